Background: an optimization exercise with open tools, aiming at a short achievable clock period and few clock cycles. Do not read the settings as production practice. RTL that was checked went through simulation tests only; none was proved equivalent to the original. The runs stand in the order in which they began. Some may have run side by side, so a run need not build on the results above it, and the first need not be the original design. Some runs may be left out. An edit can pass the tests and still lose a function that they never use. The RTL of runs 5, 6, 8 and 9 was laid out without a check of its function.

===== flow/constraint.sdc =====
create_clock -name core_clock -period 6.0 [get_ports {clk}]
set_input_delay 1.2000 -clock core_clock [delete_from_list [all_inputs] [get_ports {clk}]]
set_output_delay 1.2000 -clock core_clock [all_outputs]
set_load 0.01 [all_outputs]

===== flow/design.v =====
module ALU(Ain, Bin, ALUop, out, Z, V, N);
	input [15:0] Ain, Bin;
	input [1:0] ALUop;
	output [15:0] out;
	output Z;
	output V;
	output N;
	reg [15:0] out;
	reg Z, V, N;
always @(*) begin
case(ALUop)
	2'b00: out = Ain + Bin;  
	2'b01: out = Ain - Bin;  
	2'b10: out = Ain & Bin;  
	2'b11: out = ~(Bin);  
	default: out = 16'bxxxxxxxxxxxxxxxx;   
endcase
if(out == 0) begin  
	Z = 1;
	V = 0;
	N = 0;
end else if ( {~(Ain[15] && Bin[15]),(Ain[15] && Bin[15])} == 2'b01) begin  
	Z = 0;
	V = 1;
	N = 0;
end else if (out[15] == 1) begin  
	Z = 0;
	V = 0;
	N = 1;
end else begin 
	Z = 0;
	V = 0;
	N = 0;
end
end
endmodule 
module shifter(in, shift, sout);
	input [15:0] in; 
	input [1:0] shift; 
	output reg [15:0] sout;
always @(*) begin
case(shift)
2'b00: begin
sout = in; 
end
2'b01: begin
sout[0] = 0;
sout[1] = in[0];
sout[2] = in[1];
sout[3] = in[2];
sout[4] = in[3];
sout[5] = in[4];
sout[6] = in[5];
sout[7] = in[6];
sout[8] = in[7];
sout[9] = in[8];
sout[10] = in[9];
sout[11] = in[10];
sout[12] = in[11];
sout[13] = in[12];
sout[14] = in[13];
sout[15] = in[14];
end
2'b10: begin
sout[0] = in[1];
sout[1] = in[2];
sout[2] = in[3];
sout[3] = in[4];
sout[4] = in[5];
sout[5] = in[6];
sout[6] = in[7];
sout[7] = in[8];
sout[8] = in[9];
sout[9] = in[10];
sout[10] = in[11];
sout[11] = in[12];
sout[12] = in[13];
sout[13] = in[14];
sout[14] = in[15];
sout[15] = 0;
end
2'b11: begin
sout[0] = in[1];
sout[1] = in[2];
sout[2] = in[3];
sout[3] = in[4];
sout[4] = in[5];
sout[5] = in[6];
sout[6] = in[7];
sout[7] = in[8];
sout[8] = in[9];
sout[9] = in[10];
sout[10] = in[11];
sout[11] = in[12];
sout[12] = in[13];
sout[13] = in[14];
sout[14] = in[15];
sout[15] = in[15];
end
default: sout = 16'bxxxxxxxxxxxxxxxx;  
endcase
end 
endmodule 
module regfile(data_in,writenum,write,readnum,clk,data_out);
	input [15:0] data_in;
	input [2:0] writenum, readnum;
	input write;
	input clk;
	output [15:0] data_out;
	wire [7:0] topdecoderoutput;
	wire [7:0] bottomdecoderoutput;
	wire [15:0] R0;
	wire [15:0] R1;
	wire [15:0] R2;
	wire [15:0] R3;
	wire [15:0] R4;
	wire [15:0] R5;
	wire [15:0] R6;
	wire [15:0] R7;
decoder #(3,8) topinstance(writenum, topdecoderoutput);
vDFFE #(16) regzero(clk, (topdecoderoutput[0] && write), data_in, R0);
vDFFE #(16) regone(clk, (topdecoderoutput[1] && write), data_in, R1);
vDFFE #(16) regtwo(clk, (topdecoderoutput[2] && write), data_in, R2);
vDFFE #(16) regthree(clk, (topdecoderoutput[3] && write), data_in, R3);
vDFFE #(16) regfour(clk, (topdecoderoutput[4] && write), data_in, R4);
vDFFE #(16) regfive(clk, (topdecoderoutput[5] && write), data_in, R5);
vDFFE #(16) regsix(clk, (topdecoderoutput[6] && write), data_in, R6);
vDFFE #(16) regseven(clk, (topdecoderoutput[7] && write), data_in, R7);
decoder #(3,8) bottominstance(readnum, bottomdecoderoutput);
Mux8a #(16) bottommux(R7,R6,R5,R4,R3,R2,R1,R0, bottomdecoderoutput, data_out);
endmodule 
module decoder(a,b);
 parameter n = 2;
 parameter m = 4;
 input [n-1:0] a;
 output [m-1:0] b;
 wire [m-1:0] b = 1 << a;
endmodule
module Mux8a(regseven,regsix,regfive,regfour,regthree,regtwo,regone,regzero, decoderoutput, data_out);
	parameter k = 1;
	input [k-1:0] regseven,regsix,regfive,regfour,regthree,regtwo,regone,regzero;
	input [7:0] decoderoutput;
	output [k-1:0] data_out;
	reg [k-1:0] data_out;
always @(*) begin
	case(decoderoutput)
		8'b00000001: data_out = regzero;
		8'b00000010: data_out = regone;
		8'b00000100: data_out = regtwo;
		8'b00001000: data_out = regthree;
		8'b00010000: data_out = regfour;
		8'b00100000: data_out = regfive;
		8'b01000000: data_out = regsix;
		8'b10000000: data_out = regseven;
		default: data_out = {k{1'bx}};
	endcase
end
endmodule 
module vDFFE(clk, load, in, storedval);
	parameter n = 1;
	input clk, load;
	input [n-1:0] in;
	output [n-1:0] storedval;
	reg [n-1:0] storedval;
	wire [n-1:0] next_out;
	assign next_out = load ? in : storedval;
	always @(posedge clk)
	storedval <= next_out;
endmodule 
module datapath (clk,  
                readnum,
                vsel,
                loada,
                loadb,
                shift,
                asel,
                bsel,
                ALUop,
                loadc,
                loads,
                writenum,
                write,  
                Zout, Vout, Nout,
                C,
		mdata,
		sximm8,
		sximm5,
		PC
             );				 
	input [3:0] vsel;  
	input [15:0] mdata;				 
	input [15:0] sximm8;  
	input [8:0] PC;					 
	wire [15:0] data_in;
	input [15:0] sximm5;  
	input [2:0]  writenum;	 
	input write;
	input clk;
	input [2:0] readnum;
	wire [15:0] data_out;
	input loada;  
	wire [15:0] outa;
	input loadb;  
	wire [15:0] outb; 
	input [1:0] shift;  
	wire [15:0] sout; 		
	input bsel;  
	wire [15:0] Bin; 
	input asel;  
	wire [15:0] Ain;		 
	input [1:0] ALUop;  
	wire [15:0] out;
	wire Z, V, N;
	input loadc;  
	output [15:0] C; 
	input loads;  
	output Zout, Vout, Nout;
modifiedmux #(16) muxnine(mdata, sximm8, {7'b0, PC}, C, vsel, data_in);  
regfile REGFILE(data_in, writenum, write, readnum, clk, data_out);  
vDFFEx #(16) rlea(clk, loada, data_out, outa);  
Mux3a #(16) muxsix(16'b0, outa, asel, Ain);  
vDFFEx #(16) rleb(clk, loadb, data_out, outb);  
shifter shifterinstance(outb, shift, sout);  
Mux3a #(16) muxseven(sximm5, sout, bsel, Bin);  
ALU aluinstance(Ain, Bin, ALUop, out, Z, V, N);  
vDFFEx #(16) rlec(clk, loadc, out, C);  
modifiedvDFFEx status(clk, loads, Z, V, N, Zout, Vout, Nout);	   
endmodule 
module vDFFEx(clk, load, in, out);		 
	parameter n = 1;
	input clk, load;
	input [n-1:0] in;
	output [n-1:0] out;
	reg [n-1:0] out;
	wire [n-1:0] next_out;
	assign next_out = load ? in : out;
	always @(posedge clk)
	out <= next_out;
endmodule 
module Mux3a(a, b, selector, out);		 
	parameter k = 1;
	input [k-1:0] a, b;
	input selector;
	output [k-1:0] out;
	reg [k-1:0] out;
always @(*) begin				 
	case(selector)
		1'b1: out = a;
		1'b0: out = b;
		default: out = {k{1'bx}};
	endcase
end
endmodule 
module modifiedmux(a, b, c, d, selector, out);		 
	parameter k = 1;
	input [k-1:0] a, b, c, d;
	input [3:0] selector;
	output [k-1:0] out;
	reg [k-1:0] out;
always @(*) begin				 
	case(selector)
		4'b1000: out = a;
		4'b0100: out = b;
		4'b0010: out = c;
		4'b0001: out = d;
		default: out = {k{1'b0}};
	endcase
end
endmodule 
module modifiedvDFFEx(clk, load, Z, V, N, Zout, Vout, Nout);		 
	input clk, load, Z, V, N;
	output Zout;
	output Vout;
	output Nout;
	reg Zout, Vout, Nout;
	wire next_outz, next_outv, next_outn;
	assign next_outz = load ? Z: Zout;  
	assign next_outv = load ? V: Vout;  
	assign next_outn = load ? N: Nout;  
	always @(posedge clk) begin
		Zout <= next_outz;  
		Vout <= next_outv;
		Nout <= next_outn;
	end
endmodule 
module instructiondecoder (outtid, nsel, opcode, op, writenum, readnum, sximm5, sximm8,  ALUop, shift, cond, sxim8);
input [15:0] outtid;	 
input [2:0] nsel;
output [2:0] opcode;	 
output [1:0] op;
output reg [2:0] cond;
wire [2:0] Rm;			
wire [2:0] Rd;
wire [2:0] Rn;
wire [2:0] out;
output [2:0] writenum;
output [2:0] readnum;
output [8:0] sxim8;
reg [7:0] im8;
wire [7:0] imm8;
wire [4:0] imm5;
output [15:0] sximm8; 	 
output [15:0] sximm5; 	 
output [1:0] ALUop;		  
output reg [1:0] shift;		 
assign opcode = outtid[15:13];			  
assign op = outtid[12:11];
assign Rm = outtid[2:0];
assign Rd = outtid[7:5];
assign Rn = outtid[10:8];
always @(*) begin					 
if(opcode == 3'b100 && op == 2'b00) begin
	shift = 2'b00;		  
	cond = 3'b111;
	im8=8'b0;
end 
else if(opcode==3'b001 && op == 2'b00) begin	 
shift=2'b00;
cond = outtid[10:8];
im8 = outtid[7:0];
end
else if(opcode==3'b010 && op==2'b11) begin  
shift = 2'b00;
cond = 3'b101;  
im8 = outtid[7:0];
end
else if(opcode==3'b010 && op==2'b00) begin  
shift = 2'b00;
cond = 3'b110;
im8 = 8'b0;
end
else if(opcode == 3'b010 && op==2'b10) begin  
shift = 2'b00;
cond = 3'b111;
im8 = 8'b0;
end 
else begin 
	shift = outtid[4:3];   
	cond = 3'b111;
	im8 = 8'b0;
end
end
assign imm8 = outtid[7:0];
assign imm5 = outtid[4:0];
modifiedmuxid #(3) modifiedmuxinstance(Rn, Rd, Rm, nsel, out);		 
assign readnum = out;
assign writenum = out;
assign sximm5 = {{(16-5+1){imm5[5-1]}},imm5[3:0]};  
assign sximm8 = {{(16-8+1){imm8[8-1]}},imm8[6:0]};  
assign sxim8 = {{(9-8+1){im8[7]}},im8[6:0]};	 
assign ALUop = outtid[12:11];
endmodule
module modifiedmuxid(a, b, c, selector, out);		 
	parameter k = 1;
	input [k-1:0] a, b, c;
	input [2:0] selector;
	output [k-1:0] out;
	reg [k-1:0] out;
always @(*) begin				 
	case(selector)
		3'b100: out = a;
		3'b010: out = b;
		3'b001: out = c;
		default: out = {k{1'b0}};
	endcase
end
endmodule 
module statemachine(opcode, op, reset, clk,
nsel,
vsel,
write, 
loada,
loadb,
bsel,
asel,
loadc,
loads,
load_ir,
load_pc,
reset_pc,
addr_sel,
m_cmd,
load_addr,
halt_state_output,stage2
);
	output reg load_pc;		 
	output reg reset_pc;
	output reg [1:0] m_cmd;		 
	output reg addr_sel;		 
	output reg load_ir;		 
	output reg load_addr;		 
	output reg stage2;
	input [2:0] opcode;  
	input [1:0] op; 
	input reset;
	input clk;
	reg [5:0] present_state;
	reg [5:0] next_state;
	output reg halt_state_output;		 
	output reg [2:0] nsel;	
	output reg [3:0] vsel;  
	output reg write;
	output reg loada;  
	output reg loadb;  
	output reg bsel;  
	output reg asel;  
	output reg loadc;  
	output reg loads;  
always @(*) begin
if(reset == 1) begin			 
	next_state = 6'b100000;
end else begin
	case(present_state)		 
	6'b100000: next_state = 6'b100001;	 
	6'b100001: next_state = 6'b100010;	 
	6'b100010: next_state = 6'b100011;
	6'b100011: next_state = 6'b100100;
	6'b100100: 					 
		if(opcode == 3'b101 && op == 2'b00) begin
			next_state = 6'b110101				 ;
		end else if(opcode == 3'b101 && op == 2'b01) begin
			next_state = 6'b100101			 ;
		end else if(opcode == 3'b101 && op == 2'b10) begin
			next_state = 6'b101101			 ; 
		end else if(opcode == 3'b101 && op == 2'b11) begin
			next_state = 6'b110010				 ;
		end
			else if(opcode == 3'b110 && op == 2'b10) begin
			next_state = 6'b101000		 ;
		end else if (opcode == 3'b110 && op == 2'b00) begin
			next_state = 6'b101010			 ;
		end 
		else if (opcode == 3'b011 && op == 2'b00) begin		 
			next_state = 6'b111001				 ;
		end else if (opcode == 3'b100 && op == 2'b00) begin
			next_state = 6'b111111;
		end 
		else if(opcode == 3'b001 && op ==2'b00)begin 
			next_state = 6'b100001;
		end
		else if(opcode==3'b010 && op==2'b11) begin  
			next_state = 6'b000010;
		end
		else if(opcode==3'b010 && op==2'b00) begin
			next_state = 6'b000001;	 
		end 
		else begin 
			next_state = 6'b010101;
		end
	6'b110101				 : next_state = 6'b110110;		 
	6'b110110: next_state = 6'b110111;
	6'b110111: next_state = 6'b111000;
	6'b111000: next_state = 6'b100001;
	6'b100101			 : next_state = 6'b100110;		 
	6'b100110: next_state = 6'b100111;
	6'b100111: next_state = 6'b100001;
	6'b101000		 : next_state = 6'b100001;
	6'b101010			 : next_state = 6'b101011;
	6'b101011: next_state = 6'b101100;
	6'b101100: next_state = 6'b100001;
  	6'b101101			 : next_state = 6'b101110;
 	6'b101110: next_state =6'b110000;
  	6'b110000: next_state = 6'b110001;
  	6'b110001: next_state = 6'b100001; 
  	6'b110010				 : next_state = 6'b110011;
  	6'b110011: next_state = 6'b110100; 
  	6'b110100: next_state = 6'b100001;
	6'b111001				 : next_state = 6'b111010;	 
	6'b111010: next_state = 6'b111011;
	6'b111011: next_state = 6'b111100;
	6'b111100: next_state = 6'b111101;
	6'b111101: next_state = 6'b111110;
	6'b111110: next_state = 6'b001100;
	6'b001100: next_state = 6'b100001;
	6'b111111: next_state = 6'b010000; 	 
	6'b010000: next_state = 6'b010001;
	6'b010001: next_state = 6'b010010;
	6'b010010: next_state = 6'b010011;
	6'b010011: next_state = 6'b010100;
	6'b010100: next_state = 6'b100001;
	6'b000010:next_state=6'b100001;
	6'b000001:next_state=6'b000000;
	6'b000000:next_state = 6'b000011;
	6'b000011:next_state = 6'b100001;
 	6'b010101: next_state = 6'b010101; 	  
	default: next_state = 6'b100000; 
	endcase
end
end
always @(posedge clk)
	present_state <= next_state;
always @(*) begin
	case(present_state)				  
		6'b100000: begin				 				
	nsel = 0;
	vsel = 0;
	loada = 0;
        loadb = 0;	
        asel = 0;
        bsel = 0;
        loadc = 0;
        loads = 0;
        write = 0; 
	halt_state_output = 0;
	stage2 = 1'b0;
	reset_pc = 1;	  
	load_pc = 1;
	load_ir = 0;
	m_cmd = 2'b00;
	addr_sel = 1;
	load_addr = 0;
end
		6'b100001: begin		
	load_ir = 0;
	load_pc = 0;
	reset_pc = 0;
	addr_sel  = 1;  
	m_cmd = 2'b01;		 
	addr_sel = 1;
	load_addr = 0;
	nsel = 0;
	vsel = 0;
	loada = 0;
        loadb = 0;	
        asel = 0;
        bsel = 0;
        loadc = 0;
        loads = 0;
        write = 0; 
	halt_state_output = 0;
	stage2 = 1'b0;
end
		6'b100010: begin
	load_ir = 1;		 
	load_pc = 0;
	reset_pc = 0;
	m_cmd = 2'b01;		 
	addr_sel = 1;
	load_addr = 0;
	nsel = 0;
	vsel = 0;
	loada = 0;
        loadb = 0;	
        asel = 0;
        bsel = 0;
        loadc = 0;
        loads = 0;
        write = 0; 
	halt_state_output = 0;
	stage2 = 1'b0;
end
		6'b100011: begin
	load_ir = 0;		 
	load_pc = 1;
	reset_pc = 0;
	m_cmd = 2'b00;		 
	addr_sel = 0;
	load_addr = 0;
	nsel = 0;
	vsel = 0;
	loada = 0;
        loadb = 0;	
        asel = 0;
        bsel = 0;
        loadc = 0;
        loads = 0;
        write = 0; 
	halt_state_output = 0;
stage2 = 1'b0;
end
		6'b100100: begin			 
				nsel = 0;
				vsel = 0;
				loada = 0;
        			loadb = 0;	
        			asel = 1;
        			bsel = 1;
        			loadc = 0;
        			loads = 0;
        			write = 0; 
				stage2 = 1'b0;
				reset_pc = 0;
				load_pc  = 0;
				m_cmd = 2'b00;
				addr_sel = 0;
				load_ir = 0;
				load_addr = 0;
				halt_state_output = 0;
end
		6'b100101			 : begin		 
			nsel = 3'b001;
			vsel = 0;
			loada = 0;
       			loadb = 1;	
        		asel = 1;
        		bsel = 1;
        		loadc = 0;
        		loads = 0;
        		write = 0; 
			halt_state_output = 0;
			reset_pc = 0;
			load_pc  = 0;
			m_cmd = 2'b00;
			addr_sel = 0;
			load_ir = 0;
			load_addr = 0;
			stage2 = 1'b0;
			end	
		6'b100110: begin      
		stage2 = 1'b0;		
		nsel = 3'b100;
		vsel = 0;
		loada = 1;
        	loadb = 0;	
        	asel = 1;
        	bsel = 1;
        	loadc = 0;
        	loads = 0;
        	write = 0; 
		halt_state_output = 0;
				reset_pc = 0;
				load_pc  = 0;
				m_cmd = 2'b00;
				addr_sel = 0;
				load_ir = 0;
				load_addr = 0;
		end
		6'b100111: begin		 
		stage2 = 1'b0;
		nsel = 3'b100;
		vsel = 0;
		loada = 0;
        	loadb = 0;	
        	asel = 0;
        	bsel = 0;
        	loadc = 0;				
        	loads = 1;
        	write = 0; 
		halt_state_output = 0;
				reset_pc = 0;
				load_pc  = 0;
				m_cmd = 2'b00;
				addr_sel = 0;
				load_ir = 0;
				load_addr = 0;
	end 
	6'b101101			 : begin			 
		stage2 = 1'b0;
		nsel = 3'b001;
		vsel = 0;
		loada = 0;
        	loadb = 1;	
        	asel = 1;
        	bsel = 1;
        	loadc = 0;
        	loads = 0;
        	write = 0; 
		halt_state_output = 0;
				reset_pc = 0;
				load_pc  = 0;
				m_cmd = 2'b00;
				addr_sel = 0;
				load_ir = 0;
				load_addr = 0;
   end
		6'b101110: begin	 
      stage2 = 1'b0;
      nsel = 3'b100;
			vsel = 0;
			loada = 1;
      loadb = 0;	
      asel = 1;
      bsel = 1;
      loadc = 0;
      loads = 0;
      write = 0; 
			halt_state_output = 0;
				reset_pc = 0;
				load_pc  = 0;
				m_cmd = 2'b00;
				addr_sel = 0;
				load_ir = 0;
				load_addr = 0;
    end
      6'b110000: begin		 
      stage2 = 1'b0;
      nsel = 0;
	vsel = 0;
	loada = 0;
      loadb = 0;	
      asel = 0;
      bsel = 0;
      loadc = 1;
      loads = 0;
      write = 0; 
			halt_state_output = 0;
				reset_pc = 0;
				load_pc  = 0;
				m_cmd = 2'b00;
				addr_sel = 0;
				load_ir = 0;
				load_addr = 0;
      end
    	6'b110001: begin	 
        stage2 = 1'b0;
      nsel = 3'b010;
			vsel = 4'b0001;
			loada = 0;
      loadb = 0;	
      asel = 1;
      bsel = 1;
      loadc = 0;
      loads = 0;
      write = 1; 
			halt_state_output = 0;
				reset_pc = 0;
				load_pc  = 0;
				m_cmd = 2'b00;
				addr_sel = 0;
				load_ir = 0;
				load_addr = 0;
      end
    6'b110010				 : begin  
      stage2 = 1'b0;
      nsel = 3'b001;
			vsel = 0;
			loada = 0;
      loadb = 1;	
      asel = 1;
      bsel = 1;
      loadc = 0;
      loads = 0;
      write = 0; 
			halt_state_output = 0;
				reset_pc = 0;
				load_pc  = 0;
				m_cmd = 2'b00;
				addr_sel = 0;
				load_ir = 0;
				load_addr = 0;
    end
    6'b110011: begin	 
      stage2 = 1'b0;
      nsel = 3'b001;
			vsel = 0;
			loada = 0;
      loadb = 0;	
      asel = 1;
      bsel = 0;
      loadc = 1;
      loads = 0;
      write = 0; 
			halt_state_output = 0;
				reset_pc = 0;
				load_pc  = 0;
				m_cmd = 2'b00;
				addr_sel = 0;
				load_ir = 0;
				load_addr = 0;
      end
        6'b110100: begin	 
      stage2 = 1'b0;
      nsel = 3'b010;
			vsel = 4'b0001;
			loada = 0;
      loadb = 0;	
      asel = 1;
      bsel = 1;
      loadc = 0;
      loads = 0;
      write = 1; 
			halt_state_output = 0;
				reset_pc = 0;
				load_pc  = 0;
				m_cmd = 2'b00;
				addr_sel = 0;
				load_ir = 0;
				load_addr = 0;
    end
	6'b101000		 : begin	 
      stage2 = 1'b0;
      nsel = 3'b100;
			vsel = 4'b0100;
			loada = 0;
      			loadb = 0;	
      			asel = 1;
      			bsel = 0;
      loadc = 1;
      loads = 0;
      write = 1; 
			halt_state_output = 0;
				reset_pc = 0;
				load_pc  = 0;
				m_cmd = 2'b00;
				addr_sel = 0;
				load_ir = 0;
				load_addr = 0;
	end
	6'b101010			 : begin		 
      stage2 = 1'b0;
      nsel = 3'b001;
			vsel = 0;
			loada = 0;
      			loadb = 1;	
      			asel = 1;
      			bsel = 1;
      loadc = 0;
      loads = 0;
      write = 0; 
			halt_state_output = 0;
				load_pc = 0;
				reset_pc = 0;
				m_cmd = 2'b00;
				addr_sel = 0;
				load_ir = 0;
				load_addr = 0;
	end
	6'b101011: begin	 
      stage2 = 1'b0;
           nsel = 3'b001;
		vsel = 0;
		loada = 0;
      		loadb = 0;	
      		asel = 1;
      		bsel = 0;
      loadc = 1;
      loads = 0;
      write = 0; 
			halt_state_output = 0;
				reset_pc = 0;
				load_pc  = 0;
				m_cmd = 2'b00;
				addr_sel = 0;
				load_ir = 0;
				load_addr = 0;	
				reset_pc = 0;
				m_cmd = 2'b00;
				load_addr = 0;
	end
	6'b101100: begin	 
      stage2 = 1'b0;
      nsel = 3'b010;
			vsel = 4'b0001;
			loada = 0;
      			loadb = 0;	
      			asel = 1;
      			bsel = 1;
      loadc = 0;
      loads = 0;
      write = 1; 
		halt_state_output = 0;
				reset_pc = 0;
				load_pc  = 0;
				addr_sel  = 0;
				m_cmd = 2'b00;
				addr_sel = 0;
				load_ir = 0;
				load_addr = 0;
	end
	6'b110101				 : begin		 
stage2 = 1'b0;
                nsel = 3'b100;
		vsel = 0;
                loada = 1;
                loadb = 0;	
                asel = 1;
                bsel = 1;
                loadc = 0;
                loads = 0;
halt_state_output = 0;
                write = 0; 
		reset_pc = 0;
		load_pc  = 0;
		addr_sel  = 0;
		m_cmd = 2'b00;
		addr_sel = 0;
		load_ir = 0;
		load_addr = 0;
	end
	6'b110110: begin		 
stage2 = 1'b0;
		halt_state_output = 0;
		nsel = 3'b001;
		vsel = 0;
                loada = 0;
                loadb = 1;	
                asel = 1;
                bsel = 1;
                loadc = 0;
                loads = 0;
                write = 0; 
				reset_pc = 0;
				load_pc  = 0;
				addr_sel  = 0;
				m_cmd = 2'b00;
				addr_sel = 0;
				load_ir = 0;
				load_addr = 0;
	end 
	6'b110111:	begin	 
	stage2 = 1'b0;
		halt_state_output = 0;
		nsel = 0;
		vsel = 0;
                loada = 0;
                loadb = 0;	
                asel = 0;
                bsel = 0;
                loadc = 1;
                loads = 0;
                write = 0; 
				reset_pc = 0;
				load_pc  = 0;
				addr_sel  = 0;
				m_cmd = 2'b00;
				addr_sel = 0;
				load_ir = 0;
				load_addr = 0;
	end
	6'b111000: 	begin		 
halt_state_output = 0;
		nsel = 3'b010;
		vsel = 4'b0001;
                loada = 0;
                loadb = 0;	
		stage2 = 1'b0;
                asel = 1;
                bsel = 1;
                loadc = 0;
                loads = 0;
                write = 1; 
				reset_pc = 0;
				load_pc  = 0;
				addr_sel  = 0;
				m_cmd = 2'b00;
				addr_sel = 0;
				load_ir = 0;
				load_addr = 0;
	end
6'b111001				 : begin		 
	reset_pc = 0;	
	load_pc  = 0;
	m_cmd = 2'b00;
	addr_sel = 1;
	load_ir = 0;
	load_addr = 0;
	nsel = 3'b100;  
	vsel = 0;
	loada = 1;  
    	loadb = 0;	
    	asel = 1;
    	bsel = 1;
    	loadc = 0;
    	loads = 0;
    	write = 0; 	  
halt_state_output = 0;
stage2 = 1'b0;
end
6'b111010: begin
	reset_pc = 0;
	load_pc  = 0;
	m_cmd = 2'b00;
	addr_sel = 1;
	load_ir = 0;
	load_addr = 0;
	nsel = 3'b100;  
	vsel = 0;
	loada = 0;
    	loadb = 0;	
    	asel = 0;
    	bsel = 1;
    	loadc = 1;  
    	loads = 0;
    	write = 0; 
	halt_state_output = 0;
stage2 = 1'b0;
end	
6'b111011:  begin
	reset_pc = 0;
	load_pc  = 0;
	m_cmd = 2'b00;
	addr_sel = 1;
	load_ir = 0;
	load_addr = 1;  
	nsel = 3'b100;  
	vsel = 0;
	loada = 0;
    	loadb = 0;	
    	asel = 1;
    	bsel = 1;
    	loadc = 0;
    	loads = 0;
    	write = 0; 
halt_state_output = 0;
stage2 = 1'b0;
end	
6'b111100: begin
	reset_pc = 0;
	load_pc  = 0;
	m_cmd = 2'b01;	 
	addr_sel = 0;  
	load_ir = 0;
	load_addr = 0;  
	nsel = 3'b100;  
	vsel = 0;
stage2 = 1'b0;
	loada = 0;
    	loadb = 0;	
    	asel = 1;
    	bsel = 1;
    	loadc = 0;
    	loads = 0;
    	write = 0; 
	halt_state_output = 0;
end	
6'b111101: begin			 
	reset_pc = 0;		 
	load_pc  = 0;
	m_cmd = 2'b01;
	addr_sel = 0;  
	load_ir = 0;
stage2 = 1'b0;
	load_addr = 0;  
	nsel = 3'b100;  
	vsel = 0;
	loada = 0;
    	loadb = 0;	
    	asel = 1;
    	bsel = 1;
    	loadc = 0;
    	loads = 0;
    	write = 0; 
	halt_state_output = 0;
end	
6'b111110: begin
	reset_pc = 0;
	load_pc  = 0;
stage2 = 1'b0;
	m_cmd = 2'b01;
	addr_sel = 0;  
	load_ir = 0;
	load_addr = 0;  
	nsel = 3'b010;  
	vsel = 4'b1000;  
	loada = 0;
    	loadb = 0;	
    	asel = 1;
    	bsel = 1;
   	loadc = 0;
    	loads = 0;
    	write = 1; 
halt_state_output = 0;
end	
6'b001100: begin
	reset_pc = 0;
	load_pc  = 0;
	m_cmd = 2'b01;
stage2 = 1'b0;
	addr_sel = 0;  
	load_ir = 0;
	load_addr = 0;  
	nsel = 3'b010;  
	vsel = 4'b1000;  
	loada = 0;
    	loadb = 0;	
    	asel = 1;
    	bsel = 1;
   	loadc = 0;
    	loads = 0;
    	write = 1; 
	halt_state_output = 0;
end	
6'b111111: begin			  
	reset_pc = 0;
	load_pc  = 0;
stage2 = 1'b0;
	m_cmd = 2'b00;
	addr_sel = 0;
	load_ir = 0;
	load_addr = 0;
	nsel = 3'b100;  
	vsel = 0;
	loada = 1;  
    	loadb = 0;	
    	asel = 1;
    	bsel = 1;
    	loadc = 0;
    	loads = 0;
    	write = 0; 
halt_state_output = 0;
end	
6'b010000: begin
	reset_pc = 0;
	load_pc  = 0;
	m_cmd = 2'b00;
	addr_sel = 0;
stage2 = 1'b0;
	load_ir = 0;
	load_addr = 0;
	nsel = 3'b100;  
	vsel = 0;
	loada = 0;  
    	loadb = 0;	
    	asel = 0;
    	bsel = 1;
    	loadc = 1;
    	loads = 0;
    	write = 0; 
halt_state_output = 0;
end	
6'b010001: begin
	reset_pc = 0;
	load_pc  = 0;
	m_cmd = 2'b00;
	addr_sel = 0;
	load_ir = 0;
stage2 = 1'b0;
	load_addr = 1;
	nsel = 3'b100;  
	vsel = 0;
	loada = 0;  
    	loadb = 0;	
    	asel = 1;
    	bsel = 1;
    	loadc = 0;
    	loads = 0;
halt_state_output = 0;
    	write = 0; 
end	
6'b010010: begin  
	reset_pc = 0;
	load_pc  = 0; 
	m_cmd = 2'b00;
stage2 = 1'b0;
	addr_sel = 0;
	load_ir = 0;
	load_addr = 0;
	nsel = 3'b010;  
	vsel = 0;
	loada = 0;  
    	loadb = 1;	 
    	asel = 1;	 
    	bsel = 1;
    	loadc = 0;
    	loads = 0;
    	write = 0; 
halt_state_output = 0;
end	
6'b010011: begin
	reset_pc = 0;
	load_pc  = 0;
	m_cmd = 2'b00;
stage2 = 1'b0;
	addr_sel = 0;
	load_ir = 0;
	load_addr = 0;
	nsel = 3'b010;  
	vsel = 0;
	loada = 0;  
    	loadb = 0;	
    	asel = 1;
    	bsel = 0;
    	loadc = 1;	 
    	loads = 0;	
    	write = 0; 
halt_state_output = 0;
end	
6'b010100: begin
	reset_pc = 0;
	load_pc  = 0;
	m_cmd = 2'b10;	 
	addr_sel = 0;
	load_ir = 0;
stage2 = 1'b0;
	load_addr = 0;
	nsel = 3'b010;  
	vsel = 0;
	loada = 1;  
    	loadb = 0;	
    	asel = 1;
    	bsel = 1;
    	loadc = 0;
    	loads = 0;
    	write = 0; 
	halt_state_output = 0;
end	
	6'b010101: begin		 
	halt_state_output = 1;
	reset_pc = 1;		 
	load_pc  = 0;
	m_cmd = 2'b00;  
	addr_sel = 0;  
	load_ir = 0;
stage2 = 1'b0;
	load_addr = 0;  
	nsel = 3'b010;  
	vsel = 0;  
	loada = 0;
    	loadb = 0;	
    	asel = 1;
    	bsel = 1;
    	loadc = 0;
    	loads = 0;
    	write = 0; 
	end	
6'b000010: begin
	nsel = 3'b100;  
	vsel = 4'b0010;
stage2 = 1'b0;
	loada = 0;
        loadb = 0;	
        asel = 0;
        bsel = 0;
        loadc = 0;
        loads = 0;
        write = 1; 
	halt_state_output = 0;
	reset_pc = 0;	 
	load_pc = 0;
	load_ir = 1;
	m_cmd = 2'b00;
	addr_sel = 1;
	load_addr = 0;
	end
6'b000001: begin		 
	nsel = 3'b010;
	vsel = 4'b0000;
	loada = 0;
	loadb = 1;
	asel = 1;
	bsel = 1;
	loadc = 0;
	loads = 0;
	write = 0;
	halt_state_output = 0;
	stage2 = 1'b0;
	reset_pc = 0;
	load_pc = 0;
	load_ir = 0;
	m_cmd = 2'b00;
	addr_sel = 0;
	load_addr = 0;
	end
6'b000000: begin		 
	nsel = 3'b000;
	vsel = 4'b0000;
	loada = 0;
	loadb = 0;
	asel = 1;
	bsel = 0;
	loadc = 1;
	loads = 0;
	write = 0;
	halt_state_output = 0;
	stage2 = 1'b0;
	reset_pc = 0;
	load_pc = 0;
	load_ir = 0;
	m_cmd = 2'b00;
	addr_sel = 0;
	load_addr = 0;
	end
6'b000011: begin		 
	nsel = 3'b000;
	vsel = 4'b0000;
	loada = 0;
	loadb = 0;
	asel = 1;
	bsel = 1;
	loadc = 0;
	loads = 0;
	write = 0;
	halt_state_output = 0;
	stage2 = 1'b0;
	reset_pc = 0;
	load_pc = 1;
	load_ir = 0;
	m_cmd = 2'b00;
	addr_sel = 0;
	load_addr = 0;
	end
default: begin
	nsel = 3'b000;
	vsel = 4'b0000;
	loada = 0;
	loadb = 0;
	asel = 0;
	bsel = 0;
	loadc = 0;
	loads = 0;
	write = 0;
	halt_state_output = 0;
	stage2 = 1'b0;
	reset_pc = 0;
	load_pc = 0;
	load_ir = 0;
	m_cmd = 2'b00;
	addr_sel = 0;
	load_addr = 0;
	end
endcase
end
endmodule
module cpu(clk, reset, read_data, datapath_out, N, V, Z, mem_addr, m_cmd, write_data,halt_state_output);
input clk, reset;
input [15:0] read_data;
output [15:0] datapath_out;
output N,V,Z; 
output [8:0] mem_addr;
output halt_state_output;
wire [15:0] outtid;  
wire [2:0] nsel;
wire [2:0] opcode;
wire [1:0] op;
wire [2:0] cond;
wire [2:0] writenum;
wire [2:0] readnum;
wire [15:0] sximm8;  
wire [15:0] sximm5;  
wire [8:0] sxim8; 
wire [1:0] ALUop; 
	wire [3:0] vsel;  
	wire [15:0] mdata;
	wire [8:0] PCin;
	wire write;
	wire loada;  
	wire loadb;  
	wire [1:0] shift;  
	wire bsel;  
	wire asel;  
	wire loadc;  
	wire loads;  
wire load_ir, load_pc, reset_pc, addr_sel, load_addr;
output [1:0] m_cmd;
wire [8:0] in1;
assign in1 = 9'b0;	  
wire [8:0] PC;
wire [8:0] next_pc;
output [15:0] write_data;
wire [8:0] dataaddout;
wire [8:0] counterout;
wire [8:0] dataout_PC;
wire stage2;
vDFFE #(16) instructionregisterinstantiation(clk, load_ir, read_data, outtid);  
instructiondecoder instructiondecoderinstantiation(outtid, nsel, opcode, op, writenum, readnum, sximm5, sximm8,  ALUop, shift,cond,sxim8); 
statemachine FSM(opcode, op, reset, clk,
nsel,
vsel,
write, 
loada,
loadb,
bsel,
asel,
loadc,
loads,
load_ir,
load_pc,
reset_pc,
addr_sel,
m_cmd,
load_addr,
halt_state_output,
stage2
);
datapath DP(clk,  
                readnum,
                vsel,
                loada,
                loadb,
                shift,
                asel,
                bsel,
                ALUop,
                loadc,
                loads,
                writenum,
                write,  
                Z, V, N,
                datapath_out,
		mdata,
		sximm8,
		sximm5,
		PCin-9'd2
             );
Counter PC_counter(PC, counterout, Z, N, V, sxim8, cond,stage2,datapath_out);   
Mux3a #(9) PCmux(in1, counterout, reset_pc, next_pc); 	
vDFFE #(9) PCinstance(clk, load_pc, next_pc, PC);  
vDFFE #(9) DataAddressinstance(clk, load_addr, write_data[8:0], dataaddout);	 
Mux3a #(9) PCDataAddressmuxinstance(PC, dataaddout, addr_sel, mem_addr);	   
assign PCin = PC;	 
assign write_data = datapath_out;   
assign mdata = read_data;
endmodule 
module Counter(in, out, Z, N, V, sxim8, cond,stage2,datapath_out);	 
input [8:0] in;
input Z,V,N;
input [8:0]sxim8;
input [2:0]cond;
input stage2;
input [15:0] datapath_out;
output reg [8:0] out;		 
always @(*) begin		  
case(cond) 
	3'b000:begin
		out=in+9'd1+sxim8;	 
	end
	3'b001:begin			 
		if(Z==1)
			out=in+9'd1+sxim8;	
		else 
			out=in+9'd1;
	end
	3'b010:begin			 
		if(Z==0)
			out=in+9'd1+sxim8;
		else 
			out=in+9'd1;
	end
	3'b011:begin 			 
		if(N!=V)
			out=in+9'd1+sxim8;
		else 
			out=in+9'd1;
	end
	3'b100:begin			 
		if(N!=V || Z==1)
			out=in+9'd1+sxim8;
		else 
			out=in+9'd1;
	end
	3'b101:begin
		out=in+9'd1+sxim8;
		end
	3'b110: begin
		out = datapath_out[8:0];
		end
	default:out=in+9'd1;
endcase
end
endmodule

===== flow/config.mk =====
export PLATFORM = sky130hd
export DESIGN_NAME = cpu
export DESIGN_NICKNAME = cpu
export VERILOG_FILES = /design/flow/design.v
export SDC_FILE = /design/flow/constraint.sdc
export NUM_CORES = 4
export LEC_CHECK = 0
export CAP_MARGIN = 20
export CORE_MARGIN = 2
export CORE_UTILIZATION = 40
export SLEW_MARGIN = 20

===== flow/run.sh =====
#!/bin/bash
# synth_recipe.tcl (not shown) runs the flow's synth.tcl, then flattens the netlist and writes it again
# the make line also repeats each setting of config.mk as NAME=value (left out here)
make -C /OpenROAD-flow-scripts/flow DESIGN_CONFIG=/design/flow/config.mk WORK_HOME=/design/flow/orfs CLKGATE_MAP_FILE= SYNTH_SCRIPT=/design/flow/synth_recipe.tcl finish

==> summary.txt, run 1 <==
Tmin final 5.59 ns; die span in x roughly 190 um; deepest clock path buffer count 3; Syn Std Cell Area ~14000 sq um; Worst Setup End Kind register; synth warn 14; root buf cell clkbuf_16; largest net degree at the start of global routing 40; CTS tree done; starting DRC count in detailed routing 908; syn avg cell area ~10 sq um; Critical Path Max Stage Delay just under 0.6 ns; setup bufs post-CTS 0; Worst-Margin Slew 1.00 ns; gr ovfl total 0; crit path cell chain nand2b_1 > or3_1 > a21oi_1 > nor3_1 > inv_1 > ha_2 > buf_4 > a211oi_1 > a221oi_1 > a211oi_4 > nand2_1 > o21ai_0 > xor2_1 > ha_1 > a21oi_1 > o22ai_1 > a211o_1 > a21oi_1 > xnor2_1 > nor2_1 > a31oi_1 > or4_1 > o41a_1; port buffer count 64; Layout area overhead 14.1%; Mapped Cells between 1000 and 1500; Vias/cell 5.75; initial cell density of the core 40.7%; Fin Hold WS between 0.5 and 0.6 ns; cell taking the most area after synthesis edfxtp_1; core box area 33600 sq um; CTS buffer count 27; DRT Pass-1 Iters 5; sum of negative setup slack 0 ns; Commonest cells post-synth edfxtp_1, nand2_1, a21oi_1; dpl hpwl between 20000 and 30000 um; WL final between 30000 and 40000 um; RePlAce Congestion between 0.9 and 1; GR Util All Layers a little over a fifth; Final period util ~93%; Hold Fails Final Rpt 0; antenna violations before repair 1; Synth Flop Type edfxtp_1; die height 189 um; number of synthesized flops with an enable pin 213; worst-path fanout max 20; Worst-Skew Late Latency about 0.56 ns; die area about 36000 sq um; total number of vias between 10000 and 15000; cell family with most CP delay compound AO/OA/AOI/OAI gates; most common cell in the netlist edfxtp_1; ANT nets after route 0; share of layout cells above drive strength 1 under 10%; RSZ-0062 raised after global routing no; htree depth 1; sequential element share of the synthesized area 50.8%; Top cell by count, worst path a21oi_1; max capacitance violation total 0; outcome no timing/DRC/antenna violations; Area contributors post-synth edfxtp_1, nand2_1, dfxtp_1; Fmax ~180 MHz; post-CTS sizing 0; Slew Limit Fails 0; I/O Pins 65; hold_buf cts 0; Synth top area share a little under half; CP bufs+invs 2; antenna diode count 0; Worst Hold Class reg -> reg; skew final about 0.019 ns; Critical-path top delay cell or4_1; # setup viols final 0; Sink Count about 240; vias in the first global route 9911; register bit total from synthesis 241; startpoint class of the critical path register; Nets around 1400; wire per inst roughly 21 um; synth unique cells slightly below 90; Arrival @ worst endpoint around 6 ns; row count 67; CTS clk-pin slew, worst paths about 0.060 ns; first-pass GRT wire length between 50000 and 60000 um; CP required between 6 and 7 ns; drt drc 0; asr flop ratio synth 0%; net count after synthesis about 1400; WS Path Type reg -> reg; slew margin rel. around a third
[metrics by stage]
| stage | util (%) | setup slack [ns] | instances | cell area, sq um |
|---|---|---|---|---|
| global route | 46.5 | 0.00590 | 1855 | 15600 |
| finish | 46.5 | 0.410 | 1855 | 15600 |
| detailed placement | 43.9 | 0.300 | 1805 | 14800 |
| CTS | 46.4 | 0.284 | 1855 | 15600 |
| global placement | 43.9 | 0.464 | 1804 | 14800 |
| floorplan | - | 0.337 | 1340 | 13700 |
[final cells by class]
class,count,area [sq um]
fillers,3130,18000
flip-flops and latches,241,6960
multi-input cells,962,6150
repair buffers,107,963
clock buffers,41,749
well taps,448,561
inverters,47,176
clock inverters,9,60.1
[worst reg2reg max path, stage by stage, from the launching register on]
cell	delay (ns)
edfxtp_1	0.38
nand2b_1	0.19
or3_1	0.36
a21oi_1	0.19
nor3_1	0.12
inv_1	0.12
ha_2	0.27
buf_4	0.25
a211oi_1	0.06
a221oi_1	0.58
a211oi_4	0.08
nand2_1	0.09
o21ai_0	0.12
xor2_1	0.18
ha_1	0.37
a21oi_1	0.21
o22ai_1	0.11
a211o_1	0.31
a21oi_1	0.18
xnor2_1	0.08
nor2_1	0.10
a31oi_1	0.07
or4_1	0.59
o41a_1	0.33
[cells in the final DEF (no fill, tap or decap), drive strengths merged, types with 20 or more instances in the layout]
cell	count
nor2	84
ha	42
dfxtp	28
nor3	26
inv	49
and2	20
o21ai	83
edfxtp	213
nand3	37
xnor2	34
a31oi	20
nand2	182
clkbuf	41
nor2b	29
clkdlybuf4s50	64
nand2b	20
buf	43
a21oi	102
[registers in the layout, summed over array words and instances (netlist names), 9 cells and up]
register / cells
DataAddressinstance.storedval: 9
instructionregisterinstantiation.storedval: 16
DP.rleb.out: 16
DP.REGFILE.regthree.storedval: 16
DP.REGFILE.regsix.storedval: 16
DP.REGFILE.regone.storedval: 16
DP.REGFILE.regfive.storedval: 16
DP.REGFILE.regtwo.storedval: 16
DP.rlec.out: 16
DP.REGFILE.regzero.storedval: 16
DP.REGFILE.regseven.storedval: 16
DP.rlea.out: 16
DP.REGFILE.regfour.storedval: 16
PCinstance.storedval: 9
[cells by family after synthesis]
family                   synth area share (%)
AND/OR/NAND/NOR                          16.1
AO/OA/AOI/OAI                            18.7
flip-flops                               50.8
buffers and inverters                    4.95
XOR/XNOR                                 3.39
adder cells (fa/ha/maj)                  4.13
multiplexers                             1.87
[layer usage]
layer  up-vias  wire, um  share of wire (%)  GRT usage, %
met5         -         0                  0             0
met4         0       753                1.9          4.90
met3        50      2690                6.9          2.26
met2       402     18300                 47          35.3
met1      5148     17100                 44          29.9
li1       5062         -                  -             -
[final timing paths]
check	from	endpoint	slack, ns	depth (start not counted)
setup / recovery	instructionregisterinstantiation.storedval[14]	DP.status.Vout	0.41	23
hold / removal	DP.status.load	DP.status.Vout	0.57	0
setup reg to reg	instructionregisterinstantiation.storedval[14]	DP.status.Vout	0.41	23
hold reg to reg	DP.status.load	DP.status.Vout	0.57	0
Testbench counts, summed over its fixed seeds: cycles 242,615.
Power of run 1 is not shown: the default activity estimate is doubtful for this run.
==> run 2: changes to the inputs <==
==> flow/design.v (replaced) <==
module cpu(clk, reset, read_data, datapath_out, N, V, Z, mem_addr, m_cmd, write_data, halt_state_output);
  input clk, reset;
  input [15:0] read_data;
  output [15:0] datapath_out;
  output N, V, Z;
  output [8:0] mem_addr;
  output [1:0] m_cmd;
  output [15:0] write_data;
  output halt_state_output;
  reg [127:0] rf;             
  reg [15:0]  C;
  reg         fN, fV, fZ;
  reg         halted;
  reg [8:0]   pcF;            
  reg         fv;             
  reg [8:0]   fa, fa1;        
  reg [15:0]  IR;
  reg         iv;             
  reg [8:0]   ipc1, ipc2;     
  reg [8:0]   itgt;           
  reg [1:0]   scnt;           
  reg         d_add, d_cmp, d_and, d_mvn, d_mov, d_movi, d_ldr, d_str, d_bx, d_bl, d_halt;
  reg         d_we;           
  reg [7:0]   d_wsel;         
  reg [7:0]   d_asel;         
  reg [7:0]   d_bsel;         
  reg [1:0]   d_sh;           
  reg         c_alw, c_z, c_nz, c_lt, c_le, c_c;    
  reg         dop, dst;       
  reg [8:0]   daddr;
  reg         ld1, ld2;       
  reg [2:0]   ld1rd, ld2rd;
  reg         kill;           
  reg [8:0]   kpc;
  wire exec = iv & (scnt == 2'd0) & ~kill & ~halted;
  reg [15:0] A, Braw;
  integer k;
  always @(*) begin
    A = 16'd0; Braw = 16'd0;
    for (k = 0; k < 8; k = k + 1) begin
      A    = A    | ({16{d_asel[k]}} & rf[16*k +: 16]);
      Braw = Braw | ({16{d_bsel[k]}} & rf[16*k +: 16]);
    end
  end
  reg [15:0] shB;
  always @(*) begin
    case (d_sh)
      2'b00: shB = Braw;
      2'b01: shB = {Braw[14:0], 1'b0};
      2'b10: shB = {1'b0, Braw[15:1]};
      default: shB = {Braw[15], Braw[15:1]};
    endcase
  end
  wire [15:0] sx5  = {{11{IR[4]}}, IR[4:0]};
  wire [15:0] sx8  = {{8{IR[7]}}, IR[7:0]};
  wire        mem  = d_ldr | d_str;
  wire [15:0] addB = mem ? sx5 : shB;
  wire [15:0] sum  = A + addB;
  wire [15:0] diff = A - shB;
  wire        eqz  = (A == shB);
  wire        nV   = ~eqz & A[15] & shB[15];
  wire        nN   = ~eqz & ~nV & diff[15];
  wire [8:0]  blv  = itgt - 9'd2;
  reg [15:0] res;
  always @(*) begin
    res = 16'd0;
    if (d_add)  res = res | sum;
    if (d_and)  res = res | (A & shB);
    if (d_mvn)  res = res | ~shB;
    if (d_mov)  res = res | shB;
    if (d_movi) res = res | sx8;
    if (d_bl)   res = res | {7'd0, blv};
  end
  reg [15:0] cnext;
  always @(*) begin
    if (d_ldr)              cnext = sum;
    else if (d_str | d_bx)  cnext = Braw;
    else if (d_movi)        cnext = 16'd0;
    else                    cnext = res;
  end
  wire cwr = d_add | d_and | d_mvn | d_mov | d_movi | d_ldr | d_str | d_bx;
  wire flt   = fN | fV;
  wire takec = c_alw | (c_z & fZ) | (c_nz & ~fZ) | (c_lt & flt) | (c_le & (flt | fZ)) | c_c;
  wire taken = exec & takec;
  wire [8:0] tgt = c_c ? C[8:0] : itgt;
  wire redir = taken & ~dop;
  assign mem_addr = dop ? daddr : (redir ? tgt : pcF);
  assign m_cmd    = dop ? (dst ? 2'b10 : 2'b01) : (halted ? 2'b00 : 2'b01);
  assign write_data = C;
  assign datapath_out = C;
  assign N = fN;
  assign V = fV;
  assign Z = fZ;
  assign halt_state_output = halted;
  wire flush      = (exec & (takec | d_bx)) | kill;   
  wire ir_free    = ~iv | exec | kill;
  wire cap        = fv & ~flush & ir_free;
  wire drop_stall = fv & ~flush & ~ir_free;
  wire fetch_seq  = ~dop & ~halted & ~redir & ~(iv & d_bx) & ~drop_stall & ~kill;
  wire [8:0] fa_n = redir ? tgt : pcF;
  wire [8:0] fa1_n = fa_n + 9'd1;
  wire [15:0] rd = read_data;
  wire [4:0] op5 = rd[15:11];
  wire p_add  = op5 == 5'b10100;
  wire p_cmp  = op5 == 5'b10101;
  wire p_and  = op5 == 5'b10110;
  wire p_mvn  = op5 == 5'b10111;
  wire p_movi = op5 == 5'b11010;
  wire p_mov  = op5 == 5'b11000;
  wire p_ldr  = op5 == 5'b01100;
  wire p_str  = op5 == 5'b10000;
  wire p_b    = op5 == 5'b00100;
  wire p_bl   = op5 == 5'b01011;
  wire p_bx   = op5 == 5'b01000;
  wire p_halt = ~(p_add | p_cmp | p_and | p_mvn | p_movi | p_mov | p_ldr | p_str | p_b | p_bl | p_bx);
  wire [2:0] rRn = rd[10:8], rRd = rd[7:5], rRm = rd[2:0];
  wire use_rn = p_add | p_cmp | p_and | p_ldr | p_str | p_movi | p_bl;
  wire use_rd = p_add | p_and | p_mvn | p_mov | p_ldr | p_str | p_bx;
  wire use_rm = p_add | p_cmp | p_and | p_mvn | p_mov;
  wire dep0 = iv & d_ldr & ((use_rn & (rRn == IR[7:5])) | (use_rd & (rRd == IR[7:5])) | (use_rm & (rRm == IR[7:5])));
  wire dep1 = ld1 & ((use_rn & (rRn == ld1rd)) | (use_rd & (rRd == ld1rd)) | (use_rm & (rRm == ld1rd)));
  wire [2:0] bnum = (p_str | p_bx) ? rRd : rRm;
  wire [2:0] wnum = (p_movi | p_bl) ? rRn : rRd;
  wire [2:0] cnd = rd[10:8];
  integer r;
  always @(posedge clk) begin
    for (r = 0; r < 8; r = r + 1) begin
      if (exec & d_we & d_wsel[r])
        rf[16*r +: 16] <= res;
      else if (ld2 & (ld2rd == r))
        rf[16*r +: 16] <= read_data;
    end
    if (exec & cwr) C <= cnext;
    if (exec & d_cmp) begin
      fZ <= eqz; fV <= nV; fN <= nN;
    end
    if (cap) begin
      IR <= rd;
      ipc1 <= fa1;
      ipc2 <= fa1 + 9'd1;
      itgt <= fa1 + {rd[7], rd[7:0]};
      scnt <= dep0 ? 2'd2 : (dep1 ? 2'd1 : 2'd0);
      d_add <= p_add; d_cmp <= p_cmp; d_and <= p_and; d_mvn <= p_mvn;
      d_mov <= p_mov; d_movi <= p_movi; d_ldr <= p_ldr; d_str <= p_str;
      d_bx <= p_bx; d_bl <= p_bl; d_halt <= p_halt;
      d_we <= p_add | p_and | p_mvn | p_mov | p_movi | p_bl;
      d_wsel <= 8'd1 << wnum;
      d_asel <= 8'd1 << rRn;
      d_bsel <= 8'd1 << bnum;
      d_sh <= (p_add | p_cmp | p_and | p_mvn | p_mov) ? rd[4:3] : 2'b00;
      c_alw <= (p_b & (cnd == 3'b000 | cnd == 3'b101)) | p_bl;
      c_z   <= p_b & (cnd == 3'b001);
      c_nz  <= p_b & (cnd == 3'b010);
      c_lt  <= p_b & (cnd == 3'b011);
      c_le  <= p_b & (cnd == 3'b100);
      c_c   <= p_b & (cnd == 3'b110);
    end else if (scnt != 2'd0)
      scnt <= scnt - 2'd1;
    daddr <= sum[8:0];
    dst <= d_str;
    ld1rd <= IR[7:5];
    ld2rd <= ld1rd;
    kpc <= ipc1;
    fa <= fa_n;
    fa1 <= fa1_n;
    if (kill)
      pcF <= kpc;
    else if (drop_stall)
      pcF <= fa;
    else if (exec & d_bx)
      pcF <= Braw[8:0];
    else if (taken)
      pcF <= redir ? fa1_n : tgt;
    else if (fetch_seq)
      pcF <= fa1_n;
    if (reset) begin
      pcF <= 9'd0;
      fv <= 1'b0;
      iv <= 1'b0;
      scnt <= 2'd0;
      dop <= 1'b0;
      ld1 <= 1'b0;
      ld2 <= 1'b0;
      kill <= 1'b0;
      halted <= 1'b0;
    end else begin
      fv <= redir | fetch_seq;
      iv <= cap | (iv & ~ir_free);
      dop <= exec & mem;
      ld1 <= exec & d_ldr;
      ld2 <= ld1;
      kill <= exec & d_str & ((sum[8:0] == ipc1) | (sum[8:0] == ipc2));
      if (exec & d_halt) halted <= 1'b1;
    end
  end
endmodule
==> run 2 against run 1 <==
Worst hold slack got worse by 0.18 ns. Still clean on timing, DRC and antenna. Largest cell class unchanged. Clock skew is 0.0054 ns lower. Core utilization is 1.2 points lower. Synthesized cell count rose by 27%. Sequential share of layout area shrank 1.4 points. Non-clock buffer count decreased by 13. Via count rose by 32%. Design area grew 19%. Synthesized area up 22%. Critical path depth decreased by 10.
==> summary.txt, run 2 <==
Hold Fails Final Rpt 0 (unchanged); Synth Flop Type edfxtp_1 (unchanged); DRT Pass-1 Iters 7 (was 5); number of synthesized flops with an enable pin 226 (was 213); most frequent cells in the layout edfxtp_1, nand2_1, o21ai_0 (was edfxtp_1, nand2_1, a21oi_1); WHS Path Cells 0 (unchanged); Commonest cells post-synth edfxtp_1, nand2_1, o21ai_0 (was edfxtp_1, nand2_1, a21oi_1); startpoint class of the critical path register (unchanged); vias in the first global route 13500 (was 9911); port buffer count 64 (unchanged); synth warn 1 (was 14); largest net degree at the start of global routing 47 (was 40); setup bufs post-CTS 0 (unchanged); Most flops, register rf; die span in x 209 um (was 189 um); max capacitance violation total 0 (unchanged); hold endpoint kpc[1] (was DP.status.Vout); CTS tree done (unchanged); Worst-Skew Late Latency 0.58 ns (was 0.56 ns); initial cell density of the core 40.8% (was 40.7%); worst-path fanout max 16 (was 20); net count after synthesis 1783 (was 1402); Mapped Cells 1705 (was 1340); reg2reg start d_bsel[0] (was instructionregisterinstantiation.storedval[14]); Top Registers rf x128, C x16; r2r setup slk 0.76 ns (was 0.41 ns); htree depth 1 (unchanged); register bit total from synthesis 287 (was 241); CTS clk-pin slew, worst paths 0.06 ns (about the same); Fin Hold WS 0.387 ns (was 0.571 ns); asr flop ratio synth 0% (unchanged); CTS buffer count 31 (was 27); ANT nets after route 0 (unchanged); crit path cell chain a22oi_1 > nand4_1 > mux2i_1 > o21ai_0 > inv_1 > a21oi_1 > ha_1 > o21ai_0 > o21ai_0 > a21oi_1 > xnor2_1 > a221oi_2 > o21ai_0 (was nand2b_1 > or3_1 > a21oi_1 > nor3_1 > inv_1 > ha_2 > buf_4 > a211oi_1 > a221oi_1 > a211oi_4 > nand2_1 > o21ai_0 > xor2_1 > ha_1 > a21oi_1 > o22ai_1 > a211o_1 > a21oi_1 > xnor2_1 > nor2_1 > a31oi_1 > or4_1 > o41a_1); fillers 3870 (was 3130); drt drc 0 (unchanged); Critical Path Max Stage Delay 0.97 ns (was 0.59 ns); row count 74 (was 67); die area 43500 sq um (was 35700 sq um); Worst Setup End Kind register (unchanged); Top cell by count, worst path o21ai_0 (was a21oi_1); reg2reg path depth 13 (was 23); slew margin rel. 24.9% (was 32.8%); Synth top area share 40.6% (was 46.7%); outcome no timing/DRC/antenna violations (unchanged); Syn Std Cell Area 16700 sq um (was 13700 sq um); antenna violations before repair 1 (unchanged); first-pass GRT wire length 85700 um (was 59200 um); syn avg cell area 9.81 sq um (was 10.2 sq um); WS Path Type reg -> reg (unchanged); sequential element share of the synthesized area 47.9% (was 50.8%); Reg2Reg Capture Point C[5] (was DP.status.Vout); Sink Count 287 (was 241); crit path from d_bsel[0] (was instructionregisterinstantiation.storedval[14]); Worst Hold Class reg -> reg (unchanged); Nets 1761 (was 1448); I/O Pins 65 (unchanged); skew final 0.0132 ns (was 0.0186 ns); Vias/cell 6.28 (was 5.75); GR Util All Layers 26.0% (was 21.3%); max reg flops between 100 and 150; post-CTS sizing 0 (unchanged); Tmin final 5.24 ns (was 5.59 ns); dpl hpwl 40500 um (was 28000 um); commonest non-fill, non-tap cell in the layout edfxtp_1 (unchanged); Worst Hold Launch ipc1[1] (was DP.status.load); root buf cell clkbuf_16 (unchanged); most common cell in the netlist edfxtp_1 (unchanged); core box area 41000 sq um (was 33600 sq um); Critical-path top delay cell a221oi_2 (was or4_1); Worst-Margin Slew 1.12 ns (was 1.00 ns); Final period util 87.3% (was 93.2%); gr ovfl total 0 (unchanged); register area 8010 sq um (was 6960 sq um); Arrival @ worst endpoint 5.50 ns (was 5.89 ns); sum of negative setup slack 0 ns (unchanged); share of layout cells above drive strength 1 7.33% (was 9.03%); Slew Limit Fails 0 (unchanged); die height 209 um (was 189 um); starting DRC count in detailed routing 2041 (was 908); Layout area overhead 10.9% (was 14.1%); total number of vias 14100 (was 10700); WL final 57700 um (was 38800 um); cell taking the most area after synthesis edfxtp_1 (unchanged); deepest clock path buffer count 3 (unchanged); hold_buf cts 0 (unchanged); CP required 6.26 ns (was 6.30 ns); RSZ-0062 raised after global routing no (unchanged); multi-input logic area 7880 sq um (was 6150 sq um); RePlAce Congestion 0.947 (was 0.969); synth unique cells 85 (was 89); wire per inst 25.8 um (was 20.9 um); # setup viols final 0 (unchanged); Fmax 191 MHz (was 179 MHz); Area contributors post-synth edfxtp_1, dfxtp_1, a22oi_1 (was edfxtp_1, nand2_1, dfxtp_1)
[run 2: cell types whose count changed after synthesis, sizes merged, moves of 14 or more]
cell	previous run	this run
nand3	37	13
mux2i	14	36
clkbuf	59	101
xor2	19	39
o21ai	83	194
nand4	4	38
ha	42	58
nand2	182	223
dfxtp	28	61
a22oi	16	141
nor2b	29	15
buf	31	48
a21oi	102	75
[run 2: layout make-up]
type / count / area share [%]
Multi-Input combinational cell: 1208 / 42.4
Sequential cell: 287 / 43.1
Clock buffer: 40 / 4.36
Timing Repair Buffer: 94 / 4.66
Clock inverter: 15 / 0.546
Inverter: 61 / 1.23
Antenna cell: 2 / 0.0270
Tap cell: 532 / 3.59
[run 2: cell families after synthesis]
group / Yosys count / share of synthesized area (%)
multiplexers: 58 / 3.68
XOR/XNOR: 78 / 4.25
adder cells (fa/ha/maj): 61 / 4.64
AND/OR/NAND/NOR: 489 / 13.8
flip-flops: 287 / 47.9
buffers and inverters: 210 / 5.30
AO/OA/AOI/OAI: 522 / 20.4
[run 2: per-layer routing]
metal	vias to the layer above	global-route usage (%)	share of wire [%]
met3	154	3.88	8.7
met5	-	0	0
met2	799	42.8	47
li1	6272	-	-
met1	6843	34.5	41
met4	0	10.2	3.8
[run 2: through the flow]
stage	setup WS [ns]	util [%]	instances	area [sq um]
floorplan	1.77	-	1705	16700
global placement	1.19	43.0	2182	17600
detailed placement	1.09	43.0	2182	17600
CTS	1.06	45.2	2237	18600
global route	0.669	45.2	2237	18600
finish	0.761	45.3	2239	18600
[run 2: worst max path at each step]
stage / depth (start not counted) / to / slack (ns)
after floorplan: 10 / scnt[0] / 1.77
after global placement: 13 / C[5] / 1.19
after detailed placement: 13 / C[5] / 1.09
after CTS: 13 / C[5] / 1.06
after global routing: 13 / rf[117] / 0.67
final: 13 / C[5] / 0.76
[run 2: critical path: cells and delay by family (launching register included)]
kind | cells | cell delay, ns
AO/OA/AOI/OAI | 8 | 2.85
adder cells (fa/ha/maj) | 1 | 0.30
flip-flops | 1 | 0.87
multiplexers | 1 | 0.14
XOR/XNOR | 1 | 0.23
AND/OR/NAND/NOR | 1 | 0.40
buffers and inverters | 1 | 0.13
Testbench counts for the RTL of run 2, summed over its fixed seeds: cycles 45,678.
Power of run 2 is not shown: the default activity estimate is doubtful for this run.
==> run 3: changes to the inputs <==
--- a/flow/config.mk
+++ b/flow/config.mk
@@ -5,7 +5,10 @@
 export SDC_FILE = /design/flow/constraint.sdc
 export NUM_CORES = 4
 export LEC_CHECK = 0
+export ABC_CLOCK_PERIOD_IN_PS = 2000
 export CAP_MARGIN = 20
 export CORE_MARGIN = 2
 export CORE_UTILIZATION = 40
+export SETUP_SLACK_MARGIN = 3.5
 export SLEW_MARGIN = 20
+export TNS_END_PERCENT = 100
==> run 3 against run 2 <==
Still clean. Non-clock buffer count rose by 283. Worst setup slack gained 1.3 ns. First-iteration DRC count grew 0.20%. Core utilization up 12 points. Global-route usage increased by 3.6 points. Flip-flop and latch count unchanged. Die area unchanged.
==> summary.txt, run 3 <==
htree depth 2 (was 1); Reg2Reg Capture Point fN (was C[5]); WS Path Type reg -> reg (unchanged); synth unique cells 85 (unchanged); Top cell by count, worst path buf_4 (was o21ai_0); I/O Pins 65 (unchanged); Layout area overhead 40.7% (was 10.9%); most frequent cells in the layout edfxtp_1, buf_4, nand2_1 (was edfxtp_1, nand2_1, o21ai_0); drt drc 0 (unchanged); most common cell in the netlist edfxtp_1 (unchanged); Slew Limit Fails 0 (unchanged); Synth top area share 40.6% (unchanged); max capacitance violation total 0 (unchanged); commonest non-fill, non-tap cell in the layout edfxtp_1 (unchanged); Nets 2055 (was 1761); sequential element share of the synthesized area 47.9% (unchanged); Mapped Cells 1705 (unchanged); WHS Path Cells 0 (unchanged); root buf cell clkbuf_16 (unchanged); RSZ-0062 raised after global routing yes (was no); worst-path fanout max 5 (was 16); CTS clk-pin slew, worst paths 0.06 ns (about the same); Synth Flop Type edfxtp_1 (unchanged); r2r setup slk 2.03 ns (was 0.76 ns); vias in the first global route 14900 (was 13500); number of synthesized flops with an enable pin 226 (unchanged); DRT Pass-1 Iters 6 (was 7); syn avg cell area 9.81 sq um (unchanged); ANT nets after route 0 (unchanged); CTS tree done (unchanged); sum of negative setup slack 0 ns (unchanged); WL final 68000 um (was 57700 um); share of layout cells above drive strength 1 37.5% (was 7.33%); dpl hpwl 41500 um (was 40500 um); GR Util All Layers 29.6% (was 26.0%); final core occ 57.4% (was 45.3%); largest net degree at the start of global routing 34 (was 47); CP bufs+invs 4 (was 1); Vias/cell 6.30 (was 6.28); die height 209 um (unchanged); antenna violations before repair 3 (was 1); Fmax 252 MHz (was 191 MHz); RePlAce Congestion 0.918 (was 0.947); Tmin final 3.97 ns (was 5.24 ns); CTS buffer count 35 (was 31); Hold Fails Final Rpt 0 (unchanged); row count 74 (unchanged); Most flops, register rf (unchanged); synth warn 1 (unchanged); port buffer count 64 (unchanged); cell family with most CP delay compound AO/OA/AOI/OAI gates (unchanged); max reg flops 128 (unchanged); total number of vias 16000 (was 14100); Fin Hold WS 0.398 ns (was 0.387 ns); Syn Std Cell Area 16700 sq um (unchanged); skew final 0.0293 ns (was 0.0132 ns); Worst Hold Class reg -> reg (unchanged); Area contributors post-synth edfxtp_1, dfxtp_1, a22oi_1 (unchanged); gr ovfl total 0 (unchanged); # setup viols final 0 (unchanged); Arrival @ worst endpoint 4.27 ns (was 5.50 ns); Commonest cells post-synth edfxtp_1, nand2_1, o21ai_0 (unchanged); outcome no timing/DRC/antenna violations (unchanged); asr flop ratio synth 0% (unchanged); reg2reg path depth 15 (was 13); Sink Count 287 (unchanged); net count after synthesis 1783 (unchanged); Top Registers rf x128, C x16 (unchanged); deepest clock path buffer count 3 (unchanged); core box area 41000 sq um (unchanged); Worst-Margin Slew 1.08 ns (was 1.12 ns); hold_buf cts 0 (unchanged); Worst Setup End Kind register (unchanged); register bit total from synthesis 287 (unchanged); startpoint class of the critical path register (unchanged); Worst-Skew Late Latency 0.55 ns (was 0.58 ns); wire per inst 26.8 um (was 25.8 um); crit path cell chain buf_12 > buf_4 > a22oi_2 > nand4_1 > buf_4 > nand2_2 > o21ai_2 > buf_4 > ha_1 > o21bai_1 > a2111oi_0 > o31ai_1 > a31oi_1 > xnor2_1 > a211oi_4 (was a22oi_1 > nand4_1 > mux2i_1 > o21ai_0 > inv_1 > a21oi_1 > ha_1 > o21ai_0 > o21ai_0 > a21oi_1 > xnor2_1 > a221oi_2 > o21ai_0); die area 43500 sq um (unchanged); hold endpoint kpc[3] (was kpc[1]); cell taking the most area after synthesis edfxtp_1 (unchanged); reg2reg start d_bsel[2] (was d_bsel[0]); slew margin rel. 27.8% (was 24.9%); Worst Hold Launch ipc1[3] (was ipc1[1]); first-pass GRT wire length 96300 um (was 85700 um); starting DRC count in detailed routing 2045 (was 2041); CP required 6.30 ns (was 6.26 ns); Critical Path Max Stage Delay 0.56 ns (was 0.97 ns); Critical-path top delay cell a2111oi_0 (was a221oi_2); die span in x 209 um (unchanged); initial cell density of the core 40.8% (unchanged); Final period util 66.1% (was 87.3%)
[run 3: worst register-to-register path: stages (launching register included)]
cell and delay [ns]:
edfxtp_1 0.44, buf_12 0.17, buf_4 0.14, a22oi_2 0.17, nand4_1 0.26, buf_4 0.25, nand2_2 0.06, o21ai_2 0.07
buf_4 0.16, ha_1 0.35, o21bai_1 0.13, a2111oi_0 0.56, o31ai_1 0.15, a31oi_1 0.26, xnor2_1 0.14, a211oi_4 0.41
[run 3: logic make-up (layout without fill, tap and decap cells)]
group / Yosys count / in the layout / share of synthesized area [%]
XOR/XNOR: 78 / 78 / 4.25
AO/OA/AOI/OAI: 522 / 522 / 20.4
flip-flops: 287 / 287 / 47.9
other: 0 / 2 / 0
adder cells (fa/ha/maj): 61 / 61 / 4.64
buffers and inverters: 210 / 498 / 5.30
multiplexers: 58 / 58 / 3.68
AND/OR/NAND/NOR: 489 / 496 / 13.8
[run 3: layer usage]
layer / up-vias / global-route usage, % / part of all wire (%)
met5: - / 0 / 0.019
met4: 2 / 14.6 / 5.5
met3: 241 / 6.51 / 11
met2: 1077 / 45.8 / 45
met1: 7748 / 39.3 / 39
li1: 6892 / - / -
[run 3: what timing repair did]
action / CTS / global route
resized for setup: 459 / 198
pin swaps: 105 / 93
buffers inserted: 215 / 60
gates cloned: 6 / 8
endpoints found under the setup margin: 439 / 414
[run 3: metrics by stage]
step / std cells / area [sq um] / setup slack (ns)
2_1_floorplan: 1705 / 17400 / 2.42
3_3_place_gp: 2183 / 18200 / 1.46
3_5_place_dp: 2183 / 18200 / 1.32
4_1_cts: 2464 / 22200 / 2.11
5_1_grt: 2532 / 23500 / 1.98
6_report: 2534 / 23500 / 2.03
[run 3: how the worst max path moves through the flow]
stage / from / end / cells past startpoint
detailed placement: d_bsel[4] / C[9] / 14
floorplan: d_bsel[1] / C[10] / 15
global placement: d_bsel[3] / C[9] / 14
finish: d_bsel[2] / fN / 15
global route: d_bsel[7] / kill / 17
CTS: d_bsel[2] / rf[47] / 15
[run 3: final cells by class]
cell class,instances,area (sq um)
Timing Repair Buffer,377,3670
Clock inverter,21,216
Fill cell,3306,17500
Antenna cell,2,5.00
Inverter,61,241
Tap cell,532,666
Multi-Input combinational cell,1215,9820
Sequential cell,287,8020
Clock buffer,39,912
Power of run 3 is not shown: the default activity estimate is doubtful for this run.
==> run 4: changes to the inputs <==
==> flow/config.mk (replaced) <==
export PLATFORM = sky130hd
export DESIGN_NAME = cpu
export DESIGN_NICKNAME = cpu
export VERILOG_FILES = /design/flow/design.v
export SDC_FILE = /design/flow/constraint.sdc
export NUM_CORES = 4
export LEC_CHECK = 0
export ABC_CLOCK_PERIOD_IN_PS = 2500
export CAP_MARGIN = 20
export CORE_MARGIN = 2
export CORE_UTILIZATION = 40
export SETUP_SLACK_MARGIN = 2.5
export SLEW_MARGIN = 20
==> run 4 against run 3 <==
Still clean on timing, DRC and antenna. Cell count shrank 0.99%. Wire length grew 2.5%. Via count grew 0.55%. Largest cell class unchanged.
==> summary.txt, run 4 <==
outcome no timing/DRC/antenna violations (unchanged); most frequent cells in the layout edfxtp_1, buf_4, nand2_1 (unchanged); skew final 0.0184 ns (was 0.0293 ns); synth unique cells 85 (unchanged); critical path depth in cells 18 (was 15); Mapped Cells 1705 (unchanged); core box area 41000 sq um (unchanged); WHS Path Cells 0 (unchanged); number of synthesized flops with an enable pin 226 (unchanged); antenna diode count 0 (was 2); Worst-Skew Late Latency 0.53 ns (was 0.55 ns); antenna violations before repair 1 (was 3); row count 74 (unchanged); dpl hpwl 42300 um (was 41500 um); Worst Hold Class reg -> reg (unchanged); fillers 3416 (was 3306); gr ovfl total 0 (unchanged); max reg flops 128 (unchanged); Slew Limit Fails 0 (unchanged); DRT Pass-1 Iters 7 (was 6); reg2reg path depth 18 (was 15); max capacitance violation total 0 (unchanged); WS Path Type reg -> reg (unchanged); htree depth 2 (unchanged); Worst Setup End Kind register (unchanged); CTS tree done (unchanged); Arrival @ worst endpoint 4.37 ns (was 4.27 ns); cell family with most CP delay compound AO/OA/AOI/OAI gates (unchanged); die area 43500 sq um (unchanged); WL final 69700 um (was 68000 um); worst-path fanout max 5 (unchanged); sum of negative setup slack 0 ns (unchanged); slew margin rel. 25.7% (was 27.8%); Hold Fails Final Rpt 0 (unchanged); register bit total from synthesis 287 (unchanged); Worst-Margin Slew 1.11 ns (was 1.08 ns); cell taking the most area after synthesis edfxtp_1 (unchanged); die span in x 209 um (unchanged); synth warn 1 (unchanged); crit path cell chain buf_6 > buf_8 > buf_6 > a22oi_2 > nand4_1 > buf_4 > mux2_4 > o21ai_4 > a21oi_2 > ha_4 > buf_6 > a21o_1 > a41oi_4 > o21bai_4 > xor2_4 > a211oi_4 > buf_6 > o41ai_4 (was buf_12 > buf_4 > a22oi_2 > nand4_1 > buf_4 > nand2_2 > o21ai_2 > buf_4 > ha_1 > o21bai_1 > a2111oi_0 > o31ai_1 > a31oi_1 > xnor2_1 > a211oi_4); Area contributors post-synth edfxtp_1, dfxtp_1, a22oi_1 (unchanged); startpoint class of the critical path register (unchanged); most common cell in the netlist edfxtp_1 (unchanged); Layout area overhead 36.5% (was 40.7%); drt drc 0 (unchanged); initial cell density of the core 40.8% (unchanged); I/O Pins 65 (unchanged); vias in the first global route 15000 (was 14900); root buf cell clkbuf_16 (unchanged); commonest non-fill, non-tap cell in the layout edfxtp_1 (unchanged); die height 209 um (unchanged); Critical Path Max Stage Delay 0.43 ns (was 0.56 ns); wire per inst 27.8 um (was 26.8 um); total number of vias 16000 (about the same); largest net degree at the start of global routing 49 (was 34); Final period util 67.6% (was 66.1%); ANT nets after route 0 (unchanged); Sink Count 287 (unchanged); Cells after DPL 2183 (unchanged); CTS buffer count 35 (unchanged); net count after synthesis 1783 (unchanged); sequential element share of the synthesized area 47.9% (unchanged); GR Util All Layers 30.7% (was 29.6%); asr flop ratio synth 0% (unchanged); Nets 2029 (was 2055); Commonest cells post-synth edfxtp_1, nand2_1, o21ai_0 (unchanged); Synth top area share 40.6% (unchanged); Vias/cell 6.40 (was 6.30); Top Registers rf x128, C x16 (unchanged); fin cells 2509 (was 2534); CP bufs+invs 6 (was 4); Fmax 246 MHz (was 252 MHz); first-pass GRT wire length 99800 um (was 96300 um); starting DRC count in detailed routing 2348 (was 2045); share of layout cells above drive strength 1 32.1% (was 37.5%); Top cell by count, worst path buf_6 (was buf_4); Critical-path top delay cell edfxtp_1 (was a2111oi_0); Syn Std Cell Area 16700 sq um (unchanged); RSZ-0062 raised after global routing yes (unchanged); # setup viols final 0 (unchanged); syn avg cell area 9.81 sq um (unchanged); RePlAce Congestion 0.970 (was 0.918); CTS clk-pin slew, worst paths 0.06 ns (about the same); Most flops, register rf (unchanged); Synth Flop Type edfxtp_1 (unchanged); port buffer count 64 (unchanged); CP required 6.31 ns (was 6.30 ns); Tmin final 4.06 ns (was 3.97 ns); deepest clock path buffer count 3 (unchanged)
==> run 4: cell types whose count changed in the layout (fill, tap and decap cells not counted), sizes merged, moves of 2 or more <==
cell and delta:
clkbuf -2, and4b -3, o2111a +2, clkdlybuf4s50 +49, clkinv -3, dlygate4sd2 -16
buf -48, clkdlybuf4s15 -4, diode -2, dlymetal6s2s +3
==> run 4: cells by family (layout without fill, tap and decap cells) <==
logic type               count (synthesis)  after routing  share of synthesized area (%)
AO/OA/AOI/OAI                          522            524                           20.4
AND/OR/NAND/NOR                        489            492                           13.8
flip-flops                             287            287                           47.9
buffers and inverters                  210            477                           5.30
XOR/XNOR                                78             78                           4.25
adder cells (fa/ha/maj)                 61             61                           4.64
multiplexers                            58             58                           3.68
==> run 4: metal layers <==
metal	up-vias	global-route usage, %	share of wire, %
met5	-	0	0.016
met4	2	13.9	5.6
met3	248	6.58	12
met2	1158	46.2	43
met1	7810	42.5	39
li1	6829	-	-
==> run 4: layout make-up <==
cell class | instances | area [sq um] | share of cell area (%)
Multi-Input combinational cell | 1213 | 9530 | 41.7
Inverter | 61 | 230 | 1.01
Clock buffer | 44 | 972 | 4.26
Timing Repair Buffer | 353 | 3210 | 14.1
Clock inverter | 19 | 223 | 0.975
Tap cell | 532 | 666 | 2.91
Sequential cell | 287 | 8020 | 35.1
==> run 4: per-stage QoR <==
| step | util [%] | worst slack, ns | hold WS, ns | cell area [sq um] |
|---|---|---|---|---|
| floorplan | - | 2.36 | 0.367 | 16800 |
| global placement | 43.2 | 1.18 | 0.373 | 17700 |
| detailed placement | 43.2 | 1.19 | 0.375 | 17700 |
| CTS | 53.3 | 2.11 | 0.395 | 21900 |
| global route | 55.7 | 1.92 | 0.409 | 22800 |
| finish | 55.7 | 1.94 | 0.395 | 22800 |
==> run 4: what timing repair did <==
| item | CTS | global route |
|---|---|---|
| buffers inserted | 204 | 52 |
| pin swaps | 98 | 99 |
| gates resized for setup | 330 | 156 |
| hold buffers | 0 | 0 |
| gates cloned | 5 | 2 |
| endpoints found under the setup margin | 166 | 145 |
==> run 4: worst register-to-register path, stage by stage, from the launching register on <==
cell and delay [ns]:
edfxtp_1 0.43, buf_6 0.15, buf_8 0.13, buf_6 0.11, a22oi_2 0.16, nand4_1 0.12, buf_4 0.17, mux2_4 0.28
o21ai_4 0.20, a21oi_2 0.11, ha_4 0.31, buf_6 0.12, a21o_1 0.21, a41oi_4 0.33, o21bai_4 0.15, xor2_4 0.26
a211oi_4 0.11, buf_6 0.16, o41ai_4 0.36
==> run 4: final timing paths <==
| kind | start | end | slack (ns) |
|---|---|---|---|
| worst max-delay path | d_bsel[6] | C[10] | 1.94 |
| worst min-delay path | ipc1[1] | kpc[1] | 0.39 |
| worst max register to register | d_bsel[6] | C[10] | 1.94 |
| worst min register to register | ipc1[1] | kpc[1] | 0.39 |
Power of run 4 is not shown: the default activity estimate is doubtful for this run.
==> run 5: changes to the inputs <==
--- a/flow/design.v
+++ b/flow/design.v
@@ -10,6 +10,7 @@
   reg [127:0] rf;             
   reg [15:0]  C;
   reg         fN, fV, fZ;
+  reg         fNZ, fLT, fLE;   
   reg         halted;
   reg [8:0]   pcF;            
   reg         fv;             
@@ -23,8 +24,7 @@
   reg         d_we;           
   reg [7:0]   d_wsel;         
   reg [7:0]   d_asel;         
-  reg [7:0]   d_bsel;         
-  reg [1:0]   d_sh;           
+  reg [7:0]   d_bn, d_bl1, d_br1, d_ba1;  
   reg         c_alw, c_z, c_nz, c_lt, c_le, c_c;    
   reg         dop, dst;       
   reg [8:0]   daddr;
@@ -33,58 +33,40 @@
   reg         kill;           
   reg [8:0]   kpc;
   wire exec = iv & (scnt == 2'd0) & ~kill & ~halted;
-  reg [15:0] A, Braw;
+  reg [15:0] A, B;
   integer k;
   always @(*) begin
-    A = 16'd0; Braw = 16'd0;
+    A = 16'd0; B = 16'd0;
     for (k = 0; k < 8; k = k + 1) begin
-      A    = A    | ({16{d_asel[k]}} & rf[16*k +: 16]);
-      Braw = Braw | ({16{d_bsel[k]}} & rf[16*k +: 16]);
+      A = A | ({16{d_asel[k]}} & rf[16*k +: 16]);
+      B = B | ({16{d_bn[k]}} & rf[16*k +: 16])
+            | ({16{d_bl1[k]}} & {rf[16*k +: 15], 1'b0})
+            | ({16{d_br1[k]}} & {1'b0, rf[16*k+1 +: 15]})
+            | ({16{d_ba1[k]}} & {rf[16*k+15], rf[16*k+1 +: 15]});
     end
-  end
-  reg [15:0] shB;
-  always @(*) begin
-    case (d_sh)
-      2'b00: shB = Braw;
-      2'b01: shB = {Braw[14:0], 1'b0};
-      2'b10: shB = {1'b0, Braw[15:1]};
-      default: shB = {Braw[15], Braw[15:1]};
-    endcase
   end
   wire [15:0] sx5  = {{11{IR[4]}}, IR[4:0]};
   wire [15:0] sx8  = {{8{IR[7]}}, IR[7:0]};
   wire        mem  = d_ldr | d_str;
-  wire [15:0] addB = mem ? sx5 : shB;
-  wire [15:0] sum  = A + addB;
-  wire [15:0] diff = A - shB;
-  wire        eqz  = (A == shB);
-  wire        nV   = ~eqz & A[15] & shB[15];
+  wire [15:0] sumR = A + B;
+  wire [15:0] sumI = A + sx5;
+  wire [15:0] diff = A - B;
+  wire        eqz  = (A == B);
+  wire        nV   = ~eqz & A[15] & B[15];
   wire        nN   = ~eqz & ~nV & diff[15];
+  wire        nLT  = ~eqz & (nV | diff[15]);
   wire [8:0]  blv  = itgt - 9'd2;
-  reg [15:0] res;
-  always @(*) begin
-    res = 16'd0;
-    if (d_add)  res = res | sum;
-    if (d_and)  res = res | (A & shB);
-    if (d_mvn)  res = res | ~shB;
-    if (d_mov)  res = res | shB;
-    if (d_movi) res = res | sx8;
-    if (d_bl)   res = res | {7'd0, blv};
-  end
-  reg [15:0] cnext;
-  always @(*) begin
-    if (d_ldr)              cnext = sum;
-    else if (d_str | d_bx)  cnext = Braw;
-    else if (d_movi)        cnext = 16'd0;
-    else                    cnext = res;
-  end
+  wire [15:0] resc = ({16{d_add}} & sumR) | ({16{d_and}} & (A & B)) | ({16{d_mvn}} & ~B);
+  wire [15:0] res  = resc | ({16{d_mov}} & B) | ({16{d_movi}} & sx8) | ({16{d_bl}} & {7'd0, blv});
+  wire [15:0] cnext = resc | ({16{d_mov | d_str | d_bx}} & B) | ({16{d_ldr}} & sumI);
   wire cwr = d_add | d_and | d_mvn | d_mov | d_movi | d_ldr | d_str | d_bx;
-  wire flt   = fN | fV;
-  wire takec = c_alw | (c_z & fZ) | (c_nz & ~fZ) | (c_lt & flt) | (c_le & (flt | fZ)) | c_c;
+  wire [15:0] Braw = B;
+  wire takec = c_alw | (c_z & fZ) | (c_nz & fNZ) | (c_lt & fLT) | (c_le & fLE) | c_c;
   wire taken = exec & takec;
   wire [8:0] tgt = c_c ? C[8:0] : itgt;
   wire redir = taken & ~dop;
-  assign mem_addr = dop ? daddr : (redir ? tgt : pcF);
+  wire redir_a = iv & (scnt == 2'd0) & ~dop & takec;
+  assign mem_addr = redir_a ? tgt : (dop ? daddr : pcF);
   assign m_cmd    = dop ? (dst ? 2'b10 : 2'b01) : (halted ? 2'b00 : 2'b01);
   assign write_data = C;
   assign datapath_out = C;
@@ -120,6 +102,7 @@
   wire dep0 = iv & d_ldr & ((use_rn & (rRn == IR[7:5])) | (use_rd & (rRd == IR[7:5])) | (use_rm & (rRm == IR[7:5])));
   wire dep1 = ld1 & ((use_rn & (rRn == ld1rd)) | (use_rd & (rRd == ld1rd)) | (use_rm & (rRm == ld1rd)));
   wire [2:0] bnum = (p_str | p_bx) ? rRd : rRm;
+  wire [1:0] bsh = (p_add | p_cmp | p_and | p_mvn | p_mov) ? rd[4:3] : 2'b00;
   wire [2:0] wnum = (p_movi | p_bl) ? rRn : rRd;
   wire [2:0] cnd = rd[10:8];
   integer r;
@@ -133,6 +116,7 @@
     if (exec & cwr) C <= cnext;
     if (exec & d_cmp) begin
       fZ <= eqz; fV <= nV; fN <= nN;
+      fNZ <= ~eqz; fLT <= nLT; fLE <= nLT | eqz;
     end
     if (cap) begin
       IR <= rd;
@@ -146,8 +130,10 @@
       d_we <= p_add | p_and | p_mvn | p_mov | p_movi | p_bl;
       d_wsel <= 8'd1 << wnum;
       d_asel <= 8'd1 << rRn;
-      d_bsel <= 8'd1 << bnum;
-      d_sh <= (p_add | p_cmp | p_and | p_mvn | p_mov) ? rd[4:3] : 2'b00;
+      d_bn  <= (bsh == 2'b00) ? (8'd1 << bnum) : 8'd0;
+      d_bl1 <= (bsh == 2'b01) ? (8'd1 << bnum) : 8'd0;
+      d_br1 <= (bsh == 2'b10) ? (8'd1 << bnum) : 8'd0;
+      d_ba1 <= (bsh == 2'b11) ? (8'd1 << bnum) : 8'd0;
       c_alw <= (p_b & (cnd == 3'b000 | cnd == 3'b101)) | p_bl;
       c_z   <= p_b & (cnd == 3'b001);
       c_nz  <= p_b & (cnd == 3'b010);
@@ -156,7 +142,7 @@
       c_c   <= p_b & (cnd == 3'b110);
     end else if (scnt != 2'd0)
       scnt <= scnt - 2'd1;
-    daddr <= sum[8:0];
+    daddr <= sumI[8:0];
     dst <= d_str;
     ld1rd <= IR[7:5];
     ld2rd <= ld1rd;
@@ -189,7 +175,7 @@
       dop <= exec & mem;
       ld1 <= exec & d_ldr;
       ld2 <= ld1;
-      kill <= exec & d_str & ((sum[8:0] == ipc1) | (sum[8:0] == ipc2));
+      kill <= exec & d_str & ((sumI[8:0] == ipc1) | (sumI[8:0] == ipc2));
       if (exec & d_halt) halted <= 1'b1;
     end
   end
==> flow/config.mk (replaced) <==
export PLATFORM = sky130hd
export DESIGN_NAME = cpu
export DESIGN_NICKNAME = cpu
export VERILOG_FILES = /design/flow/design.v
export SDC_FILE = /design/flow/constraint.sdc
export NUM_CORES = 4
export LEC_CHECK = 0
export ABC_CLOCK_PERIOD_IN_PS = 2000
export CAP_MARGIN = 20
export CORE_MARGIN = 2
export CORE_UTILIZATION = 40
export SETUP_SLACK_MARGIN = 3.5
export SLEW_MARGIN = 20
export TNS_END_PERCENT = 100
==> run 5 against run 4 <==
Still clean on timing, DRC and antenna. Fmax is 0.23% higher. Critical path depth is 1 higher. Clock skew is 0.016 ns higher.
==> summary.txt, run 5 <==
syn avg cell area 9.82 sq um (was 9.81 sq um); Critical-path top delay cell edfxtp_1 (unchanged); CTS clk-pin slew, worst paths 0.06 ns (about the same); xor/xnor share of the synthesized area 4.09% (was 4.25%); CP required 6.26 ns (was 6.31 ns); share of layout cells above drive strength 1 36.3% (was 32.1%); Sink Count 312 (was 287); Most flops, register rf (unchanged); Worst-Skew Late Latency 0.58 ns (was 0.53 ns); sum of negative setup slack 0 ns (unchanged); hold_buf cts 0 (unchanged); WL final 86300 um (was 69700 um); Slew Limit Fails 0 (unchanged); Worst Hold Class reg -> reg (unchanged); Reg2Reg Capture Point rf[93] (was C[10]); crit path from d_ba1[2] (was d_bsel[6]); RSZ-0062 raised after global routing yes (unchanged); number of synthesized flops with an enable pin 251 (was 226); most common cell in the netlist edfxtp_1 (unchanged); largest net degree at the start of global routing 36 (was 49); gr ovfl total 0 (unchanged); synth warn 1 (unchanged); outcome no timing/DRC/antenna violations (unchanged); Fmax 247 MHz (was 246 MHz); register bit total from synthesis 312 (was 287); dpl hpwl 52200 um (was 42300 um); sequential element share of the synthesized area 46.3% (was 47.9%); reg2reg start d_ba1[2] (was d_bsel[6]); Vias/cell 6.67 (was 6.40); Syn Std Cell Area 18900 sq um (was 16700 sq um); GR Util All Layers 33.0% (was 30.7%); Nets 2307 (was 2029); CTS buffer count 38 (was 35); worst-path fanout max 8 (was 5); Worst Setup End Kind register (unchanged); root buf cell clkbuf_16 (unchanged); antenna violations before repair 1 (unchanged); net count after synthesis 2004 (was 1783); first-pass GRT wire length 121000 um (was 99800 um); total number of vias 19100 (was 16000); skew final 0.0341 ns (was 0.0184 ns); max reg flops 128 (unchanged); main combinational cell family by area after synthesis compound AO/OA/AOI/OAI gates (unchanged); deepest clock path buffer count 3 (unchanged); most frequent cells in the layout edfxtp_1, buf_4, a22oi_1 (was edfxtp_1, buf_4, nand2_1); core box area 46700 sq um (was 41000 sq um); initial cell density of the core 40.5% (was 40.8%); starting DRC count in detailed routing 2997 (was 2348); Final period util 67.5% (was 67.6%); RePlAce Congestion 1.01 (was 0.970); Synth Flop Type edfxtp_1 (unchanged); ANT nets after route 0 (unchanged); asr flop ratio synth 0% (unchanged); Worst-Margin Slew 1.31 ns (was 1.11 ns); mux cell area share after synthesis 4.28% (was 3.68%); Top Registers rf x128, C x16 (unchanged); # setup viols final 0 (unchanged); row count 79 (was 74); Area contributors post-synth edfxtp_1, a22oi_1, dfxtp_1 (was edfxtp_1, dfxtp_1, a22oi_1); Compound-Gate Fraction of Synth Area 22.0% (was 20.4%); synth unique cells 73 (was 85); r2r setup slk 1.95 ns (was 1.94 ns); startpoint class of the critical path register (unchanged); Layout area overhead 40.5% (was 36.5%); simple-gate area share of the yosys netlist 14.5% (was 13.8%); DRT Pass-1 Iters 18 (was 7); slew margin rel. 12.5% (was 25.7%); max capacitance violation total 0 (unchanged); die area 49000 sq um (was 43500 sq um); WS Path Type reg -> reg (unchanged); commonest non-fill, non-tap cell in the layout edfxtp_1 (unchanged); Post-Synth Adder-Cell Area 4.21% (was 4.64%); I/O Pins 65 (unchanged); drt drc 0 (unchanged); Hold Fails Final Rpt 0 (unchanged); CP endpoint rf[93] (was C[10]); WHS Path Cells 0 (unchanged); Arrival @ worst endpoint 4.31 ns (was 4.37 ns); Critical Path Max Stage Delay 0.40 ns (was 0.43 ns); Mapped Cells 1925 (was 1705); cell taking the most area after synthesis edfxtp_1 (unchanged); CTS tree done (unchanged); reg2reg path depth 19 (was 18); die height 221 um (was 209 um); crit path cell chain or2_4 > buf_8 > buf_4 > buf_12 > a22o_1 > a221oi_2 > nand4_1 > buf_6 > ha_4 > nor3_4 > nand2_1 > nor3_2 > or2_1 > o211ai_1 > buf_4 > xnor2_4 > a2111oi_4 > buf_6 > a21oi_1 (was buf_6 > buf_8 > buf_6 > a22oi_2 > nand4_1 > buf_4 > mux2_4 > o21ai_4 > a21oi_2 > ha_4 > buf_6 > a21o_1 > a41oi_4 > o21bai_4 > xor2_4 > a211oi_4 > buf_6 > o41ai_4); port buffer count 64 (unchanged); vias in the first global route 18000 (was 15000); Synth top area share 39.9% (was 40.6%); wire per inst 30.1 um (was 27.8 um); die span in x 221 um (was 209 um); htree depth 2 (unchanged); Tmin final 4.05 ns (was 4.06 ns); Commonest cells post-synth edfxtp_1, a22oi_1, nor2_1 (was edfxtp_1, nand2_1, o21ai_0)
==> run 5: cell types whose count changed after synthesis, sizes merged, moves of 17 or more <==
cell	previous run	this run
o21ai	194	107
a22o	5	31
a21oi	75	121
nand3	13	54
and3	11	28
clkbuf	101	123
edfxtp	226	251
a221oi	6	31
nand2	223	132
nor2	84	172
a22oi	141	199
==> run 5: cells by family after synthesis <==
logic type | count (synthesis)
adder cells (fa/ha/maj) | 62
flip-flops | 312
multiplexers | 77
AND/OR/NAND/NOR | 569
buffers and inverters | 218
AO/OA/AOI/OAI | 605
XOR/XNOR | 82
==> run 5: what timing repair did <==
| action | CTS | global route |
|---|---|---|
| setup endpoints to repair | 502 | 475 |
| pin swaps | 146 | 92 |
| cloned | 10 | 12 |
| gates resized for setup | 533 | 246 |
| buffers inserted | 246 | 53 |
==> run 5: worst min-delay path by stage <==
stage / to / from / slack (ns)
final: kpc[1] / ipc1[1] / 0.40
after detailed placement: kpc[1] / ipc1[1] / 0.38
after CTS: kpc[1] / ipc1[1] / 0.40
after global routing: kpc[7] / ipc1[7] / 0.43
after global placement: kpc[0] / ipc1[0] / 0.38
after floorplan: kpc[7] / ipc1[7] / 0.36
==> run 5: layout make-up <==
type / count / area (sq um)
Fill cell: 3864 / 20100
Multi-Input combinational cell: 1397 / 11400
Sequential cell: 312 / 8770
Timing Repair Buffer: 416 / 4170
Clock buffer: 50 / 1030
Tap cell: 607 / 759
Inverter: 63 / 239
Clock inverter: 19 / 181
Antenna cell: 2 / 5.00
==> run 5: stage by stage <==
stage          utilization (%)  area (sq um)  std cells  setup slack (ns)  hold slack [ns]
3_5_place_dp              43.0         20100       2474              1.28            0.384
3_3_place_gp              43.0         20100       2474              1.29            0.382
2_1_floorplan                -         19100       1925              2.12            0.362
6_report                  57.0         26600       2866              1.95            0.402
4_1_cts                   53.6         25000       2799              2.08            0.404
5_1_grt                   56.9         26600       2864              1.79            0.429
==> run 5: worst max-delay path: cells and delay by family, from the launching register on <==
| family | cells | cell delay (ns) |
|---|---|---|
| XOR/XNOR | 1 | 0.14 |
| buffers and inverters | 6 | 0.95 |
| AO/OA/AOI/OAI | 5 | 0.90 |
| flip-flops | 1 | 0.40 |
| AND/OR/NAND/NOR | 6 | 1.16 |
| adder cells (fa/ha/maj) | 1 | 0.17 |
==> run 5: per-layer routing <==
layer  GRT usage (%)  vias up  part of all wire [%]
met1            43.1     9310                    38
met3            8.80      346                    12
li1                -     7945                     -
met5               0        -                     0
met4            17.3        0                   6.3
met2            50.2     1524                    44
Power of run 5 is not shown: the default activity estimate is doubtful for this run.
==> run 6: changes to the inputs <==
==> flow/config.mk (replaced) <==
export PLATFORM = sky130hd
export DESIGN_NAME = cpu
export DESIGN_NICKNAME = cpu
export VERILOG_FILES = /design/flow/design.v
export SDC_FILE = /design/flow/constraint.sdc
export NUM_CORES = 4
export LEC_CHECK = 0
export ABC_CLOCK_PERIOD_IN_PS = 1000
export CAP_MARGIN = 20
export CORE_MARGIN = 2
export CORE_UTILIZATION = 40
export SETUP_SLACK_MARGIN = 4.0
export SLEW_MARGIN = 20
export TNS_END_PERCENT = 100
==> run 6 against run 5 <==
Non-clock buffer count up 83. Critical endpoint is now rf[45]. Synthesized area unchanged. Fmax grew 0.48%. Flip-flop and latch count unchanged. Critical path depth stayed put. Die area did not move. Highest routed layer unchanged. Still clean. Cell count increased by 2.9%. Clock skew grew 0.0020 ns. Core utilization increased by 3.7 points. Global-route usage increased by 2.2 points. Via count grew 4.7%.
==> summary.txt, run 6 <==
Most flops, register rf (unchanged); Worst-Skew Late Latency 0.58 ns (about the same); row count 79 (unchanged); Tmin final 4.03 ns (was 4.05 ns); port buffer count 64 (unchanged); CTS clk-pin slew, worst paths 0.06 ns (about the same); htree depth 2 (unchanged); register bit total from synthesis 312 (unchanged); Fmax 248 MHz (was 247 MHz); skew final 0.0361 ns (was 0.0341 ns); setup ws final 1.97 ns (was 1.95 ns); deepest clock path buffer count 3 (unchanged); CTS tree done (unchanged); reg2reg start d_ba1[2] (unchanged); # setup viols final 0 (unchanged); max capacitance violation total 0 (unchanged); fillers 3584 (was 3864); Slew Limit Fails 0 (unchanged); Worst Hold Launch ipc1[1] (unchanged); share of layout cells above drive strength 1 42.9% (was 36.3%); max reg flops 128 (unchanged); commonest non-fill, non-tap cell in the layout edfxtp_1 (unchanged); die area 49000 sq um (unchanged); slew margin rel. 11.0% (was 12.5%); CP required 6.27 ns (was 6.26 ns); most frequent cells in the layout edfxtp_1, buf_4, a22oi_1 (unchanged); max layer used met4 (unchanged); largest net degree at the start of global routing 34 (was 36); reg2reg path depth 19 (unchanged); ANT nets after route 0 (unchanged); total number of vias 20000 (was 19100); Sink Count 312 (unchanged); CTS buffer count 38 (unchanged); Fin Hold WS 0.402 ns (about the same); Nets 2391 (was 2307); Synth Flop Type edfxtp_1 (unchanged); vias in the first global route 18800 (was 18000); initial cell density of the core 40.5% (unchanged); WL final 91800 um (was 86300 um); die span in x 221 um (unchanged); Top Registers rf x128, C x16 (unchanged); met3 WL post-DR 12600 um (was 10400 um); Area contributors post-synth edfxtp_1, a22oi_1, dfxtp_1 (unchanged); antenna violations before repair 0 (was 1); drt drc 0 (unchanged); Syn Std Cell Area 18900 sq um (unchanged); Mapped Cells 1925 (unchanged); RSZ-0062 raised after global routing yes (unchanged); pre-CTS setup slack 1.28 ns (unchanged); WHS Path Cells 0 (unchanged); die height 221 um (unchanged); DRT Pass-1 Iters 18 (unchanged); Commonest cells post-synth edfxtp_1, a22oi_1, nor2_1 (unchanged); sum of negative setup slack 0 ns (unchanged); net count after synthesis 2004 (unchanged); Final period util 67.1% (was 67.5%); r2r setup slk 1.97 ns (was 1.95 ns); gr ovfl total 0 (unchanged); Synth top area share 39.9% (unchanged); post-route cell area 28300 sq um (was 26600 sq um); startpoint class of the critical path register (unchanged); dpl hpwl 52200 um (unchanged); Worst Setup End Kind register (unchanged); WS Path Type reg -> reg (unchanged); Hold Fails Final Rpt 0 (unchanged); most common cell in the netlist edfxtp_1 (unchanged); hold endpoint kpc[1] (unchanged); number of synthesized flops with an enable pin 251 (unchanged); Area after DPL 20100 sq um (unchanged); wire per inst 31.1 um (was 30.1 um); synth warn 1 (unchanged); GR Util All Layers 35.2% (was 33.0%); root buf cell clkbuf_16 (unchanged); Vias/cell 6.79 (was 6.67); core box area 46700 sq um (unchanged); Reg2Reg Capture Point rf[45] (was rf[93]); RePlAce Congestion 1.01 (unchanged); DRT met1 WL 32500 um (about the same); met2 wire length 39700 um (was 38000 um); starting DRC count in detailed routing 3276 (was 2997); asr flop ratio synth 0% (unchanged); Worst Hold Class reg -> reg (unchanged); syn avg cell area 9.82 sq um (unchanged); cell taking the most area after synthesis edfxtp_1 (unchanged); first-pass GRT wire length 128000 um (was 121000 um); worst-path fanout max 8 (unchanged); I/O Pins 65 (unchanged); synth unique cells 73 (unchanged); outcome no timing/DRC/antenna violations (unchanged); sequential element share of the synthesized area 46.3% (unchanged); Arrival @ worst endpoint 4.30 ns (was 4.31 ns); Layout area overhead 49.6% (was 40.5%); Worst-Margin Slew 1.33 ns (was 1.31 ns)
run 6: cell counts after synthesis:
No cell type changed its count.
run 6: cells by family after synthesis:
logic type	after synthesis	share of synthesized area, %
AO/OA/AOI/OAI	605	22.0
XOR/XNOR	82	4.09
adder cells (fa/ha/maj)	62	4.21
buffers and inverters	218	4.66
flip-flops	312	46.3
multiplexers	77	4.28
AND/OR/NAND/NOR	569	14.5
run 6: critical path, cell delays in order (launching register included):
cell and delay [ns]:
edfxtp_1 0.40, or2_4 0.26, buf_8 0.15, buf_4 0.14, buf_12 0.12, a22o_1 0.23, a221oi_2 0.19, nand4_1 0.15
buf_6 0.16, ha_4 0.17, nor3_4 0.21, nand2_1 0.11, nor3_2 0.23, or2_1 0.19, o211ai_1 0.10, buf_4 0.18
xnor2_4 0.14, a2111oi_4 0.31, buf_6 0.20, a21oi_1 0.07
run 6: area by class of cell:
| cell class | count | area [sq um] | area share (%) |
|---|---|---|---|
| clock buffers | 50 | 1030 | 3.63 |
| repair buffers | 499 | 5240 | 18.5 |
| diodes | 1 | 2.50 | 0.00885 |
| inverters | 63 | 244 | 0.863 |
| multi-input cells | 1398 | 12100 | 42.6 |
| flip-flops and latches | 312 | 8770 | 31.0 |
| clock inverters | 19 | 181 | 0.642 |
| well taps | 607 | 759 | 2.69 |
run 6: how the worst max path moves through the flow:
stage          startpoint  endpoint  slack, ns  cells past startpoint
2_1_floorplan    d_ba1[7]   rf[108]       2.12                     16
3_3_place_gp     d_ba1[6]    rf[44]       1.29                     13
3_5_place_dp     d_br1[0]       fLT       1.28                     12
4_1_cts          d_ba1[2]    rf[44]       2.08                     16
5_1_grt          d_ba1[2]    rf[44]       1.82                     18
6_report         d_ba1[2]    rf[45]       1.97                     19
run 6: through the flow:
| stage | instances | utilization [%] |
|---|---|---|
| after CTS | 2879 | 56.9 |
| after global routing | 2948 | 60.6 |
| final | 2949 | 60.6 |
| after global placement | 2474 | 43.0 |
| after floorplan | 1925 | - |
| after detailed placement | 2474 | 43.0 |
run 6: what timing repair did:
item | in CTS | in global routing
endpoints found under the setup margin | 565 | 533
pin swaps | 189 | 130
cloned | 24 | 7
gates resized for setup | 813 | 283
setup buffers | 312 | 62
hold buffers | 0 | 0
run 6: layer usage:
layer	track usage [%]	vias up
li1	-	8105
met2	53.0	1728
met5	0	-
met4	21.7	0
met1	44.1	9741
met3	11.0	457
Power of run 6 is not shown: the default activity estimate is doubtful for this run.
==> run 7: changes to the inputs <==
--- a/flow/design.v
+++ b/flow/design.v
@@ -10,14 +10,20 @@
   reg [127:0] rf;             
   reg [15:0]  C;
   reg         fN, fV, fZ;
-  reg         fNZ, fLT, fLE;   
+  reg         fNZ, fLT, fLE, fGE, fGT;   
   reg         halted;
   reg [8:0]   pcF;            
   reg         fv;             
   reg [8:0]   fa, fa1;        
+  reg         fpred;          
+  reg [3:0]   bv;
+  reg [35:0]  bpc, btg;       
+  reg [1:0]   bptr;
   reg [15:0]  IR;
   reg         iv;             
-  reg [8:0]   ipc1, ipc2;     
+  reg [8:0]   ipc0, ipc1, ipc2;   
+  reg         ipred;          
+  reg         d_bwd;          
   reg [8:0]   itgt;           
   reg [1:0]   scnt;           
   reg         d_add, d_cmp, d_and, d_mvn, d_mov, d_movi, d_ldr, d_str, d_bx, d_bl, d_halt;
@@ -25,7 +31,7 @@
   reg [7:0]   d_wsel;         
   reg [7:0]   d_asel;         
   reg [7:0]   d_bn, d_bl1, d_br1, d_ba1;  
-  reg         c_alw, c_z, c_nz, c_lt, c_le, c_c;    
+  reg         c_alw, c_z, c_nz, c_lt, c_le, c_ge, c_gt, c_c;    
   reg         dop, dst;       
   reg [8:0]   daddr;
   reg         ld1, ld2;       
@@ -61,7 +67,8 @@
   wire [15:0] cnext = resc | ({16{d_mov | d_str | d_bx}} & B) | ({16{d_ldr}} & sumI);
   wire cwr = d_add | d_and | d_mvn | d_mov | d_movi | d_ldr | d_str | d_bx;
   wire [15:0] Braw = B;
-  wire takec = c_alw | (c_z & fZ) | (c_nz & fNZ) | (c_lt & fLT) | (c_le & fLE) | c_c;
+  wire takec = c_alw | (c_z & fZ) | (c_nz & fNZ) | (c_lt & fLT) | (c_le & fLE)
+             | (c_ge & fGE) | (c_gt & fGT) | c_c;
   wire taken = exec & takec;
   wire [8:0] tgt = c_c ? C[8:0] : itgt;
   wire redir = taken & ~dop;
@@ -81,6 +88,17 @@
   wire fetch_seq  = ~dop & ~halted & ~redir & ~(iv & d_bx) & ~drop_stall & ~kill;
   wire [8:0] fa_n = redir ? tgt : pcF;
   wire [8:0] fa1_n = fa_n + 9'd1;
+  reg        hit;
+  reg [8:0]  htg;
+  integer q;
+  always @(*) begin
+    hit = 1'b0; htg = 9'd0;
+    for (q = 0; q < 4; q = q + 1)
+      if (bv[q] & (bpc[9*q +: 9] == fa_n)) begin
+        hit = 1'b1; htg = htg | btg[9*q +: 9];
+      end
+  end
+  wire [8:0] nxt_n = hit ? htg : fa1_n;
   wire [15:0] rd = read_data;
   wire [4:0] op5 = rd[15:11];
   wire p_add  = op5 == 5'b10100;
@@ -105,6 +123,8 @@
   wire [1:0] bsh = (p_add | p_cmp | p_and | p_mvn | p_mov) ? rd[4:3] : 2'b00;
   wire [2:0] wnum = (p_movi | p_bl) ? rRn : rRd;
   wire [2:0] cnd = rd[10:8];
+  wire p_bc = p_b & (cnd == 3'b001 | cnd == 3'b010 | cnd == 3'b011 | cnd == 3'b100);
+  wire pr = fpred & p_bc;    
   integer r;
   always @(posedge clk) begin
     for (r = 0; r < 8; r = r + 1) begin
@@ -116,13 +136,16 @@
     if (exec & cwr) C <= cnext;
     if (exec & d_cmp) begin
       fZ <= eqz; fV <= nV; fN <= nN;
-      fNZ <= ~eqz; fLT <= nLT; fLE <= nLT | eqz;
+      fNZ <= ~eqz; fLT <= nLT; fLE <= nLT | eqz; fGE <= ~nLT; fGT <= ~(nLT | eqz);
     end
     if (cap) begin
       IR <= rd;
       ipc1 <= fa1;
       ipc2 <= fa1 + 9'd1;
-      itgt <= fa1 + {rd[7], rd[7:0]};
+      itgt <= pr ? fa1 : fa1 + {rd[7], rd[7:0]};
+      ipc0 <= fa;
+      ipred <= pr;
+      d_bwd <= p_bc & rd[7] & ~fpred;
       scnt <= dep0 ? 2'd2 : (dep1 ? 2'd1 : 2'd0);
       d_add <= p_add; d_cmp <= p_cmp; d_and <= p_and; d_mvn <= p_mvn;
       d_mov <= p_mov; d_movi <= p_movi; d_ldr <= p_ldr; d_str <= p_str;
@@ -135,10 +158,12 @@
       d_br1 <= (bsh == 2'b10) ? (8'd1 << bnum) : 8'd0;
       d_ba1 <= (bsh == 2'b11) ? (8'd1 << bnum) : 8'd0;
       c_alw <= (p_b & (cnd == 3'b000 | cnd == 3'b101)) | p_bl;
-      c_z   <= p_b & (cnd == 3'b001);
-      c_nz  <= p_b & (cnd == 3'b010);
-      c_lt  <= p_b & (cnd == 3'b011);
-      c_le  <= p_b & (cnd == 3'b100);
+      c_z   <= p_b & (pr ? (cnd == 3'b010) : (cnd == 3'b001));
+      c_nz  <= p_b & (pr ? (cnd == 3'b001) : (cnd == 3'b010));
+      c_lt  <= p_b & ~pr & (cnd == 3'b011);
+      c_le  <= p_b & ~pr & (cnd == 3'b100);
+      c_ge  <= pr & (cnd == 3'b011);
+      c_gt  <= pr & (cnd == 3'b100);
       c_c   <= p_b & (cnd == 3'b110);
     end else if (scnt != 2'd0)
       scnt <= scnt - 2'd1;
@@ -149,6 +174,15 @@
     kpc <= ipc1;
     fa <= fa_n;
     fa1 <= fa1_n;
+    fpred <= hit;
+    for (q = 0; q < 4; q = q + 1)
+      if (exec & d_str & (sumI[8:0] == bpc[9*q +: 9])) bv[q] <= 1'b0;
+    if (exec & takec & d_bwd) begin
+      bv[bptr] <= 1'b1;
+      bpc[9*bptr +: 9] <= ipc0;
+      btg[9*bptr +: 9] <= itgt;
+      bptr <= bptr + 2'd1;
+    end
     if (kill)
       pcF <= kpc;
     else if (drop_stall)
@@ -156,9 +190,9 @@
     else if (exec & d_bx)
       pcF <= Braw[8:0];
     else if (taken)
-      pcF <= redir ? fa1_n : tgt;
+      pcF <= redir ? nxt_n : tgt;
     else if (fetch_seq)
-      pcF <= fa1_n;
+      pcF <= nxt_n;
     if (reset) begin
       pcF <= 9'd0;
       fv <= 1'b0;
@@ -169,6 +203,8 @@
       ld2 <= 1'b0;
       kill <= 1'b0;
       halted <= 1'b0;
+      bv <= 4'd0;
+      bptr <= 2'd0;
     end else begin
       fv <= redir | fetch_seq;
       iv <= cap | (iv & ~ir_free);
==> flow/config.mk (replaced) <==
export PLATFORM = sky130hd
export DESIGN_NAME = cpu
export DESIGN_NICKNAME = cpu
export VERILOG_FILES = /design/flow/design.v
export SDC_FILE = /design/flow/constraint.sdc
export NUM_CORES = 4
export LEC_CHECK = 0
export ABC_CLOCK_PERIOD_IN_PS = 2000
export CAP_MARGIN = 20
export CORE_MARGIN = 2
export CORE_UTILIZATION = 40
export SETUP_SLACK_MARGIN = 3.5
export SLEW_MARGIN = 20
export TNS_END_PERCENT = 100
==> run 7 against run 6 <==
Worst setup slack worse by 0.27 ns. Design area is 20% higher. Die area rose by 24%. Wire length is 17% higher. Worst hold slack got worse by 0.021 ns. Synthesized area up 24%. Synthesized cell count increased by 22%. Critical path depth down 2. Largest cell class unchanged.
==> summary.txt, run 7 <==
Arrival @ worst endpoint 4.66 ns (was 4.30 ns); Final period util 71.6% (was 67.1%); initial cell density of the core 40.6% (was 40.5%); wire per inst 30.0 um (was 31.1 um); Area contributors post-synth edfxtp_1, a22oi_1, dfxtp_1 (unchanged); starting DRC count in detailed routing 3669 (was 3276); die height 246 um (was 221 um); most common cell in the netlist edfxtp_1 (unchanged); Synth top area share 43.1% (was 39.9%); GR Util met2 51.0% (was 53.0%); max reg flops 128 (unchanged); asr flop ratio synth 0% (unchanged); number of synthesized flops with an enable pin 337 (was 251); outcome no timing/DRC/antenna violations (unchanged); Sink Count 405 (was 312); CTS clk-pin slew, worst paths 0.06 ns (about the same); grt met3 use 10.7% (was 11.0%); Commonest cells post-synth edfxtp_1, nand2_1, a22oi_1 (was edfxtp_1, a22oi_1, nor2_1); fillers 4617 (was 3584); crit path cell chain buf_6 > a22o_1 > a221oi_2 > nand3_1 > nor2_2 > nand4_1 > buf_6 > ha_4 > or3_4 > buf_4 > a21oi_4 > or4_4 > a21oi_4 > a211oi_2 > xnor2_1 > a2111o_2 > mux2_4 (was or2_4 > buf_8 > buf_4 > buf_12 > a22o_1 > a221oi_2 > nand4_1 > buf_6 > ha_4 > nor3_4 > nand2_1 > nor3_2 > or2_1 > o211ai_1 > buf_4 > xnor2_4 > a2111oi_4 > buf_6 > a21oi_1); port buffer count 64 (unchanged); Worst-Skew Late Latency 0.62 ns (was 0.58 ns); CTS tree done (unchanged); skew final 0.0508 ns (was 0.0361 ns); I/O Pins 65 (unchanged); CTS buffer count 47 (was 38); register bit total from synthesis 405 (was 312); # setup viols final 0 (unchanged); dpl hpwl 61900 um (was 52200 um); first-pass GRT wire length 151000 um (was 128000 um); CP required 6.37 ns (was 6.27 ns); gr ovfl total 0 (unchanged); Worst-Margin Slew 1.07 ns (was 1.33 ns); Critical-path top delay cell a2111o_2 (was edfxtp_1); post-route cell area 33800 sq um (was 28300 sq um); Slew Limit Fails 0 (unchanged); Layout area overhead 44.0% (was 49.6%); share of layout cells above drive strength 1 35.7% (was 42.9%); Top Registers rf x128, bpc x36, btg x36 (was rf x128, C x16); Syn Std Cell Area 23500 sq um (was 18900 sq um); WL final 108000 um (was 91800 um); most frequent cells in the layout edfxtp_1, buf_4, nand2_1 (was edfxtp_1, buf_4, a22oi_1); cell taking the most area after synthesis edfxtp_1 (unchanged); sequential element share of the synthesized area 48.9% (was 46.3%); slew margin rel. 28.8% (was 11.0%); antenna violations before repair 3 (was 0); Nets 2865 (was 2391); Most flops, register rf (unchanged); core box area 57900 sq um (was 46700 sq um); synth unique cells 75 (was 73); total number of vias 23400 (was 20000); drt drc 0 (unchanged); GR Util All Layers 33.9% (was 35.2%); die area 60700 sq um (was 49000 sq um); Area after DPL 25100 sq um (was 20100 sq um); synth warn 1 (unchanged); Vias/cell 6.51 (was 6.79); Synth Flop Type edfxtp_1 (unchanged); Worst Hold Class reg -> reg (unchanged); vias in the first global route 22100 (was 18800); sum of negative setup slack 0 ns (unchanged); DRT Pass-1 Iters 10 (was 18); Mapped Cells 2347 (was 1925); net count after synthesis 2430 (was 2004); deepest clock path buffer count 3 (unchanged); Worst Setup End Kind register (unchanged); row count 88 (was 79); root buf cell clkbuf_16 (unchanged); largest net degree at the start of global routing 40 (was 34); RePlAce Congestion 0.976 (was 1.01); ANT nets after route 0 (unchanged); most used routing layer met2 (unchanged); syn avg cell area 10.0 sq um (was 9.82 sq um); GRT met1 Usage 44.2% (was 44.1%); htree depth 2 (unchanged); max capacitance violation total 0 (unchanged); WS Path Type reg -> reg (unchanged); startpoint class of the critical path register (unchanged); RSZ-0062 raised after global routing yes (unchanged); die span in x 246 um (was 221 um); Critical Path Max Stage Delay 0.58 ns (was 0.40 ns); Hold Fails Final Rpt 0 (unchanged); Fmax 233 MHz (was 248 MHz); commonest non-fill, non-tap cell in the layout edfxtp_1 (unchanged); Tmin final 4.29 ns (was 4.03 ns); worst-path fanout max 8 (unchanged)
-- run 7: changes by cell type after synthesis, sizes merged, moves of 17 or more --
cell / before / now
nand2: 132 / 274
o21ai: 107 / 208
edfxtp: 251 / 337
inv: 63 / 146
xnor2: 48 / 123
nor2: 172 / 125
a21oi: 121 / 83
and3: 28 / 8
clkbuf: 123 / 141
mux2i: 46 / 29
nor4: 5 / 22
-- run 7: metal layers --
| layer | up-vias | part of all wire (%) |
|---|---|---|
| met3 | 486 | 13 |
| li1 | 9621 | - |
| met5 | - | 0.010 |
| met1 | 11400 | 37 |
| met4 | 2 | 5.9 |
| met2 | 1870 | 43 |
-- run 7: cells by family after synthesis --
group | Yosys count | share of synthesized area, %
AO/OA/AOI/OAI | 682 | 19.4
XOR/XNOR | 162 | 6.04
adder cells (fa/ha/maj) | 66 | 3.60
buffers and inverters | 314 | 5.31
flip-flops | 405 | 48.9
multiplexers | 75 | 3.81
AND/OR/NAND/NOR | 643 | 12.9
-- run 7: final cells by class --
| cell class | instances | area (sq um) | share of cell area (%) |
|---|---|---|---|
| Sequential cell | 405 | 11500 | 34.0 |
| Timing Repair Buffer | 544 | 5890 | 17.4 |
| Multi-Input combinational cell | 1636 | 13300 | 39.4 |
| Antenna cell | 1 | 2.50 | 0.00740 |
| Tap cell | 765 | 957 | 2.83 |
| Clock buffer | 63 | 1320 | 3.90 |
| Inverter | 148 | 569 | 1.68 |
| Clock inverter | 24 | 267 | 0.788 |
-- run 7: timing repair --
item / in CTS / in global routing
endpoints found under the setup margin: 633 / 524
pin swaps: 186 / 124
gates resized for setup: 633 / 270
cloned: 27 / 1
hold buffers: 0 / 0
buffers inserted: 335 / 86
-- run 7: path summary, 6_finish.rpt --
kind	from	end	slack, ns	cells after the start
worst min register to register	ipc1[0]	kpc[0]	0.38	0
worst min-delay path	ipc1[0]	kpc[0]	0.38	0
worst max-delay path	d_bl1[2]	rf[79]	1.71	17
worst max register to register	d_bl1[2]	rf[79]	1.71	17
-- run 7: critical path, delay by kind of cell, from the launching register on --
| kind | cells | cell delay, ns |
|---|---|---|
| xor gates and xnor gates | 1 | 0.12 |
| muxes | 1 | 0.32 |
| buffers and inverters | 3 | 0.55 |
| AOI/OAI and AO/OA | 6 | 1.36 |
| and+or+nand+nor | 5 | 1.01 |
| DFF | 1 | 0.50 |
| adders and majority gates | 1 | 0.16 |
-- run 7: metrics by stage --
stage	hold WS, ns	setup WS [ns]	std cells	utilization (%)
floorplan	0.367	1.94	2347	-
global placement	0.380	1.17	3049	43.3
detailed placement	0.382	1.08	3049	43.3
CTS	0.387	1.88	3498	55.2
global route	0.387	1.63	3585	58.4
finish	0.381	1.71	3586	58.4
Testbench counts for the RTL of run 7, summed over its fixed seeds: cycles 44,776.
Power of run 7 is not shown: the default activity estimate is doubtful for this run.
==> run 8: changes to the inputs <==
==> flow/design.v (replaced) <==
module cpu(clk, reset, read_data, datapath_out, N, V, Z, mem_addr, m_cmd, write_data, halt_state_output);
  input clk, reset;
  input [15:0] read_data;
  output [15:0] datapath_out;
  output N, V, Z;
  output [8:0] mem_addr;
  output [1:0] m_cmd;
  output [15:0] write_data;
  output halt_state_output;
  reg [127:0] rf;             
  reg [15:0]  C;
  reg         fN, fV, fZ;
  reg         fNZ, fLT, fLE, fGE, fGT;   
  reg         halted;
  reg [8:0]   pcF;            
  reg         fv;             
  reg [8:0]   fa, fa1;        
  reg         fpred;          
  reg [3:0]   bv;
  reg [35:0]  bpc, btg;       
  reg [1:0]   bptr;
  reg [15:0]  IR;
  reg         iv;             
  reg [8:0]   ipc0, ipc1, ipc2;   
  reg         d_bwd;          
  reg [8:0]   itgt;           
  reg [1:0]   scnt;           
  reg [15:0]  Aop, Bop;       
  reg         d_add, d_cmp, d_and, d_mvn, d_mov, d_movi, d_ldr, d_str, d_bx, d_bl, d_halt, d_cc;
  reg         d_we;           
  reg [7:0]   d_wsel;         
  reg [2:0]   d_wnum;         
  reg [2:0]   d_srcA, d_srcB;
  reg [1:0]   d_bsh;
  reg         c_alw, c_z, c_nz, c_lt, c_le, c_ge, c_gt;    
  reg         tk;             
  reg         ra;             
  reg         dop, dst;       
  reg [8:0]   daddr;
  reg         mcw, mcr;       
  reg         ld1, ld2;       
  reg [2:0]   ld1rd, ld2rd;
  reg         kill;           
  reg [8:0]   kpc;
  function [15:0] shf;
    input [15:0] x;
    input [1:0] s;
    case (s)
      2'b00: shf = x;
      2'b01: shf = {x[14:0], 1'b0};
      2'b10: shf = {1'b0, x[15:1]};
      default: shf = {x[15], x[15:1]};
    endcase
  endfunction
  wire exec = iv & (scnt == 2'd0) & ~kill & ~halted;
  wire [15:0] A = Aop, B = Bop;
  wire [15:0] sx5  = {{11{IR[4]}}, IR[4:0]};
  wire [15:0] sx8  = {{8{IR[7]}}, IR[7:0]};
  wire        mem  = d_ldr | d_str;
  wire [15:0] sumR = A + B;
  wire [15:0] sumI = A + sx5;
  wire [15:0] diff = A - B;
  wire        eqz  = (A == B);
  wire        nV   = ~eqz & A[15] & B[15];
  wire        nN   = ~eqz & ~nV & diff[15];
  wire        nLT  = ~eqz & (nV | diff[15]);
  wire [8:0]  blv  = itgt - 9'd2;
  wire [15:0] resc = ({16{d_add}} & sumR) | ({16{d_and}} & (A & B)) | ({16{d_mvn}} & ~B);
  wire [15:0] res  = resc | ({16{d_mov}} & B) | ({16{d_movi}} & sx8) | ({16{d_bl}} & {7'd0, blv});
  wire [15:0] cnext = resc | ({16{d_mov | d_str | d_bx}} & B) | ({16{d_ldr}} & sumI);
  wire cwr = d_add | d_and | d_mvn | d_mov | d_movi | d_ldr | d_str | d_bx;
  wire wrE = exec & d_we;
  wire cmpE = exec & d_cmp;
  wire gZ   = cmpE ? eqz : fZ;
  wire gNZ  = cmpE ? ~eqz : fNZ;
  wire gLT  = cmpE ? nLT : fLT;
  wire gLE  = cmpE ? (nLT | eqz) : fLE;
  wire gGE  = cmpE ? ~nLT : fGE;
  wire gGT  = cmpE ? ~(nLT | eqz) : fGT;
  wire taken = exec & tk;
  wire redir = taken & ~dop;
  wire slow  = d_bx | d_cc;      
  assign mem_addr = ra ? itgt : (dop ? daddr : pcF);
  assign m_cmd    = {mcw, mcr};
  assign write_data = C;
  assign datapath_out = C;
  assign N = fN;
  assign V = fV;
  assign Z = fZ;
  assign halt_state_output = halted;
  wire flush      = (exec & (tk | slow)) | kill;   
  wire ir_free    = ~iv | exec | kill;
  wire cap        = fv & ~flush & ir_free;
  wire drop_stall = fv & ~flush & ~ir_free;
  wire fetch_seq  = ~dop & ~halted & ~redir & ~(iv & slow) & ~drop_stall & ~kill;
  wire [8:0] fa_n = ra ? itgt : pcF;
  wire [8:0] fa1_n = fa_n + 9'd1;
  reg        hit;
  reg [8:0]  htg;
  integer q;
  always @(*) begin
    hit = 1'b0; htg = 9'd0;
    for (q = 0; q < 4; q = q + 1)
      if (bv[q] & (bpc[9*q +: 9] == fa_n)) begin
        hit = 1'b1; htg = htg | btg[9*q +: 9];
      end
  end
  wire [8:0] nxt_n = hit ? htg : fa1_n;
  wire [15:0] rd = read_data;
  wire [4:0] op5 = rd[15:11];
  wire p_add  = op5 == 5'b10100;
  wire p_cmp  = op5 == 5'b10101;
  wire p_and  = op5 == 5'b10110;
  wire p_mvn  = op5 == 5'b10111;
  wire p_movi = op5 == 5'b11010;
  wire p_mov  = op5 == 5'b11000;
  wire p_ldr  = op5 == 5'b01100;
  wire p_str  = op5 == 5'b10000;
  wire p_b    = op5 == 5'b00100;
  wire p_bl   = op5 == 5'b01011;
  wire p_bx   = op5 == 5'b01000;
  wire p_halt = ~(p_add | p_cmp | p_and | p_mvn | p_movi | p_mov | p_ldr | p_str | p_b | p_bl | p_bx);
  wire [2:0] rRn = rd[10:8], rRd = rd[7:5], rRm = rd[2:0];
  wire use_rn = p_add | p_cmp | p_and | p_ldr | p_str | p_movi | p_bl;
  wire use_rd = p_add | p_and | p_mvn | p_mov | p_ldr | p_str | p_bx;
  wire use_rm = p_add | p_cmp | p_and | p_mvn | p_mov;
  wire dep0 = iv & d_ldr & ((use_rn & (rRn == IR[7:5])) | (use_rd & (rRd == IR[7:5])) | (use_rm & (rRm == IR[7:5])));
  wire dep1 = ld1 & ((use_rn & (rRn == ld1rd)) | (use_rd & (rRd == ld1rd)) | (use_rm & (rRm == ld1rd)));
  wire [2:0] bnum = (p_str | p_bx) ? rRd : rRm;
  wire [1:0] bsh = (p_add | p_cmp | p_and | p_mvn | p_mov) ? rd[4:3] : 2'b00;
  wire [2:0] wnum = (p_movi | p_bl) ? rRn : rRd;
  wire [2:0] cnd = rd[10:8];
  wire p_bc = p_b & (cnd == 3'b001 | cnd == 3'b010 | cnd == 3'b011 | cnd == 3'b100);
  wire pr = fpred & p_bc;    
  wire [1:0] scnt_c = dep0 ? 2'd2 : (dep1 ? 2'd1 : 2'd0);
  wire n_alw = (p_b & (cnd == 3'b000 | cnd == 3'b101)) | p_bl;
  wire n_z   = p_b & (pr ? (cnd == 3'b010) : (cnd == 3'b001));
  wire n_nz  = p_b & (pr ? (cnd == 3'b001) : (cnd == 3'b010));
  wire n_lt  = p_b & ~pr & (cnd == 3'b011);
  wire n_le  = p_b & ~pr & (cnd == 3'b100);
  wire n_ge  = pr & (cnd == 3'b011);
  wire n_gt  = pr & (cnd == 3'b100);
  reg [15:0] rfA, rfB;
  integer k;
  always @(*) begin
    rfA = 16'd0; rfB = 16'd0;
    for (k = 0; k < 8; k = k + 1) begin
      if (rRn == k)  rfA = rf[16*k +: 16];
      if (bnum == k) rfB = rf[16*k +: 16];
    end
  end
  wire [15:0] Anew = (wrE & (d_wnum == rRn)) ? res : ((ld2 & (ld2rd == rRn)) ? rd : rfA);
  wire [15:0] Bnew = (wrE & (d_wnum == bnum)) ? res : ((ld2 & (ld2rd == bnum)) ? rd : rfB);
  wire       iv_n   = cap | (iv & ~ir_free);
  wire [1:0] scnt_n = cap ? scnt_c : ((scnt != 2'd0) ? scnt - 2'd1 : 2'd0);
  wire       a_alw = cap ? n_alw : c_alw;
  wire       a_z   = cap ? n_z   : c_z;
  wire       a_nz  = cap ? n_nz  : c_nz;
  wire       a_lt  = cap ? n_lt  : c_lt;
  wire       a_le  = cap ? n_le  : c_le;
  wire       a_ge  = cap ? n_ge  : c_ge;
  wire       a_gt  = cap ? n_gt  : c_gt;
  wire tk_n = a_alw | (a_z & gZ) | (a_nz & gNZ) | (a_lt & gLT) | (a_le & gLE) | (a_ge & gGE) | (a_gt & gGT);
  wire dop_n = exec & mem;
  integer r;
  always @(posedge clk) begin
    for (r = 0; r < 8; r = r + 1) begin
      if (wrE & d_wsel[r])
        rf[16*r +: 16] <= res;
      else if (ld2 & (ld2rd == r))
        rf[16*r +: 16] <= read_data;
    end
    if (exec & cwr) C <= cnext;
    if (cmpE) begin
      fZ <= eqz; fV <= nV; fN <= nN;
    end
    fNZ <= gNZ; fLT <= gLT; fLE <= gLE; fGE <= gGE; fGT <= gGT;
    if (cap) begin
      IR <= rd;
      Aop <= Anew;
      Bop <= shf(Bnew, bsh);
      ipc1 <= fa1;
      ipc2 <= fa1 + 9'd1;
      itgt <= pr ? fa1 : fa1 + {rd[7], rd[7:0]};
      ipc0 <= fa;
      d_bwd <= p_bc & rd[7] & ~fpred;
      d_add <= p_add; d_cmp <= p_cmp; d_and <= p_and; d_mvn <= p_mvn;
      d_mov <= p_mov; d_movi <= p_movi; d_ldr <= p_ldr; d_str <= p_str;
      d_bx <= p_bx; d_bl <= p_bl; d_halt <= p_halt;
      d_cc <= p_b & (cnd == 3'b110);
      d_we <= p_add | p_and | p_mvn | p_mov | p_movi | p_bl;
      d_wsel <= 8'd1 << wnum;
      d_wnum <= wnum;
      d_srcA <= rRn;
      d_srcB <= bnum;
      d_bsh <= bsh;
    end else if (ld2) begin
      if (ld2rd == d_srcA) Aop <= rd;
      if (ld2rd == d_srcB) Bop <= shf(rd, d_bsh);
    end
    c_alw <= a_alw; c_z <= a_z; c_nz <= a_nz; c_lt <= a_lt; c_le <= a_le; c_ge <= a_ge; c_gt <= a_gt;
    tk <= tk_n;
    scnt <= scnt_n;
    daddr <= sumI[8:0];
    dst <= d_str;
    ld1rd <= IR[7:5];
    ld2rd <= ld1rd;
    kpc <= ipc1;
    fa <= fa_n;
    fa1 <= fa1_n;
    fpred <= hit;
    for (q = 0; q < 4; q = q + 1)
      if (exec & d_str & (sumI[8:0] == bpc[9*q +: 9])) bv[q] <= 1'b0;
    if (taken & d_bwd) begin
      bv[bptr] <= 1'b1;
      bpc[9*bptr +: 9] <= ipc0;
      btg[9*bptr +: 9] <= itgt;
      bptr <= bptr + 2'd1;
    end
    if (kill)
      pcF <= kpc;
    else if (drop_stall)
      pcF <= fa;
    else if (exec & d_bx)
      pcF <= Bop[8:0];
    else if (exec & d_cc)
      pcF <= C[8:0];
    else if (taken)
      pcF <= redir ? nxt_n : itgt;
    else if (fetch_seq)
      pcF <= nxt_n;
    if (reset) begin
      pcF <= 9'd0;
      fv <= 1'b0;
      iv <= 1'b0;
      scnt <= 2'd0;
      ra <= 1'b0;
      dop <= 1'b0;
      mcw <= 1'b0;
      mcr <= 1'b1;
      ld1 <= 1'b0;
      ld2 <= 1'b0;
      kill <= 1'b0;
      halted <= 1'b0;
      bv <= 4'd0;
      bptr <= 2'd0;
    end else begin
      fv <= redir | fetch_seq;
      iv <= iv_n;
      ra <= tk_n & iv_n & (scnt_n == 2'd0) & ~dop_n;
      dop <= dop_n;
      mcw <= exec & d_str;
      mcr <= dop_n ? ~d_str : ~(halted | (exec & d_halt));
      ld1 <= exec & d_ldr;
      ld2 <= ld1;
      kill <= exec & d_str & ((sumI[8:0] == ipc1) | (sumI[8:0] == ipc2));
      if (exec & d_halt) halted <= 1'b1;
    end
  end
endmodule
==> run 8 against run 7 <==
Still clean. Clock skew is 0.018 ns lower. Flip-flop and latch count is 6 higher. Global-route usage is 3.6 points lower. Via count is 2.2% higher.
==> summary.txt, run 8 <==
reg2reg path depth 12 (was 17); ANT nets after route 0 (unchanged); Synth Flop Type edfxtp_1 (unchanged); skew final 0.0332 ns (was 0.0508 ns); WS Path Type reg -> reg (unchanged); die span in x 257 um (was 246 um); Sink Count 411 (was 405); most frequent cells in the layout nand2_1, edfxtp_1, buf_4 (was edfxtp_1, buf_4, nand2_1); WL final 105000 um (was 108000 um); Commonest cells post-synth nand2_1, o21ai_0, edfxtp_1 (was edfxtp_1, nand2_1, a22oi_1); Worst Setup End Kind register (unchanged); final core occ 53.7% (was 58.4%); RSZ-0062 raised after global routing yes (unchanged); sequential element share of the synthesized area 44.9% (was 48.9%); antenna diode count 0 (was 1); I/O Pins 65 (unchanged); startpoint class of the critical path register (unchanged); share of layout cells above drive strength 1 30.8% (was 35.7%); sum of negative setup slack 0 ns (unchanged); WHS Path Cells 0 (unchanged); Layout area overhead 32.6% (was 44.0%); Syn Std Cell Area 25600 sq um (was 23500 sq um); starting DRC count in detailed routing 2754 (was 3669); Tmin final 3.37 ns (was 4.29 ns); gr ovfl total 0 (unchanged); CTS clk-pin slew, worst paths 0.06 ns (about the same); # setup viols final 0 (unchanged); syn avg cell area 9.41 sq um (was 10.0 sq um); RePlAce Congestion 0.965 (was 0.976); DRT Pass-1 Iters 9 (was 10); most common cell in the netlist nand2_1 (was edfxtp_1); largest net degree at the start of global routing 47 (was 40); antenna violations before repair 0 (was 3); Synth top area share 38.4% (was 43.1%); GR Util All Layers 30.4% (was 33.9%); register bit total from synthesis 411 (was 405); Arrival @ worst endpoint 3.71 ns (was 4.66 ns); Slew Limit Fails 0 (unchanged); slew margin rel. 29.2% (was 28.8%); net count after synthesis 2803 (was 2430); Top Registers rf x128, bpc x36, btg x36 (unchanged); CP required 6.34 ns (was 6.37 ns); port buffer count 64 (unchanged); CTS tree done (unchanged); total number of vias 23900 (was 23400); initial cell density of the core 40.5% (was 40.6%); Fmax 297 MHz (was 233 MHz); Worst-Skew Late Latency 0.62 ns (about the same); deepest clock path buffer count 3 (unchanged); Vias/cell 6.16 (was 6.51); drt drc 0 (unchanged); CTS buffer count 46 (was 47); Worst-Margin Slew 1.06 ns (was 1.07 ns); synth unique cells 101 (was 75); die area 66000 sq um (was 60700 sq um); die height 257 um (was 246 um); commonest non-fill, non-tap cell in the layout nand2_1 (was edfxtp_1); Hold Fails Final Rpt 0 (unchanged); cell taking the most area after synthesis edfxtp_1 (unchanged); max capacitance violation total 0 (unchanged); setup ws final 2.63 ns (was 1.71 ns); Worst Hold Class reg -> reg (unchanged); htree depth 2 (unchanged); first-pass GRT wire length 151000 um (about the same); Mapped Cells 2721 (was 2347); number of synthesized flops with an enable pin 327 (was 337); wire per inst 27.0 um (was 30.0 um); worst-path fanout max 5 (was 8); row count 92 (was 88); hold_buf cts 0 (unchanged); root buf cell clkbuf_16 (unchanged); Most flops, register rf (unchanged); core box area 63200 sq um (was 57900 sq um); dpl hpwl 68700 um (was 61900 um); max reg flops 128 (unchanged); fillers 5416 (was 4617); Nets 3076 (was 2865); outcome no timing/DRC/antenna violations (unchanged); Area contributors post-synth edfxtp_1, dfxtp_1, o21ai_0 (was edfxtp_1, a22oi_1, dfxtp_1); pre-CTS setup slack 0.815 ns (was 1.08 ns); synth warn 1 (unchanged); vias in the first global route 22800 (was 22100); Final period util 56.1% (was 71.6%); asr flop ratio synth 0% (unchanged)
[run 8: cell types whose count changed after synthesis, moves of 28 or more]
cell	previous run	this run
o21ai_0	207	331
o22ai_1	5	33
nand4_1	66	26
mux2i_1	21	66
nand2_1	274	373
a22oi_1	210	51
a21oi_1	83	120
[run 8: path summary, 6_finish.rpt]
path,startpoint,endpoint,slack [ns]
worst max-delay path,Bop[5],rf[15],2.63
worst min-delay path,ipc1[2],kpc[2],0.39
worst max register to register,Bop[5],rf[15],2.63
worst min register to register,ipc1[2],kpc[2],0.39
[run 8: logic make-up (layout without fill, tap and decap cells)]
group / count (synthesis) / after routing / share of synthesized area, %
flip-flops: 411 / 411 / 44.9
AND/OR/NAND/NOR: 787 / 789 / 14.4
multiplexers: 104 / 104 / 5.06
adder cells (fa/ha/maj): 64 / 64 / 3.22
buffers and inverters: 379 / 684 / 6.22
XOR/XNOR: 174 / 174 / 6.16
AO/OA/AOI/OAI: 802 / 805 / 20.0
[run 8: cell type report]
cell class | count | area [sq um] | area share, %
repair buffers | 424 | 4150 | 12.2
clock buffers | 60 | 1230 | 3.63
inverters | 171 | 727 | 2.14
repair inverters | 4 | 45.0 | 0.133
well taps | 846 | 1060 | 3.12
flip-flops and latches | 411 | 11500 | 33.9
clock inverters | 25 | 245 | 0.723
multi-input cells | 1936 | 15000 | 44.1
[run 8: timing repair]
action,in CTS,in global routing
pin swaps,153,80
gates cloned,13,2
buffers inserted,230,46
setup endpoints to repair,576,337
resized for setup,679,167
[run 8: layer usage]
metal	routed length (um)	vias up	GRT usage [%]	part of all wire [%]
li1	-	10500	-	-
met1	41400	11800	40.0	40
met2	49000	1300	49.6	47
met3	9240	298	5.05	8.8
met4	5100	0	12.6	4.9
met5	0	-	0	0
[run 8: critical path, cell delays in order (launching register included)]
cell and delay [ns]:
edfxtp_1 0.53, inv_2 0.10, ha_4 0.29, or3b_4 0.38
a31o_4 0.24, nor2b_4 0.14, a31o_4 0.24, a311oi_4 0.25
xnor2_2 0.12, a221oi_2 0.37, buf_6 0.21, buf_12 0.14
o21ai_1 0.07
[run 8: stage by stage]
step,instance area [sq um],hold WS (ns),instances
after CTS,32900,0.394,3829
after floorplan,26400,0.367,2721
final,33900,0.390,3877
after global routing,33900,0.415,3877
after global placement,27500,0.386,3500
after detailed placement,27500,0.381,3501
Power of run 8 is not shown: the default activity estimate is doubtful for this run.
==> run 9: changes to the inputs <==
--- a/flow/design.v
+++ b/flow/design.v
@@ -140,17 +140,25 @@
   wire n_le  = p_b & ~pr & (cnd == 3'b100);
   wire n_ge  = pr & (cnd == 3'b011);
   wire n_gt  = pr & (cnd == 3'b100);
-  reg [15:0] rfA, rfB;
+  reg [15:0] rfN, rfD, rfM, rfA_h, rfB_h;
   integer k;
   always @(*) begin
-    rfA = 16'd0; rfB = 16'd0;
+    rfN = 16'd0; rfD = 16'd0; rfM = 16'd0; rfA_h = 16'd0; rfB_h = 16'd0;
     for (k = 0; k < 8; k = k + 1) begin
-      if (rRn == k)  rfA = rf[16*k +: 16];
-      if (bnum == k) rfB = rf[16*k +: 16];
+      if (rRn == k)   rfN = rf[16*k +: 16];
+      if (rRd == k)   rfD = rf[16*k +: 16];
+      if (rRm == k)   rfM = rf[16*k +: 16];
+      if (d_srcA == k) rfA_h = rf[16*k +: 16];
+      if (d_srcB == k) rfB_h = rf[16*k +: 16];
     end
   end
-  wire [15:0] Anew = (wrE & (d_wnum == rRn)) ? res : ((ld2 & (ld2rd == rRn)) ? rd : rfA);
-  wire [15:0] Bnew = (wrE & (d_wnum == bnum)) ? res : ((ld2 & (ld2rd == bnum)) ? rd : rfB);
+  wire [15:0] vN = (wrE & (d_wnum == rRn)) ? res : ((ld2 & (ld2rd == rRn)) ? rd : rfN);
+  wire [15:0] vD = (wrE & (d_wnum == rRd)) ? res : ((ld2 & (ld2rd == rRd)) ? rd : rfD);
+  wire [15:0] vM = (wrE & (d_wnum == rRm)) ? res : ((ld2 & (ld2rd == rRm)) ? rd : rfM);
+  wire        bRd = p_str | p_bx;
+  wire [15:0] Bnew = bRd ? vD : shf(vM, bsh);
+  wire [15:0] Ahold = (ld2 & (ld2rd == d_srcA)) ? rd : rfA_h;
+  wire [15:0] Bhold = shf((ld2 & (ld2rd == d_srcB)) ? rd : rfB_h, d_bsh);
   wire       iv_n   = cap | (iv & ~ir_free);
   wire [1:0] scnt_n = cap ? scnt_c : ((scnt != 2'd0) ? scnt - 2'd1 : 2'd0);
   wire       a_alw = cap ? n_alw : c_alw;
@@ -177,8 +185,6 @@
     fNZ <= gNZ; fLT <= gLT; fLE <= gLE; fGE <= gGE; fGT <= gGT;
     if (cap) begin
       IR <= rd;
-      Aop <= Anew;
-      Bop <= shf(Bnew, bsh);
       ipc1 <= fa1;
       ipc2 <= fa1 + 9'd1;
       itgt <= pr ? fa1 : fa1 + {rd[7], rd[7:0]};
@@ -194,10 +200,9 @@
       d_srcA <= rRn;
       d_srcB <= bnum;
       d_bsh <= bsh;
-    end else if (ld2) begin
-      if (ld2rd == d_srcA) Aop <= rd;
-      if (ld2rd == d_srcB) Bop <= shf(rd, d_bsh);
-    end
+    end
+    Aop <= cap ? vN : Ahold;
+    Bop <= cap ? Bnew : Bhold;
     c_alw <= a_alw; c_z <= a_z; c_nz <= a_nz; c_lt <= a_lt; c_le <= a_le; c_ge <= a_ge; c_gt <= a_gt;
     tk <= tk_n;
     scnt <= scnt_n;
==> run 9 against run 8 <==
Still clean. Worst hold slack better by 0.0038 ns. Synthesized cell count is 18% higher. Non-clock buffer count is 68 higher. Count of clock-buffer cells in the layout is 11 higher. Cell count is 15% higher. Wire length is 20% higher. Via count is 21% higher. Die area is 15% higher. First-iteration DRC count is 62% higher. Core utilization is 0.052 points higher. Register-to-register slack better by 0.32 ns. Global-route usage is 1.5 points higher. Critical path type unchanged. Critical endpoint is now C[14].
==> summary.txt, run 9 <==
crit path from IR[0] (was Bop[5]); Fmax 328 MHz (was 297 MHz); post-route cell area 39200 sq um (was 33900 sq um); asr flop ratio synth 0% (unchanged); reg2reg path depth 10 (was 12); cell family with most CP delay compound AO/OA/AOI/OAI gates (unchanged); Synth top area share 30.1% (was 38.4%); most frequent cells in the layout nand2_1, edfxtp_1, buf_4 (unchanged); fillers 6327 (was 5416); RePlAce Congestion 0.978 (was 0.965); drt drc 0 (unchanged); share of layout cells above drive strength 1 32.2% (was 30.8%); row count 99 (was 92); outcome no timing/DRC/antenna violations (unchanged); Tmin final 3.05 ns (was 3.37 ns); worst-path fanout max 3 (was 5); die span in x 275 um (was 257 um); Worst Hold Class reg -> reg (unchanged); Most flops, register rf (unchanged); Worst-Margin Slew 0.962 ns (was 1.06 ns); Vias/cell 6.44 (was 6.16); vias in the first global route 26200 (was 22800); CTS buffer count 48 (was 46); register bit total from synthesis 411 (unchanged); I/O Pins 65 (unchanged); synth unique cells 106 (was 101); ANT nets after route 0 (unchanged); net count after synthesis 3281 (was 2803); die area 75700 sq um (was 66000 sq um); Commonest cells post-synth nand2_1, o21ai_0, edfxtp_1 (unchanged); commonest non-fill, non-tap cell in the layout nand2_1 (unchanged); deepest clock path buffer count 3 (unchanged); multi-input logic area 19100 sq um (was 15000 sq um); Hold Fails Final Rpt 0 (unchanged); hold endpoint kpc[7] (was kpc[2]); sum of negative setup slack 0 ns (unchanged); Nets 3552 (was 3076); skew final 0.0521 ns (was 0.0332 ns); htree depth 2 (unchanged); CP bufs+invs 0 (was 3); CP required 6.37 ns (was 6.34 ns); total number of vias 28800 (was 23900); WHS Path Cells 0 (unchanged); register area 11300 sq um (was 11500 sq um); Layout area overhead 33.1% (was 32.6%); first-pass GRT wire length 179000 um (was 151000 um); WS Path Type reg -> reg (unchanged); RSZ-0062 raised after global routing yes (unchanged); hold_buf cts 0 (unchanged); startpoint class of the critical path register (unchanged); gr ovfl total 0 (unchanged); initial cell density of the core 40.4% (was 40.5%); CTS tree done (unchanged); max capacitance violation total 0 (unchanged); max reg flops 128 (unchanged); WL final 126000 um (was 105000 um); Worst Hold Launch ipc1[7] (was ipc1[2]); root buf cell clkbuf_16 (unchanged); Critical Path Max Stage Delay 0.41 ns (was 0.53 ns); # setup viols final 0 (unchanged); sequential element share of the synthesized area 38.0% (was 44.9%); port buffer count 64 (unchanged); pre-CTS setup slack 1.84 ns (was 0.815 ns); final core occ 53.8% (was 53.7%); critical path depth in cells 10 (was 12); crit path cell chain ha_2 > fa_2 > a211o_1 > a21o_4 > a2111oi_4 > nor3_2 > o32a_1 > a21o_1 > nand4b_1 > o311ai_2 (was inv_2 > ha_4 > or3b_4 > a31o_4 > nor2b_4 > a31o_4 > a311oi_4 > xnor2_2 > a221oi_2 > buf_6 > buf_12 > o21ai_1); Reg2Reg Capture Point C[14] (was rf[15]); DRT Pass-1 Iters 8 (was 9); Area after DPL 31100 sq um (was 27500 sq um); Sink Count 411 (unchanged); slew margin rel. 35.9% (was 29.2%); Final period util 50.8% (was 56.1%); Area contributors post-synth edfxtp_1, dfxtp_1, nand2_1 (was edfxtp_1, dfxtp_1, o21ai_0); cell taking the most area after synthesis edfxtp_1 (unchanged); Worst-Skew Late Latency 0.65 ns (was 0.62 ns); synth warn 1 (unchanged); most common cell in the netlist nand2_1 (unchanged); Synth Flop Type edfxtp_1 (unchanged); Arrival @ worst endpoint 3.41 ns (was 3.71 ns); die height 275 um (was 257 um); dpl hpwl 77500 um (was 68700 um); GR Util All Layers 31.9% (was 30.4%); core box area 72800 sq um (was 63200 sq um); largest net degree at the start of global routing 50 (was 47); syn avg cell area 9.20 sq um (was 9.41 sq um); CTS clk-pin slew, worst paths 0.06 ns (about the same); Worst Setup End Kind register (unchanged); reg2reg start IR[0] (was Bop[5]); setup ws final 2.95 ns (was 2.63 ns); wire per inst 28.2 um (was 27.0 um); antenna violations before repair 4 (was 0); starting DRC count in detailed routing 4448 (was 2754); r2r setup slk 2.95 ns (was 2.63 ns); number of synthesized flops with an enable pin 295 (was 327); Top Registers rf x128, bpc x36, btg x36 (unchanged); Critical-path top delay cell edfxtp_1 (unchanged); Slew Limit Fails 0 (unchanged); Mapped Cells 3199 (was 2721); Syn Std Cell Area 29400 sq um (was 25600 sq um)
run 9: cell type report:
type | instances | area share [%]
diodes | 2 | 0.0128
well taps | 959 | 3.06
inverters | 157 | 1.69
clock buffers | 71 | 3.50
multi-input cells | 2358 | 48.7
flip-flops and latches | 411 | 28.8
repair inverters | 2 | 0.0447
repair buffers | 492 | 13.6
clock inverters | 19 | 0.572
run 9: cells by family (layout without fill, tap and decap cells):
kind of cell,after synthesis,count (layout),share of synthesized area (%)
buffers and inverters,435,741,6.13
other,0,2,0
DFF,411,411,38.0
muxes,255,255,12.0
xor gates and xnor gates,173,173,5.26
AOI/OAI and AO/OA,940,940,21.0
and+or+nand+nor,921,926,14.9
adders and majority gates,64,64,2.80
run 9: timing repair:
item	CTS	global route
resized for setup	639	318
endpoints found under the setup margin	523	271
pin swaps	123	159
gates cloned	19	7
buffers inserted	246	82
run 9: how the worst max path moves through the flow:
stage                  end
4_1_cts        mem_addr[8]
2_1_floorplan      itgt[8]
3_5_place_dp       Bop[14]
5_1_grt              bv[3]
3_3_place_gp       Bop[13]
6_report             C[14]
run 9: routing by layer:
layer | vias up | global-route usage, % | wire length (um)
li1 | 12400 | - | -
met1 | 14000 | 42.9 | 49100
met2 | 1982 | 48.6 | 55100
met3 | 423 | 7.41 | 14800
met4 | 0 | 14.8 | 7110
met5 | - | 0 | 0
run 9: per-stage QoR:
step	hold slack, ns	cells
after floorplan	0.368	3199
after global placement	0.374	4025
after detailed placement	0.380	4025
after CTS	0.393	4380
after global routing	0.405	4470
final	0.394	4471
Power of run 9 is not shown: the default activity estimate is doubtful for this run.
==> run 10: changes to the inputs <==
--- a/flow/design.v
+++ b/flow/design.v
@@ -35,10 +35,12 @@
   reg         c_alw, c_z, c_nz, c_lt, c_le, c_ge, c_gt;    
   reg         tk;             
   reg         ra;             
+  reg [8:0]   mar;            
   reg         dop, dst;       
   reg [8:0]   daddr;
   reg         mcw, mcr;       
   reg         ld1, ld2;       
+  reg         ld2c;           
   reg [2:0]   ld1rd, ld2rd;
   reg         kill;           
   reg [8:0]   kpc;
@@ -58,7 +60,11 @@
   wire [15:0] sx8  = {{8{IR[7]}}, IR[7:0]};
   wire        mem  = d_ldr | d_str;
   wire [15:0] sumR = A + B;
-  wire [15:0] sumI = A + sx5;
+  wire [5:0]  lo5  = {1'b0, A[4:0]} + {1'b0, IR[4:0]};
+  wire [10:0] hiP  = A[15:5] + 11'd1;
+  wire [10:0] hiM  = A[15:5] - 11'd1;
+  wire [10:0] hiI  = (lo5[5] & ~IR[4]) ? hiP : ((~lo5[5] & IR[4]) ? hiM : A[15:5]);
+  wire [15:0] sumI = {hiI, lo5[4:0]};
   wire [15:0] diff = A - B;
   wire        eqz  = (A == B);
   wire        nV   = ~eqz & A[15] & B[15];
@@ -80,7 +86,7 @@
   wire taken = exec & tk;
   wire redir = taken & ~dop;
   wire slow  = d_bx | d_cc;      
-  assign mem_addr = ra ? itgt : (dop ? daddr : pcF);
+  assign mem_addr = mar;
   assign m_cmd    = {mcw, mcr};
   assign write_data = C;
   assign datapath_out = C;
@@ -93,7 +99,7 @@
   wire cap        = fv & ~flush & ir_free;
   wire drop_stall = fv & ~flush & ~ir_free;
   wire fetch_seq  = ~dop & ~halted & ~redir & ~(iv & slow) & ~drop_stall & ~kill;
-  wire [8:0] fa_n = ra ? itgt : pcF;
+  wire [8:0] fa_n = mar;
   wire [8:0] fa1_n = fa_n + 9'd1;
   reg        hit;
   reg [8:0]  htg;
@@ -121,8 +127,8 @@
   wire p_bx   = op5 == 5'b01000;
   wire p_halt = ~(p_add | p_cmp | p_and | p_mvn | p_movi | p_mov | p_ldr | p_str | p_b | p_bl | p_bx);
   wire [2:0] rRn = rd[10:8], rRd = rd[7:5], rRm = rd[2:0];
-  wire use_rn = p_add | p_cmp | p_and | p_ldr | p_str | p_movi | p_bl;
-  wire use_rd = p_add | p_and | p_mvn | p_mov | p_ldr | p_str | p_bx;
+  wire use_rn = p_add | p_cmp | p_and | p_ldr | p_str;
+  wire use_rd = p_str | p_bx;
   wire use_rm = p_add | p_cmp | p_and | p_mvn | p_mov;
   wire dep0 = iv & d_ldr & ((use_rn & (rRn == IR[7:5])) | (use_rd & (rRd == IR[7:5])) | (use_rm & (rRm == IR[7:5])));
   wire dep1 = ld1 & ((use_rn & (rRn == ld1rd)) | (use_rd & (rRd == ld1rd)) | (use_rm & (rRm == ld1rd)));
@@ -152,13 +158,14 @@
       if (d_srcB == k) rfB_h = rf[16*k +: 16];
     end
   end
-  wire [15:0] vN = (wrE & (d_wnum == rRn)) ? res : ((ld2 & (ld2rd == rRn)) ? rd : rfN);
-  wire [15:0] vD = (wrE & (d_wnum == rRd)) ? res : ((ld2 & (ld2rd == rRd)) ? rd : rfD);
-  wire [15:0] vM = (wrE & (d_wnum == rRm)) ? res : ((ld2 & (ld2rd == rRm)) ? rd : rfM);
+  wire        ldw = ld2 & ~ld2c;    
+  wire [15:0] vN = (wrE & (d_wnum == rRn)) ? res : ((ldw & (ld2rd == rRn)) ? rd : rfN);
+  wire [15:0] vD = (wrE & (d_wnum == rRd)) ? res : ((ldw & (ld2rd == rRd)) ? rd : rfD);
+  wire [15:0] vM = (wrE & (d_wnum == rRm)) ? res : ((ldw & (ld2rd == rRm)) ? rd : rfM);
   wire        bRd = p_str | p_bx;
   wire [15:0] Bnew = bRd ? vD : shf(vM, bsh);
-  wire [15:0] Ahold = (ld2 & (ld2rd == d_srcA)) ? rd : rfA_h;
-  wire [15:0] Bhold = shf((ld2 & (ld2rd == d_srcB)) ? rd : rfB_h, d_bsh);
+  wire [15:0] Ahold = (ldw & (ld2rd == d_srcA)) ? rd : rfA_h;
+  wire [15:0] Bhold = shf((ldw & (ld2rd == d_srcB)) ? rd : rfB_h, d_bsh);
   wire       iv_n   = cap | (iv & ~ir_free);
   wire [1:0] scnt_n = cap ? scnt_c : ((scnt != 2'd0) ? scnt - 2'd1 : 2'd0);
   wire       a_alw = cap ? n_alw : c_alw;
@@ -168,14 +175,34 @@
   wire       a_le  = cap ? n_le  : c_le;
   wire       a_ge  = cap ? n_ge  : c_ge;
   wire       a_gt  = cap ? n_gt  : c_gt;
-  wire tk_n = a_alw | (a_z & gZ) | (a_nz & gNZ) | (a_lt & gLT) | (a_le & gLE) | (a_ge & gGE) | (a_gt & gGT);
+  wire tk_n = cap & (n_alw | (n_z & gZ) | (n_nz & gNZ) | (n_lt & gLT) | (n_le & gLE) | (n_ge & gGE) | (n_gt & gGT));
   wire dop_n = exec & mem;
+  wire ra_n  = tk_n & ~dop_n;
+  wire [8:0] itgt_n = cap ? (pr ? fa1 : fa1 + {rd[7], rd[7:0]}) : itgt;
+  reg [8:0] pcF_n;
+  always @(*) begin
+    if (kill)
+      pcF_n = kpc;
+    else if (drop_stall)
+      pcF_n = fa;
+    else if (exec & d_bx)
+      pcF_n = Bop[8:0];
+    else if (exec & d_cc)
+      pcF_n = C[8:0];
+    else if (taken)
+      pcF_n = redir ? nxt_n : itgt;
+    else if (fetch_seq)
+      pcF_n = nxt_n;
+    else
+      pcF_n = pcF;
+  end
+  wire [8:0] mar_n = ra_n ? itgt_n : (dop_n ? sumI[8:0] : pcF_n);
   integer r;
   always @(posedge clk) begin
     for (r = 0; r < 8; r = r + 1) begin
       if (wrE & d_wsel[r])
         rf[16*r +: 16] <= res;
-      else if (ld2 & (ld2rd == r))
+      else if (ldw & (ld2rd == r))
         rf[16*r +: 16] <= read_data;
     end
     if (exec & cwr) C <= cnext;
@@ -187,7 +214,6 @@
       IR <= rd;
       ipc1 <= fa1;
       ipc2 <= fa1 + 9'd1;
-      itgt <= pr ? fa1 : fa1 + {rd[7], rd[7:0]};
       ipc0 <= fa;
       d_bwd <= p_bc & rd[7] & ~fpred;
       d_add <= p_add; d_cmp <= p_cmp; d_and <= p_and; d_mvn <= p_mvn;
@@ -205,6 +231,7 @@
     Bop <= cap ? Bnew : Bhold;
     c_alw <= a_alw; c_z <= a_z; c_nz <= a_nz; c_lt <= a_lt; c_le <= a_le; c_ge <= a_ge; c_gt <= a_gt;
     tk <= tk_n;
+    itgt <= itgt_n;
     scnt <= scnt_n;
     daddr <= sumI[8:0];
     dst <= d_str;
@@ -222,20 +249,12 @@
       btg[9*bptr +: 9] <= itgt;
       bptr <= bptr + 2'd1;
     end
-    if (kill)
-      pcF <= kpc;
-    else if (drop_stall)
-      pcF <= fa;
-    else if (exec & d_bx)
-      pcF <= Bop[8:0];
-    else if (exec & d_cc)
-      pcF <= C[8:0];
-    else if (taken)
-      pcF <= redir ? nxt_n : itgt;
-    else if (fetch_seq)
-      pcF <= nxt_n;
+    pcF <= pcF_n;
+    mar <= mar_n;
+    ld2c <= ld1 & wrE & (d_wnum == ld1rd);
     if (reset) begin
       pcF <= 9'd0;
+      mar <= 9'd0;
       fv <= 1'b0;
       iv <= 1'b0;
       scnt <= 2'd0;
@@ -252,7 +271,7 @@
     end else begin
       fv <= redir | fetch_seq;
       iv <= iv_n;
-      ra <= tk_n & iv_n & (scnt_n == 2'd0) & ~dop_n;
+      ra <= ra_n;
       dop <= dop_n;
       mcw <= exec & d_str;
       mcr <= dop_n ? ~d_str : ~(halted | (exec & d_halt));
==> run 10 against run 9 <==
Core utilization up 0.074 points. Wire length fell by 1.0%. Sequential share of layout area increased by 1.1 points. Synthesized cell count down 2.9%. Register-to-register slack got worse by 0.04 ns. Cell count shrank 4.5%. Worst hold slack lost 0.023 ns. Synthesized area down 5.0%. Critical path type unchanged. Critical endpoint is now mar[1].
==> summary.txt, run 10 <==
outcome no timing/DRC/antenna violations (unchanged); max capacitance violation total 0 (unchanged); Top Registers rf x128, bpc x36, btg x36 (unchanged); Critical Path Max Stage Delay 0.53 ns (was 0.41 ns); dpl hpwl 74700 um (was 77500 um); syn avg cell area 9.00 sq um (was 9.20 sq um); total number of vias 28200 (was 28800); Final period util 51.3% (was 50.8%); core box area 68900 sq um (was 72800 sq um); worst-path fanout max 7 (was 3); commonest non-fill, non-tap cell in the layout nand2_1 (unchanged); sum of negative setup slack 0 ns (unchanged); I/O Pins 65 (unchanged); root buf cell clkbuf_16 (unchanged); Hold Fails Final Rpt 0 (unchanged); CTS clk-pin slew, worst paths 0.07 ns (was 0.06 ns); vias in the first global route 26000 (was 26200); DRT Pass-1 Iters 7 (was 8); register bit total from synthesis 404 (was 411); r2r setup slk 2.92 ns (was 2.95 ns); Most flops, register rf (unchanged); deepest clock path buffer count 3 (unchanged); asr flop ratio synth 0% (unchanged); starting DRC count in detailed routing 4566 (was 4448); WL final 125000 um (was 126000 um); post-route cell area 37100 sq um (was 39200 sq um); Synth top area share 30.7% (was 30.1%); Slew Limit Fails 0 (unchanged); CTS tree done (unchanged); cell family with most CP delay simple AND/OR/NAND/NOR gates (was compound AO/OA/AOI/OAI gates); initial cell density of the core 40.6% (was 40.4%); die area 72000 sq um (was 75700 sq um); Worst-Margin Slew 1.06 ns (was 0.962 ns); Arrival @ worst endpoint 3.59 ns (was 3.41 ns); synth warn 1 (unchanged); port buffer count 64 (unchanged); Nets 3371 (was 3552); Area after DPL 29700 sq um (was 31100 sq um); first-pass GRT wire length 174000 um (was 179000 um); startpoint class of the critical path register (unchanged); Area contributors post-synth edfxtp_1, dfxtp_1, o21ai_0 (was edfxtp_1, dfxtp_1, nand2_1); slew margin rel. 29.6% (was 35.9%); number of synthesized flops with an enable pin 286 (was 295); Mapped Cells 3105 (was 3199); Fin Hold WS 0.371 ns (was 0.394 ns); Fmax 325 MHz (was 328 MHz); share of layout cells above drive strength 1 31.1% (was 32.2%); Critical-path top delay cell or4_4 (was edfxtp_1); RSZ-0062 raised after global routing yes (unchanged); ANT nets after route 0 (unchanged); row count 96 (was 99); Worst Setup End Kind register (unchanged); skew final 0.0551 ns (was 0.0521 ns); largest net degree at the start of global routing 79 (was 50); Commonest cells post-synth nand2_1, o21ai_0, edfxtp_1 (unchanged); die span in x 268 um (was 275 um); wire per inst 29.2 um (was 28.2 um); Vias/cell 6.60 (was 6.44); RePlAce Congestion 0.971 (was 0.978); antenna violations before repair 7 (was 4); final core occ 53.8% (about the same); WS Path Type reg -> reg (unchanged); crit path cell chain inv_2 > ha_4 > inv_4 > nor4_2 > or4_4 > o21ai_2 > nand3_4 > mux2i_4 > a211oi_4 > buf_6 > buf_6 > nor2_1 > nor3_1 > nor3_1 (was ha_2 > fa_2 > a211o_1 > a21o_4 > a2111oi_4 > nor3_2 > o32a_1 > a21o_1 > nand4b_1 > o311ai_2); net count after synthesis 3179 (was 3281); CP bufs+invs 4 (was 0); most common cell in the netlist nand2_1 (unchanged); drt drc 0 (unchanged); most frequent cells in the layout nand2_1, edfxtp_1, o21ai_0 (was nand2_1, edfxtp_1, buf_4); Layout area overhead 32.7% (was 33.1%); htree depth 2 (unchanged); CP required 6.51 ns (was 6.37 ns); Tmin final 3.08 ns (was 3.05 ns); cell taking the most area after synthesis edfxtp_1 (unchanged); gr ovfl total 0 (unchanged); Syn Std Cell Area 28000 sq um (was 29400 sq um); GR Util All Layers 32.8% (was 31.9%); synth unique cells 85 (was 106); Sink Count 404 (was 411); Worst-Skew Late Latency 0.64 ns (was 0.65 ns); CTS buffer count 49 (was 48); die height 268 um (was 275 um); Synth Flop Type edfxtp_1 (unchanged); max reg flops 128 (unchanged); # setup viols final 0 (unchanged); Worst Hold Class reg -> reg (unchanged); hold_buf cts 0 (unchanged); sequential element share of the synthesized area 39.2% (was 38.0%)
## run 10: cell types whose count changed after synthesis, sizes merged, moves of 22 or more
cell,delta
buf,-37
clkbuf,+35
a21oi,+30
o21ai,+28
nand2,+24
mux2i,-23
a22oi,+22
## run 10: cells by family (layout without fill, tap and decap cells)
group | count (synthesis) | count (layout) | synth area share [%]
DFF | 404 | 404 | 39.2
muxes | 235 | 235 | 12.0
other | 0 | 1 | 0
adders and majority gates | 56 | 56 | 2.59
AOI/OAI and AO/OA | 923 | 923 | 20.3
xor gates and xnor gates | 184 | 184 | 5.76
and+or+nand+nor | 883 | 883 | 14.2
buffers and inverters | 420 | 653 | 6.06
## run 10: worst reg2reg max path, stage by stage, from the launching register on
cell,delay (ns)
dfxtp_4,0.40
inv_2,0.08
ha_4,0.26
inv_4,0.11
nor4_2,0.06
or4_4,0.53
o21ai_2,0.28
nand3_4,0.13
mux2i_4,0.22
a211oi_4,0.26
buf_6,0.16
buf_6,0.13
nor2_1,0.05
nor3_1,0.21
nor3_1,0.06
## run 10: final cells by class
type	count	area (sq um)
tap	931	1160
fill	6008	31800
clock inverter	19	215
sequential	404	11100
inverter	144	609
antenna	1	2.50
multi-input combinational	2281	17900
timing repair inverter	1	7.51
timing repair buffer	416	4710
clock buffer	73	1420
## run 10: path summary, 6_finish.rpt
| path | from | cells past startpoint | to |
|---|---|---|---|
| setup / recovery | Bop[10] | 14 | mar[1] |
| hold / removal | ipc1[1] | 0 | kpc[1] |
| hold reg to reg | ipc1[1] | 0 | kpc[1] |
| setup reg to reg | Bop[10] | 14 | mar[1] |
## run 10: metal layers
layer / share of wire [%] / vias to the layer above / global-route usage, %
met3: 14 / 545 / 9.53
met5: 0.090 / - / 0
met4: 6.3 / 16 / 17.0
li1: - / 11800 / -
met1: 37 / 13600 / 42.8
met2: 43 / 2266 / 49.2
## run 10: repair_timing
item / 4_1_cts / 5_1_grt
gates cloned: 18 / 8
hold endpoints to repair: 0 / 0
resized for setup: 654 / 279
setup endpoints to repair: 574 / 303
pin swaps: 140 / 101
setup buffers: 187 / 75
## run 10: stage by stage
step / worst slack [ns] / std cells
2_1_floorplan: 2.78 / 3105
3_3_place_gp: 1.62 / 3888
3_5_place_dp: 1.63 / 3888
4_1_cts: 2.90 / 4185
5_1_grt: 2.87 / 4269
6_report: 2.92 / 4270
Testbench counts for the RTL of run 10, summed over its fixed seeds: cycles 44,536.
Power of run 10 is not shown: the default activity estimate is doubtful for this run.
==> run 11: changes to the inputs <==
--- a/flow/design.v
+++ b/flow/design.v
@@ -65,11 +65,15 @@
   wire [10:0] hiM  = A[15:5] - 11'd1;
   wire [10:0] hiI  = (lo5[5] & ~IR[4]) ? hiP : ((~lo5[5] & IR[4]) ? hiM : A[15:5]);
   wire [15:0] sumI = {hiI, lo5[4:0]};
-  wire [15:0] diff = A - B;
+  wire        c15  = (A[14:0] >= B[14:0]);
   wire        eqz  = (A == B);
-  wire        nV   = ~eqz & A[15] & B[15];
-  wire        nN   = ~eqz & ~nV & diff[15];
-  wire        nLT  = ~eqz & (nV | diff[15]);
+  wire        ab15 = A[15] & B[15];
+  wire        nV   = ~eqz & ab15;
+  wire        r15  = A[15] ^ ~B[15] ^ c15;
+  wire        nN   = ~eqz & ~nV & r15;
+  wire        nLT1 = ~eqz & (ab15 | (A[15] ^ B[15]));
+  wire        nLT0 = ~eqz & (ab15 | ~(A[15] ^ B[15]));
+  wire        nLT  = c15 ? nLT1 : nLT0;
   wire [8:0]  blv  = itgt - 9'd2;
   wire [15:0] resc = ({16{d_add}} & sumR) | ({16{d_and}} & (A & B)) | ({16{d_mvn}} & ~B);
   wire [15:0] res  = resc | ({16{d_mov}} & B) | ({16{d_movi}} & sx8) | ({16{d_bl}} & {7'd0, blv});
@@ -159,11 +163,13 @@
     end
   end
   wire        ldw = ld2 & ~ld2c;    
-  wire [15:0] vN = (wrE & (d_wnum == rRn)) ? res : ((ldw & (ld2rd == rRn)) ? rd : rfN);
-  wire [15:0] vD = (wrE & (d_wnum == rRd)) ? res : ((ldw & (ld2rd == rRd)) ? rd : rfD);
-  wire [15:0] vM = (wrE & (d_wnum == rRm)) ? res : ((ldw & (ld2rd == rRm)) ? rd : rfM);
+  wire [15:0] oN = (ldw & (ld2rd == rRn)) ? rd : rfN;
+  wire [15:0] oD = (ldw & (ld2rd == rRd)) ? rd : rfD;
+  wire [15:0] oM = (ldw & (ld2rd == rRm)) ? rd : rfM;
+  wire        eN = wrE & (d_wnum == rRn);
+  wire        eD = wrE & (d_wnum == rRd);
+  wire        eM = wrE & (d_wnum == rRm);
   wire        bRd = p_str | p_bx;
-  wire [15:0] Bnew = bRd ? vD : shf(vM, bsh);
   wire [15:0] Ahold = (ldw & (ld2rd == d_srcA)) ? rd : rfA_h;
   wire [15:0] Bhold = shf((ldw & (ld2rd == d_srcB)) ? rd : rfB_h, d_bsh);
   wire       iv_n   = cap | (iv & ~ir_free);
@@ -175,28 +181,44 @@
   wire       a_le  = cap ? n_le  : c_le;
   wire       a_ge  = cap ? n_ge  : c_ge;
   wire       a_gt  = cap ? n_gt  : c_gt;
-  wire tk_n = cap & (n_alw | (n_z & gZ) | (n_nz & gNZ) | (n_lt & gLT) | (n_le & gLE) | (n_ge & gGE) | (n_gt & gGT));
+  wire gLT1 = cmpE ? nLT1 : fLT;
+  wire gLT0 = cmpE ? nLT0 : fLT;
+  wire gLE1 = cmpE ? (nLT1 | eqz) : fLE;
+  wire gLE0 = cmpE ? (nLT0 | eqz) : fLE;
+  wire [7:0] ttab1 = {1'b0, 1'b0, 1'b1, fpred ^ gLE1, fpred ^ gLT1, fpred ^ gNZ, fpred ^ gZ, 1'b1};
+  wire [7:0] ttab0 = {1'b0, 1'b0, 1'b1, fpred ^ gLE0, fpred ^ gLT0, fpred ^ gNZ, fpred ^ gZ, 1'b1};
+  wire tk1 = cap & ((p_b & ttab1[cnd]) | p_bl);
+  wire tk0 = cap & ((p_b & ttab0[cnd]) | p_bl);
+  wire tk_n = c15 ? tk1 : tk0;
   wire dop_n = exec & mem;
   wire ra_n  = tk_n & ~dop_n;
+  wire ra1   = tk1 & ~dop_n;
+  wire ra0   = tk0 & ~dop_n;
   wire [8:0] itgt_n = cap ? (pr ? fa1 : fa1 + {rd[7], rd[7:0]}) : itgt;
-  reg [8:0] pcF_n;
-  always @(*) begin
-    if (kill)
-      pcF_n = kpc;
-    else if (drop_stall)
-      pcF_n = fa;
-    else if (exec & d_bx)
-      pcF_n = Bop[8:0];
-    else if (exec & d_cc)
-      pcF_n = C[8:0];
-    else if (taken)
-      pcF_n = redir ? nxt_n : itgt;
-    else if (fetch_seq)
-      pcF_n = nxt_n;
-    else
-      pcF_n = pcF;
-  end
-  wire [8:0] mar_n = ra_n ? itgt_n : (dop_n ? sumI[8:0] : pcF_n);
+  wire selK = kill;
+  wire selD = fv & iv & ~exec & ~kill;       
+  wire selX = exec & d_bx;
+  wire selC = exec & d_cc;
+  wire selT = taken & dop;                   
+  wire selN = redir | fetch_seq;             
+  wire selH = ~(selK | selD | selX | selC | selT | selN);
+  wire [8:0] pcF_n = ({9{selK}} & kpc) | ({9{selD}} & fa) | ({9{selX}} & Bop[8:0])
+                   | ({9{selC}} & C[8:0]) | ({9{selT}} & itgt) | ({9{selN}} & nxt_n)
+                   | ({9{selH}} & pcF);
+  wire        sA  = cap & eN;
+  wire        sB0 = cap & (bRd ? eD : (eM & (bsh == 2'b00)));
+  wire        sBL = cap & ~bRd & eM & (bsh == 2'b01);
+  wire        sBR = cap & ~bRd & eM & bsh[1];
+  wire        sBA = cap & ~bRd & eM & (bsh == 2'b11);
+  wire [15:0] Aoth = cap ? (eN ? 16'd0 : oN) : Ahold;
+  wire [15:0] Both = cap ? (bRd ? (eD ? 16'd0 : oD) : (eM ? 16'd0 : shf(oM, bsh))) : Bhold;
+  wire [15:0] Anext = ({16{sA}} & res) | Aoth;
+  wire [15:0] Bnext = ({16{sB0}} & res) | ({16{sBL}} & {res[14:0], 1'b0})
+                    | ({16{sBR}} & {sBA & res[15], res[15:1]}) | Both;
+  wire [8:0] mar_o = dop_n ? sumI[8:0] : pcF_n;
+  wire [8:0] mar1  = ra1 ? itgt_n : mar_o;
+  wire [8:0] mar0  = ra0 ? itgt_n : mar_o;
+  wire [8:0] mar_n = c15 ? mar1 : mar0;
   integer r;
   always @(posedge clk) begin
     for (r = 0; r < 8; r = r + 1) begin
@@ -227,8 +249,8 @@
       d_srcB <= bnum;
       d_bsh <= bsh;
     end
-    Aop <= cap ? vN : Ahold;
-    Bop <= cap ? Bnew : Bhold;
+    Aop <= Anext;
+    Bop <= Bnext;
     c_alw <= a_alw; c_z <= a_z; c_nz <= a_nz; c_lt <= a_lt; c_le <= a_le; c_ge <= a_ge; c_gt <= a_gt;
     tk <= tk_n;
     itgt <= itgt_n;
==> flow/flow/run.sh (new file) <==
#!/bin/bash
set -euo pipefail
export BUFFER_PORTS_ARGS="-buffer_cell sky130_fd_sc_hd__buf_4"
bash standard.sh > standard_flow.log 2>&1
==> flow/standard.sh (new file) <==
#!/bin/bash
# synth_recipe.tcl (not shown) runs the flow's synth.tcl, then flattens the netlist and writes it again
# the make line also repeats each setting of config.mk as NAME=value (left out here)
make -C /OpenROAD-flow-scripts/flow DESIGN_CONFIG=/design/flow/config.mk WORK_HOME=/design/flow/orfs CLKGATE_MAP_FILE= SYNTH_SCRIPT=/design/flow/synth_recipe.tcl "${@:-finish}"
removed: flow/run.sh
==> run 11 against run 10 <==
First-iteration DRC count shrank 16%. Synthesized area shrank 1.1%. Wire length shrank 1.5%. Worst hold slack gained 0.023 ns. Design area shrank 2.1%. Highest routed layer unchanged.
==> summary.txt, run 11 <==
worst-path fanout max 5 (was 7); WL final 123000 um (was 125000 um); DRT Pass-1 Iters 9 (was 7); gr ovfl total 0 (unchanged); sum of negative setup slack 0 ns (unchanged); reg2reg start d_srcB[1] (was Bop[10]); Synth Flop Type edfxtp_1 (unchanged); fillers 5925 (was 6008); CTS buffer count 47 (was 49); Vias/cell 6.58 (was 6.60); wire per inst 29.7 um (was 29.2 um); Tmin final 3.26 ns (was 3.08 ns); syn avg cell area 9.14 sq um (was 9.00 sq um); htree depth 2 (unchanged); core box area 68500 sq um (was 68900 sq um); RSZ-0062 raised after global routing yes (unchanged); Reg2Reg Capture Point Bop[11] (was mar[1]); hold_buf cts 0 (unchanged); I/O Pins 65 (unchanged); drt drc 0 (unchanged); Worst-Margin Slew 0.938 ns (was 1.06 ns); dpl hpwl 77200 um (was 74700 um); root buf cell clkbuf_16 (unchanged); r2r setup slk 2.74 ns (was 2.92 ns); port buffer count 64 (unchanged); CTS tree done (unchanged); Slew Limit Fails 0 (unchanged); slew margin rel. 37.5% (was 29.6%); Worst Setup End Kind register (unchanged); total number of vias 27200 (was 28200); asr flop ratio synth 0% (unchanged); CP endpoint Bop[11] (was mar[1]); Worst-Skew Late Latency 0.65 ns (was 0.64 ns); register bit total from synthesis 402 (was 404); cell taking the most area after synthesis edfxtp_1 (unchanged); sequential element share of the synthesized area 39.5% (was 39.2%); Syn Std Cell Area 27600 sq um (was 28000 sq um); row count 96 (unchanged); max capacitance violation total 0 (unchanged); Commonest cells post-synth nand2_1, o21ai_0, edfxtp_1 (unchanged); net count after synthesis 3099 (was 3179); number of synthesized flops with an enable pin 288 (was 286); mux cell area share after synthesis 11.2% (was 12.0%); Critical-path top delay cell a222oi_1 (was or4_4); antenna violations before repair 3 (was 7); Critical Path Max Stage Delay 0.77 ns (was 0.53 ns); reg2reg path depth 11 (was 14); first-pass GRT wire length 176000 um (was 174000 um); WS Path Type reg -> reg (unchanged); Top Registers rf x128, bpc x36, btg x36 (unchanged); GR Util All Layers 33.4% (was 32.8%); crit path cell chain buf_6 > buf_12 > mux2_2 > a22oi_2 > o221ai_2 > a222oi_1 > a21oi_2 > buf_4 > a221o_1 > a221oi_2 > o221ai_1 (was inv_2 > ha_4 > inv_4 > nor4_2 > or4_4 > o21ai_2 > nand3_4 > mux2i_4 > a211oi_4 > buf_6 > buf_6 > nor2_1 > nor3_1 > nor3_1); Fmax 306 MHz (was 325 MHz); Nets 3291 (was 3371); crit path from d_srcB[1] (was Bop[10]); Synth top area share 31.3% (was 30.7%); most common cell in the netlist nand2_1 (unchanged); CTS clk-pin slew, worst paths 0.07 ns (about the same); largest net degree at the start of global routing 65 (was 79); Post-Synth Adder-Cell Area 2.66% (was 2.59%); Sink Count 402 (was 404); ANT nets after route 0 (unchanged); xor/xnor share of the synthesized area 6.08% (was 5.76%); Mapped Cells 3024 (was 3105); startpoint class of the critical path register (unchanged); most frequent cells in the layout nand2_1, edfxtp_1, buf_4 (was nand2_1, edfxtp_1, o21ai_0); Area contributors post-synth edfxtp_1, dfxtp_1, o21ai_0 (unchanged); Worst Hold Class reg -> reg (unchanged); # setup viols final 0 (unchanged); starting DRC count in detailed routing 3851 (was 4566); main combinational cell family by area after synthesis compound AO/OA/AOI/OAI gates (unchanged); outcome no timing/DRC/antenna violations (unchanged); deepest clock path buffer count 3 (unchanged); share of layout cells above drive strength 1 32.0% (was 31.1%); skew final 0.0468 ns (was 0.0551 ns); max reg flops 128 (unchanged); commonest non-fill, non-tap cell in the layout nand2_1 (unchanged); initial cell density of the core 40.4% (was 40.6%); die height 267 um (was 268 um); die area 71200 sq um (was 72000 sq um); Final period util 54.4% (was 51.3%); synth unique cells 86 (was 85); CP required 6.48 ns (was 6.51 ns); simple-gate area share of the yosys netlist 13.6% (was 14.2%); RePlAce Congestion 0.998 (was 0.971); Layout area overhead 31.4% (was 32.7%); vias in the first global route 25600 (was 26000); Hold Fails Final Rpt 0 (unchanged); Arrival @ worst endpoint 3.74 ns (was 3.59 ns); Most flops, register rf (unchanged); die span in x 267 um (was 268 um); synth warn 1 (unchanged); Compound-Gate Fraction of Synth Area 21.0% (was 20.3%)
-- run 11: kinds of logic (layout without fill, tap and decap cells) --
logic type               after synthesis  in the layout
XOR/XNOR                             191            191
multiplexers                         226            226
flip-flops                           402            402
adder cells (fa/ha/maj)               57             57
buffers and inverters                413            639
AO/OA/AOI/OAI                        913            914
other                                  0              1
AND/OR/NAND/NOR                      822            825
-- run 11: per-stage QoR --
stage / instance area, sq um / std cells / setup WS, ns / utilization (%) / hold slack, ns
floorplan: 28800 / 3024 / 2.82 / - / 0.329
global placement: 29300 / 3766 / 1.71 / 42.8 / 0.376
detailed placement: 29300 / 3767 / 1.68 / 42.9 / 0.378
CTS: 35000 / 4074 / 2.91 / 51.1 / 0.394
global route: 36300 / 4136 / 2.68 / 53.1 / 0.408
finish: 36300 / 4137 / 2.74 / 53.1 / 0.394
-- run 11: layout make-up --
cell class	count	area [sq um]	area share, %
antenna	1	2.50	0.00689
clock inverter	29	312	0.857
clock buffer	58	1290	3.55
inverter	145	591	1.63
timing repair buffer	407	4330	11.9
tap	882	1100	3.04
multi-input combinational	2213	17700	48.6
sequential	402	11100	30.4
-- run 11: timing repair --
action                     CTS  global route
setup endpoints to repair  487           279
setup buffers              205            58
gates cloned                15             4
gates resized for setup    497           203
pin swaps                  161           127
-- run 11: how the worst min path moves through the flow --
stage | start | end | depth (start not counted)
detailed placement | ipc1[3] | kpc[3] | 0
global route | ipc1[2] | kpc[2] | 0
global placement | ipc1[0] | kpc[0] | 0
CTS | ipc1[3] | kpc[3] | 0
finish | ipc1[3] | kpc[3] | 0
floorplan | ld1rd[0] | ld2rd[0] | 0
-- run 11: routing by layer --
metal | GRT usage (%) | routed length [um] | up-vias
li1 | - | - | 11600
met1 | 44.4 | 47600 | 13300
met2 | 50.9 | 53700 | 1898
met3 | 8.66 | 14700 | 466
met4 | 15.5 | 6990 | 4
met5 | 0 | 23 | -
-- run 11: worst max-delay path: cells and delay by family, from the launching register on --
family	cells	cell delay [ns]
compound gates	7	1.97
flops	1	0.34
buf+inv	3	0.44
mux	1	0.33
Testbench counts for the RTL of run 11, summed over its fixed seeds: cycles 44,536.
Power of run 11 is not shown: the default activity estimate is doubtful for this run.
==> run 12: changes to the inputs <==
--- a/flow/design.v
+++ b/flow/design.v
@@ -9,6 +9,9 @@
   output halt_state_output;
   reg [127:0] rf;             
   reg [15:0]  C;
+  reg [15:0]  Wr, Wc;
+  reg [7:0]   wv;
+  reg         wcv;
   reg         fN, fV, fZ;
   reg         fNZ, fLT, fLE, fGE, fGT;   
   reg         halted;
@@ -75,9 +78,10 @@
   wire        nLT0 = ~eqz & (ab15 | ~(A[15] ^ B[15]));
   wire        nLT  = c15 ? nLT1 : nLT0;
   wire [8:0]  blv  = itgt - 9'd2;
-  wire [15:0] resc = ({16{d_add}} & sumR) | ({16{d_and}} & (A & B)) | ({16{d_mvn}} & ~B);
-  wire [15:0] res  = resc | ({16{d_mov}} & B) | ({16{d_movi}} & sx8) | ({16{d_bl}} & {7'd0, blv});
-  wire [15:0] cnext = resc | ({16{d_mov | d_str | d_bx}} & B) | ({16{d_ldr}} & sumI);
+  wire [15:0] rlog = ({16{d_and}} & (A & B)) | ({16{d_mvn}} & ~B);
+  wire [15:0] ro   = rlog | ({16{d_mov}} & B) | ({16{d_movi}} & sx8) | ({16{d_bl}} & {7'd0, blv});
+  wire [15:0] res  = ({16{d_add}} & sumR) | ro;
+  wire [15:0] cnext = ({16{d_add}} & sumR) | rlog | ({16{d_mov | d_str | d_bx}} & B) | ({16{d_ldr}} & sumI);
   wire cwr = d_add | d_and | d_mvn | d_mov | d_movi | d_ldr | d_str | d_bx;
   wire wrE = exec & d_we;
   wire cmpE = exec & d_cmp;
@@ -92,7 +96,7 @@
   wire slow  = d_bx | d_cc;      
   assign mem_addr = mar;
   assign m_cmd    = {mcw, mcr};
-  assign write_data = C;
+  assign write_data = Wc;    
   assign datapath_out = C;
   assign N = fN;
   assign V = fV;
@@ -150,16 +154,21 @@
   wire n_le  = p_b & ~pr & (cnd == 3'b100);
   wire n_ge  = pr & (cnd == 3'b011);
   wire n_gt  = pr & (cnd == 3'b100);
+  reg [127:0] rfe;
+  integer e;
+  always @(*)
+    for (e = 0; e < 8; e = e + 1)
+      rfe[16*e +: 16] = wv[e] ? Wr : rf[16*e +: 16];
   reg [15:0] rfN, rfD, rfM, rfA_h, rfB_h;
   integer k;
   always @(*) begin
     rfN = 16'd0; rfD = 16'd0; rfM = 16'd0; rfA_h = 16'd0; rfB_h = 16'd0;
     for (k = 0; k < 8; k = k + 1) begin
-      if (rRn == k)   rfN = rf[16*k +: 16];
-      if (rRd == k)   rfD = rf[16*k +: 16];
-      if (rRm == k)   rfM = rf[16*k +: 16];
-      if (d_srcA == k) rfA_h = rf[16*k +: 16];
-      if (d_srcB == k) rfB_h = rf[16*k +: 16];
+      if (rRn == k)   rfN = rfe[16*k +: 16];
+      if (rRd == k)   rfD = rfe[16*k +: 16];
+      if (rRm == k)   rfM = rfe[16*k +: 16];
+      if (d_srcA == k) rfA_h = rfe[16*k +: 16];
+      if (d_srcB == k) rfB_h = rfe[16*k +: 16];
     end
   end
   wire        ldw = ld2 & ~ld2c;    
@@ -203,7 +212,7 @@
   wire selN = redir | fetch_seq;             
   wire selH = ~(selK | selD | selX | selC | selT | selN);
   wire [8:0] pcF_n = ({9{selK}} & kpc) | ({9{selD}} & fa) | ({9{selX}} & Bop[8:0])
-                   | ({9{selC}} & C[8:0]) | ({9{selT}} & itgt) | ({9{selN}} & nxt_n)
+                   | ({9{selC}} & (wcv ? Wc[8:0] : C[8:0])) | ({9{selT}} & itgt) | ({9{selN}} & nxt_n)
                    | ({9{selH}} & pcF);
   wire        sA  = cap & eN;
   wire        sB0 = cap & (bRd ? eD : (eM & (bsh == 2'b00)));
@@ -212,9 +221,12 @@
   wire        sBA = cap & ~bRd & eM & (bsh == 2'b11);
   wire [15:0] Aoth = cap ? (eN ? 16'd0 : oN) : Ahold;
   wire [15:0] Both = cap ? (bRd ? (eD ? 16'd0 : oD) : (eM ? 16'd0 : shf(oM, bsh))) : Bhold;
-  wire [15:0] Anext = ({16{sA}} & res) | Aoth;
-  wire [15:0] Bnext = ({16{sB0}} & res) | ({16{sBL}} & {res[14:0], 1'b0})
-                    | ({16{sBR}} & {sBA & res[15], res[15:1]}) | Both;
+  wire        ad  = d_add;
+  wire [15:0] Anext = ({16{sA & ad}} & sumR) | ({16{sA & ~ad}} & ro) | Aoth;
+  wire [15:0] Bnext = ({16{sB0 & ad}} & sumR) | ({16{sBL & ad}} & {sumR[14:0], 1'b0})
+                    | ({16{sBR & ad}} & {sBA & sumR[15], sumR[15:1]})
+                    | ({16{sB0 & ~ad}} & ro) | ({16{sBL & ~ad}} & {ro[14:0], 1'b0})
+                    | ({16{sBR & ~ad}} & {sBA & ro[15], ro[15:1]}) | Both;
   wire [8:0] mar_o = dop_n ? sumI[8:0] : pcF_n;
   wire [8:0] mar1  = ra1 ? itgt_n : mar_o;
   wire [8:0] mar0  = ra0 ? itgt_n : mar_o;
@@ -222,12 +234,14 @@
   integer r;
   always @(posedge clk) begin
     for (r = 0; r < 8; r = r + 1) begin
-      if (wrE & d_wsel[r])
-        rf[16*r +: 16] <= res;
+      if (wv[r])
+        rf[16*r +: 16] <= Wr;
       else if (ldw & (ld2rd == r))
         rf[16*r +: 16] <= read_data;
     end
-    if (exec & cwr) C <= cnext;
+    Wr <= res;
+    Wc <= cnext;
+    if (wcv) C <= Wc;
     if (cmpE) begin
       fZ <= eqz; fV <= nV; fN <= nN;
     end
@@ -288,6 +302,8 @@
       ld2 <= 1'b0;
       kill <= 1'b0;
       halted <= 1'b0;
+      wv <= 8'd0;
+      wcv <= 1'b0;
       bv <= 4'd0;
       bptr <= 2'd0;
     end else begin
@@ -301,6 +317,8 @@
       ld2 <= ld1;
       kill <= exec & d_str & ((sumI[8:0] == ipc1) | (sumI[8:0] == ipc2));
       if (exec & d_halt) halted <= 1'b1;
+      wv <= wrE ? d_wsel : 8'd0;
+      wcv <= exec & cwr;
     end
   end
 endmodule
==> run 12 against run 11 <==
Die area is 12% higher. First-iteration DRC count is 22% higher. Global-route usage is 0.86 points higher. Clock skew is 0.028 ns higher. Fmax is 10% higher. Cell count is 14% higher. Sequential share of layout area is 1.7 points lower. Worst setup slack better by 0.30 ns. Critical path depth is 1 higher. Worst hold slack worse by 0.0086 ns. Non-clock buffer count is 31 higher. Synthesized cell count is 14% higher. Largest cell class unchanged. Highest routed layer unchanged.
==> summary.txt, run 12 <==
outcome no timing/DRC/antenna violations (unchanged); register bit total from synthesis 443 (was 402); crit path cell chain ha_4 > and4_4 > and3_4 > a2111o_1 > a211o_4 > a211oi_2 > a31oi_2 > a21oi_4 > buf_12 > buf_4 > mux2i_1 > a22o_1 (was buf_6 > buf_12 > mux2_2 > a22oi_2 > o221ai_2 > a222oi_1 > a21oi_2 > buf_4 > a221o_1 > a221oi_2 > o221ai_1); first-pass GRT wire length 204000 um (was 176000 um); RePlAce Congestion 1.01 (was 0.998); startpoint class of the critical path register (unchanged); core box area 77200 sq um (was 68500 sq um); most common cell in the netlist nand2_1 (unchanged); commonest non-fill, non-tap cell in the layout nand2_1 (unchanged); I/O Pins 65 (unchanged); Commonest cells post-synth nand2_1, o21ai_0, edfxtp_1 (unchanged); setup ws final 3.03 ns (was 2.74 ns); Top Registers rf x128, bpc x36, btg x36 (unchanged); r2r setup slk 3.03 ns (was 2.74 ns); CP required 6.60 ns (was 6.48 ns); max reg flops 128 (unchanged); DRT Pass-1 Iters 7 (was 9); reg2reg start Aop[7] (was d_srcB[1]); Vias/cell 6.62 (was 6.58); Most flops, register rf (unchanged); RSZ-0062 raised after global routing yes (unchanged); skew final 0.0747 ns (was 0.0468 ns); final core occ 54.0% (was 53.1%); fillers 6586 (was 5925); Worst-Skew Late Latency 0.67 ns (was 0.65 ns); asr flop ratio synth 0% (unchanged); number of synthesized flops with an enable pin 288 (unchanged); starting DRC count in detailed routing 4686 (was 3851); worst-path fanout max 6 (was 5); Arrival @ worst endpoint 3.56 ns (was 3.74 ns); die span in x 283 um (was 267 um); syn avg cell area 9.06 sq um (was 9.14 sq um); largest net degree at the start of global routing 79 (was 65); Critical Path Max Stage Delay 0.43 ns (was 0.77 ns); pre-CTS setup slack 1.60 ns (was 1.68 ns); htree depth 2 (unchanged); crit path from Aop[7] (was d_srcB[1]); ANT nets after route 0 (unchanged); deepest clock path buffer count 3 (unchanged); synth unique cells 103 (was 86); CTS buffer count 52 (was 47); drt drc 0 (unchanged); Worst Hold Class reg -> reg (unchanged); slew margin rel. 25.5% (was 37.5%); Tmin final 2.97 ns (was 3.26 ns); sum of negative setup slack 0 ns (unchanged); most frequent cells in the layout nand2_1, buf_4, edfxtp_1 (was nand2_1, edfxtp_1, buf_4); max capacitance violation total 0 (unchanged); GR Util All Layers 34.3% (was 33.4%); cell taking the most area after synthesis edfxtp_1 (unchanged); reg2reg path depth 12 (was 11); Hold Fails Final Rpt 0 (unchanged); root buf cell clkbuf_16 (unchanged); # setup viols final 0 (unchanged); total number of vias 31200 (was 27200); gr ovfl total 0 (unchanged); dpl hpwl 87600 um (was 77200 um); vias in the first global route 28200 (was 25600); WL final 146000 um (was 123000 um); die area 80000 sq um (was 71200 sq um); CTS clk-pin slew, worst paths 0.08 ns (was 0.07 ns); Final period util 49.4% (was 54.4%); Sink Count 443 (was 402); Critical-path top delay cell dfxtp_4 (was a222oi_1); CP endpoint mar[7] (was Bop[11]); Worst-Margin Slew 1.12 ns (was 0.938 ns); synth warn 1 (unchanged); Reg2Reg Capture Point mar[7] (was Bop[11]); port buffer count 64 (unchanged); die height 283 um (was 267 um); Synth Flop Type edfxtp_1 (unchanged); initial cell density of the core 40.3% (was 40.4%); Fmax 337 MHz (was 306 MHz); Slew Limit Fails 0 (unchanged); hold_buf cts 0 (unchanged); sequential element share of the synthesized area 37.8% (was 39.5%); CTS tree done (unchanged); wire per inst 30.9 um (was 29.7 um); WS Path Type reg -> reg (unchanged); Area contributors post-synth edfxtp_1, dfxtp_1, mux4_2 (was edfxtp_1, dfxtp_1, o21ai_0); Nets 3703 (was 3291); share of layout cells above drive strength 1 33.9% (was 32.0%); antenna violations before repair 6 (was 3); Syn Std Cell Area 31100 sq um (was 27600 sq um); net count after synthesis 3511 (was 3099); Layout area overhead 33.9% (was 31.4%); Synth top area share 27.8% (was 31.3%); Mapped Cells 3436 (was 3024); Worst Setup End Kind register (unchanged); row count 102 (was 96)
run 12: changes by cell type after synthesis, moves of 22 or more:
cell      previous run  this run
mux2_2              53        89
o211ai_1            33        57
a211oi_1            30        57
nand3_1             31        58
mux2i_1            111       134
inv_1              141       182
dfxtp_1            114       155
o32ai_1              0        22
nand2_1            377       403
nor2_1             183       227
buf_2               25        80
o21ai_0            357       328
run 12: metrics by stage:
stage	hold WS [ns]	instances	area, sq um
global route	0.395	4712	41700
floorplan	0.329	3436	32200
finish	0.386	4717	41700
detailed placement	0.377	4294	32700
global placement	0.372	4293	32700
CTS	0.384	4615	39600
run 12: repair_timing:
item | CTS | global route
gates cloned | 29 | 5
pin swaps | 113 | 126
endpoints found under the setup margin | 161 | 180
buffers inserted | 194 | 92
resized for setup | 563 | 270
run 12: area by class of cell:
type / instances / area, sq um / area share [%]
inverter: 191 / 830 / 1.99
clock buffer: 74 / 1580 / 3.80
timing repair buffer: 438 / 4990 / 12.0
clock inverter: 24 / 323 / 0.775
multi-input combinational: 2498 / 20600 / 49.5
timing repair inverter: 4 / 38.8 / 0.0931
sequential: 443 / 11900 / 28.7
antenna: 5 / 12.5 / 0.0300
tap: 1040 / 1300 / 3.12
run 12: kinds of logic after synthesis:
kind of cell / share of synthesized area [%]
multiplexers: 13.0
adder cells (fa/ha/maj): 2.36
AO/OA/AOI/OAI: 20.4
buffers and inverters: 6.44
AND/OR/NAND/NOR: 14.5
flip-flops: 37.8
XOR/XNOR: 5.57
run 12: worst min path at each step:
stage               cells after the start     start        to
finish                                  0   ipc1[5]    kpc[5]
floorplan                               0  ld1rd[0]  ld2rd[0]
CTS                                     0   ipc1[3]    kpc[3]
global placement                        0   ipc1[7]    kpc[7]
detailed placement                      0   ipc1[7]    kpc[7]
global route                            0   ipc1[5]    kpc[5]
run 12: worst max-delay path: cells and delay by family (launching register included):
family	cells	cell delay (ns)
DFF	1	0.43
muxes	1	0.20
AOI/OAI and AO/OA	6	1.42
and+or+nand+nor	2	0.33
buffers and inverters	2	0.26
adders and majority gates	1	0.22
run 12: metal layers:
layer	GRT usage (%)	routed length, um	up-vias
met3	12.0	19800	686
met1	44.9	55500	15000
met4	18.5	11200	4
li1	-	-	13100
met2	49.5	59400	2488
met5	0	50	-
Testbench counts for the RTL of run 12, summed over its fixed seeds: cycles 44,536.
Power of run 12 is not shown: the default activity estimate is doubtful for this run.
==> run 13: changes to the inputs <==
--- a/flow/design.v
+++ b/flow/design.v
@@ -27,7 +27,6 @@
   reg [8:0]   ipc0, ipc1, ipc2;   
   reg         d_bwd;          
   reg [8:0]   itgt;           
-  reg [1:0]   scnt;           
   reg [15:0]  Aop, Bop;       
   reg         d_add, d_cmp, d_and, d_mvn, d_mov, d_movi, d_ldr, d_str, d_bx, d_bl, d_halt, d_cc;
   reg         d_we;           
@@ -57,7 +56,7 @@
       default: shf = {x[15], x[15:1]};
     endcase
   endfunction
-  wire exec = iv & (scnt == 2'd0) & ~kill & ~halted;
+  wire exec = iv & ~kill & ~halted;
   wire [15:0] A = Aop, B = Bop;
   wire [15:0] sx5  = {{11{IR[4]}}, IR[4:0]};
   wire [15:0] sx8  = {{8{IR[7]}}, IR[7:0]};
@@ -103,10 +102,10 @@
   assign Z = fZ;
   assign halt_state_output = halted;
   wire flush      = (exec & (tk | slow)) | kill;   
-  wire ir_free    = ~iv | exec | kill;
-  wire cap        = fv & ~flush & ir_free;
-  wire drop_stall = fv & ~flush & ~ir_free;
-  wire fetch_seq  = ~dop & ~halted & ~redir & ~(iv & slow) & ~drop_stall & ~kill;
+  wire drop_dep   = fv & ~flush & dep;
+  wire cap        = fv & ~flush & ~dep;
+  wire fetch_seq  = ~dop & ~halted & ~redir & ~(iv & slow) & ~kill;
+  wire fv_n       = (redir | fetch_seq) & ~drop_dep;
   wire [8:0] fa_n = mar;
   wire [8:0] fa1_n = fa_n + 9'd1;
   reg        hit;
@@ -146,7 +145,7 @@
   wire [2:0] cnd = rd[10:8];
   wire p_bc = p_b & (cnd == 3'b001 | cnd == 3'b010 | cnd == 3'b011 | cnd == 3'b100);
   wire pr = fpred & p_bc;    
-  wire [1:0] scnt_c = dep0 ? 2'd2 : (dep1 ? 2'd1 : 2'd0);
+  wire dep = dep0 | dep1;
   wire n_alw = (p_b & (cnd == 3'b000 | cnd == 3'b101)) | p_bl;
   wire n_z   = p_b & (pr ? (cnd == 3'b010) : (cnd == 3'b001));
   wire n_nz  = p_b & (pr ? (cnd == 3'b001) : (cnd == 3'b010));
@@ -159,16 +158,14 @@
   always @(*)
     for (e = 0; e < 8; e = e + 1)
       rfe[16*e +: 16] = wv[e] ? Wr : rf[16*e +: 16];
-  reg [15:0] rfN, rfD, rfM, rfA_h, rfB_h;
+  reg [15:0] rfN, rfD, rfM;
   integer k;
   always @(*) begin
-    rfN = 16'd0; rfD = 16'd0; rfM = 16'd0; rfA_h = 16'd0; rfB_h = 16'd0;
+    rfN = 16'd0; rfD = 16'd0; rfM = 16'd0;
     for (k = 0; k < 8; k = k + 1) begin
       if (rRn == k)   rfN = rfe[16*k +: 16];
       if (rRd == k)   rfD = rfe[16*k +: 16];
       if (rRm == k)   rfM = rfe[16*k +: 16];
-      if (d_srcA == k) rfA_h = rfe[16*k +: 16];
-      if (d_srcB == k) rfB_h = rfe[16*k +: 16];
     end
   end
   wire        ldw = ld2 & ~ld2c;    
@@ -179,10 +176,7 @@
   wire        eD = wrE & (d_wnum == rRd);
   wire        eM = wrE & (d_wnum == rRm);
   wire        bRd = p_str | p_bx;
-  wire [15:0] Ahold = (ldw & (ld2rd == d_srcA)) ? rd : rfA_h;
-  wire [15:0] Bhold = shf((ldw & (ld2rd == d_srcB)) ? rd : rfB_h, d_bsh);
-  wire       iv_n   = cap | (iv & ~ir_free);
-  wire [1:0] scnt_n = cap ? scnt_c : ((scnt != 2'd0) ? scnt - 2'd1 : 2'd0);
+  wire       iv_n   = cap;
   wire       a_alw = cap ? n_alw : c_alw;
   wire       a_z   = cap ? n_z   : c_z;
   wire       a_nz  = cap ? n_nz  : c_nz;
@@ -205,22 +199,22 @@
   wire ra0   = tk0 & ~dop_n;
   wire [8:0] itgt_n = cap ? (pr ? fa1 : fa1 + {rd[7], rd[7:0]}) : itgt;
   wire selK = kill;
-  wire selD = fv & iv & ~exec & ~kill;       
+  wire selD = drop_dep & ~kill;              
   wire selX = exec & d_bx;
   wire selC = exec & d_cc;
   wire selT = taken & dop;                   
-  wire selN = redir | fetch_seq;             
+  wire selN = (redir | fetch_seq) & ~drop_dep;    
   wire selH = ~(selK | selD | selX | selC | selT | selN);
   wire [8:0] pcF_n = ({9{selK}} & kpc) | ({9{selD}} & fa) | ({9{selX}} & Bop[8:0])
                    | ({9{selC}} & (wcv ? Wc[8:0] : C[8:0])) | ({9{selT}} & itgt) | ({9{selN}} & nxt_n)
                    | ({9{selH}} & pcF);
-  wire        sA  = cap & eN;
-  wire        sB0 = cap & (bRd ? eD : (eM & (bsh == 2'b00)));
-  wire        sBL = cap & ~bRd & eM & (bsh == 2'b01);
-  wire        sBR = cap & ~bRd & eM & bsh[1];
-  wire        sBA = cap & ~bRd & eM & (bsh == 2'b11);
-  wire [15:0] Aoth = cap ? (eN ? 16'd0 : oN) : Ahold;
-  wire [15:0] Both = cap ? (bRd ? (eD ? 16'd0 : oD) : (eM ? 16'd0 : shf(oM, bsh))) : Bhold;
+  wire        sA  = eN;
+  wire        sB0 = (bRd ? eD : (eM & (bsh == 2'b00)));
+  wire        sBL = ~bRd & eM & (bsh == 2'b01);
+  wire        sBR = ~bRd & eM & bsh[1];
+  wire        sBA = ~bRd & eM & (bsh == 2'b11);
+  wire [15:0] Aoth = eN ? 16'd0 : oN;
+  wire [15:0] Both = bRd ? (eD ? 16'd0 : oD) : (eM ? 16'd0 : shf(oM, bsh));
   wire        ad  = d_add;
   wire [15:0] Anext = ({16{sA & ad}} & sumR) | ({16{sA & ~ad}} & ro) | Aoth;
   wire [15:0] Bnext = ({16{sB0 & ad}} & sumR) | ({16{sBL & ad}} & {sumR[14:0], 1'b0})
@@ -268,7 +262,6 @@
     c_alw <= a_alw; c_z <= a_z; c_nz <= a_nz; c_lt <= a_lt; c_le <= a_le; c_ge <= a_ge; c_gt <= a_gt;
     tk <= tk_n;
     itgt <= itgt_n;
-    scnt <= scnt_n;
     daddr <= sumI[8:0];
     dst <= d_str;
     ld1rd <= IR[7:5];
@@ -278,7 +271,7 @@
     fa1 <= fa1_n;
     fpred <= hit;
     for (q = 0; q < 4; q = q + 1)
-      if (exec & d_str & (sumI[8:0] == bpc[9*q +: 9])) bv[q] <= 1'b0;
+      if (dop & dst & (daddr == bpc[9*q +: 9])) bv[q] <= 1'b0;
     if (taken & d_bwd) begin
       bv[bptr] <= 1'b1;
       bpc[9*bptr +: 9] <= ipc0;
@@ -293,7 +286,6 @@
       mar <= 9'd0;
       fv <= 1'b0;
       iv <= 1'b0;
-      scnt <= 2'd0;
       ra <= 1'b0;
       dop <= 1'b0;
       mcw <= 1'b0;
@@ -307,7 +299,7 @@
       bv <= 4'd0;
       bptr <= 2'd0;
     end else begin
-      fv <= redir | fetch_seq;
+      fv <= fv_n;
       iv <= iv_n;
       ra <= ra_n;
       dop <= dop_n;
==> run 13 against run 12 <==
Worst setup slack lost 0.047 ns. Clock skew grew 0.014 ns. Synthesized area shrank 12%. Critical path depth shrank 2. Cell count shrank 12%. Still clean on timing, DRC and antenna. Wire length shrank 17%. Count of clock-buffer cells in the layout shrank 4. Synthesized cell count shrank 13%. Largest cell class unchanged. Critical path type unchanged.
==> summary.txt, run 13 <==
outcome no timing/DRC/antenna violations (unchanged); worst-path fanout max 4 (was 6); RePlAce Congestion 1.01 (about the same); sum of negative setup slack 0 ns (unchanged); asr flop ratio synth 0% (unchanged); Worst Setup End Kind register (unchanged); WS Path Type reg -> reg (unchanged); port buffer count 64 (unchanged); core box area 67400 sq um (was 77200 sq um); CTS buffer count 51 (was 52); Worst-Skew Late Latency 0.66 ns (was 0.67 ns); Sink Count 443 (unchanged); most common cell in the netlist nand2_1 (unchanged); die span in x 266 um (was 283 um); Tmin final 3.01 ns (was 2.97 ns); Layout area overhead 34.2% (was 33.9%); commonest non-fill, non-tap cell in the layout nand2_1 (unchanged); Hold Fails Final Rpt 0 (unchanged); CP required 6.56 ns (was 6.60 ns); drt drc 0 (unchanged); Syn Std Cell Area 27400 sq um (was 31100 sq um); Nets 3309 (was 3703); Synth Flop Type edfxtp_1 (unchanged); register bit total from synthesis 443 (unchanged); Compound-Gate Fraction of Synth Area 18.6% (was 20.4%); die height 266 um (was 283 um); gr ovfl total 0 (unchanged); first-pass GRT wire length 174000 um (was 204000 um); initial cell density of the core 40.6% (was 40.3%); simple-gate area share of the yosys netlist 14.7% (was 14.5%); vias in the first global route 25400 (was 28200); total number of vias 26600 (was 31200); synth unique cells 90 (was 103); WL final 121000 um (was 146000 um); RSZ-0062 raised after global routing yes (unchanged); Commonest cells post-synth nand2_1, o21ai_0, edfxtp_1 (unchanged); Fmax 332 MHz (was 337 MHz); synth warn 1 (unchanged); antenna violations before repair 3 (was 6); net count after synthesis 3062 (was 3511); CP bufs+invs 0 (was 2); most frequent cells in the layout nand2_1, buf_4, edfxtp_1 (unchanged); Critical Path Max Stage Delay 0.46 ns (was 0.43 ns); Top Registers rf x128, bpc x36, btg x36 (unchanged); Critical-path top delay cell edfxtp_1 (was dfxtp_4); dpl hpwl 74900 um (was 87600 um); sequential element share of the synthesized area 42.7% (was 37.8%); Worst Hold Class reg -> reg (unchanged); hold_buf cts 0 (unchanged); Arrival @ worst endpoint 3.57 ns (was 3.56 ns); largest net degree at the start of global routing 47 (was 79); Post-Synth Adder-Cell Area 2.69% (was 2.36%); Synth top area share 30.7% (was 27.8%); main combinational cell family by area after synthesis compound AO/OA/AOI/OAI gates (unchanged); GR Util All Layers 33.0% (was 34.3%); die area 70500 sq um (was 80000 sq um); syn avg cell area 9.16 sq um (was 9.06 sq um); wire per inst 29.2 um (was 30.9 um); Final period util 50.2% (was 49.4%); Area contributors post-synth edfxtp_1, dfxtp_1, o21ai_0 (was edfxtp_1, dfxtp_1, mux4_2); max reg flops 128 (unchanged); cell family with most CP delay compound AO/OA/AOI/OAI gates (unchanged); Vias/cell 6.41 (was 6.62); share of layout cells above drive strength 1 32.4% (was 33.9%); number of synthesized flops with an enable pin 280 (was 288); CTS tree done (unchanged); Most flops, register rf (unchanged); I/O Pins 65 (unchanged); DRT Pass-1 Iters 9 (was 7); slew margin rel. 24.6% (was 25.5%); crit path cell chain ha_1 > o21a_1 > a21o_1 > a21oi_4 > mux2i_4 > xor2_4 > xor2_1 > nor3_2 > a221oi_2 > a211oi_1 (was ha_4 > and4_4 > and3_4 > a2111o_1 > a211o_4 > a211oi_2 > a31oi_2 > a21oi_4 > buf_12 > buf_4 > mux2i_1 > a22o_1); Mapped Cells 2987 (was 3436); skew final 0.0882 ns (was 0.0747 ns); deepest clock path buffer count 3 (unchanged); root buf cell clkbuf_16 (unchanged); mux cell area share after synthesis 9.34% (was 13.0%); Slew Limit Fails 0 (unchanged); starting DRC count in detailed routing 3439 (was 4686); CTS clk-pin slew, worst paths 0.06 ns (was 0.08 ns); cell taking the most area after synthesis edfxtp_1 (unchanged); row count 95 (was 102); startpoint class of the critical path register (unchanged); xor/xnor share of the synthesized area 6.11% (was 5.57%); # setup viols final 0 (unchanged); Worst-Margin Slew 1.13 ns (was 1.12 ns); htree depth 2 (unchanged); fillers 5825 (was 6586); ANT nets after route 0 (unchanged); max capacitance violation total 0 (unchanged)
[run 13: changes by cell type after synthesis, sizes merged, moves of 14 or more]
| cell | previous run | this run |
|---|---|---|
| nor3 | 72 | 37 |
| nor2 | 229 | 215 |
| buf | 127 | 67 |
| a211oi | 58 | 30 |
| mux2 | 91 | 58 |
| a31oi | 28 | 8 |
| o211ai | 57 | 40 |
| a21oi | 154 | 126 |
| clkbuf | 179 | 164 |
| mux4 | 74 | 28 |
| o21ai | 339 | 308 |
| o32ai | 23 | 6 |
[run 13: per-layer routing]
metal  track usage (%)  wire length (um)
met4              16.2              7140
met5                 0                31
met2              51.0             53300
met1              43.9             47200
met3              6.90             13600
[run 13: metrics by stage]
stage / setup WS [ns] / utilization, % / instance area [sq um] / hold WS (ns) / std cells
after floorplan: 2.68 / - / 28200 / 0.329 / 2987
after global routing: 2.89 / 54.5 / 36700 / 0.398 / 4150
after CTS: 3.04 / 52.2 / 35200 / 0.392 / 4072
after detailed placement: 1.79 / 42.6 / 28700 / 0.377 / 3722
final: 2.99 / 54.5 / 36700 / 0.394 / 4153
after global placement: 1.80 / 42.6 / 28700 / 0.374 / 3722
[run 13: timing repair]
item	in CTS	in global routing
pin swaps	151	126
setup buffers	224	69
gates cloned	30	9
endpoints found under the setup margin	271	204
gates resized for setup	513	194
[run 13: final cells by class]
type / instances / area (sq um) / share of cell area (%)
flip-flops and latches: 443 / 11800 / 32.3
repair inverters: 11 / 156 / 0.426
inverters: 183 / 783 / 2.13
well taps: 873 / 1090 / 2.98
clock inverters: 26 / 274 / 0.746
diodes: 3 / 7.51 / 0.0205
clock buffers: 70 / 1440 / 3.92
multi-input cells: 2136 / 16800 / 45.7
repair buffers: 408 / 4340 / 11.8
[run 13: path summary, 6_finish.rpt]
| path | from | end | slack [ns] | cells after the start |
|---|---|---|---|---|
| setup / recovery | IR[3] | kill | 2.99 | 10 |
| hold reg to reg | ipc1[7] | kpc[7] | 0.39 | 0 |
| hold / removal | ipc1[7] | kpc[7] | 0.39 | 0 |
| setup reg to reg | IR[3] | kill | 2.99 | 10 |
[run 13: worst reg2reg max path: cells and delay by family, from the launching register on]
family                     cells  cell delay (ns)
adders and majority gates      1             0.38
xor gates and xnor gates       2             0.47
muxes                          1             0.33
DFF                            1             0.46
AOI/OAI and AO/OA              5             1.03
and+or+nand+nor                1             0.25
[run 13: cells by family after synthesis]
logic type               count (synthesis)
buffers and inverters                  414
AND/OR/NAND/NOR                        878
adder cells (fa/ha/maj)                 57
multiplexers                           213
XOR/XNOR                               190
flip-flops                             443
AO/OA/AOI/OAI                          792
Testbench counts for the RTL of run 13, summed over its fixed seeds: cycles 44,865.
Power of run 13 is not shown: the default activity estimate is doubtful for this run.
==> run 14: changes to the inputs <==
--- a/flow/design.v
+++ b/flow/design.v
@@ -93,7 +93,7 @@
   wire taken = exec & tk;
   wire redir = taken & ~dop;
   wire slow  = d_bx | d_cc;      
-  assign mem_addr = mar;
+  assign mem_addr = ra ? itgt : mar;    
   assign m_cmd    = {mcw, mcr};
   assign write_data = Wc;    
   assign datapath_out = C;
@@ -106,7 +106,7 @@
   wire cap        = fv & ~flush & ~dep;
   wire fetch_seq  = ~dop & ~halted & ~redir & ~(iv & slow) & ~kill;
   wire fv_n       = (redir | fetch_seq) & ~drop_dep;
-  wire [8:0] fa_n = mar;
+  wire [8:0] fa_n = mem_addr;
   wire [8:0] fa1_n = fa_n + 9'd1;
   reg        hit;
   reg [8:0]  htg;
@@ -195,8 +195,6 @@
   wire tk_n = c15 ? tk1 : tk0;
   wire dop_n = exec & mem;
   wire ra_n  = tk_n & ~dop_n;
-  wire ra1   = tk1 & ~dop_n;
-  wire ra0   = tk0 & ~dop_n;
   wire [8:0] itgt_n = cap ? (pr ? fa1 : fa1 + {rd[7], rd[7:0]}) : itgt;
   wire selK = kill;
   wire selD = drop_dep & ~kill;              
@@ -222,9 +220,7 @@
                     | ({16{sB0 & ~ad}} & ro) | ({16{sBL & ~ad}} & {ro[14:0], 1'b0})
                     | ({16{sBR & ~ad}} & {sBA & ro[15], ro[15:1]}) | Both;
   wire [8:0] mar_o = dop_n ? sumI[8:0] : pcF_n;
-  wire [8:0] mar1  = ra1 ? itgt_n : mar_o;
-  wire [8:0] mar0  = ra0 ? itgt_n : mar_o;
-  wire [8:0] mar_n = c15 ? mar1 : mar0;
+  wire [8:0] mar_n = mar_o;
   integer r;
   always @(posedge clk) begin
     for (r = 0; r < 8; r = r + 1) begin
==> run 14 against run 13 <==
Cell count rose by 2.1%. Design area up 0.84%. Non-clock buffer count fell by 10. Wire length is 0.41% higher. Clock skew is 0.033 ns lower. Worst setup slack gained 0.088 ns. First-iteration DRC count rose by 20%. Worst hold slack improved by 0.0023 ns.
==> summary.txt, run 14 <==
startpoint class of the critical path register (unchanged); Hold Fails Final Rpt 0 (unchanged); die span in x 268 um (was 266 um); Worst Setup End Kind output port (was register); Mapped Cells 3064 (was 2987); reg2reg path depth 14 (was 10); asr flop ratio synth 0% (unchanged); Tmin final 2.92 ns (was 3.01 ns); largest net degree at the start of global routing 79 (was 47); synth unique cells 100 (was 90); gr ovfl total 0 (unchanged); synth warn 1 (unchanged); root buf cell clkbuf_16 (unchanged); Synth top area share 31.0% (was 30.7%); Nets 3341 (was 3309); Synth Flop Type edfxtp_1 (unchanged); Slew Limit Fails 0 (unchanged); Worst-Skew Late Latency 0.65 ns (was 0.66 ns); slew margin rel. 25.3% (was 24.6%); Reg2Reg Capture Point mar[3] (was kill); number of synthesized flops with an enable pin 289 (was 280); Critical Path Max Stage Delay 0.41 ns (was 0.46 ns); Vias/cell 6.37 (was 6.41); total number of vias 27000 (was 26600); crit path cell chain buf_12 > buf_6 > mux2i_4 > inv_2 > buf_6 (was ha_1 > o21a_1 > a21o_1 > a21oi_4 > mux2i_4 > xor2_4 > xor2_1 > nor3_2 > a221oi_2 > a211oi_1); setup ws final 3.08 ns (was 2.99 ns); port buffer count 64 (unchanged); skew final 0.0551 ns (was 0.0882 ns); GR Util All Layers 32.1% (was 33.0%); wire per inst 28.7 um (was 29.2 um); Sink Count 444 (was 443); dpl hpwl 76700 um (was 74900 um); CTS clk-pin slew, worst paths 0.06 ns (about the same); CTS buffer count 50 (was 51); most common cell in the netlist nand2_1 (unchanged); Top Registers rf x128, bpc x36, btg x36 (unchanged); Final period util 48.7% (was 50.2%); first-pass GRT wire length 171000 um (was 174000 um); CTS tree done (unchanged); Worst-Margin Slew 1.12 ns (was 1.13 ns); Top cell by count, worst path buf_6; register area 11900 sq um (was 11800 sq um); Area contributors post-synth edfxtp_1, dfxtp_1, o21ai_0 (unchanged); Cells after DPL 3842 (was 3722); Most flops, register rf (unchanged); register bit total from synthesis 444 (was 443); multi-input logic area 17000 sq um (was 16800 sq um); fillers 5993 (was 5825); CP endpoint mem_addr[2] (was kill); WS Path Type reg -> out (was reg -> reg); sequential element share of the synthesized area 42.1% (was 42.7%); most frequent cells in the layout nand2_1, edfxtp_1, o21ai_0 (was nand2_1, buf_4, edfxtp_1); syn avg cell area 9.12 sq um (was 9.16 sq um); outcome no timing/DRC/antenna violations (unchanged); fin cells 4240 (was 4153); net count after synthesis 3139 (was 3062); drt drc 0 (unchanged); I/O Pins 65 (unchanged); Arrival @ worst endpoint 1.72 ns (was 3.57 ns); Layout area overhead 32.4% (was 34.2%); WL final 122000 um (was 121000 um); Commonest cells post-synth nand2_1, o21ai_0, edfxtp_1 (unchanged); DRT Pass-1 Iters 8 (was 9); core box area 68900 sq um (was 67400 sq um); Fmax 342 MHz (was 332 MHz); Syn Std Cell Area 28000 sq um (was 27400 sq um); worst-path fanout max 5 (was 4); initial cell density of the core 40.5% (was 40.6%); die height 268 um (was 266 um); Critical-path top delay cell dfxtp_4 (was edfxtp_1); starting DRC count in detailed routing 4134 (was 3439); r2r setup slk 3.11 ns (was 2.99 ns); share of layout cells above drive strength 1 31.5% (was 32.4%); # setup viols final 0 (unchanged); die area 72000 sq um (was 70500 sq um); Area after DPL 29200 sq um (was 28700 sq um); ANT nets after route 0 (unchanged); pre-CTS setup slack 1.66 ns (was 1.79 ns); commonest non-fill, non-tap cell in the layout nand2_1 (unchanged); htree depth 2 (unchanged); CP required 4.80 ns (was 6.56 ns); deepest clock path buffer count 3 (unchanged); RePlAce Congestion 1.04 (was 1.01); Worst Hold Class reg -> reg (unchanged); cell taking the most area after synthesis edfxtp_1 (unchanged); antenna violations before repair 2 (was 3); reg2reg start ra (was IR[3]); row count 96 (was 95); crit path from ra (was IR[3]); max reg flops 128 (unchanged); sum of negative setup slack 0 ns (unchanged); max capacitance violation total 0 (unchanged); RSZ-0062 raised after global routing yes (unchanged); vias in the first global route 25200 (was 25400); post-route cell area 37000 sq um (was 36700 sq um)
==> run 14: cell types whose count changed after synthesis, moves of 10 or more <==
cell | previous run | this run
o22ai_1 | 33 | 20
mux2i_1 | 127 | 90
a21oi_1 | 126 | 142
nor2_1 | 215 | 203
mux2_2 | 58 | 77
nand2_1 | 390 | 362
nor3_1 | 32 | 63
a222oi_1 | 7 | 22
xor2_1 | 38 | 28
a221o_1 | 25 | 3
o21bai_1 | 1 | 12
a31oi_1 | 7 | 28
o2111ai_1 | 11 | 23
==> run 14: critical path: cells and delay by family, from the launching register on <==
kind / cells / cell delay [ns]
buf+inv: 4 / 0.43
flops: 1 / 0.41
mux: 1 / 0.23
==> run 14: what timing repair did <==
action | 4_1_cts | 5_1_grt
resized for setup | 439 | 278
endpoints found under the setup margin | 244 | 151
cloned | 18 | 7
hold buffers | 0 | 0
pin swaps | 80 | 134
endpoints found under the hold margin | 0 | 0
buffers inserted | 196 | 81
==> run 14: logic make-up (layout without fill, tap and decap cells) <==
kind of cell	Yosys count	in the layout	synth area share [%]
DFF	444	444	42.1
muxes	199	199	8.74
other	0	1	0
AOI/OAI and AO/OA	840	840	19.4
and+or+nand+nor	890	893	14.7
adders and majority gates	57	57	2.63
xor gates and xnor gates	190	190	6.05
buffers and inverters	444	685	6.26
==> run 14: metrics by stage <==
stage / hold WS, ns / utilization (%)
after global placement: 0.384 / 42.3
after global routing: 0.404 / 53.7
after CTS: 0.396 / 50.6
final: 0.397 / 53.7
after detailed placement: 0.381 / 42.3
after floorplan: 0.329 / -
==> run 14: how the worst min path moves through the flow <==
stage | from | end | slack, ns | depth (start not counted)
floorplan | ld1rd[0] | ld2rd[0] | 0.33 | 0
global placement | ipc1[6] | kpc[6] | 0.38 | 0
detailed placement | ipc1[7] | kpc[7] | 0.38 | 0
CTS | ipc1[2] | kpc[2] | 0.40 | 0
global route | ipc1[3] | kpc[3] | 0.40 | 0
finish | ipc1[2] | kpc[2] | 0.40 | 0
==> run 14: cell type report <==
cell class,instances,share of cell area [%]
Multi-Input combinational cell,2179,45.9
Sequential cell,444,32.2
Timing Repair Buffer,398,11.7
Clock buffer,67,3.91
Tap cell,931,3.15
Inverter,189,2.17
Clock inverter,27,0.977
Timing Repair inverter,4,0.0845
Antenna cell,1,0.00676
==> run 14: per-layer routing <==
layer	GRT usage, %	vias up	wire, um
met5	0	-	0
met2	48.5	1975	52000
met1	42.5	12900	47200
met4	16.4	0	8030
li1	-	11600	-
met3	8.10	517	14500
Testbench counts for the RTL of run 14, summed over its fixed seeds: cycles 44,865.
Power of run 14 is not shown: the default activity estimate is doubtful for this run.
==> run 15: changes to the inputs <==
--- a/flow/design.v
+++ b/flow/design.v
@@ -25,6 +25,7 @@
   reg [15:0]  IR;
   reg         iv;             
   reg [8:0]   ipc0, ipc1, ipc2;   
+  reg [8:0]   kc1, kc2;       
   reg         d_bwd;          
   reg [8:0]   itgt;           
   reg [15:0]  Aop, Bop;       
@@ -104,6 +105,7 @@
   wire flush      = (exec & (tk | slow)) | kill;   
   wire drop_dep   = fv & ~flush & dep;
   wire cap        = fv & ~flush & ~dep;
+  wire capw       = fv & ~flush;           
   wire fetch_seq  = ~dop & ~halted & ~redir & ~(iv & slow) & ~kill;
   wire fv_n       = (redir | fetch_seq) & ~drop_dep;
   wire [8:0] fa_n = mem_addr;
@@ -236,10 +238,12 @@
       fZ <= eqz; fV <= nV; fN <= nN;
     end
     fNZ <= gNZ; fLT <= gLT; fLE <= gLE; fGE <= gGE; fGT <= gGT;
-    if (cap) begin
+    if (capw) begin
       IR <= rd;
       ipc1 <= fa1;
       ipc2 <= fa1 + 9'd1;
+      kc1 <= fa1 - {{4{rd[4]}}, rd[4:0]};
+      kc2 <= fa1 + 9'd1 - {{4{rd[4]}}, rd[4:0]};
       ipc0 <= fa;
       d_bwd <= p_bc & rd[7] & ~fpred;
       d_add <= p_add; d_cmp <= p_cmp; d_and <= p_and; d_mvn <= p_mvn;
@@ -303,7 +307,7 @@
       mcr <= dop_n ? ~d_str : ~(halted | (exec & d_halt));
       ld1 <= exec & d_ldr;
       ld2 <= ld1;
-      kill <= exec & d_str & ((sumI[8:0] == ipc1) | (sumI[8:0] == ipc2));
+      kill <= exec & d_str & ((A[8:0] == kc1) | (A[8:0] == kc2));
       if (exec & d_halt) halted <= 1'b1;
       wv <= wrE ? d_wsel : 8'd0;
       wcv <= exec & cwr;
==> run 15 against run 14 <==
Still clean. Critical path depth stayed put. Global-route usage rose by 1.6 points. First-iteration DRC count is 0.75% higher. Critical endpoint is now mem_addr[0]. Largest cell class unchanged. Highest routed layer unchanged.
==> summary.txt, run 15 <==
outcome no timing/DRC/antenna violations (unchanged); largest net degree at the start of global routing 64 (was 79); # setup viols final 0 (unchanged); max capacitance violation total 0 (unchanged); die area 74400 sq um (was 72000 sq um); gr ovfl total 0 (unchanged); number of synthesized flops with an enable pin 298 (was 289); antenna violations before repair 1 (was 2); GR Util met2 51.4% (was 48.5%); register area 12200 sq um (was 11900 sq um); Cells after DPL 3955 (was 3842); max reg flops 128 (unchanged); commonest non-fill, non-tap cell in the layout nand2_1 (unchanged); Synth top area share 31.0% (about the same); fillers 6118 (was 5993); startpoint class of the critical path register (unchanged); most used routing layer met2 (unchanged); ANT nets after route 0 (unchanged); die height 273 um (was 268 um); Slew Limit Fails 0 (unchanged); CTS buffer count 52 (was 50); fin cells 4435 (was 4240); register bit total from synthesis 453 (was 444); initial cell density of the core 40.4% (was 40.5%); WS Path Type reg -> out (unchanged); WHS Path Cells 0 (unchanged); deepest clock path buffer count 3 (unchanged); grt met3 use 7.14% (was 8.10%); vias in the first global route 27000 (was 25200); Commonest cells post-synth nand2_1, o21ai_0, edfxtp_1 (unchanged); multi-input logic area 17700 sq um (was 17000 sq um); skew final 0.0418 ns (was 0.0551 ns); most common cell in the netlist nand2_1 (unchanged); starting DRC count in detailed routing 4165 (was 4134); share of layout cells above drive strength 1 32.7% (was 31.5%); drt drc 0 (unchanged); Arrival @ worst endpoint 1.82 ns (was 1.72 ns); most frequent cells in the layout nand2_1, buf_4, edfxtp_1 (was nand2_1, edfxtp_1, o21ai_0); total number of vias 28500 (was 27000); CTS tree done (unchanged); worst-path fanout max 8 (was 5); Top Registers rf x128, bpc x36, btg x36 (unchanged); Worst Setup End Kind output port (unchanged); I/O Pins 65 (unchanged); Mapped Cells 3151 (was 3064); Fmax 332 MHz (was 342 MHz); r2r setup slk 3.05 ns (was 3.11 ns); asr flop ratio synth 0% (unchanged); Sink Count 453 (was 444); GRT met1 Usage 44.1% (was 42.5%); synth warn 1 (unchanged); net count after synthesis 3249 (was 3139); RePlAce Congestion 0.978 (was 1.04); cell taking the most area after synthesis edfxtp_1 (unchanged); pre-CTS setup slack 1.51 ns (was 1.66 ns); Final period util 50.3% (was 48.7%); Reg2Reg Capture Point mar[5] (was mar[3]); Critical-path top delay cell dfxtp_4 (unchanged); Hold Fails Final Rpt 0 (unchanged); CP required 4.80 ns (about the same); Tmin final 3.02 ns (was 2.92 ns); synth unique cells 84 (was 100); Critical Path Max Stage Delay 0.44 ns (was 0.41 ns); WL final 132000 um (was 122000 um); Layout area overhead 35.0% (was 32.4%); syn avg cell area 9.17 sq um (was 9.12 sq um); root buf cell clkbuf_16 (unchanged); reg2reg start ra (unchanged); wire per inst 29.7 um (was 28.7 um); RSZ-0062 raised after global routing yes (unchanged); DRT Pass-1 Iters 8 (unchanged); CP endpoint mem_addr[0] (was mem_addr[2]); Worst Hold Class reg -> reg (unchanged); CTS clk-pin slew, worst paths 0.06 ns (about the same); Worst-Skew Late Latency 0.65 ns (about the same); first-pass GRT wire length 186000 um (was 171000 um); Syn Std Cell Area 28900 sq um (was 28000 sq um); setup ws final 2.98 ns (was 3.08 ns); Nets 3539 (was 3341); Vias/cell 6.43 (was 6.37); sum of negative setup slack 0 ns (unchanged); slew margin rel. 21.3% (was 25.3%); dpl hpwl 81700 um (was 76700 um); GR Util All Layers 33.7% (was 32.1%); Synth Flop Type edfxtp_1 (unchanged); crit path from ra (unchanged); Area contributors post-synth edfxtp_1, dfxtp_1, o21ai_0 (unchanged); crit path cell chain buf_12 > buf_4 > mux2i_4 > inv_2 > buf_6 (was buf_12 > buf_6 > mux2i_4 > inv_2 > buf_6); core box area 71500 sq um (was 68900 sq um); sequential element share of the synthesized area 41.7% (was 42.1%); Most flops, register rf (unchanged); Worst-Margin Slew 1.18 ns (was 1.12 ns); row count 98 (was 96); htree depth 2 (unchanged); die span in x 273 um (was 268 um); port buffer count 64 (unchanged); reg2reg path depth 13 (was 14)
## run 15: cell type report
type,instances,area share (%)
multi-input cells,2231,45.3
flip-flops and latches,453,31.3
repair buffers,490,13.4
clock buffers,73,3.85
well taps,950,3.05
inverters,208,2.35
clock inverters,24,0.629
repair inverters,5,0.122
diodes,1,0.00641
## run 15: stage by stage
| step | instance area, sq um | hold WS [ns] | util, % |
|---|---|---|---|
| after global placement | 30400 | 0.403 | 42.5 |
| after global routing | 39000 | 0.385 | 54.6 |
| after detailed placement | 30400 | 0.379 | 42.5 |
| final | 39000 | 0.374 | 54.6 |
| after CTS | 36800 | 0.378 | 51.5 |
| after floorplan | 29900 | 0.323 | - |
## run 15: critical path: cells and delay by family, from the launching register on
kind	cells	cell delay [ns]
muxes	1	0.27
buffers and inverters	4	0.45
DFF	1	0.44
## run 15: worst min path at each step
stage	startpoint	to
global route	ipc1[1]	kpc[1]
CTS	ipc1[7]	kpc[7]
floorplan	ipc1[0]	kpc[0]
global placement	ipc1[3]	kpc[3]
finish	ipc1[0]	kpc[0]
detailed placement	ipc1[0]	kpc[0]
## run 15: cells by family (layout without fill, tap and decap cells)
family	Yosys count	in the layout	synth area share [%]
multiplexers	196	196	8.38
flip-flops	453	453	41.7
AO/OA/AOI/OAI	883	883	19.7
other	0	1	0
adder cells (fa/ha/maj)	80	80	3.72
XOR/XNOR	191	191	5.79
buffers and inverters	467	800	6.19
AND/OR/NAND/NOR	881	881	14.5
## run 15: layer usage
layer  vias to the layer above  part of all wire (%)
met3                       546                    11
li1                      12100                     -
met2                      2008                    43
met4                         0                   7.3
met5                         -                     0
met1                     13900                    38
## run 15: repair_timing
item | in CTS | in global routing
hold buffers | 0 | 0
setup endpoints to repair | 217 | 104
cloned | 21 | 6
pin swaps | 99 | 143
resized for setup | 496 | 252
setup buffers | 254 | 101
Testbench counts for the RTL of run 15, summed over its fixed seeds: cycles 44,865.
Power of run 15 is not shown: the default activity estimate is doubtful for this run.
==> run 16: changes to the inputs <==
--- a/flow/design.v
+++ b/flow/design.v
@@ -307,7 +307,7 @@
       mcr <= dop_n ? ~d_str : ~(halted | (exec & d_halt));
       ld1 <= exec & d_ldr;
       ld2 <= ld1;
-      kill <= exec & d_str & ((A[8:0] == kc1) | (A[8:0] == kc2));
+      kill <= exec & d_str & ((A[8:0] == kc1) | (A[8:0] == kc2) | fpred);
       if (exec & d_halt) halted <= 1'b1;
       wv <= wrE ? d_wsel : 8'd0;
       wcv <= exec & cwr;
==> run 16 against run 15 <==
Design area fell by 3.0%. Flip-flop and latch count did not move. Wire length fell by 8.2%. Cell count fell by 2.1%. Synthesized cell count barely moved. Clock skew rose by 0.017 ns. Count of clock-buffer cells in the layout rose by 3. Via count fell by 3.0%. Largest cell class unchanged. Register-to-register slack improved by 0.08 ns.
==> summary.txt, run 16 <==
syn avg cell area 9.17 sq um (about the same); gr ovfl total 0 (unchanged); I/O Pins 65 (unchanged); DRT Pass-1 Iters 12 (was 8); core box area 71500 sq um (unchanged); hold_buf cts 0 (unchanged); slew margin rel. 23.0% (was 21.3%); drt drc 0 (unchanged); Most flops, register rf (unchanged); Area contributors post-synth edfxtp_1, dfxtp_1, o21ai_0 (unchanged); root buf cell clkbuf_16 (unchanged); Syn Std Cell Area 28900 sq um (about the same); asr flop ratio synth 0% (unchanged); CTS buffer count 55 (was 52); startpoint class of the critical path register (unchanged); Hold Fails Final Rpt 0 (unchanged); deepest clock path buffer count 3 (unchanged); initial cell density of the core 40.4% (about the same); RePlAce Congestion 1.01 (was 0.978); most frequent cells in the layout nand2_1, edfxtp_1, o21ai_0 (was nand2_1, buf_4, edfxtp_1); WL final 121000 um (was 132000 um); die area 74400 sq um (about the same); Worst-Skew Late Latency 0.67 ns (was 0.65 ns); max reg flops 128 (unchanged); htree depth 2 (unchanged); port buffer count 64 (unchanged); cell taking the most area after synthesis edfxtp_1 (unchanged); net count after synthesis 3248 (was 3249); Arrival @ worst endpoint 1.76 ns (was 1.82 ns); sum of negative setup slack 0 ns (unchanged); Final period util 49.3% (was 50.3%); synth warn 1 (unchanged); Commonest cells post-synth nand2_1, o21ai_0, edfxtp_1 (unchanged); vias in the first global route 25600 (was 27000); Fmax 338 MHz (was 332 MHz); synth unique cells 103 (was 84); Layout area overhead 31.0% (was 35.0%); CP required 4.80 ns (about the same); CTS clk-pin slew, worst paths 0.07 ns (was 0.06 ns); max capacitance violation total 0 (unchanged); die height 273 um (about the same); die span in x 273 um (about the same); commonest non-fill, non-tap cell in the layout nand2_1 (unchanged); Synth top area share 31.0% (about the same); first-pass GRT wire length 170000 um (was 186000 um); starting DRC count in detailed routing 4224 (was 4165); Worst Hold Class reg -> reg (unchanged); worst-path fanout max 4 (was 8); WS Path Type reg -> out (unchanged); outcome no timing/DRC/antenna violations (unchanged); CTS tree done (unchanged); skew final 0.0585 ns (was 0.0418 ns); antenna violations before repair 6 (was 1); Slew Limit Fails 0 (unchanged); Sink Count 453 (unchanged); Top Registers rf x128, bpc x36, btg x36 (unchanged); RSZ-0062 raised after global routing yes (unchanged); Mapped Cells 3150 (was 3151); dpl hpwl 76400 um (was 81700 um); Worst Setup End Kind output port (unchanged); Worst-Margin Slew 1.15 ns (was 1.18 ns); ANT nets after route 0 (unchanged); register bit total from synthesis 453 (unchanged); row count 98 (unchanged); share of layout cells above drive strength 1 29.9% (was 32.7%); Vias/cell 6.37 (was 6.43); Tmin final 2.96 ns (was 3.02 ns); number of synthesized flops with an enable pin 298 (unchanged); sequential element share of the synthesized area 41.7% (about the same); Synth Flop Type edfxtp_1 (unchanged); # setup viols final 0 (unchanged); most common cell in the netlist nand2_1 (unchanged); GR Util All Layers 30.5% (was 33.7%); largest net degree at the start of global routing 79 (was 64); wire per inst 27.8 um (was 29.7 um); Nets 3442 (was 3539); total number of vias 27700 (was 28500)
-- run 16: cell type report --
cell class	instances	area, sq um
Antenna cell	1	2.50
Clock buffer	76	1600
Clock inverter	28	409
Fill cell	6334	33600
Inverter	207	893
Multi-Input combinational cell	2241	17600
Sequential cell	453	12200
Tap cell	950	1190
Timing Repair Buffer	385	3970
Timing Repair inverter	1	8.76
-- run 16: path summary, 6_finish.rpt --
path,slack [ns],cells past startpoint,start,endpoint
hold / removal,0.31,0,ipc1[2],kpc[2]
setup reg to reg,3.13,17,ra,pcF[4]
hold reg to reg,0.31,0,ipc1[2],kpc[2]
setup / recovery,3.04,5,ra,mem_addr[4]
-- run 16: logic make-up after synthesis --
kind of cell,share of synthesized area (%)
DFF,41.7
buffers and inverters,6.34
xor gates and xnor gates,5.97
muxes,8.57
AOI/OAI and AO/OA,19.3
and+or+nand+nor,14.4
adders and majority gates,3.72
-- run 16: metal layers --
layer	share of wire [%]	wire, um	vias up	track usage (%)
li1	-	-	11800	-
met5	0.061	74	-	0
met2	44	52900	1900	47.0
met1	39	47500	13500	40.7
met3	11	13500	477	7.24
met4	5.7	6910	10	13.1
-- run 16: critical path, cell delays in order, from the launching register on --
cell and delay [ns]:
dfxtp_4 0.39, buf_12 0.14, mux2i_4 0.26, buf_6 0.15
inv_4 0.04, buf_6 0.11
-- run 16: per-stage QoR --
| step | std cells | hold slack, ns | instance area [sq um] | utilization [%] | worst slack (ns) |
|---|---|---|---|---|---|
| 2_1_floorplan | 3150 | 0.323 | 29700 | - | 2.08 |
| 3_3_place_gp | 3947 | 0.331 | 30200 | 42.3 | 1.72 |
| 3_5_place_dp | 3947 | 0.329 | 30200 | 42.3 | 1.66 |
| 4_1_cts | 4238 | 0.320 | 35800 | 50.0 | 3.10 |
| 5_1_grt | 4341 | 0.324 | 37800 | 52.9 | 3.01 |
| 6_report | 4342 | 0.311 | 37800 | 52.9 | 3.04 |
-- run 16: what timing repair did --
item / CTS / global route
endpoints found under the setup margin: 239 / 100
resized for setup: 399 / 235
cloned: 11 / 6
setup buffers: 176 / 96
pin swaps: 132 / 142
Testbench counts for the RTL of run 16, summed over its fixed seeds: cycles 44,865.
Power of run 16 is not shown: the default activity estimate is doubtful for this run.
==> run 17: changes to the inputs <==
--- a/flow/design.v
+++ b/flow/design.v
@@ -38,6 +38,7 @@
   reg         c_alw, c_z, c_nz, c_lt, c_le, c_ge, c_gt;    
   reg         tk;             
   reg         ra;             
+  reg         ra_o;           
   reg [8:0]   mar;            
   reg         dop, dst;       
   reg [8:0]   daddr;
@@ -94,7 +95,7 @@
   wire taken = exec & tk;
   wire redir = taken & ~dop;
   wire slow  = d_bx | d_cc;      
-  assign mem_addr = ra ? itgt : mar;    
+  assign mem_addr = ra_o ? itgt : mar;    
   assign m_cmd    = {mcw, mcr};
   assign write_data = Wc;    
   assign datapath_out = C;
@@ -108,18 +109,24 @@
   wire capw       = fv & ~flush;           
   wire fetch_seq  = ~dop & ~halted & ~redir & ~(iv & slow) & ~kill;
   wire fv_n       = (redir | fetch_seq) & ~drop_dep;
-  wire [8:0] fa_n = mem_addr;
-  wire [8:0] fa1_n = fa_n + 9'd1;
-  reg        hit;
-  reg [8:0]  htg;
+  wire [8:0] fa_n = ra ? itgt : mar;
+  reg        hitT, hitM;
+  reg [8:0]  htgT, htgM;
   integer q;
   always @(*) begin
-    hit = 1'b0; htg = 9'd0;
-    for (q = 0; q < 4; q = q + 1)
-      if (bv[q] & (bpc[9*q +: 9] == fa_n)) begin
-        hit = 1'b1; htg = htg | btg[9*q +: 9];
+    hitT = 1'b0; htgT = 9'd0; hitM = 1'b0; htgM = 9'd0;
+    for (q = 0; q < 4; q = q + 1) begin
+      if (bv[q] & (bpc[9*q +: 9] == itgt)) begin
+        hitT = 1'b1; htgT = htgT | btg[9*q +: 9];
+      end
+      if (bv[q] & (bpc[9*q +: 9] == mar)) begin
+        hitM = 1'b1; htgM = htgM | btg[9*q +: 9];
       end
+    end
   end
+  wire       hit   = ra ? hitT : hitM;
+  wire [8:0] htg   = ra ? htgT : htgM;
+  wire [8:0] fa1_n = ra ? itgt + 9'd1 : mar + 9'd1;
   wire [8:0] nxt_n = hit ? htg : fa1_n;
   wire [15:0] rd = read_data;
   wire [4:0] op5 = rd[15:11];
@@ -287,6 +294,7 @@
       fv <= 1'b0;
       iv <= 1'b0;
       ra <= 1'b0;
+      ra_o <= 1'b0;
       dop <= 1'b0;
       mcw <= 1'b0;
       mcr <= 1'b1;
@@ -302,6 +310,7 @@
       fv <= fv_n;
       iv <= iv_n;
       ra <= ra_n;
+      ra_o <= ra_n & ~halted & ~(exec & d_halt);
       dop <= dop_n;
       mcw <= exec & d_str;
       mcr <= dop_n ? ~d_str : ~(halted | (exec & d_halt));
==> run 17 against run 16 <==
Still clean. Worst hold slack better by 0.026 ns. Global-route usage up 0.65 points. Fmax rose by 0.32%. Wire length about the same. Critical path type is now in -> reg.
==> summary.txt, run 17 <==
outcome no timing/DRC/antenna violations (unchanged); hold endpoint kpc[1] (was kpc[2]); mux cell area share after synthesis 6.90% (was 8.57%); CTS clk-pin slew, worst paths 0.06 ns (was 0.07 ns); Most flops, register rf (unchanged); row count 99 (was 98); sum of negative setup slack 0 ns (unchanged); WHS Path Cells 0 (unchanged); Post-Synth Adder-Cell Area 3.66% (was 3.72%); startpoint class of the critical path input pin (was register); syn avg cell area 9.00 sq um (was 9.17 sq um); Worst-Margin Slew 1.19 ns (was 1.15 ns); GRT met1 Usage 42.0% (was 40.7%); net count after synthesis 3362 (was 3248); Sink Count 454 (was 453); Worst-Skew Late Latency 0.66 ns (was 0.67 ns); Compound-Gate Fraction of Synth Area 20.6% (was 19.3%); most common cell in the netlist nand2_1 (unchanged); Tmin final 2.95 ns (was 2.96 ns); gr ovfl total 0 (unchanged); antenna violations before repair 5 (was 6); synth unique cells 90 (was 103); Reg2Reg Capture Point Aop[14] (was pcF[4]); sequential element share of the synthesized area 41.1% (was 41.7%); RePlAce Congestion 0.957 (was 1.01); Mapped Cells 3264 (was 3150); Area after DPL 31000 sq um (was 30200 sq um); post-route cell area 37600 sq um (was 37800 sq um); deepest clock path buffer count 3 (unchanged); Layout area overhead 27.9% (was 31.0%); I/O Pins 65 (unchanged); total number of vias 27800 (was 27700); register bit total from synthesis 454 (was 453); pre-CTS setup slack 1.58 ns (was 1.66 ns); DRT Pass-1 Iters 7 (was 12); dpl hpwl 77900 um (was 76400 um); drt drc 0 (unchanged); register area 12200 sq um (about the same); first-pass GRT wire length 176000 um (was 170000 um); crit path cell chain buf_16 > xnor2_4 > or4_4 > nor4_4 > o311ai_4 > buf_4 > o221a_4 > a221oi_2 > nor2_1 > o32a_1 (was buf_12 > mux2i_4 > buf_6 > inv_4 > buf_6); Critical Path Max Stage Delay 0.48 ns (was 0.39 ns); largest net degree at the start of global routing 79 (unchanged); ANT nets after route 0 (unchanged); reg2reg path depth 10 (was 17); r2r setup slk 3.09 ns (was 3.13 ns); multi-input logic area 17600 sq um (about the same); reg2reg start Aop[0] (was ra); root buf cell clkbuf_16 (unchanged); Vias/cell 6.31 (was 6.37); port buffer count 64 (unchanged); max reg flops 128 (unchanged); die area 75600 sq um (was 74400 sq um); skew final 0.0642 ns (was 0.0585 ns); Top Registers rf x128, bpc x36, btg x36 (unchanged); commonest non-fill, non-tap cell in the layout nand2_1 (unchanged); asr flop ratio synth 0% (unchanged); most frequent cells in the layout nand2_1, edfxtp_1, o21ai_0 (unchanged); simple-gate area share of the yosys netlist 14.5% (was 14.4%); Nets 3497 (was 3442); WS Path Type in -> reg (was reg -> out); core box area 72800 sq um (was 71500 sq um); GR Util met2 47.5% (was 47.0%); CTS tree done (unchanged); CTS buffer count 53 (was 55); RSZ-0062 raised after global routing yes (unchanged); Hold Fails Final Rpt 0 (unchanged); most used routing layer met2 (unchanged); Final period util 49.2% (was 49.3%); Slew Limit Fails 0 (unchanged); final core occ 51.6% (was 52.9%); fillers 6601 (was 6334); WL final 121000 um (about the same); Area contributors post-synth edfxtp_1, dfxtp_1, o21ai_0 (unchanged); antenna diode count 0 (was 1); synth warn 1 (unchanged); Fmax 339 MHz (was 338 MHz); Critical-path top delay cell or4_4 (was dfxtp_4); GR Util All Layers 31.1% (was 30.5%); grt met3 use 6.35% (was 7.24%); number of synthesized flops with an enable pin 298 (unchanged); Worst Hold Class reg -> reg (unchanged); starting DRC count in detailed routing 3993 (was 4224); Syn Std Cell Area 29400 sq um (was 28900 sq um); setup ws final 3.05 ns (was 3.04 ns); htree depth 2 (unchanged); Worst Hold Launch ipc1[1] (was ipc1[2]); CP required 6.54 ns (was 4.80 ns); cell taking the most area after synthesis edfxtp_1 (unchanged); die height 275 um (was 273 um); Worst Setup End Kind register (was output port); xor/xnor share of the synthesized area 6.80% (was 5.97%); wire per inst 27.5 um (was 27.8 um); Synth Flop Type edfxtp_1 (unchanged); Synth top area share 30.5% (was 31.0%); Arrival @ worst endpoint 3.49 ns (was 1.76 ns); initial cell density of the core 40.3% (was 40.4%); slew margin rel. 20.9% (was 23.0%); vias in the first global route 26100 (was 25600); max capacitance violation total 0 (unchanged); # setup viols final 0 (unchanged); Commonest cells post-synth nand2_1, o21ai_0, edfxtp_1 (unchanged); die span in x 275 um (was 273 um); share of layout cells above drive strength 1 25.9% (was 29.9%); main combinational cell family by area after synthesis compound AO/OA/AOI/OAI gates (unchanged); worst-path fanout max 7 (was 4)
-- run 17: metal layers --
metal	part of all wire (%)	up-vias
met2	43	1846
met4	5.8	8
met1	40	13400
met3	11	437
li1	-	12200
met5	0.044	-
-- run 17: worst max-delay path: cells and delay by family --
family | cells | cell delay (ns)
compound gates | 4 | 1.03
buf+inv | 2 | 0.34
xor+xnor | 1 | 0.14
simple gates | 3 | 0.76
-- run 17: through the flow --
step	hold WS (ns)	instances
2_1_floorplan	0.323	3264
3_3_place_gp	0.324	4067
3_5_place_dp	0.327	4067
4_1_cts	0.337	4354
5_1_grt	0.346	4403
6_report	0.337	4403
-- run 17: worst max path at each step --
stage | startpoint | endpoint
after CTS | read_data[2] | Bop[14]
final | read_data[14] | mar[4]
after global placement | read_data[2] | Bop[14]
after floorplan | read_data[2] | kc2[8]
after global routing | read_data[14] | mar[6]
after detailed placement | read_data[2] | Bop[14]
-- run 17: area by class of cell --
| cell class | count | share of cell area [%] |
|---|---|---|
| inverters | 224 | 2.45 |
| clock buffers | 70 | 3.97 |
| well taps | 959 | 3.19 |
| flip-flops and latches | 454 | 32.5 |
| repair buffers | 348 | 10.1 |
| repair inverters | 2 | 0.0366 |
| clock inverters | 30 | 1.04 |
| multi-input cells | 2316 | 46.8 |
-- run 17: cells by family after synthesis --
| group | after synthesis |
|---|---|
| XOR/XNOR | 228 |
| flip-flops | 454 |
| AND/OR/NAND/NOR | 913 |
| buffers and inverters | 497 |
| AO/OA/AOI/OAI | 919 |
| multiplexers | 173 |
| adder cells (fa/ha/maj) | 80 |
-- run 17: repair_timing --
item / CTS / global route
resized for setup: 415 / 125
hold buffers: 0 / 0
setup endpoints to repair: 310 / 119
gates cloned: 18 / 0
buffers inserted: 169 / 48
pin swaps: 105 / 95
Testbench counts for the RTL of run 17, summed over its fixed seeds: cycles 44,865.
Power of run 17 is not shown: the default activity estimate is doubtful for this run.
==> run 18: changes to the inputs <==
--- a/flow/design.v
+++ b/flow/design.v
@@ -38,7 +38,7 @@
   reg         c_alw, c_z, c_nz, c_lt, c_le, c_ge, c_gt;    
   reg         tk;             
   reg         ra;             
-  reg         ra_o;           
+  reg         ra_o, ma_o;     
   reg [8:0]   mar;            
   reg         dop, dst;       
   reg [8:0]   daddr;
@@ -95,7 +95,7 @@
   wire taken = exec & tk;
   wire redir = taken & ~dop;
   wire slow  = d_bx | d_cc;      
-  assign mem_addr = ra_o ? itgt : mar;    
+  assign mem_addr = ({9{ra_o}} & itgt) | ({9{ma_o}} & mar);    
   assign m_cmd    = {mcw, mcr};
   assign write_data = Wc;    
   assign datapath_out = C;
@@ -295,6 +295,7 @@
       iv <= 1'b0;
       ra <= 1'b0;
       ra_o <= 1'b0;
+      ma_o <= 1'b1;
       dop <= 1'b0;
       mcw <= 1'b0;
       mcr <= 1'b1;
@@ -311,6 +312,7 @@
       iv <= iv_n;
       ra <= ra_n;
       ra_o <= ra_n & ~halted & ~(exec & d_halt);
+      ma_o <= ~(ra_n & ~halted & ~(exec & d_halt));
       dop <= dop_n;
       mcw <= exec & d_str;
       mcr <= dop_n ? ~d_str : ~(halted | (exec & d_halt));
==> run 18 against run 17 <==
Fmax is 1.2% higher. Sequential share of layout area is 0.072 points lower. First-iteration DRC count is 3.8% lower. Worst hold slack worse by 0.013 ns. Global-route usage is 0.72 points lower. Cell count is 0.23% higher. Register-to-register slack better by 0.02 ns. Flip-flop and latch count is 1 higher.
==> summary.txt, run 18 <==
Slew Limit Fails 0 (unchanged); CTS clk-pin slew, worst paths 0.06 ns (about the same); WHS Path Cells 0 (unchanged); max reg flops 128 (unchanged); row count 99 (unchanged); CTS buffer count 53 (unchanged); register bit total from synthesis 455 (was 454); htree depth 2 (unchanged); gr ovfl total 0 (unchanged); Critical-path top delay cell or4_4 (unchanged); port buffer count 64 (unchanged); Worst Setup End Kind register (unchanged); Mapped Cells 3222 (was 3264); crit path cell chain buf_16 > xor2_4 > or4_4 > nand2_4 > a21oi_2 > a221o_1 > o22ai_1 > a21oi_1 > or4_1 (was buf_16 > xnor2_4 > or4_4 > nor4_4 > o311ai_4 > buf_4 > o221a_4 > a221oi_2 > nor2_1 > o32a_1); RSZ-0062 raised after global routing yes (unchanged); ANT nets after route 0 (unchanged); hold_buf cts 0 (unchanged); starting DRC count in detailed routing 3843 (was 3993); Final period util 48.6% (was 49.2%); I/O Pins 65 (unchanged); Fmax 343 MHz (was 339 MHz); most common cell in the netlist nand2_1 (unchanged); Nets 3505 (was 3497); drt drc 0 (unchanged); commonest non-fill, non-tap cell in the layout nand2_1 (unchanged); Worst-Skew Late Latency 0.66 ns (about the same); synth unique cells 91 (was 90); core box area 72600 sq um (was 72800 sq um); outcome no timing/DRC/antenna violations (unchanged); Sink Count 455 (was 454); die area 75200 sq um (was 75600 sq um); startpoint class of the critical path input pin (unchanged); register area 12200 sq um (about the same); cell taking the most area after synthesis edfxtp_1 (unchanged); Area contributors post-synth edfxtp_1, dfxtp_1, o21ai_0 (unchanged); Commonest cells post-synth nand2_1, o21ai_0, edfxtp_1 (unchanged); Hold Fails Final Rpt 0 (unchanged); sum of negative setup slack 0 ns (unchanged); Syn Std Cell Area 29200 sq um (was 29400 sq um); deepest clock path buffer count 3 (unchanged); worst-path fanout max 4 (was 7); die span in x 274 um (was 275 um); Worst-Margin Slew 1.21 ns (was 1.19 ns); Layout area overhead 29.4% (was 27.9%); initial cell density of the core 40.3% (about the same); number of synthesized flops with an enable pin 298 (unchanged); wire per inst 27.1 um (was 27.5 um); GR Util All Layers 30.4% (was 31.1%); die height 274 um (was 275 um); WL final 119000 um (was 121000 um); CP required 6.48 ns (was 6.54 ns); reg2reg path depth 8 (was 10); pre-CTS setup slack 1.61 ns (was 1.58 ns); Arrival @ worst endpoint 3.39 ns (was 3.49 ns); most frequent cells in the layout nand2_1, o21ai_0, edfxtp_1 (was nand2_1, edfxtp_1, o21ai_0); sequential element share of the synthesized area 41.4% (was 41.1%); net count after synthesis 3320 (was 3362); WS Path Type in -> reg (unchanged); DRT Pass-1 Iters 7 (unchanged); total number of vias 27600 (was 27800); Synth top area share 30.6% (was 30.5%); CTS tree done (unchanged); RePlAce Congestion 0.963 (was 0.957); Most flops, register rf (unchanged); first-pass GRT wire length 170000 um (was 176000 um); slew margin rel. 19.3% (was 20.9%); asr flop ratio synth 0% (unchanged); multi-input logic area 17500 sq um (was 17600 sq um); Critical Path Max Stage Delay 0.58 ns (was 0.48 ns); synth warn 1 (unchanged); Top Registers rf x128, bpc x36, btg x36 (unchanged); Synth Flop Type edfxtp_1 (unchanged); Vias/cell 6.25 (was 6.31); share of layout cells above drive strength 1 27.9% (was 25.9%); Worst Hold Class reg -> reg (unchanged); root buf cell clkbuf_16 (unchanged); largest net degree at the start of global routing 60 (was 79); vias in the first global route 25200 (was 26100); skew final 0.0537 ns (was 0.0642 ns); Tmin final 2.92 ns (was 2.95 ns); final core occ 52.1% (was 51.6%); Fin Hold WS 0.323 ns (was 0.337 ns); fillers 6429 (was 6601); max capacitance violation total 0 (unchanged); dpl hpwl 75000 um (was 77900 um); antenna violations before repair 3 (was 5); # setup viols final 0 (unchanged); setup ws final 3.08 ns (was 3.05 ns); syn avg cell area 9.07 sq um (was 9.00 sq um)
## run 18: cells by family after synthesis
family / synth area share (%)
AOI/OAI and AO/OA: 20.3
and+or+nand+nor: 13.7
buffers and inverters: 6.24
DFF: 41.4
xor gates and xnor gates: 6.89
muxes: 7.80
adders and majority gates: 3.68
## run 18: what timing repair did
action,CTS,global route
pin swaps,138,86
endpoints found under the setup margin,285,158
resized for setup,456,176
gates cloned,11,2
buffers inserted,209,67
## run 18: stage by stage
| stage | instances | cell area, sq um |
|---|---|---|
| finish | 4413 | 37800 |
| CTS | 4342 | 36400 |
| global route | 4411 | 37800 |
| floorplan | 3222 | 30000 |
| global placement | 4022 | 30600 |
| detailed placement | 4022 | 30600 |
## run 18: path summary, 6_finish.rpt
path                                   start      to  slack [ns]
worst min register to register       ipc1[1]  kpc[1]        0.32
worst max-delay path            read_data[0]  Bop[7]        3.08
worst min-delay path                 ipc1[1]  kpc[1]        0.32
worst max register to register      ld2rd[2]  Bop[7]        3.11
## run 18: area by class of cell
class                   instances  share of cell area (%)
clock buffers                  76                    4.00
clock inverters                24                   0.784
well taps                     959                    3.17
diodes                          2                  0.0132
flip-flops and latches        455                    32.4
inverters                     191                    2.23
repair inverters                1                  0.0232
multi-input cells            2307                    46.4
repair buffers                398                    11.0
## run 18: layer usage
metal	global-route usage, %	routed length [um]	vias up	part of all wire, %
met3	6.36	14100	388	12
met2	44.9	50800	1865	43
met1	42.6	48100	13300	40
met4	13.9	6380	0	5.3
li1	-	-	12100	-
met5	0	0	-	0
## run 18: critical path: cells and delay by family
kind	cells	cell delay (ns)
buffers and inverters	1	0.13
AOI/OAI and AO/OA	4	0.72
and+or+nand+nor	3	1.19
xor gates and xnor gates	1	0.15
Testbench counts for the RTL of run 18, summed over its fixed seeds: cycles 44,865.
Power of run 18 is not shown: the default activity estimate is doubtful for this run.
==> run 19: changes to the inputs <==
--- a/flow/design.v
+++ b/flow/design.v
@@ -18,6 +18,8 @@
   reg [8:0]   pcF;            
   reg         fv;             
   reg [8:0]   fa, fa1;        
+  reg         drop_r;         
+  reg [8:0]   fa_d;           
   reg         fpred;          
   reg [3:0]   bv;
   reg [35:0]  bpc, btg;       
@@ -108,7 +110,7 @@
   wire cap        = fv & ~flush & ~dep;
   wire capw       = fv & ~flush;           
   wire fetch_seq  = ~dop & ~halted & ~redir & ~(iv & slow) & ~kill;
-  wire fv_n       = (redir | fetch_seq) & ~drop_dep;
+  wire fv_n       = (redir | fetch_seq) & ~drop_dep & ~drop_r;
   wire [8:0] fa_n = ra ? itgt : mar;
   reg        hitT, hitM;
   reg [8:0]  htgT, htgM;
@@ -206,13 +208,13 @@
   wire ra_n  = tk_n & ~dop_n;
   wire [8:0] itgt_n = cap ? (pr ? fa1 : fa1 + {rd[7], rd[7:0]}) : itgt;
   wire selK = kill;
-  wire selD = drop_dep & ~kill;              
+  wire selD = drop_r & ~kill;                
   wire selX = exec & d_bx;
   wire selC = exec & d_cc;
   wire selT = taken & dop;                   
-  wire selN = (redir | fetch_seq) & ~drop_dep;    
+  wire selN = (redir | fetch_seq) & ~drop_r;      
   wire selH = ~(selK | selD | selX | selC | selT | selN);
-  wire [8:0] pcF_n = ({9{selK}} & kpc) | ({9{selD}} & fa) | ({9{selX}} & Bop[8:0])
+  wire [8:0] pcF_n = ({9{selK}} & kpc) | ({9{selD}} & fa_d) | ({9{selX}} & Bop[8:0])
                    | ({9{selC}} & (wcv ? Wc[8:0] : C[8:0])) | ({9{selT}} & itgt) | ({9{selN}} & nxt_n)
                    | ({9{selH}} & pcF);
   wire        sA  = eN;
@@ -275,6 +277,7 @@
     ld2rd <= ld1rd;
     kpc <= ipc1;
     fa <= fa_n;
+    fa_d <= fa;
     fa1 <= fa1_n;
     fpred <= hit;
     for (q = 0; q < 4; q = q + 1)
@@ -292,6 +295,7 @@
       pcF <= 9'd0;
       mar <= 9'd0;
       fv <= 1'b0;
+      drop_r <= 1'b0;
       iv <= 1'b0;
       ra <= 1'b0;
       ra_o <= 1'b0;
@@ -309,6 +313,7 @@
       bptr <= 2'd0;
     end else begin
       fv <= fv_n;
+      drop_r <= drop_dep;
       iv <= iv_n;
       ra <= ra_n;
       ra_o <= ra_n & ~halted & ~(exec & d_halt);
==> run 19 against run 18 <==
Still clean. Global-route usage rose by 0.45 points. Non-clock buffer count rose by 6. Cell count fell by 0.34%. Clock skew fell by 0.010 ns. Worst setup slack got worse by 0.023 ns. First-iteration DRC count fell by 0.26%. Worst hold slack improved by 0.017 ns. Core utilization rose by 0.42 points. Synthesized cell count fell by 0.90%. Fmax fell by 0.78%. Design area rose by 1.5%. Wire length rose by 2.1%. Largest cell class unchanged.
==> summary.txt, run 19 <==
outcome no timing/DRC/antenna violations (unchanged); Slew Limit Fails 0 (unchanged); most common cell in the netlist nand2_1 (unchanged); htree depth 2 (unchanged); Synth top area share 30.3% (was 30.6%); deepest clock path buffer count 3 (unchanged); total number of vias 27900 (was 27600); CTS tree done (unchanged); Worst Hold Launch ipc1[3] (was ipc1[1]); register bit total from synthesis 465 (was 455); Mapped Cells 3193 (was 3222); commonest non-fill, non-tap cell in the layout nand2_1 (unchanged); r2r setup slk 3.06 ns (was 3.11 ns); cell taking the most area after synthesis edfxtp_1 (unchanged); fillers 6369 (was 6429); first-pass GRT wire length 175000 um (was 170000 um); initial cell density of the core 40.4% (was 40.3%); Worst Hold Class reg -> reg (unchanged); hold_buf cts 0 (unchanged); syn avg cell area 9.26 sq um (was 9.07 sq um); Worst-Margin Slew 1.20 ns (was 1.21 ns); wire per inst 27.7 um (was 27.1 um); CP required 6.53 ns (was 6.48 ns); die height 276 um (was 274 um); share of layout cells above drive strength 1 29.0% (was 27.9%); starting DRC count in detailed routing 3833 (was 3843); WL final 122000 um (was 119000 um); WHS Path Cells 0 (unchanged); net count after synthesis 3291 (was 3320); max capacitance violation total 0 (unchanged); max reg flops 128 (unchanged); DRT Pass-1 Iters 18 (was 7); Worst Setup End Kind register (unchanged); Syn Std Cell Area 29600 sq um (was 29200 sq um); Worst-Skew Late Latency 0.68 ns (was 0.66 ns); sum of negative setup slack 0 ns (unchanged); Most flops, register rf (unchanged); gr ovfl total 0 (unchanged); Area contributors post-synth edfxtp_1, dfxtp_1, xnor2_1 (was edfxtp_1, dfxtp_1, o21ai_0); synth unique cells 89 (was 91); I/O Pins 65 (unchanged); Reg2Reg Capture Point Bop[13] (was Bop[7]); RePlAce Congestion 0.961 (was 0.963); Hold Fails Final Rpt 0 (unchanged); skew final 0.0437 ns (was 0.0537 ns); row count 99 (unchanged); Tmin final 2.94 ns (was 2.92 ns); Sink Count 465 (was 455); Arrival @ worst endpoint 3.47 ns (was 3.39 ns); CTS clk-pin slew, worst paths 0.06 ns (about the same); Top Registers rf x128, bpc x36, btg x36 (unchanged); hold endpoint kpc[3] (was kpc[1]); sequential element share of the synthesized area 41.6% (was 41.4%); WS Path Type reg -> reg (was in -> reg); port buffer count 64 (unchanged); Synth Flop Type edfxtp_1 (unchanged); most frequent cells in the layout nand2_1, edfxtp_1, buf_4 (was nand2_1, o21ai_0, edfxtp_1); die span in x 276 um (was 274 um); slew margin rel. 20.0% (was 19.3%); vias in the first global route 25600 (was 25200); antenna diode count 0 (was 2); Commonest cells post-synth nand2_1, o21ai_0, edfxtp_1 (unchanged); asr flop ratio synth 0% (unchanged); largest net degree at the start of global routing 79 (was 60); Vias/cell 6.33 (was 6.25); Layout area overhead 29.9% (was 29.4%); Fmax 340 MHz (was 343 MHz); die area 76100 sq um (was 75200 sq um); Final period util 49.0% (was 48.6%); register area 12500 sq um (was 12200 sq um); # setup viols final 0 (unchanged); ANT nets after route 0 (unchanged); reg2reg start Bop[1] (was ld2rd[2]); CTS buffer count 53 (unchanged); synth warn 1 (unchanged); dpl hpwl 76000 um (was 75000 um); reg2reg path depth 10 (was 8); RSZ-0062 raised after global routing yes (unchanged); drt drc 0 (unchanged); Fin Hold WS 0.341 ns (was 0.323 ns); worst-path fanout max 5 (was 4); Nets 3492 (was 3505); root buf cell clkbuf_16 (unchanged); number of synthesized flops with an enable pin 298 (unchanged); core box area 73100 sq um (was 72600 sq um); antenna violations before repair 1 (was 3); startpoint class of the critical path register (was input pin); multi-input logic area 17800 sq um (was 17500 sq um); GR Util All Layers 30.9% (was 30.4%)
run 19: what timing repair did:
action                     in CTS  in global routing
buffers inserted              179                103
gates cloned                   18                  7
resized for setup             423                227
pin swaps                     131                144
setup endpoints to repair     299                161
run 19: layer usage:
layer	track usage, %	vias to the layer above	wire (um)
li1	-	12100	-
met1	40.6	13500	47800
met2	47.9	1843	53600
met3	7.30	440	13200
met4	14.4	0	7410
met5	0.188	-	0
run 19: worst max path at each step:
stage / startpoint / endpoint / slack, ns / cells after the start
6_report: Bop[1] / Bop[13] / 3.06 / 10
5_1_grt: Bop[1] / Bop[13] / 2.97 / 10
4_1_cts: Aop[1] / Bop[14] / 3.13 / 10
3_5_place_dp: read_data[1] / Bop[13] / 1.57 / 7
3_3_place_gp: read_data[1] / Bop[13] / 1.61 / 7
2_1_floorplan: read_data[2] / kc2[8] / 2.63 / 14
run 19: cells by family after synthesis:
| kind of cell | share of synthesized area, % |
|---|---|
| AO/OA/AOI/OAI | 19.8 |
| XOR/XNOR | 6.87 |
| adder cells (fa/ha/maj) | 3.64 |
| buffers and inverters | 6.14 |
| flip-flops | 41.6 |
| multiplexers | 8.46 |
| AND/OR/NAND/NOR | 13.5 |
run 19: through the flow:
step	worst slack (ns)	instances	instance area [sq um]	util, %
global route	2.97	4398	38400	52.5
finish	3.06	4398	38400	52.5
CTS	3.13	4288	36300	49.7
floorplan	2.63	3193	30300	-
detailed placement	1.57	3991	30800	42.2
global placement	1.61	3991	30800	42.2
run 19: critical path, stage by stage, from the launching register on:
cell      delay [ns]
dfxtp_4         0.38
buf_4           0.17
fa_2            0.23
nor2b_4         0.16
o211ai_1        0.13
a2111o_1        0.45
a21oi_2         0.23
mux2i_2         0.28
nand2_2         0.13
a32o_1          0.26
or4_1           0.40
run 19: area by class of cell:
class	count	share of cell area, %
multi-input cells	2276	46.4
flip-flops and latches	465	32.5
repair buffers	404	10.8
clock buffers	70	3.94
well taps	959	3.13
inverters	189	2.10
clock inverters	30	1.06
repair inverters	5	0.114
Testbench counts for the RTL of run 19, summed over its fixed seeds: cycles 45,058.
Power of run 19 is not shown: the default activity estimate is doubtful for this run.

## afterwards: timing with drivers on the ports
How much do the figures lean on ideal ports? The routed layouts below were timed once more, with nothing changed but the port constraints. Step 1: set_driving_cell puts a clkbuf_16 on clk and a buf_2 on each other input, an assumption about the parent block. Step 2, shift: input delay + t, output delay - t, t = (earliest + latest rising clock arrival at the registers) / 2. This alone moves slack from input paths to output paths. Three values: ideal, step 1, step 2; two values: the first two.
| run | t (ns) | slack for setup (ns) | worst setup path after step 2 | clock arrival spread, ns | slew at the worst register clock pin (ns) |
|---|---|---|---|---|---|
| run 1 | 0.601 | 0.410 / 0.410 / 0.410 | register to register | 0.018 / 0.019 | 0.06 / 0.06 |
| run 2 | 0.627 | 0.761 / 0.761 / 0.761 | register to register | 0.013 / 0.013 | 0.07 / 0.07 |
| run 3 | 0.589 | 2.033 / 2.033 / 2.033 | register to register | 0.029 / 0.029 | 0.06 / 0.06 |
| run 4 | 0.570 | 1.943 / 1.943 / 1.943 | register to register | 0.018 / 0.019 | 0.06 / 0.06 |
| run 5 | 0.617 | 1.953 / 1.953 / 1.953 | register to register | 0.034 / 0.034 | 0.06 / 0.06 |
| run 6 | 0.621 | 1.972 / 1.972 / 1.972 | register to register | 0.036 / 0.036 | 0.06 / 0.06 |
| run 7 | 0.657 | 1.707 / 1.707 / 1.707 | register to register | 0.051 / 0.051 | 0.07 / 0.07 |
| run 8 | 0.676 | 2.633 / 2.614 / 1.938 | input to register | 0.038 / 0.037 | 0.07 / 0.07 |
| run 9 | 0.689 | 2.955 / 2.955 / 2.459 | input to register | 0.054 / 0.054 | 0.07 / 0.07 |
| run 10 | 0.688 | 2.919 / 2.863 / 2.453 | input to register | 0.056 / 0.056 | 0.07 / 0.07 |
| run 11 | 0.688 | 2.735 / 2.735 / 2.309 | input to register | 0.047 / 0.047 | 0.07 / 0.07 |
| run 12 | 0.702 | 3.035 / 2.986 / 2.285 | input to register | 0.076 / 0.075 | 0.08 / 0.08 |
| run 13 | 0.675 | 2.988 / 2.847 / 2.172 | input to register | 0.089 / 0.090 | 0.07 / 0.07 |
| run 14 | 0.688 | 3.077 / 2.988 / 2.300 | input to register | 0.055 / 0.056 | 0.07 / 0.07 |
| run 15 | 0.695 | 2.984 / 2.918 / 2.308 | input to register | 0.045 / 0.045 | 0.07 / 0.07 |
| run 16 | 0.705 | 3.040 / 2.972 / 2.365 | input to register | 0.060 / 0.060 | 0.07 / 0.07 |
| run 17 | 0.692 | 3.049 / 2.934 / 2.242 | input to register | 0.064 / 0.064 | 0.08 / 0.08 |
| run 18 | 0.697 | 3.084 / 2.950 / 2.253 | input to register | 0.055 / 0.055 | 0.07 / 0.07 |
| run 19 | 0.724 | 3.061 / 2.972 / 2.248 | input to register | 0.046 / 0.046 | 0.07 / 0.07 |
After both steps every run listed still meets setup and hold. The setup slack of run 18, which loses most, moves by -0.134 ns with the drivers and by -0.831 ns with both steps.
